This is an optimization exercise on Yosys and OpenROAD, whose aim is small area and a short achievable clock period, not a production implementation.
At most, simulation tests tie the RTL to the original design; equivalence was not proved.
The runs stand in the order in which they began. Some may have run side by side, so a run need not build on the results above it, and the first need not be the original design.
Some runs may be left out. An edit can pass the tests and still lose a function that they never use.
Function not checked in runs 13 and 20: the RTL went through the layout flow alone.
Power figures rest on the tool's default switching activity, not on a simulated workload.

$ cat design/flow/config.mk
export PLATFORM = sky130hd
export DESIGN_NAME = bcd_top
export DESIGN_NICKNAME = bcd_top
export VERILOG_FILES = /design/flow/design.v
export SDC_FILE = /design/flow/constraint.sdc
export NUM_CORES = 4
export LEC_CHECK = 0
export CAP_MARGIN = 20
export CORE_MARGIN = 2
export CORE_UTILIZATION = 40
export PLACE_DENSITY = 0.6
export SLEW_MARGIN = 20
$ cat design/flow/constraint.sdc
create_clock -name core_clock -period 12.0 [get_ports {clk}]
set_input_delay 2.4000 -clock core_clock [delete_from_list [all_inputs] [get_ports {clk}]]
set_output_delay 2.4000 -clock core_clock [all_outputs]
set_load 0.01 [all_outputs]
$ cat design/flow/design.v
module bcd_top (
  input  wire        clk,
  input  wire [15:0] bin_in,
  output reg  [18:0] bcd_out
);
  reg  [15:0] b_q;
  wire [18:0] p;
  binbcd16 u_conv (.B(b_q), .P(p));
  always @(posedge clk) begin
    b_q     <= bin_in;
    bcd_out <= p;
  end
endmodule

  module binbcd16(B,P);
	input [15:0] B;
	output [18:0] P;
	reg [18:0] P;
	reg [35:0] z;
	integer i;
  always @(B)
  begin
    for(i = 0; i <= 35; i = i+1)
	z[i] = 0;
    z[18:3] = B;
    for(i = 0; i <= 12; i = i+1)
    begin
	if(z[19:16] > 4)	
		z[19:16] = z[19:16] + 3;
	if(z[23:20] > 4) 	
		z[23:20] = z[23:20] + 3;
	if(z[27:24] > 4) 	
		z[27:24] = z[27:24] + 3;
	if(z[31:28] > 4) 	
		z[31:28] = z[31:28] + 3;
		if(z[35:32] > 4) 	
		z[35:32] = z[35:32] + 3;
	z[35:1] = z[34:0];
    end      
    P = z[35:16];	
  end 
endmodule
$ cat design/flow/run.sh
#!/bin/bash
# synth_recipe.tcl (not shown) runs the flow's synth.tcl, then flattens the netlist and writes it again
# the make line also repeats each setting of config.mk as NAME=value (left out here)
make -C /OpenROAD-flow-scripts/flow DESIGN_CONFIG=/design/flow/config.mk WORK_HOME=/design/flow/orfs CLKGATE_MAP_FILE= SYNTH_SCRIPT=/design/flow/synth_recipe.tcl finish
==> results of run 1 <==
## final cells by class
class	instances	area, um2	share of cell area, %
tap	211	264.0	3.859
clock inverter	3	20.02	0.2926
timing repair buffer	43	410.4	5.999
multi-input combinational	726	5145	75.20
sequential	35	700.7	10.24
inverter	47	176.4	2.579
clock buffer	5	125.1	1.829
## routing by layer
metal  part of all wire (%)  wire length, um
met5                      0                0
met3                    5.9              969
met1                     49             8026
met4                    2.1              347
met2                     43             7020
## kinds of logic after synthesis
logic type	after synthesis
adders and majority gates	41
and+or+nand+nor	294
xor gates and xnor gates	32
AOI/OAI and AO/OA	313
buffers and inverters	97
DFF	35
muxes	46
## through the flow
step,hold WS [ps],setup slack (ps),std cells,utilization [%],cell area [um2]
after floorplan,309.6,3018,858,-,6252
after global placement,310.6,1992,1062,43.89,6696
after detailed placement,316.1,1779,1062,43.89,6696
after CTS,330.5,1698,1070,44.84,6842
after global routing,330.5,443.1,1070,44.84,6842
final,327.6,1597,1070,44.84,6842
## layout by cell type, fill, tap and decap left out, drive strengths merged, types with 6 or more instances in the layout
| master | instances |
|---|---|
| nand2 | 80 |
| nor2 | 67 |
| a21oi | 59 |
| o21ai | 51 |
| inv | 45 |
| ha | 40 |
| dfxtp | 35 |
| clkdlybuf4s50 | 35 |
| mux2i | 32 |
| nor3 | 32 |
| nand3 | 27 |
| xnor2 | 24 |
| o211ai | 23 |
| a211oi | 21 |
| a31oi | 17 |
| mux2 | 14 |
| and3 | 11 |
| a22oi | 11 |
| nor4 | 10 |
| nand2b | 9 |
| and2 | 9 |
| or3 | 9 |
| a21boi | 9 |
| a32oi | 8 |
| nand4 | 8 |
| o2111ai | 8 |
| o22ai | 8 |
| a21o | 8 |
| buf | 8 |
| a2111oi | 8 |
| a221oi | 7 |
| a311oi | 7 |
| xor2 | 6 |
| a32o | 6 |
| o21a | 6 |
| o31ai | 6 |
| or2 | 6 |
## sequential cells by signal, summed over array words and instances (netlist names)
signal	cells
bcd_out	19
b_q	16
## worst max-delay path by stage
stage	cells after the start	slack [ps]	to
after floorplan	47	3020	bcd_out[13]
after global placement	47	1990	bcd_out[13]
after detailed placement	47	1780	bcd_out[13]
after CTS	47	1700	bcd_out[13]
after global routing	47	440	bcd_out[13]
final	47	1600	bcd_out[13]
==> flow_metrics.tcl, run 1 <==
set metrics [dict create \
    synth_most_common_cell "nand2_1" \
    numCtsBuffers 5 \
    synthAdderAreaFrac_pct 8.165 \
    area.growth.synth_to_final_pct 9.426 \
    synth_fp_nets 915 \
    yosys_most_used_dff "dfxtp_1" \
    synthesized_area_fraction_occupied_by_and_or_nand_nor_cells_pct 24.03 \
    maximum_number_of_pins_on_one_net_before_global_route_repair 26 \
    detailedRoute.firstIterationViolations 801 \
    yosys.area.top_type "dfxtp_1" \
    crit-reg2reg-launch "b_q[13]" \
    synthArstFlopShare_pct 0 \
    slowest_stage_cell_crit_path "and2_1" \
    worst-path-buf-inv 6 \
    flop_to_flop_setup_slack_ps 1600 \
    avgRoutedWirePerCell_um 15.29 \
    tritoncts "yes" \
    timing.max_slew.rel_slack_pct 38.01 \
    antenna_found_initial 0 \
    count_of_buffers_inserted_at_the_top_level_ports 35 \
    count_of_final_setup_violators 0 \
    synthXorXnorAreaFrac_pct 4.923 \
    hold_path_depth 0 \
    worst_path_most_repeated_cell "ha_1" \
    groute.layer.met1.usage_pct 28.41 \
    fillerInstances 1543 \
    hold_viol 0 \
    totalNegativeSetupSlack_ps 0 \
    die_x_um 129.0 \
    gpl.final_weighted_congestion 0.8800 \
    critical_path.max_stage_delay_ps 690 \
    n_antenna_cell 0 \
    ioPinCount 36 \
    skew_ps 8.226 \
    post-dp-hpwl_um 11720 \
    met2_resource_use_gr_pct 30.47 \
    groute.usage.overall_pct 19.93 \
    post_cts_resized 0 \
    synth_top_cells_by_count "nand2_1 (76), nor2_1 (66), a21oi_1 (57)" \
    fp.dieArea_um2 16650 \
    final_wirelength_um 16360 \
    timing.final.crit_period_ps 10400 \
    critPathTopFamily "compound AO/OA/AOI/OAI gates" \
    r2r_end "bcd_out[13]" \
    share_of_cells_above_drive_strength_1_pct 8.731 \
    path_clk_slew_ps 60 \
    post_cts_hold_buffer_count 0 \
    grt_remaining_overflow 0 \
    route.antenna.remaining_nets 0 \
    htree_levels 2 \
    number_of_detailed_routing_iterations_run_before_antenna_repair 7 \
    max_slew_vio_count 0 \
    rsz0062_at_grt "false" \
    num_vias 6576 \
    post_synth_instance_area_um2 6252 \
    rr_worst_depth 47 \
    synth_cells 858 \
    groute.layer.met3.usage_pct 3.633 \
    synth.mux.area_fraction_pct 7.705 \
    synth_top_family_by_area "compound AO/OA/AOI/OAI gates" \
    cts.sinks 35 \
    timing.fmax_mhz 96.12 \
    ys_ff_latch 35 \
    total_drc_errors_in_the_routed_layout 0 \
    critical_path_peak_fanout 22 \
    chipHeight_um 129.0 \
    fin_crit_sh_pct 86.69 \
    worstSkewPairLatency_ps 310 \
    worst_slew_pin_slew_ps 923.7 \
    first_pass_grt_wire_length_um 28060 \
    hold_path.startpoint "b_q[0]" \
    synth_seq_area_share_pct 11.21 \
    ys_warn_count 2 \
    clock_tree.root_cell "clkbuf_16" \
    crit_path_start "b_q[13]" \
    startpoint_class "flip-flop" \
    starting_density_of_the_core_pct 40.98 \
    top_usage_layer "met2" \
    holdCritPathClass "reg2reg" \
    grt_pass1_vias 5878 \
    rows 45 \
    core_area_um2 15260 \
    syn_area_per_cell_um2 7.287 \
    timing_worst_setup_path_type "reg2reg" \
    synth_edf_count 0 \
    status "timing/DRC/antenna clean" \
    post_synthesis_compound_gate_area_fraction_pct 37.38 \
    worstPathArrival_ps 10590 \
    number_of_max_cap_violations 0 \
    cts-root-to-sink-buffers 2 \
    critical_path.endpoint_type "flip-flop" \
    synthTopCellsByArea "dfxtp_1 (11%), ha_1 (8.0%), mux2i_1 (5.0%)" \
    number_of_buffers_inserted_to_repair_setup_after_cts 0 \
    synth_top_area_share_pct 11.21 \
    hold_end "bcd_out[0]" \
    viasPerCell 6.146 \
    finish.net_count 915 \
    synth.lib_cells_used.distinct 104 \
    timing.critical_path.required_ps 12190 \
]
Power of run 1 is not shown: the default activity estimate is doubtful for this run.
==> inputs of run 2 (changes only) <==
==> design/flow/design.v (replaced) <==
module bcd_top (
  input  wire        clk,
  input  wire [15:0] bin_in,
  output reg  [18:0] bcd_out
);
  reg  [15:0] b_q;
  wire [18:0] p;
  binbcd16 u_conv (.B(b_q), .P(p));
  always @(posedge clk) begin
    b_q     <= bin_in;
    bcd_out <= p;
  end
endmodule

module binbcd16(B,P);
  input [15:0] B;
  output [18:0] P;
  wire t1;
  wire t2;
  wire t3;
  wire t4;
  wire t5;
  wire t6;
  wire t7;
  wire t8;
  wire t9;
  wire t10;
  wire t11;
  wire t12;
  wire t13;
  wire t14;
  wire t15;
  wire t16;
  wire t17;
  wire t18;
  wire t19;
  wire t20;
  wire t21;
  wire t22;
  wire t23;
  wire t24;
  wire t25;
  wire t26;
  wire t27;
  wire t28;
  wire t29;
  wire t30;
  wire t31;
  wire t32;
  wire t33;
  wire t34;
  wire t35;
  wire t36;
  wire t37;
  wire t38;
  wire t39;
  wire t40;
  wire t41;
  wire t42;
  wire t43;
  wire t44;
  wire t45;
  wire t46;
  wire t47;
  wire t48;
  wire t49;
  wire t50;
  wire t51;
  wire t52;
  wire t53;
  wire t54;
  wire t55;
  wire t56;
  wire t57;
  wire t58;
  wire t59;
  wire t60;
  wire t61;
  wire t62;
  wire t63;
  wire t64;
  wire t65;
  wire t66;
  wire t67;
  wire t68;
  wire t69;
  wire t70;
  wire t71;
  wire t72;
  wire t73;
  wire t74;
  wire t75;
  wire t76;
  wire t77;
  wire t78;
  wire t79;
  wire t80;
  wire t81;
  wire t82;
  wire t83;
  wire t84;
  wire t85;
  wire t86;
  wire t87;
  wire t88;
  wire t89;
  wire t90;
  wire t91;
  wire t92;
  wire t93;
  wire t94;
  wire t95;
  wire t96;
  wire t97;
  wire t98;
  wire t99;
  wire t100;
  wire t101;
  wire t102;
  wire t103;
  wire t104;
  wire t105;
  wire t106;
  wire t107;
  wire t108;
  wire t109;
  wire t110;
  wire t111;
  wire t112;
  wire t113;
  wire t114;
  wire t115;
  wire t116;
  wire t117;
  wire t118;
  wire t119;
  wire t120;
  wire t121;
  wire t122;
  wire t123;
  wire t124;
  wire t125;
  wire t126;
  wire t127;
  wire t128;
  wire t129;
  wire t130;
  wire t131;
  wire t132;
  assign t4 = 1'b0 | (B[15] & (B[14] | B[13]));
  assign t3 = (B[15] & ~B[14] & ~B[13]) | (1'b0 & B[13]);
  assign t2 = (1'b0 & ~B[13]) | (B[14] & ~B[15]) | (B[14] & B[13]);
  assign t1 = (B[13] & ~(B[15] | 1'b0)) | (~B[13] & (1'b0 | (B[15] & B[14])));
  assign t8 = t3 | (t2 & (t1 | B[12]));
  assign t7 = (t2 & ~t1 & ~B[12]) | (t3 & B[12]);
  assign t6 = (t3 & ~B[12]) | (t1 & ~t2) | (t1 & B[12]);
  assign t5 = (B[12] & ~(t2 | t3)) | (~B[12] & (t3 | (t2 & t1)));
  assign t12 = t7 | (t6 & (t5 | B[11]));
  assign t11 = (t6 & ~t5 & ~B[11]) | (t7 & B[11]);
  assign t10 = (t7 & ~B[11]) | (t5 & ~t6) | (t5 & B[11]);
  assign t9 = (B[11] & ~(t6 | t7)) | (~B[11] & (t7 | (t6 & t5)));
  assign t16 = t11 | (t10 & (t9 | B[10]));
  assign t15 = (t10 & ~t9 & ~B[10]) | (t11 & B[10]);
  assign t14 = (t11 & ~B[10]) | (t9 & ~t10) | (t9 & B[10]);
  assign t13 = (B[10] & ~(t10 | t11)) | (~B[10] & (t11 | (t10 & t9)));
  assign t20 = 1'b0 | (t4 & (t8 | t12));
  assign t19 = (t4 & ~t8 & ~t12) | (1'b0 & t12);
  assign t18 = (1'b0 & ~t12) | (t8 & ~t4) | (t8 & t12);
  assign t17 = (t12 & ~(t4 | 1'b0)) | (~t12 & (1'b0 | (t4 & t8)));
  assign t24 = t15 | (t14 & (t13 | B[9]));
  assign t23 = (t14 & ~t13 & ~B[9]) | (t15 & B[9]);
  assign t22 = (t15 & ~B[9]) | (t13 & ~t14) | (t13 & B[9]);
  assign t21 = (B[9] & ~(t14 | t15)) | (~B[9] & (t15 | (t14 & t13)));
  assign t28 = t19 | (t18 & (t17 | t16));
  assign t27 = (t18 & ~t17 & ~t16) | (t19 & t16);
  assign t26 = (t19 & ~t16) | (t17 & ~t18) | (t17 & t16);
  assign t25 = (t16 & ~(t18 | t19)) | (~t16 & (t19 | (t18 & t17)));
  assign t32 = t23 | (t22 & (t21 | B[8]));
  assign t31 = (t22 & ~t21 & ~B[8]) | (t23 & B[8]);
  assign t30 = (t23 & ~B[8]) | (t21 & ~t22) | (t21 & B[8]);
  assign t29 = (B[8] & ~(t22 | t23)) | (~B[8] & (t23 | (t22 & t21)));
  assign t36 = t27 | (t26 & (t25 | t24));
  assign t35 = (t26 & ~t25 & ~t24) | (t27 & t24);
  assign t34 = (t27 & ~t24) | (t25 & ~t26) | (t25 & t24);
  assign t33 = (t24 & ~(t26 | t27)) | (~t24 & (t27 | (t26 & t25)));
  assign t40 = t31 | (t30 & (t29 | B[7]));
  assign t39 = (t30 & ~t29 & ~B[7]) | (t31 & B[7]);
  assign t38 = (t31 & ~B[7]) | (t29 & ~t30) | (t29 & B[7]);
  assign t37 = (B[7] & ~(t30 | t31)) | (~B[7] & (t31 | (t30 & t29)));
  assign t44 = t35 | (t34 & (t33 | t32));
  assign t43 = (t34 & ~t33 & ~t32) | (t35 & t32);
  assign t42 = (t35 & ~t32) | (t33 & ~t34) | (t33 & t32);
  assign t41 = (t32 & ~(t34 | t35)) | (~t32 & (t35 | (t34 & t33)));
  assign t48 = 1'b0 | (t20 & (t28 | t36));
  assign t47 = (t20 & ~t28 & ~t36) | (1'b0 & t36);
  assign t46 = (1'b0 & ~t36) | (t28 & ~t20) | (t28 & t36);
  assign t45 = (t36 & ~(t20 | 1'b0)) | (~t36 & (1'b0 | (t20 & t28)));
  assign t52 = t39 | (t38 & (t37 | B[6]));
  assign t51 = (t38 & ~t37 & ~B[6]) | (t39 & B[6]);
  assign t50 = (t39 & ~B[6]) | (t37 & ~t38) | (t37 & B[6]);
  assign t49 = (B[6] & ~(t38 | t39)) | (~B[6] & (t39 | (t38 & t37)));
  assign t56 = t43 | (t42 & (t41 | t40));
  assign t55 = (t42 & ~t41 & ~t40) | (t43 & t40);
  assign t54 = (t43 & ~t40) | (t41 & ~t42) | (t41 & t40);
  assign t53 = (t40 & ~(t42 | t43)) | (~t40 & (t43 | (t42 & t41)));
  assign t60 = t47 | (t46 & (t45 | t44));
  assign t59 = (t46 & ~t45 & ~t44) | (t47 & t44);
  assign t58 = (t47 & ~t44) | (t45 & ~t46) | (t45 & t44);
  assign t57 = (t44 & ~(t46 | t47)) | (~t44 & (t47 | (t46 & t45)));
  assign t64 = t51 | (t50 & (t49 | B[5]));
  assign t63 = (t50 & ~t49 & ~B[5]) | (t51 & B[5]);
  assign t62 = (t51 & ~B[5]) | (t49 & ~t50) | (t49 & B[5]);
  assign t61 = (B[5] & ~(t50 | t51)) | (~B[5] & (t51 | (t50 & t49)));
  assign t68 = t55 | (t54 & (t53 | t52));
  assign t67 = (t54 & ~t53 & ~t52) | (t55 & t52);
  assign t66 = (t55 & ~t52) | (t53 & ~t54) | (t53 & t52);
  assign t65 = (t52 & ~(t54 | t55)) | (~t52 & (t55 | (t54 & t53)));
  assign t72 = t59 | (t58 & (t57 | t56));
  assign t71 = (t58 & ~t57 & ~t56) | (t59 & t56);
  assign t70 = (t59 & ~t56) | (t57 & ~t58) | (t57 & t56);
  assign t69 = (t56 & ~(t58 | t59)) | (~t56 & (t59 | (t58 & t57)));
  assign t76 = t63 | (t62 & (t61 | B[4]));
  assign t75 = (t62 & ~t61 & ~B[4]) | (t63 & B[4]);
  assign t74 = (t63 & ~B[4]) | (t61 & ~t62) | (t61 & B[4]);
  assign t73 = (B[4] & ~(t62 | t63)) | (~B[4] & (t63 | (t62 & t61)));
  assign t80 = t67 | (t66 & (t65 | t64));
  assign t79 = (t66 & ~t65 & ~t64) | (t67 & t64);
  assign t78 = (t67 & ~t64) | (t65 & ~t66) | (t65 & t64);
  assign t77 = (t64 & ~(t66 | t67)) | (~t64 & (t67 | (t66 & t65)));
  assign t84 = t71 | (t70 & (t69 | t68));
  assign t83 = (t70 & ~t69 & ~t68) | (t71 & t68);
  assign t82 = (t71 & ~t68) | (t69 & ~t70) | (t69 & t68);
  assign t81 = (t68 & ~(t70 | t71)) | (~t68 & (t71 | (t70 & t69)));
  assign t88 = t75 | (t74 & (t73 | B[3]));
  assign t87 = (t74 & ~t73 & ~B[3]) | (t75 & B[3]);
  assign t86 = (t75 & ~B[3]) | (t73 & ~t74) | (t73 & B[3]);
  assign t85 = (B[3] & ~(t74 | t75)) | (~B[3] & (t75 | (t74 & t73)));
  assign t92 = t79 | (t78 & (t77 | t76));
  assign t91 = (t78 & ~t77 & ~t76) | (t79 & t76);
  assign t90 = (t79 & ~t76) | (t77 & ~t78) | (t77 & t76);
  assign t89 = (t76 & ~(t78 | t79)) | (~t76 & (t79 | (t78 & t77)));
  assign t96 = t83 | (t82 & (t81 | t80));
  assign t95 = (t82 & ~t81 & ~t80) | (t83 & t80);
  assign t94 = (t83 & ~t80) | (t81 & ~t82) | (t81 & t80);
  assign t93 = (t80 & ~(t82 | t83)) | (~t80 & (t83 | (t82 & t81)));
  assign t100 = t48 | (t60 & (t72 | t84));
  assign t99 = (t60 & ~t72 & ~t84) | (t48 & t84);
  assign t98 = (t48 & ~t84) | (t72 & ~t60) | (t72 & t84);
  assign t97 = (t84 & ~(t60 | t48)) | (~t84 & (t48 | (t60 & t72)));
  assign t104 = t87 | (t86 & (t85 | B[2]));
  assign t103 = (t86 & ~t85 & ~B[2]) | (t87 & B[2]);
  assign t102 = (t87 & ~B[2]) | (t85 & ~t86) | (t85 & B[2]);
  assign t101 = (B[2] & ~(t86 | t87)) | (~B[2] & (t87 | (t86 & t85)));
  assign t108 = t91 | (t90 & (t89 | t88));
  assign t107 = (t90 & ~t89 & ~t88) | (t91 & t88);
  assign t106 = (t91 & ~t88) | (t89 & ~t90) | (t89 & t88);
  assign t105 = (t88 & ~(t90 | t91)) | (~t88 & (t91 | (t90 & t89)));
  assign t112 = t95 | (t94 & (t93 | t92));
  assign t111 = (t94 & ~t93 & ~t92) | (t95 & t92);
  assign t110 = (t95 & ~t92) | (t93 & ~t94) | (t93 & t92);
  assign t109 = (t92 & ~(t94 | t95)) | (~t92 & (t95 | (t94 & t93)));
  assign t116 = t99 | (t98 & (t97 | t96));
  assign t115 = (t98 & ~t97 & ~t96) | (t99 & t96);
  assign t114 = (t99 & ~t96) | (t97 & ~t98) | (t97 & t96);
  assign t113 = (t96 & ~(t98 | t99)) | (~t96 & (t99 | (t98 & t97)));
  assign t120 = t103 | (t102 & (t101 | B[1]));
  assign t119 = (t102 & ~t101 & ~B[1]) | (t103 & B[1]);
  assign t118 = (t103 & ~B[1]) | (t101 & ~t102) | (t101 & B[1]);
  assign t117 = (B[1] & ~(t102 | t103)) | (~B[1] & (t103 | (t102 & t101)));
  assign t124 = t107 | (t106 & (t105 | t104));
  assign t123 = (t106 & ~t105 & ~t104) | (t107 & t104);
  assign t122 = (t107 & ~t104) | (t105 & ~t106) | (t105 & t104);
  assign t121 = (t104 & ~(t106 | t107)) | (~t104 & (t107 | (t106 & t105)));
  assign t128 = t111 | (t110 & (t109 | t108));
  assign t127 = (t110 & ~t109 & ~t108) | (t111 & t108);
  assign t126 = (t111 & ~t108) | (t109 & ~t110) | (t109 & t108);
  assign t125 = (t108 & ~(t110 | t111)) | (~t108 & (t111 | (t110 & t109)));
  assign t132 = t115 | (t114 & (t113 | t112));
  assign t131 = (t114 & ~t113 & ~t112) | (t115 & t112);
  assign t130 = (t115 & ~t112) | (t113 & ~t114) | (t113 & t112);
  assign t129 = (t112 & ~(t114 | t115)) | (~t112 & (t115 | (t114 & t113)));
  assign P = {t100, t116, t132, t131, t130, t129, t128, t127, t126, t125, t124, t123, t122, t121, t120, t119, t118, t117, B[0]};
endmodule
--- a/design/flow/config.mk
+++ b/design/flow/config.mk
@@ -5,6 +5,7 @@
 export SDC_FILE = /design/flow/constraint.sdc
 export NUM_CORES = 4
 export LEC_CHECK = 0
+export ABC_AREA = 1
 export CAP_MARGIN = 20
 export CORE_MARGIN = 2
 export CORE_UTILIZATION = 40
==> run 2 against run 1 <==
Routed wire length decreased by 56%. Global-route usage decreased by 4.3 points. Still clean on timing, DRC and antenna. Critical path type unchanged. Critical endpoint is now bcd_out[5]. Flip-flop and latch count unchanged. First-iteration DRC count decreased by 87%. Die area decreased by 43%. Largest cell class unchanged.
==> flow_metrics.tcl, run 2 <==
set metrics [dict create \
    post-dp-hpwl_um 5942 \
    ioPinCount 36 \
    cts.sinks 35 \
    gpl.final_weighted_congestion 0.8351 \
    critical_path.endpoint_type "flip-flop" \
    numCtsBuffers 5 \
    tritoncts "yes" \
    status "timing/DRC/antenna clean" \
    synth_top_cells_by_count "nand2_1 (265), nand3_1 (78), inv_1 (61)" \
    largest_reg_flops 19 \
    synth_top_area_share_pct 28.45 \
    route.antenna.remaining_nets 0 \
    clock_tree.root_cell "clkbuf_8" \
    viasPerCell 4.773 \
    critical_path_peak_fanout 8 \
    timing.critical_path.required_ps 12180 \
    finish.net_count 695 \
    syn_area_per_cell_um2 5.497 \
    top_library_cells_by_usage_in_the_layout_fill_and_taps_aside "nand2_1 (265), nand3_1 (78), inv_1 (61), nand2_2 (47), nor2_1 (43)" \
    rsz0062_at_grt "false" \
    fp.dieArea_um2 9503 \
    num_vias 3756 \
    worstSkewPairLatency_ps 290 \
    htree_levels 2 \
    slowest_stage_cell_crit_path "dfxtp_1" \
    timing.final.crit_period_ps 3781 \
    antenna_found_initial 0 \
    worst_slew_pin_slew_ps 332.8 \
    most_common_library_cell_in_the_layout_ignoring_fill_and_taps "nand2_1" \
    rows 34 \
    fin_crit_sh_pct 31.51 \
    critical_path.max_stage_delay_ps 400 \
    multi_input_comb_area_um2 2497 \
    synth_seq_area_share_pct 20.04 \
    number_of_max_cap_violations 0 \
    worstPathArrival_ps 3960 \
    timing.max_slew.rel_slack_pct 77.82 \
    worst_path_most_repeated_cell "nand2_2" \
    fillerInstances 913 \
    maximum_number_of_pins_on_one_net_before_global_route_repair 13 \
    die_x_um 97.49 \
    ys_ff_latch 35 \
    first_pass_grt_wire_length_um 13120 \
    count_of_final_setup_violators 0 \
    count_of_buffers_inserted_at_the_top_level_ports 35 \
    hold_viol 0 \
    chipHeight_um 97.49 \
    timing_worst_setup_path_type "reg2reg" \
    rr_worst_depth 35 \
    n_antenna_cell 0 \
    post_cts_resized 0 \
    largest_register "bcd_out" \
    cts-root-to-sink-buffers 2 \
    startpoint_class "flip-flop" \
    grt_remaining_overflow 0 \
    holdCritPathClass "reg2reg" \
    path_clk_slew_ps 80 \
    area.growth.synth_to_final_pct 16.43 \
    final_wirelength_um 7161 \
    core_area_um2 8593 \
    timing.fmax_mhz 264.5 \
    groute.usage.overall_pct 15.65 \
    largest_registers "bcd_out: 19 flops, b_q: 16 flops" \
    synthArstFlopShare_pct 0 \
    synth_edf_count 0 \
    max_slew_vio_count 0 \
    starting_density_of_the_core_pct 40.68 \
    post_synth_instance_area_um2 3496 \
    synthTopCellsByArea "nand2_1 (28%), dfxtp_1 (20%), nand3_1 (11%)" \
    grt_pass1_vias 3363 \
    skew_ps 4.880 \
    synth.lib_cells_used.distinct 23 \
    number_of_buffers_inserted_to_repair_setup_after_cts 0 \
    detailedRoute.firstIterationViolations 108 \
    avgRoutedWirePerCell_um 9.099 \
    synth_fp_nets 653 \
    totalNegativeSetupSlack_ps 0 \
    yosys_most_used_dff "dfxtp_1" \
    ff_latch_area_um2 700.7 \
    yosys.area.top_type "nand2_1" \
    post_cts_hold_buffer_count 0 \
    share_of_cells_above_drive_strength_1_pct 16.79 \
    synth_most_common_cell "nand2_1" \
    total_drc_errors_in_the_routed_layout 0 \
    number_of_detailed_routing_iterations_run_before_antenna_repair 5 \
    hold_path_depth 0 \
    ys_warn_count 1 \
    synth_cells 636 \
]
-- run 2: cell types whose count changed after synthesis, sizes merged, moves of 17 or more --
cell	previous run	this run
clkbuf	25	0
nor3	32	1
inv	45	78
nand3	27	86
a211oi	21	0
buf	25	0
ha	40	0
mux2i	32	0
o21ai	51	26
a31oi	17	0
xnor2	24	0
o211ai	23	0
a21oi	59	24
nand2	80	322
-- run 2: final timing paths --
check | startpoint | end | slack, ps
min reg2reg | b_q[0] | bcd_out[0] | 330
min | b_q[0] | bcd_out[0] | 330
max | b_q[14] | bcd_out[5] | 8220
max reg2reg | b_q[14] | bcd_out[5] | 8220
-- run 2: cells by family after synthesis --
logic type / share of synthesized area, %
simple gates: 62.56
buf+inv: 8.518
compound gates: 8.876
flops: 20.04
-- run 2: per-layer routing --
metal  vias to the layer above  wire, um  track usage (%)
met5                         -         0                0
met4                         0        70            3.632
met3                         7       223            2.806
met2                        53      3132            26.68
met1                      1607      3735            20.54
li1                       2089         -                -
-- run 2: area by class of cell --
type | count | area share (%)
tap | 108 | 3.320
clock inverter | 3 | 0.4919
inverter | 79 | 7.316
sequential | 35 | 17.21
clock buffer | 5 | 1.691
timing repair buffer | 35 | 8.607
multi-input combinational | 522 | 61.36
-- run 2: stage by stage --
step	hold slack [ps]	instances	setup WS (ps)	utilization, %	area [um2]
2_1_floorplan	309.6	636	8746	-	3496
3_3_place_gp	314.6	779	8267	46.33	3981
3_5_place_dp	317.8	779	8237	46.33	3981
4_1_cts	337.0	787	8209	47.36	4070
5_1_grt	351.2	787	7659	47.36	4070
6_report	334.1	787	8219	47.36	4070
-- run 2: critical path: cells and delay by family, from the launching register on --
family | cells | cell delay [ps]
AND/OR/NAND/NOR | 25 | 2310
flip-flops | 1 | 400
buffers and inverters | 7 | 520
AO/OA/AOI/OAI | 3 | 440
Power of run 2 is not shown: the default activity estimate is doubtful for this run.
==> inputs of run 3 (changes only) <==
==> design/flow/flow/run.sh (new file) <==
#!/bin/bash
# Own layout flow: the standard ORFS flow, with two changes:
#  - synthesis maps the logic with flow/abc_area.script (area-oriented ABC
#    mapping) instead of ORFS's; everything else in synthesis is synth_recipe.tcl
#  - placement/CTS/route timing repair aims at a setup margin of $MARGIN ns
set -uo pipefail
HERE=$(pwd)
source flow/params.sh
# scripts folder = ORFS scripts with our ABC script in place of abc_area.script
mkdir -p scripts_ovr
for f in "$FLOW_HOME"/scripts/*; do ln -sf "$f" scripts_ovr/; done
rm -f scripts_ovr/abc_area.script
cp flow/abc_area.script scripts_ovr/abc_area.script
{ echo "set ::env(SCRIPTS_DIR) $HERE/scripts_ovr"; cat synth_recipe.tcl; } > my_synth.tcl
bash standard.sh SYNTH_SCRIPT=$HERE/my_synth.tcl ABC_AREA=1 ABC_CLOCK_PERIOD_IN_PS=$ABC_D synth > synth.log 2>&1 || { tail -50 synth.log; exit 1; }
bash standard.sh SETUP_SLACK_MARGIN=$MARGIN $EXTRA finish > finish.log 2>&1 || { tail -50 finish.log; exit 1; }
cp -r orfs/logs orfs_logs 2>/dev/null
cp -r orfs/reports orfs_reports 2>/dev/null
==> design/flow/flow/abc_area.script (new file) <==
strash
dch
map -a
topo
stime -c
buffer -c
upsize -c
dnsize -c
==> design/flow/flow/params.sh (new file) <==
ABC_D=4000
MARGIN=0
EXTRA=""
==> design/flow/standard.sh (new file) <==
#!/bin/bash
# synth_recipe.tcl (not shown) runs the flow's synth.tcl, then flattens the netlist and writes it again
# the make line also repeats each setting of config.mk as NAME=value (left out here)
make -C /OpenROAD-flow-scripts/flow DESIGN_CONFIG=/design/flow/config.mk WORK_HOME=/design/flow/orfs CLKGATE_MAP_FILE= SYNTH_SCRIPT=/design/flow/synth_recipe.tcl "${@:-finish}"
--- a/design/flow/config.mk
+++ b/design/flow/config.mk
@@ -5,7 +5,6 @@
 export SDC_FILE = /design/flow/constraint.sdc
 export NUM_CORES = 4
 export LEC_CHECK = 0
-export ABC_AREA = 1
 export CAP_MARGIN = 20
 export CORE_MARGIN = 2
 export CORE_UTILIZATION = 40
removed: design/flow/run.sh
==> run 3 against run 2 <==
Count of clock-buffer cells in the layout did not move. Fmax fell by 21%. Utilization is 2.0 points higher. Clock skew is 2.6 ps higher. Global-route usage decreased by 1.3 points.
==> flow_metrics.tcl, run 3 <==
set metrics [dict create \
    hold_path.startpoint "b_q[0]" \
    grt_remaining_overflow 0 \
    cts.sinks 35 \
    post_synth_instance_area_um2 2754 \
    core_area_um2 6719 \
    critical_path_depth 35 \
    worst_path_most_repeated_cell "nand2_1" \
    met3WireLength_um 136 \
    route.antenna.remaining_nets 0 \
    post_cts_hold_buffer_count 0 \
    grt_pass1_vias 2284 \
    worst_slew_pin_slew_ps 415.3 \
    cts-root-to-sink-buffers 2 \
    path_clk_slew_ps 80 \
    critical_path_peak_fanout 4 \
    worst-path-buf-inv 7 \
    placed_cell_area_um2 3204 \
    synth_most_common_cell "nor2_1" \
    timing.critical_path.required_ps 12180 \
    synth_cells 426 \
    timing.fmax_mhz 208.1 \
    worstSkewPairLatency_ps 290 \
    gpl.final_weighted_congestion 0.7937 \
    n_antenna_cell 0 \
    fp.dieArea_um2 7565 \
    number_of_detailed_routing_iterations_run_before_antenna_repair 4 \
    synth_edf_count 0 \
    hold_path_depth 0 \
    hold_viol 0 \
    critPathTopFamily "compound AO/OA/AOI/OAI gates" \
    top_metal_layer_carrying_routed_signals "met4" \
    die_x_um 86.98 \
    detailedRoute.firstIterationViolations 77 \
    yosys.area.top_type "dfxtp_1" \
    viasPerCell 4.852 \
    synth_seq_area_share_pct 25.44 \
    finish.net_count 485 \
    syn_area_per_cell_um2 6.465 \
    number_of_buffers_inserted_to_repair_setup_after_cts 0 \
    synthTopCellsByArea "dfxtp_1 (25%), nor2_1 (9.3%), inv_1 (8.7%)" \
    ys_warn_count 1 \
    synthArstFlopShare_pct 0 \
    ys_ff_latch 35 \
    crit-reg2reg-launch "b_q[15]" \
    slowest_stage_cell_crit_path "dfxtp_1" \
    startpoint_class "flip-flop" \
    hold_end "bcd_out[0]" \
    timing_worst_setup_path_type "reg2reg" \
    first_pass_grt_wire_length_um 8949 \
    flop_to_flop_setup_slack_ps 7200 \
    count_of_buffers_inserted_at_the_top_level_ports 35 \
    maximum_number_of_pins_on_one_net_before_global_route_repair 13 \
    antenna_found_initial 0 \
    skew_ps 7.434 \
    fillerInstances 684 \
    avgRoutedWirePerCell_um 9.186 \
    most_common_library_cell_in_the_layout_ignoring_fill_and_taps "nor2_1" \
    totalNegativeSetupSlack_ps 0 \
    r2r_end "bcd_out[3]" \
    routedLengthMet1_um 2391 \
    chipHeight_um 86.98 \
    synth_top_area_share_pct 25.44 \
    final_wirelength_um 5043 \
    total_drc_errors_in_the_routed_layout 0 \
    met2_wirelength_um 2445 \
    starting_density_of_the_core_pct 40.99 \
    num_vias 2664 \
    ioPinCount 36 \
    critical_path.endpoint_type "flip-flop" \
    number_of_max_cap_violations 0 \
    numCtsBuffers 5 \
    synth.lib_cells_used.distinct 39 \
    timing.final.crit_period_ps 4805 \
    largest_register "bcd_out" \
    post-route-cell-area_um2 3317 \
    post_cts_resized 0 \
    largest_reg_flops 19 \
    synth_fp_nets 443 \
    area.growth.synth_to_final_pct 20.45 \
    rsz0062_at_grt "false" \
    htree_levels 2 \
    count_of_final_setup_violators 0 \
    rr_worst_depth 35 \
    synth_top_cells_by_count "nor2_1 (68), inv_1 (64), nand2_1 (64)" \
    timing.max_slew.rel_slack_pct 72.13 \
    post-dp-hpwl_um 4145 \
    max_slew_vio_count 0 \
    clock_tree.root_cell "clkbuf_8" \
    tritoncts "yes" \
    yosys_most_used_dff "dfxtp_1" \
    fin_crit_sh_pct 40.04 \
    top_library_cells_by_usage_in_the_layout_fill_and_taps_aside "nor2_1 (68), inv_1 (64), nand2_1 (64), inv_2 (38)" \
    holdCritPathClass "reg2reg" \
    rows 30 \
    status "timing/DRC/antenna clean" \
    worstPathArrival_ps 4980 \
    share_of_cells_above_drive_strength_1_pct 21.11 \
    largest_registers "bcd_out: 19 flops, b_q: 16 flops" \
    groute.usage.overall_pct 14.34 \
    hold_ws_ps 337.1 \
    critical_path.max_stage_delay_ps 350 \
]
[run 3: metal layers]
metal	global-route usage [%]	vias up
met2	25.68	27
met4	4.261	0
li1	-	1461
met3	3.128	5
met5	0	-
met1	17.02	1171
[run 3: worst max path at each step]
| stage | start | to |
|---|---|---|
| final | b_q[15] | bcd_out[3] |
| after global routing | b_q[13] | bcd_out[3] |
| after CTS | b_q[15] | bcd_out[3] |
| after detailed placement | b_q[15] | bcd_out[3] |
| after global placement | b_q[15] | bcd_out[3] |
| after floorplan | b_q[15] | bcd_out[14] |
[run 3: cell type report]
cell class | count | area (um2) | area share [%]
tap | 80 | 100.1 | 3.018
timing repair buffer | 35 | 350.3 | 10.56
clock buffer | 5 | 68.82 | 2.075
multi-input combinational | 285 | 1655 | 49.91
clock inverter | 3 | 43.79 | 1.320
sequential | 35 | 700.7 | 21.12
inverter | 106 | 397.9 | 12.00
[run 3: stage by stage]
step	setup slack, ps	utilization, %	std cells
global placement	7300	47.69	541
CTS	7210	49.37	549
global route	6488	49.37	549
finish	7195	49.37	549
floorplan	7875	-	426
detailed placement	7278	47.69	541
[run 3: cells by family (layout without fill, tap and decap cells)]
group                     after synthesis  after routing  synth area share, %
DFF                                    35             35                25.44
and+or+nand+nor                       163            163                25.03
xor gates and xnor gates                1              1               0.3181
AOI/OAI and AO/OA                     121            121                34.76
buffers and inverters                 106            149                14.45
Power of run 3 is not shown: the default activity estimate is doubtful for this run.
==> inputs of run 4 (changes only) <==
==> design/flow/design.v (replaced) <==
module bcd_top (
  input  wire        clk,
  input  wire [15:0] bin_in,
  output reg  [18:0] bcd_out
);
  reg  [15:0] b_q;
  wire [18:0] p;
  binbcd16 u_conv (.B(b_q), .P(p));
  always @(posedge clk) begin
    b_q     <= bin_in;
    bcd_out <= p;
  end
endmodule

module binbcd16(B, P);
  input [15:0] B;
  output [18:0] P;
  wire w1;
  wire w2;
  wire w3;
  wire w4;
  wire w5;
  wire w6;
  wire w7;
  wire w8;
  wire w9;
  wire w10;
  wire w11;
  wire w12;
  wire w13;
  wire w14;
  wire w15;
  wire w16;
  wire w17;
  wire w18;
  wire w19;
  wire w20;
  wire w21;
  wire w22;
  wire w23;
  wire w24;
  wire w25;
  wire w26;
  wire w27;
  wire w28;
  wire w29;
  wire w30;
  wire w31;
  wire w32;
  wire w33;
  wire w34;
  wire w35;
  wire w36;
  wire w37;
  wire w38;
  wire w39;
  wire w40;
  wire w41;
  wire w42;
  wire w43;
  wire w44;
  wire w45;
  wire w46;
  wire w47;
  wire w48;
  wire w49;
  wire w50;
  wire w51;
  wire w52;
  wire w53;
  wire w54;
  wire w55;
  wire w56;
  wire w57;
  wire w58;
  wire w59;
  wire w60;
  wire w61;
  wire w62;
  wire w63;
  wire w64;
  wire w65;
  wire w66;
  wire w67;
  wire w68;
  wire w69;
  wire w70;
  wire w71;
  wire w72;
  wire w73;
  wire w74;
  wire w75;
  wire w76;
  wire w77;
  wire w78;
  wire w79;
  wire w80;
  wire w81;
  wire w82;
  wire w83;
  wire w84;
  wire w85;
  wire w86;
  wire w87;
  wire w88;
  wire w89;
  wire w90;
  wire w91;
  wire w92;
  wire w93;
  wire w94;
  wire w95;
  wire w96;
  wire w97;
  wire w98;
  wire w99;
  wire w100;
  wire w101;
  wire w102;
  wire w103;
  wire w104;
  wire w105;
  wire w106;
  wire w107;
  wire w108;
  wire w109;
  wire w110;
  wire w111;
  wire w112;
  wire w113;
  wire w114;
  wire w115;
  wire w116;
  wire w117;
  wire w118;
  wire w119;
  wire w120;
  wire w121;
  wire w122;
  wire w123;
  wire w124;
  wire w125;
  wire w126;
  wire w127;
  wire w128;
  wire w129;
  wire w130;
  wire w131;
  wire w132;
  wire w133;
  wire w134;
  wire w135;
  wire w136;
  wire w137;
  wire w138;
  wire w139;
  wire w140;
  wire w141;
  wire w142;
  wire w143;
  wire w144;
  wire w145;
  wire w146;
  wire w147;
  wire w148;
  wire w149;
  wire w150;
  wire w151;
  wire w152;
  wire w153;
  wire w154;
  wire w155;
  wire w156;
  wire w157;
  wire w158;
  wire w159;
  wire w160;
  wire w161;
  wire w162;
  wire w163;
  wire w164;
  wire w165;
  wire w166;
  wire w167;
  wire w168;
  wire w169;
  wire w170;
  wire w171;
  wire w172;
  wire w173;
  wire w174;
  wire w175;
  wire w176;
  wire w177;
  wire w178;
  wire w179;
  wire w180;
  wire w181;
  wire w182;
  wire w183;
  wire w184;
  wire w185;
  wire w186;
  wire w187;
  wire w188;
  wire w189;
  wire w190;
  wire w191;
  wire w192;
  wire w193;
  wire w194;
  wire w195;
  wire w196;
  wire w197;
  wire w198;
  wire w199;
  wire w200;
  wire w201;
  wire w202;
  wire w203;
  wire w204;
  wire w205;
  wire w206;
  wire w207;
  wire w208;
  wire w209;
  wire w210;
  wire w211;
  wire w212;
  wire w213;
  wire w214;
  wire w215;
  wire w216;
  wire w217;
  wire w218;
  wire w219;
  wire w220;
  wire w221;
  wire w222;
  wire w223;
  wire w224;
  wire w225;
  wire w226;
  wire w227;
  wire w228;
  wire w229;
  wire w230;
  wire w231;
  wire w232;
  wire w233;
  wire w234;
  wire w235;
  wire w236;
  wire w237;
  wire w238;
  wire w239;
  wire w240;
  wire w241;
  wire w242;
  wire w243;
  wire w244;
  wire w245;
  wire w246;
  wire w247;
  wire w248;
  wire w249;
  wire w250;
  wire w251;
  wire w252;
  wire w253;
  wire w254;
  wire w255;
  wire w256;
  wire w257;
  wire w258;
  wire w259;
  wire w260;
  wire w261;
  wire w262;
  wire w263;
  wire w264;
  wire w265;
  wire w266;
  wire w267;
  wire w268;
  wire w269;
  wire w270;
  wire w271;
  wire w272;
  wire w273;
  wire w274;
  wire w275;
  wire w276;
  wire w277;
  wire w278;
  wire w279;
  wire w280;
  wire w281;
  wire w282;
  wire w283;
  wire w284;
  wire w285;
  assign w1 = B[15] ? 1'b0 : 1'b1;
  assign w2 = B[15] ? 1'b1 : 1'b0;
  assign w3 = B[14] ? 1'b0 : w1;
  assign w4 = B[14] ? w1 : 1'b0;
  assign w5 = B[14] ? 1'b0 : w2;
  assign w6 = B[14] ? w2 : 1'b0;
  assign w7 = B[13] ? w5 : w3;
  assign w8 = B[13] ? w3 : w6;
  assign w9 = B[13] ? w6 : w4;
  assign w10 = B[13] ? w4 : 1'b0;
  assign w11 = B[13] ? 1'b0 : w5;
  assign w12 = w5 & B[13];
  assign w13 = w6 | w12;
  assign w14 = B[12] ? w9 : w7;
  assign w15 = B[12] ? w7 : w10;
  assign w16 = B[12] ? w10 : w8;
  assign w17 = B[12] ? w8 : w11;
  assign w18 = B[12] ? w11 : w9;
  assign w19 = w9 & B[12];
  assign w20 = w10 | w11 | w19;
  assign w21 = w13 ? 1'b0 : 1'b1;
  assign w22 = w13 ? 1'b1 : 1'b0;
  assign w23 = B[11] ? w16 : w14;
  assign w24 = B[11] ? w14 : w17;
  assign w25 = B[11] ? w17 : w15;
  assign w26 = B[11] ? w15 : w18;
  assign w27 = B[11] ? w18 : w16;
  assign w28 = w16 & B[11];
  assign w29 = w17 | w18 | w28;
  assign w30 = w20 ? 1'b0 : w21;
  assign w31 = w20 ? w21 : 1'b0;
  assign w32 = w20 ? 1'b0 : w22;
  assign w33 = w20 ? w22 : 1'b0;
  assign w34 = B[10] ? w25 : w23;
  assign w35 = B[10] ? w23 : w26;
  assign w36 = B[10] ? w26 : w24;
  assign w37 = B[10] ? w24 : w27;
  assign w38 = B[10] ? w27 : w25;
  assign w39 = w25 & B[10];
  assign w40 = w26 | w27 | w39;
  assign w41 = w29 ? w32 : w30;
  assign w42 = w29 ? w30 : w33;
  assign w43 = w29 ? w33 : w31;
  assign w44 = w29 ? w31 : 1'b0;
  assign w45 = w29 ? 1'b0 : w32;
  assign w46 = w32 & w29;
  assign w47 = w33 | w46;
  assign w48 = B[9] ? w36 : w34;
  assign w49 = B[9] ? w34 : w37;
  assign w50 = B[9] ? w37 : w35;
  assign w51 = B[9] ? w35 : w38;
  assign w52 = B[9] ? w38 : w36;
  assign w53 = w36 & B[9];
  assign w54 = w37 | w38 | w53;
  assign w55 = w40 ? w43 : w41;
  assign w56 = w40 ? w41 : w44;
  assign w57 = w40 ? w44 : w42;
  assign w58 = w40 ? w42 : w45;
  assign w59 = w40 ? w45 : w43;
  assign w60 = w43 & w40;
  assign w61 = w44 | w45 | w60;
  assign w62 = w47 ? 1'b0 : 1'b1;
  assign w63 = w47 ? 1'b1 : 1'b0;
  assign w64 = B[8] ? w50 : w48;
  assign w65 = B[8] ? w48 : w51;
  assign w66 = B[8] ? w51 : w49;
  assign w67 = B[8] ? w49 : w52;
  assign w68 = B[8] ? w52 : w50;
  assign w69 = w50 & B[8];
  assign w70 = w51 | w52 | w69;
  assign w71 = w54 ? w57 : w55;
  assign w72 = w54 ? w55 : w58;
  assign w73 = w54 ? w58 : w56;
  assign w74 = w54 ? w56 : w59;
  assign w75 = w54 ? w59 : w57;
  assign w76 = w57 & w54;
  assign w77 = w58 | w59 | w76;
  assign w78 = w61 ? 1'b0 : w62;
  assign w79 = w61 ? w62 : 1'b0;
  assign w80 = w61 ? 1'b0 : w63;
  assign w81 = w61 ? w63 : 1'b0;
  assign w82 = B[7] ? w66 : w64;
  assign w83 = B[7] ? w64 : w67;
  assign w84 = B[7] ? w67 : w65;
  assign w85 = B[7] ? w65 : w68;
  assign w86 = B[7] ? w68 : w66;
  assign w87 = w66 & B[7];
  assign w88 = w67 | w68 | w87;
  assign w89 = w70 ? w73 : w71;
  assign w90 = w70 ? w71 : w74;
  assign w91 = w70 ? w74 : w72;
  assign w92 = w70 ? w72 : w75;
  assign w93 = w70 ? w75 : w73;
  assign w94 = w73 & w70;
  assign w95 = w74 | w75 | w94;
  assign w96 = w77 ? w80 : w78;
  assign w97 = w77 ? w78 : w81;
  assign w98 = w77 ? w81 : w79;
  assign w99 = w77 ? w79 : 1'b0;
  assign w100 = w77 ? 1'b0 : w80;
  assign w101 = w80 & w77;
  assign w102 = w81 | w101;
  assign w103 = B[6] ? w84 : w82;
  assign w104 = B[6] ? w82 : w85;
  assign w105 = B[6] ? w85 : w83;
  assign w106 = B[6] ? w83 : w86;
  assign w107 = B[6] ? w86 : w84;
  assign w108 = w84 & B[6];
  assign w109 = w85 | w86 | w108;
  assign w110 = w88 ? w91 : w89;
  assign w111 = w88 ? w89 : w92;
  assign w112 = w88 ? w92 : w90;
  assign w113 = w88 ? w90 : w93;
  assign w114 = w88 ? w93 : w91;
  assign w115 = w91 & w88;
  assign w116 = w92 | w93 | w115;
  assign w117 = w95 ? w98 : w96;
  assign w118 = w95 ? w96 : w99;
  assign w119 = w95 ? w99 : w97;
  assign w120 = w95 ? w97 : w100;
  assign w121 = w95 ? w100 : w98;
  assign w122 = w98 & w95;
  assign w123 = w99 | w100 | w122;
  assign w124 = w102 ? 1'b0 : 1'b1;
  assign w125 = w102 ? 1'b1 : 1'b0;
  assign w126 = B[5] ? w105 : w103;
  assign w127 = B[5] ? w103 : w106;
  assign w128 = B[5] ? w106 : w104;
  assign w129 = B[5] ? w104 : w107;
  assign w130 = B[5] ? w107 : w105;
  assign w131 = w105 & B[5];
  assign w132 = w106 | w107 | w131;
  assign w133 = w109 ? w112 : w110;
  assign w134 = w109 ? w110 : w113;
  assign w135 = w109 ? w113 : w111;
  assign w136 = w109 ? w111 : w114;
  assign w137 = w109 ? w114 : w112;
  assign w138 = w112 & w109;
  assign w139 = w113 | w114 | w138;
  assign w140 = w116 ? w119 : w117;
  assign w141 = w116 ? w117 : w120;
  assign w142 = w116 ? w120 : w118;
  assign w143 = w116 ? w118 : w121;
  assign w144 = w116 ? w121 : w119;
  assign w145 = w119 & w116;
  assign w146 = w120 | w121 | w145;
  assign w147 = w123 ? 1'b0 : w124;
  assign w148 = w123 ? w124 : 1'b0;
  assign w149 = w123 ? 1'b0 : w125;
  assign w150 = w123 ? w125 : 1'b0;
  assign w151 = B[4] ? w128 : w126;
  assign w152 = B[4] ? w126 : w129;
  assign w153 = B[4] ? w129 : w127;
  assign w154 = B[4] ? w127 : w130;
  assign w155 = B[4] ? w130 : w128;
  assign w156 = w128 & B[4];
  assign w157 = w129 | w130 | w156;
  assign w158 = w132 ? w135 : w133;
  assign w159 = w132 ? w133 : w136;
  assign w160 = w132 ? w136 : w134;
  assign w161 = w132 ? w134 : w137;
  assign w162 = w132 ? w137 : w135;
  assign w163 = w135 & w132;
  assign w164 = w136 | w137 | w163;
  assign w165 = w139 ? w142 : w140;
  assign w166 = w139 ? w140 : w143;
  assign w167 = w139 ? w143 : w141;
  assign w168 = w139 ? w141 : w144;
  assign w169 = w139 ? w144 : w142;
  assign w170 = w142 & w139;
  assign w171 = w143 | w144 | w170;
  assign w172 = w146 ? w149 : w147;
  assign w173 = w146 ? w147 : w150;
  assign w174 = w146 ? w150 : w148;
  assign w175 = w146 ? w148 : 1'b0;
  assign w176 = w146 ? 1'b0 : w149;
  assign w177 = w149 & w146;
  assign w178 = w150 | w177;
  assign w179 = B[3] ? w153 : w151;
  assign w180 = B[3] ? w151 : w154;
  assign w181 = B[3] ? w154 : w152;
  assign w182 = B[3] ? w152 : w155;
  assign w183 = B[3] ? w155 : w153;
  assign w184 = w153 & B[3];
  assign w185 = w154 | w155 | w184;
  assign w186 = w157 ? w160 : w158;
  assign w187 = w157 ? w158 : w161;
  assign w188 = w157 ? w161 : w159;
  assign w189 = w157 ? w159 : w162;
  assign w190 = w157 ? w162 : w160;
  assign w191 = w160 & w157;
  assign w192 = w161 | w162 | w191;
  assign w193 = w164 ? w167 : w165;
  assign w194 = w164 ? w165 : w168;
  assign w195 = w164 ? w168 : w166;
  assign w196 = w164 ? w166 : w169;
  assign w197 = w164 ? w169 : w167;
  assign w198 = w167 & w164;
  assign w199 = w168 | w169 | w198;
  assign w200 = w171 ? w174 : w172;
  assign w201 = w171 ? w172 : w175;
  assign w202 = w171 ? w175 : w173;
  assign w203 = w171 ? w173 : w176;
  assign w204 = w171 ? w176 : w174;
  assign w205 = w174 & w171;
  assign w206 = w175 | w176 | w205;
  assign w207 = w178 ? 1'b0 : 1'b1;
  assign w208 = w178 ? 1'b1 : 1'b0;
  assign w209 = B[2] ? w181 : w179;
  assign w210 = B[2] ? w179 : w182;
  assign w211 = B[2] ? w182 : w180;
  assign w212 = B[2] ? w180 : w183;
  assign w213 = B[2] ? w183 : w181;
  assign w214 = w181 & B[2];
  assign w215 = w182 | w183 | w214;
  assign w216 = w185 ? w188 : w186;
  assign w217 = w185 ? w186 : w189;
  assign w218 = w185 ? w189 : w187;
  assign w219 = w185 ? w187 : w190;
  assign w220 = w185 ? w190 : w188;
  assign w221 = w188 & w185;
  assign w222 = w189 | w190 | w221;
  assign w223 = w192 ? w195 : w193;
  assign w224 = w192 ? w193 : w196;
  assign w225 = w192 ? w196 : w194;
  assign w226 = w192 ? w194 : w197;
  assign w227 = w192 ? w197 : w195;
  assign w228 = w195 & w192;
  assign w229 = w196 | w197 | w228;
  assign w230 = w199 ? w202 : w200;
  assign w231 = w199 ? w200 : w203;
  assign w232 = w199 ? w203 : w201;
  assign w233 = w199 ? w201 : w204;
  assign w234 = w199 ? w204 : w202;
  assign w235 = w202 & w199;
  assign w236 = w203 | w204 | w235;
  assign w237 = w206 ? 1'b0 : w207;
  assign w238 = w206 ? w207 : 1'b0;
  assign w239 = w206 ? 1'b0 : w208;
  assign w240 = w206 ? w208 : 1'b0;
  assign w241 = B[1] ? w211 : w209;
  assign w242 = B[1] ? w209 : w212;
  assign w243 = B[1] ? w212 : w210;
  assign w244 = B[1] ? w210 : w213;
  assign w245 = B[1] ? w213 : w211;
  assign w246 = w211 & B[1];
  assign w247 = w212 | w213 | w246;
  assign w248 = w215 ? w218 : w216;
  assign w249 = w215 ? w216 : w219;
  assign w250 = w215 ? w219 : w217;
  assign w251 = w215 ? w217 : w220;
  assign w252 = w215 ? w220 : w218;
  assign w253 = w218 & w215;
  assign w254 = w219 | w220 | w253;
  assign w255 = w222 ? w225 : w223;
  assign w256 = w222 ? w223 : w226;
  assign w257 = w222 ? w226 : w224;
  assign w258 = w222 ? w224 : w227;
  assign w259 = w222 ? w227 : w225;
  assign w260 = w225 & w222;
  assign w261 = w226 | w227 | w260;
  assign w262 = w229 ? w232 : w230;
  assign w263 = w229 ? w230 : w233;
  assign w264 = w229 ? w233 : w231;
  assign w265 = w229 ? w231 : w234;
  assign w266 = w229 ? w234 : w232;
  assign w267 = w232 & w229;
  assign w268 = w233 | w234 | w267;
  assign w269 = w236 ? w239 : w237;
  assign w270 = w236 ? w237 : w240;
  assign w271 = w236 ? w240 : w238;
  assign w272 = w236 ? w238 : 1'b0;
  assign w273 = w236 ? 1'b0 : w239;
  assign w274 = w239 & w236;
  assign w275 = w240 | w274;
  assign w276 = w242 | w244;
  assign w277 = w243 | w244;
  assign w278 = w249 | w251;
  assign w279 = w250 | w251;
  assign w280 = w256 | w258;
  assign w281 = w257 | w258;
  assign w282 = w263 | w265;
  assign w283 = w264 | w265;
  assign w284 = w270 | w272;
  assign w285 = w271 | w272;
  assign P = {w285, w284, w268, w266, w283, w282, w261, w259, w281, w280, w254, w252, w279, w278, w247, w245, w277, w276, B[0]};
endmodule
==> design/flow/flow/run.sh (replaced) <==
#!/bin/bash
# Own layout flow: the standard ORFS flow, with these changes:
#  - synthesis maps the logic with flow/abc_area.script (area-oriented ABC
#    mapping) instead of ORFS's; everything else in synthesis is synth_recipe.tcl
#  - no half/full-adder extraction before ABC (ADDER_MAP_FILE empty)
#  - every port gets a $PORTBUF buffer
#  - placement/CTS/route timing repair aims at a setup margin of $MARGIN ns
set -uo pipefail
HERE=$(pwd)
source flow/params.sh
# scripts folder = ORFS scripts with our ABC script in place of abc_area.script
mkdir -p scripts_ovr
for f in "$FLOW_HOME"/scripts/*; do ln -sf "$f" scripts_ovr/; done
rm -f scripts_ovr/abc_area.script
cp flow/abc_area.script scripts_ovr/abc_area.script
{ echo "set ::env(SCRIPTS_DIR) $HERE/scripts_ovr"; cat synth_recipe.tcl; } > my_synth.tcl
bash standard.sh SYNTH_SCRIPT=$HERE/my_synth.tcl ADDER_MAP_FILE= ABC_AREA=1 ABC_CLOCK_PERIOD_IN_PS=$ABC_D synth > synth.log 2>&1 || { tail -50 synth.log; exit 1; }
bash standard.sh SETUP_SLACK_MARGIN=$MARGIN "BUFFER_PORTS_ARGS=-buffer_cell $PORTBUF" $EXTRA finish > finish.log 2>&1 || { tail -50 finish.log; exit 1; }
==> design/flow/flow/params.sh (replaced) <==
ABC_D=4000
MARGIN=0
EXTRA=""
PORTBUF=sky130_fd_sc_hd__buf_1
--- a/design/flow/config.mk
+++ b/design/flow/config.mk
@@ -7,6 +7,6 @@
 export LEC_CHECK = 0
 export CAP_MARGIN = 20
 export CORE_MARGIN = 2
-export CORE_UTILIZATION = 40
-export PLACE_DENSITY = 0.6
+export CORE_UTILIZATION = 65
+export PLACE_DENSITY = 0.75
 export SLEW_MARGIN = 20
==> run 4 against run 3 <==
Sequential share of layout area about the same. Global-route usage up 11 points. Via count rose by 15%. Synthesized area increased by 10%. Still clean. Final area shrank 0.15%.
==> flow_metrics.tcl, run 4 <==
set metrics [dict create \
    ir_worst_vdd_mv 0.1969 \
    detailedRoute.firstIterationViolations 139 \
    maximum_number_of_pins_on_one_net_before_global_route_repair 12 \
    cts.sinks 35 \
    gpl.final_weighted_congestion 0.8894 \
    top_library_cells_by_usage_in_the_layout_fill_and_taps_aside "nand2_1 (132), nor2_1 (66), inv_1 (42), o21ai_1 (38)" \
    count_of_final_setup_violators 0 \
    r2r_end "bcd_out[13]" \
    power.share.clock_pct 12.4 \
    route.antenna.remaining_nets 0 \
    timing.critical_path.required_ps 12160 \
    synth_fp_nets 510 \
    post-dp-hpwl_um 4942 \
    chipHeight_um 72.38 \
    area.growth.synth_to_final_pct 8.975 \
    synth.lib_cells_used.distinct 39 \
    rows 24 \
    fin_crit_sh_pct 34.28 \
    critical_path_peak_fanout 11 \
    clock_tree.root_cell "clkbuf_8" \
    die_x_um 72.38 \
    htree_levels 2 \
    critPathTopFamily "simple AND/OR/NAND/NOR gates" \
    antenna_found_initial 0 \
    status "timing/DRC/antenna clean" \
    rr_worst_depth 27 \
    worst_path_most_repeated_cell "nand2_1" \
    sw_frac_of_total_pct 49.60 \
    timing.final.crit_period_ps 4114 \
    ioPinCount 36 \
    hold_end "bcd_out[0]" \
    count_of_buffers_inserted_at_the_top_level_ports 35 \
    number_of_buffers_inserted_to_repair_setup_after_cts 0 \
    avgRoutedWirePerCell_um 10.46 \
    crit-reg2reg-launch "b_q[13]" \
    share_comb_of_total_power_pct 65.3 \
    final_wirelength_um 6128 \
    synth_top_cells_by_count "nand2_1 (132), nor2_1 (66), inv_1 (42)" \
    p_per_area_nw_per_um2 213.5 \
    worstPathArrival_ps 4270 \
    core_area_um2 4444 \
    share_of_cells_above_drive_strength_1_pct 19.10 \
    cts-root-to-sink-buffers 2 \
    grt_remaining_overflow 0 \
    n_antenna_cell 0 \
    power.leakage_nw 1.605 \
    rsz0062_at_grt "false" \
    syn_area_per_cell_um2 6.165 \
    most_common_library_cell_in_the_layout_ignoring_fill_and_taps "nand2_1" \
    timing.max_slew.rel_slack_pct 66.47 \
    totalNegativeSetupSlack_ps 0 \
    synth_top_area_share_pct 23.05 \
    post_cts_hold_buffer_count 0 \
    viasPerCell 5.242 \
    totalPowerFinal_mw 0.7071 \
    hold_ws_ps 345.7 \
    hold_path.startpoint "b_q[0]" \
    timing.fmax_mhz 243.1 \
    total_drc_errors_in_the_routed_layout 0 \
    place_ws_ps 7946 \
    starting_density_of_the_core_pct 68.38 \
    path_clk_slew_ps 80 \
    synthArstFlopShare_pct 0 \
    fillerInstances 403 \
    post_synth_instance_area_um2 3039 \
    timing_worst_setup_path_type "reg2reg" \
    numCtsBuffers 5 \
    ys_warn_count 1 \
    number_of_max_cap_violations 0 \
    largest_register "bcd_out" \
    skew_ps 11.89 \
    holdCritPathClass "reg2reg" \
    finish.net_count 551 \
    largest_reg_flops 19 \
    hold_viol 0 \
    post_cts_resized 0 \
    synth_most_common_cell "nand2_1" \
    first_pass_grt_wire_length_um 11070 \
    finish.utilization_pct 74.52 \
    synth_seq_area_share_pct 23.05 \
    flop_to_flop_setup_slack_ps 7890 \
    post-route-worst-setup-slack_ps 7886 \
    tritoncts "yes" \
    yosys_most_used_dff "dfxtp_1" \
    worst-path-buf-inv 3 \
    largest_registers "bcd_out: 19 flops, b_q: 16 flops" \
    ys_ff_latch 35 \
    pwr-share-seq_pct 22.3 \
    max_slew_vio_count 0 \
    critical_path.max_stage_delay_ps 410 \
    worstSkewPairLatency_ps 300 \
    netSwitchingPower_mw 0.3507 \
    groute.usage.overall_pct 25.72 \
    yosys.area.top_type "dfxtp_1" \
    worst_slew_pin_slew_ps 499.0 \
    startpoint_class "flip-flop" \
    synth_cells 493 \
    number_of_detailed_routing_iterations_run_before_antenna_repair 4 \
    grt_pass1_vias 2805 \
    num_vias 3072 \
    critical_path.endpoint_type "flip-flop" \
    synth_edf_count 0 \
    slowest_stage_cell_crit_path "dfxtp_1" \
    cell_internal_pwr_mw 0.3564 \
    hold_path_depth 0 \
    fp.dieArea_um2 5239 \
    synthTopCellsByArea "dfxtp_1 (23%), nand2_1 (16%), nor2_1 (8.2%)" \
]
-- run 4: changes by cell type in the layout (fill, tap and decap cells not counted), sizes merged, moves of 9 or more --
cell	before	now
o22ai	19	0
nand2	66	140
a22oi	12	1
o21ai	39	78
buf	0	35
clkdlybuf4s50	35	0
mux2i	0	10
a21oi	31	22
inv	102	71
nor2	75	88
-- run 4: area by class of cell --
| cell class | instances | area [um2] | area share [%] |
|---|---|---|---|
| Timing Repair Buffer | 35 | 131.4 | 3.967 |
| Tap cell | 52 | 65.06 | 1.964 |
| Clock inverter | 1 | 5.005 | 0.1511 |
| Multi-Input combinational cell | 385 | 2053 | 61.99 |
| Clock buffer | 6 | 82.58 | 2.493 |
| Sequential cell | 35 | 700.7 | 21.16 |
| Inverter | 72 | 274.0 | 8.274 |
-- run 4: metal layers --
layer	routed length, um	vias to the layer above	GRT usage (%)
met5	0	-	0
met4	89	0	8.230
met3	215	10	5.833
met2	2927	49	45.57
met1	2895	1336	30.77
li1	-	1677	-
-- run 4: cells by family (layout without fill, tap and decap cells) --
kind of cell / Yosys count / in the layout / share of synthesized area, %
AOI/OAI and AO/OA: 122 / 122 / 25.73
DFF: 35 / 35 / 23.05
muxes: 11 / 11 / 3.664
and+or+nand+nor: 252 / 252 / 38.16
buffers and inverters: 73 / 114 / 9.386
-- run 4: worst max path at each step --
stage                     cells past startpoint  slack, ps  startpoint           to
after floorplan                              24       8600     b_q[14]  bcd_out[16]
after global placement                       26       8080     b_q[13]  bcd_out[13]
after detailed placement                     26       7950     b_q[13]  bcd_out[13]
after CTS                                    26       7910     b_q[13]  bcd_out[13]
after global routing                         27       7370     b_q[13]  bcd_out[13]
final                                        27       7890     b_q[13]  bcd_out[13]
-- run 4: power by group through the flow --
| stage | logic, mW | clock network, mW | registers [mW] |
|---|---|---|---|
| after detailed placement | 0.458 | 0 | 0.160 |
| after global placement | 0.443 | 0 | 0.160 |
| after global routing | 0.524 | 0.0962 | 0.160 |
| final | 0.462 | 0.0879 | 0.158 |
| after floorplan | 0.365 | 0 | 0.174 |
| after CTS | 0.460 | 0.0914 | 0.158 |
-- run 4: through the flow --
| stage | cell area (um2) | std cells |
|---|---|---|
| 4_1_cts | 3312 | 586 |
| 5_1_grt | 3312 | 586 |
| 2_1_floorplan | 3039 | 493 |
| 3_3_place_gp | 3224 | 579 |
| 3_5_place_dp | 3224 | 579 |
| 6_report | 3312 | 586 |
-- run 4: worst reg2reg max path, cell delays in order (launching register included) --
cell and delay [ps]:
dfxtp_1 410, inv_2 90, o21ai_2 160, nand2_1 80, o21ai_2 80, nand2_1 80, o21ai_2 80, nor2_1 60
a31oi_1 280, nand2_1 110, o21ai_2 110, nand2_1 120, a22oi_1 220, nand2_2 130, inv_2 140, nand2_1 100
o21ai_2 80, nand2_1 80, nor2_2 400, nor2_1 110, a31oi_2 200, o21a_2 170, inv_2 40, or2_4 240
nor2_8 130, nor2_1 60, nor2_1 120, o211ai_1 120
==> inputs of run 5 (changes only) <==
==> design/flow/flow/abc_area.script (replaced) <==
strash
dch
map -D 3000
topo
stime -c
buffer -c
upsize -c
dnsize -c
==> design/flow/flow/params.sh (replaced) <==
ABC_D=4000
MARGIN=8.2
EXTRA=""
PORTBUF=sky130_fd_sc_hd__buf_1
--- a/design/flow/config.mk
+++ b/design/flow/config.mk
@@ -7,6 +7,6 @@
 export LEC_CHECK = 0
 export CAP_MARGIN = 20
 export CORE_MARGIN = 2
-export CORE_UTILIZATION = 65
-export PLACE_DENSITY = 0.75
+export CORE_UTILIZATION = 55
+export PLACE_DENSITY = 0.7
 export SLEW_MARGIN = 20
==> run 5 against run 4 <==
Still clean on timing, DRC and antenna. Critical path depth is 1 higher. Die area is 8.3% higher. Register-to-register slack better by 280 ps. Sequential power hardly changed. Synthesized cell count is 5.3% lower. Cell count is 2.4% higher. Clock skew is 8.1 ps higher. Hold slack worse by 12 ps. Largest cell class unchanged. Largest power group unchanged. Highest routed layer unchanged.
==> flow_metrics.tcl, run 5 <==
set metrics [dict create \
    status "timing/DRC/antenna clean" \
    worst_slew_pin_slew_ps 409.3 \
    synth_fp_nets 484 \
    critical_path.max_stage_delay_ps 380 \
    holdCritPathClass "reg2reg" \
    route.antenna.remaining_nets 0 \
    power.leakage_nw 1.654 \
    top_metal_layer_carrying_routed_signals "met4" \
    synth_cells 467 \
    tritoncts "yes" \
    cts.sinks 35 \
    slowest_stage_cell_crit_path "dfxtp_4" \
    fp.dieArea_um2 5673 \
    timing_worst_setup_path_type "reg2reg" \
    finish.net_count 549 \
    largest_register "bcd_out" \
    hold_ws_ps 333.5 \
    num_vias 3257 \
    critical_path.endpoint_type "flip-flop" \
    synth_edf_count 0 \
    core_area_um2 4817 \
    hold_path.startpoint "b_q[0]" \
    synthTopCellsByArea "dfxtp_1 (25%), nand2_1 (19%), o21ai_1 (8.9%)" \
    synth_top_cells_by_count "nand2_1 (145), o21ai_1 (50), nor2_1 (48)" \
    crit-reg2reg-launch "b_q[15]" \
    worstPathArrival_ps 4010 \
    syn_area_per_cell_um2 5.991 \
    ys_warn_count 1 \
    layout_cells_excl_fill 600 \
    startpoint_class "flip-flop" \
    synth.lib_cells_used.distinct 32 \
    rsz0062_at_grt "true" \
    met3WireLength_um 264 \
    post_synth_instance_area_um2 2798 \
    synthArstFlopShare_pct 0 \
    synth_seq_area_share_pct 25.04 \
    post_cts_hold_buffer_count 0 \
    grt_remaining_overflow 0 \
    totalNegativeSetupSlack_ps 0 \
    viasPerCell 5.428 \
    detailedRoute.firstIterationViolations 114 \
    gpl.final_weighted_congestion 0.8600 \
    chipHeight_um 75.32 \
    crit_path_start "b_q[15]" \
    numCtsBuffers 5 \
    timing.critical_path.required_ps 12170 \
    hold_path_depth 0 \
    antenna_found_initial 0 \
    flop_to_flop_setup_slack_ps 8170 \
    rows 25 \
    place_ws_ps 8195 \
    timing.final.crit_period_ps 3833 \
    first_pass_grt_wire_length_um 9998 \
    routedLengthMet1_um 3168 \
    groute.usage.overall_pct 21.97 \
    critPathTopFamily "simple AND/OR/NAND/NOR gates" \
    post-dp-hpwl_um 4562 \
    max_slew_vio_count 0 \
    hold_end "bcd_out[0]" \
    met2_wirelength_um 3907 \
    hold_viol 0 \
    htree_levels 2 \
    largest_registers "bcd_out: 19 flops, b_q: 16 flops" \
    largest_reg_flops 19 \
    share_of_cells_above_drive_strength_1_pct 31.52 \
    worstSkewPairLatency_ps 300 \
    timing.max_slew.rel_slack_pct 72.51 \
    count_of_final_setup_violators 0 \
    worst_path_most_repeated_cell "nand2_1" \
    n_antenna_cell 0 \
    die_x_um 75.32 \
    maximum_number_of_pins_on_one_net_before_global_route_repair 12 \
    synth_most_common_cell "nand2_1" \
    ioPinCount 36 \
    worst-path-buf-inv 3 \
    most_common_library_cell_in_the_layout_ignoring_fill_and_taps "nand2_1" \
    area.growth.synth_to_final_pct 34.39 \
    yosys_most_used_dff "dfxtp_1" \
    ys_ff_latch 35 \
    timing.fmax_mhz 260.9 \
    total_drc_errors_in_the_routed_layout 0 \
    post-route-worst-setup-slack_ps 8167 \
    yosys.area.top_type "dfxtp_1" \
    fin_crit_sh_pct 31.94 \
    r2r_end "bcd_out[13]" \
    placed_cells_incl_taps 567 \
    ir_worst_vdd_mv 0.2029 \
    critical_path_peak_fanout 10 \
    skew_ps 19.96 \
    top_library_cells_by_usage_in_the_layout_fill_and_taps_aside "nand2_1 (130), o21ai_2 (44), inv_1 (40), nor2_1 (36), buf_1 (35)" \
    avgRoutedWirePerCell_um 12.50 \
    grt_pass1_vias 2551 \
    synth_top_area_share_pct 25.04 \
    starting_density_of_the_core_pct 58.08 \
    clock_tree.root_cell "clkbuf_8" \
    count_of_buffers_inserted_at_the_top_level_ports 35 \
    p_per_area_nw_per_um2 219.1 \
    rr_worst_depth 28 \
    totalPowerFinal_mw 0.8237 \
    number_of_detailed_routing_iterations_run_before_antenna_repair 5 \
    path_clk_slew_ps 90 \
    final_wirelength_um 7500 \
    number_of_max_cap_violations 0 \
    cts-root-to-sink-buffers 2 \
]
[run 5: logic make-up after synthesis]
family | count (synthesis) | synth area share (%)
DFF | 35 | 25.04
buffers and inverters | 55 | 7.424
AOI/OAI and AO/OA | 136 | 27.95
and+or+nand+nor | 234 | 36.63
muxes | 7 | 2.952
[run 5: layout make-up]
cell class,count,area (um2)
flip-flops and latches,35,713.2
repair buffers,56,301.5
well taps,67,83.83
clock inverters,2,35.03
fillers,376,1057
multi-input cells,381,2325
inverters,53,219.0
clock buffers,6,82.58
[run 5: what timing repair did]
item / CTS / global route
endpoints found under the setup margin: 1 / 18
resized for setup: 5 / 117
buffers inserted: 0 / 21
pin swaps: 0 / 41
endpoints found under the hold margin: 0 / 0
cloned: 0 / 4
[run 5: worst max-delay path by stage]
stage          cells after the start          end
2_1_floorplan                     27  bcd_out[13]
3_3_place_gp                      23  bcd_out[13]
3_5_place_dp                      26  bcd_out[13]
4_1_cts                           27  bcd_out[13]
5_1_grt                           28  bcd_out[13]
6_report                          28  bcd_out[13]
[run 5: per-stage QoR]
step / cell area (um2) / utilization, %
after detailed placement: 3004 / 62.36
final: 3760 / 78.05
after global placement: 3004 / 62.36
after CTS: 3136 / 65.09
after floorplan: 2798 / -
after global routing: 3760 / 78.05
[run 5: layer usage]
metal | global-route usage, % | up-vias
met1 | 28.15 | 1476
met5 | 0 | -
met2 | 38.07 | 72
li1 | - | 1687
met3 | 5.159 | 22
met4 | 4.094 | 0
[run 5: power breakdown]
part	total (mW)	leakage [nW]	switching [mW]	internal (mW)
Sequential	0.160	0.296	0.0107	0.149
Combinational	0.550	1.30	0.344	0.206
Clock	0.114	0.0612	0.0466	0.0673
==> inputs of run 6 (changes only) <==
==> design/flow/flow/params.sh (replaced) <==
ABC_D=4000
MARGIN=8.6
EXTRA=""
PORTBUF=sky130_fd_sc_hd__buf_1
==> run 6 against run 5 <==
Clock skew is 3.3 ps higher. Synthesized area stayed put. Global-route usage is 4.8 points higher. Hold slack better by 1.7 ps. First-iteration DRC count is 110% higher. Final area is 9.8% higher. Die area stayed put. Total power is 25% higher. Combinational power is 37% higher. Sequential share of layout area is 1.7 points lower. Largest cell class unchanged.
==> flow_metrics.tcl, run 6 <==
set metrics [dict create \
    status "timing/DRC/antenna clean" \
    synthTopCellsByArea "dfxtp_1 (25%), nand2_1 (19%), o21ai_1 (8.9%)" \
    slowest_stage_cell_crit_path "dfxtp_4" \
    hold_viol 0 \
    avgRoutedWirePerCell_um 15.62 \
    placed_cell_area_um2 3004 \
    startpoint_class "flip-flop" \
    area.growth.synth_to_final_pct 47.50 \
    route.antenna.remaining_nets 0 \
    die_x_um 75.32 \
    fin_crit_sh_pct 34.16 \
    placed_cells_incl_taps 567 \
    rows 25 \
    ioPinCount 36 \
    post_synth_instance_area_um2 2798 \
    ff_latch_area_um2 713.2 \
    groute.usage.overall_pct 26.77 \
    ys_warn_count 1 \
    totalNegativeSetupSlack_ps 0 \
    hold_end "bcd_out[0]" \
    post-dp-hpwl_um 4562 \
    core_area_um2 4817 \
    count_of_buffers_inserted_at_the_top_level_ports 35 \
    htree_levels 2 \
    most_common_library_cell_in_the_layout_ignoring_fill_and_taps "nand2_1" \
    crit-reg2reg-launch "b_q[14]" \
    synth_top_area_share_pct 25.04 \
    cts-root-to-sink-buffers 2 \
    post_cts_hold_buffer_count 0 \
    number_of_detailed_routing_iterations_run_before_antenna_repair 5 \
    syn_area_per_cell_um2 5.991 \
    critPathTopFamily "simple AND/OR/NAND/NOR gates" \
    antenna_found_initial 0 \
    final_wirelength_um 9635 \
    largest_register "bcd_out" \
    synth_cells 467 \
    timing.critical_path.required_ps 12210 \
    maximum_number_of_pins_on_one_net_before_global_route_repair 12 \
    grt_remaining_overflow 0 \
    count_of_final_setup_violators 0 \
    ys_ff_latch 35 \
    total_drc_errors_in_the_routed_layout 0 \
    rr_worst_depth 29 \
    clock_tree.root_cell "clkbuf_8" \
    largest_registers "bcd_out: 19 flops, b_q: 16 flops" \
    worstPathArrival_ps 4310 \
    synth_seq_area_share_pct 25.04 \
    detailedRoute.firstIterationViolations 243 \
    path_clk_slew_ps 90 \
    synth_edf_count 0 \
    yosys_most_used_dff "dfxtp_1" \
    flop_to_flop_setup_slack_ps 7900 \
    share_of_cells_above_drive_strength_1_pct 38.36 \
    num_vias 3607 \
    numCtsBuffers 5 \
    rsz0062_at_grt "true" \
    tritoncts "yes" \
    timing.fmax_mhz 243.9 \
    worst-path-buf-inv 6 \
    hold_path_depth 0 \
    timing.max_slew.rel_slack_pct 60.27 \
    skew_ps 23.24 \
    cts.sinks 35 \
    synth.lib_cells_used.distinct 32 \
    first_pass_grt_wire_length_um 11960 \
    starting_density_of_the_core_pct 58.08 \
    grt_pass1_vias 2968 \
    post-route-cell-area_um2 4126 \
    p_per_area_nw_per_um2 250.4 \
    top_library_cells_by_usage_in_the_layout_fill_and_taps_aside "nand2_1 (129), o21ai_2 (46), inv_1 (36), buf_1 (35), nor2_1 (33)" \
    synth_fp_nets 484 \
    critical_path_peak_fanout 7 \
    largest_reg_flops 19 \
    ir_worst_vdd_mv 0.2467 \
    timing.final.crit_period_ps 4100 \
    n_antenna_cell 0 \
    multi_input_comb_area_um2 2510 \
    synth_top_cells_by_count "nand2_1 (145), o21ai_1 (50), nor2_1 (48)" \
    gpl.final_weighted_congestion 0.8600 \
    synth_most_common_cell "nand2_1" \
    number_of_max_cap_violations 0 \
    yosys.area.top_type "dfxtp_1" \
    viasPerCell 5.846 \
    fillerInstances 288 \
    finish.net_count 566 \
    r2r_end "bcd_out[13]" \
    worstSkewPairLatency_ps 310 \
    worst_slew_pin_slew_ps 591.4 \
    timing_worst_setup_path_type "reg2reg" \
    layout_cells_excl_fill 617 \
    power.leakage_nw 1.804 \
    fp.dieArea_um2 5673 \
    max_slew_vio_count 0 \
    holdCritPathClass "reg2reg" \
    critical_path.max_stage_delay_ps 400 \
    critical_path.endpoint_type "flip-flop" \
    chipHeight_um 75.32 \
    hold_path.startpoint "b_q[0]" \
    synthArstFlopShare_pct 0 \
]
## run 6: cell counts after synthesis
No cell type changed its count.
## run 6: area by class of cell
type | instances | share of cell area [%]
multi-input combinational | 379 | 60.82
sequential | 35 | 17.28
timing repair buffer | 75 | 11.64
inverter | 53 | 5.367
tap | 67 | 2.032
clock buffer | 6 | 2.001
clock inverter | 2 | 0.8490
## run 6: cells by family (layout without fill, tap and decap cells)
family	count (synthesis)	after routing	synth area share [%]
buffers and inverters	55	136	7.424
flip-flops	35	35	25.04
multiplexers	7	7	2.952
AO/OA/AOI/OAI	136	136	27.95
AND/OR/NAND/NOR	234	236	36.63
## run 6: timing repair
item / 4_1_cts / 5_1_grt
cloned: 1 / 1
endpoints found under the hold margin: 0 / 0
pin swaps: 38 / 45
resized for setup: 112 / 86
buffers inserted: 22 / 18
setup endpoints to repair: 16 / 18
## run 6: metrics by stage
step / utilization (%) / worst slack, ps / hold WS [ps] / total power [mW]
after floorplan: - / 8653 / 309.6 / 0.4829
after global placement: 62.36 / 8242 / 310.1 / 0.5521
after detailed placement: 62.36 / 8195 / 323.0 / 0.5582
after CTS: 76.10 / 8349 / 339.4 / 0.8075
after global routing: 85.66 / 7640 / 346.5 / 1.077
final: 85.66 / 7900 / 335.2 / 1.033
## run 6: metal layers
| metal | up-vias | share of wire, % | global-route usage (%) |
|---|---|---|---|
| met5 | - | 0 | 0 |
| met1 | 1654 | 39 | 31.40 |
| li1 | 1722 | - | - |
| met3 | 54 | 6.4 | 5.820 |
| met2 | 177 | 51 | 48.89 |
| met4 | 0 | 3.8 | 7.602 |
## run 6: how the worst max path moves through the flow
stage,startpoint,end,slack [ps],cells past startpoint
finish,b_q[14],bcd_out[13],7900,29
global placement,b_q[12],bcd_out[13],8240,23
CTS,b_q[15],bcd_out[13],8350,30
global route,b_q[14],bcd_out[13],7640,30
floorplan,b_q[15],bcd_out[13],8650,27
detailed placement,b_q[14],bcd_out[13],8190,26
## run 6: report_power, final
part	total (mW)	internal, mW	switching [mW]
clock network	0.116	0.0673	0.0482
logic	0.756	0.302	0.454
registers	0.162	0.149	0.0123
total	1.03	0.519	0.514
## run 6: worst register-to-register path: cells and delay by family, from the launching register on
kind | cells | cell delay, ps
AOI/OAI and AO/OA | 8 | 710
buffers and inverters | 6 | 750
DFF | 1 | 400
muxes | 1 | 180
and+or+nand+nor | 14 | 1990
==> inputs of run 7 (changes only) <==
==> design/flow/flow/params.sh (replaced) <==
ABC_D=4000
MARGIN=0
EXTRA=""
PORTBUF=sky130_fd_sc_hd__buf_1
--- a/design/flow/config.mk
+++ b/design/flow/config.mk
@@ -7,6 +7,6 @@
 export LEC_CHECK = 0
 export CAP_MARGIN = 20
 export CORE_MARGIN = 2
-export CORE_UTILIZATION = 55
-export PLACE_DENSITY = 0.7
+export CORE_UTILIZATION = 65
+export PLACE_DENSITY = 0.75
 export SLEW_MARGIN = 20
==> run 7 against run 6 <==
Still clean. Clock power rose by 11%. Synthesized area did not move. Clock skew fell by 16 ps. Cell count fell by 9.6%. First-iteration DRC count fell by 44%. Count of clock-buffer cells in the layout did not move. Sequential share of layout area rose by 5.2 points. Die area fell by 15%. Largest cell class unchanged.
==> flow_metrics.tcl, run 7 <==
set metrics [dict create \
    synth_seq_area_share_pct 25.04 \
    starting_density_of_the_core_pct 68.95 \
    worst_slew_pin_slew_ps 398.0 \
    max_slew_vio_count 0 \
    grt_pass1_vias 2672 \
    synth_most_common_cell "nand2_1" \
    post_cts_resized 0 \
    chipHeight_um 69.61 \
    critical_path_peak_fanout 9 \
    holdCritPathClass "reg2reg" \
    fp.dieArea_um2 4845 \
    fin_crit_sh_pct 32.39 \
    count_of_final_setup_violators 0 \
    hold_path_depth 0 \
    number_of_buffers_inserted_to_repair_setup_after_cts 0 \
    path_clk_slew_ps 80 \
    clock_tree.root_cell "clkbuf_8" \
    timing.max_slew.rel_slack_pct 73.26 \
    placed_cell_area_um2 2983 \
    final_wirelength_um 5705 \
    rr_worst_depth 23 \
    ys_warn_count 1 \
    synth.lib_cells_used.distinct 32 \
    totalNegativeSetupSlack_ps 0 \
    synthArstFlopShare_pct 0 \
    startpoint_class "flip-flop" \
    ir_worst_vdd_mv 0.2048 \
    tritoncts "yes" \
    synth_edf_count 0 \
    post-dp-hpwl_um 4535 \
    route.antenna.remaining_nets 0 \
    die_x_um 69.61 \
    flop_to_flop_setup_slack_ps 8110 \
    numCtsBuffers 5 \
    avgRoutedWirePerCell_um 10.22 \
    timing.fmax_mhz 257.2 \
    synth_fp_nets 484 \
    crit_path_start "b_q[12]" \
    groute.usage.overall_pct 25.44 \
    power.leakage_nw 1.448 \
    finish.net_count 524 \
    crit-reg2reg-launch "b_q[12]" \
    number_of_max_cap_violations 0 \
    status "timing/DRC/antenna clean" \
    yosys_most_used_dff "dfxtp_1" \
    top_library_cells_by_usage_in_the_layout_fill_and_taps_aside "nand2_1 (145), o21ai_1 (50), nor2_1 (48), inv_1 (41), o21ai_0 (36)" \
    post_synth_instance_area_um2 2798 \
    share_of_cells_above_drive_strength_1_pct 11.42 \
    first_pass_grt_wire_length_um 10400 \
    synth_top_area_share_pct 25.04 \
    total_drc_errors_in_the_routed_layout 0 \
    area.growth.synth_to_final_pct 11.36 \
    skew_ps 7.479 \
    p_per_area_nw_per_um2 220.6 \
    critical_path.endpoint_type "flip-flop" \
    timing.final.crit_period_ps 3887 \
    n_antenna_cell 0 \
    synthTopCellsByArea "dfxtp_1 (25%), nand2_1 (19%), o21ai_1 (8.9%)" \
    hold_path.startpoint "b_q[0]" \
    rows 23 \
    antenna_found_initial 0 \
    timing.critical_path.required_ps 12180 \
    cts.sinks 35 \
    ioPinCount 36 \
    ys_ff_latch 35 \
    gpl.final_weighted_congestion 0.8435 \
    core_area_um2 4058 \
    yosys.area.top_type "dfxtp_1" \
    htree_levels 2 \
    hold_end "bcd_out[0]" \
    detailedRoute.firstIterationViolations 137 \
    syn_area_per_cell_um2 5.991 \
    synth_top_cells_by_count "nand2_1 (145), o21ai_1 (50), nor2_1 (48)" \
    viasPerCell 5.256 \
    timing_worst_setup_path_type "reg2reg" \
    number_of_detailed_routing_iterations_run_before_antenna_repair 4 \
    worstPathArrival_ps 4060 \
    count_of_buffers_inserted_at_the_top_level_ports 35 \
    maximum_number_of_pins_on_one_net_before_global_route_repair 12 \
    worstSkewPairLatency_ps 290 \
    largest_reg_flops 19 \
    most_common_library_cell_in_the_layout_ignoring_fill_and_taps "nand2_1" \
    hold_viol 0 \
    synth_cells 467 \
    grt_remaining_overflow 0 \
    post_cts_hold_buffer_count 0 \
    largest_registers "bcd_out: 19 flops, b_q: 16 flops" \
    largest_register "bcd_out" \
    cts-root-to-sink-buffers 2 \
    num_vias 2933 \
    post-route-cell-area_um2 3115 \
    r2r_end "bcd_out[13]" \
    rsz0062_at_grt "false" \
]
run 7: cell types whose count changed in the layout (fill, tap and decap cells not counted), sizes merged:
cell	delta
buf	-40
nand3	-1
bufinv	+1
inv	+1
nand2	-1
clkinv	-2
run 7: area by class of cell:
cell class,instances,area (um2)
inverters,53,198.9
well taps,50,62.56
flip-flops and latches,35,700.7
repair buffers,35,131.4
clock inverters,2,60.06
clock buffers,6,72.57
fillers,333,942.2
multi-input cells,377,1889
run 7: critical path: stages, from the launching register on:
cell and delay [ps]:
dfxtp_1 570, mux2i_4 330, nand2_1 90, o21ai_2 90, inv_2 50, nand2_1 50, o21ai_1 70, o21ai_1 240
nand2_1 100, o21ai_2 100, inv_1 60, o21ai_1 220, mux2i_1 140, and2_1 180, nor2_2 240, inv_2 100
o21ai_1 230, nand2_1 100, nor2_2 240, nor2_1 140, nor2_4 180, nor2_1 60, a21oi_1 110, o211ai_1 90
run 7: per-stage QoR:
step                      total power [mW]  util [%]  hold WS [ps]  cells  worst slack [ps]
final                               0.6872     76.78         353.1    558              8113
after global routing                0.7591     76.78         364.1    558              7518
after CTS                           0.6881     76.78         354.9    558              8142
after detailed placement            0.5572     73.51         334.1    550              8191
after global placement              0.5482     73.51         310.3    550              8264
after floorplan                     0.4829         -         309.6    467              8653
run 7: cells by family (layout without fill, tap and decap cells):
logic type             after synthesis  after routing  share of synthesized area [%]
and+or+nand+nor                    234            234                          36.63
buffers and inverters               55             96                          7.424
AOI/OAI and AO/OA                  136            136                          27.95
muxes                                7              7                          2.952
DFF                                 35             35                          25.04
run 7: how the worst max path moves through the flow:
stage                              to  depth (start not counted)
after floorplan           bcd_out[13]                         27
after global placement    bcd_out[13]                         23
after detailed placement  bcd_out[13]                         23
after CTS                 bcd_out[13]                         23
after global routing       bcd_out[9]                         25
final                     bcd_out[13]                         23
run 7: routing by layer:
metal  global-route usage, %  part of all wire, %  vias up  wire [um]
li1                        -                    -     1619          -
met1                   31.09                   49     1267       2814
met2                   43.80                   46       42       2634
met3                   5.959                  3.5        5        198
met4                   8.497                  1.0        0         57
met5                       0                    0        -          0
run 7: power breakdown:
part	switching (mW)	internal, mW
clock network	0.0455	0.0831
logic	0.261	0.139
registers	0.00992	0.149
total	0.316	0.371
==> inputs of run 8 (changes only) <==
--- a/design/flow/config.mk
+++ b/design/flow/config.mk
@@ -8,5 +8,7 @@
 export CAP_MARGIN = 20
 export CORE_MARGIN = 2
 export CORE_UTILIZATION = 65
+export CTS_BUF_LIST = sky130_fd_sc_hd__clkbuf_4
+export CTS_CLUSTER_SIZE = 40
 export PLACE_DENSITY = 0.75
 export SLEW_MARGIN = 20
==> run 8 against run 7 <==
Setup slack gained 3.3 ps. Die area is the same. Sequential share of layout area grew 0.20 points. Non-clock buffer count is the same. Sequential power is essentially flat. Count of clock-buffer cells in the layout is the same. Via count shrank 0.24%. Total power shrank 2.7%. Critical path depth grew 1. Flip-flop and latch count is the same. Fmax is essentially flat. Largest cell class unchanged. Largest power group unchanged.
==> flow_metrics.tcl, run 8 <==
set metrics [dict create \
    power.leakage_nw 1.438 \
    worstSkewPairLatency_ps 350 \
    post_synth_instance_area_um2 2798 \
    syn_area_per_cell_um2 5.991 \
    total_drc_errors_in_the_routed_layout 0 \
    antenna_found_initial 0 \
    grt_remaining_overflow 0 \
    critical_path.max_stage_delay_ps 450 \
    final_wirelength_um 5665 \
    layout_cells_excl_fill 558 \
    placed_cells_incl_taps 550 \
    largest_register "bcd_out" \
    largest_reg_flops 19 \
    timing.max_slew.rel_slack_pct 73.14 \
    largest_registers "bcd_out: 19 flops, b_q: 16 flops" \
    synth.lib_cells_used.distinct 32 \
    detailedRoute.firstIterationViolations 132 \
    area.growth.synth_to_final_pct 10.38 \
    slowest_stage_cell_crit_path "dfxtp_1" \
    n_antenna_cell 0 \
    holdCritPathClass "reg2reg" \
    timing_worst_setup_path_type "reg2reg" \
    timing.fmax_mhz 257.5 \
    p_per_area_nw_per_um2 216.5 \
    yosys_most_used_dff "dfxtp_1" \
    worstPathArrival_ps 4110 \
    number_of_buffers_inserted_to_repair_setup_after_cts 0 \
    worst_slew_pin_slew_ps 399.8 \
    top_library_cells_by_usage_in_the_layout_fill_and_taps_aside "nand2_1 (145), o21ai_1 (50), nor2_1 (48), inv_1 (41), o21ai_0 (36)" \
    post_cts_resized 0 \
    synth_top_cells_by_count "nand2_1 (145), o21ai_1 (50), nor2_1 (48)" \
    synthArstFlopShare_pct 0 \
    clock_tree.root_cell "clkbuf_4" \
    rows 23 \
    num_vias 2926 \
    share_of_cells_above_drive_strength_1_pct 11.61 \
    critical_path_peak_fanout 6 \
    synth_cells 467 \
    count_of_final_setup_violators 0 \
    max_slew_vio_count 0 \
    fin_crit_sh_pct 32.37 \
    htree_levels 2 \
    synth_top_area_share_pct 25.04 \
    status "timing/DRC/antenna clean" \
    post-dp-hpwl_um 4535 \
    number_of_max_cap_violations 0 \
    hold_viol 0 \
    totalNegativeSetupSlack_ps 0 \
    startpoint_class "flip-flop" \
    ys_warn_count 1 \
    post_cts_hold_buffer_count 0 \
    ir_worst_vdd_mv 0.2049 \
    synth_most_common_cell "nand2_1" \
    tritoncts "yes" \
    rsz0062_at_grt "false" \
    timing.critical_path.required_ps 12230 \
    grt_pass1_vias 2637 \
    finish.net_count 524 \
    numCtsBuffers 5 \
    gpl.final_weighted_congestion 0.8435 \
    number_of_detailed_routing_iterations_run_before_antenna_repair 4 \
    ioPinCount 36 \
    synthTopCellsByArea "dfxtp_1 (25%), nand2_1 (19%), o21ai_1 (8.9%)" \
    fp.dieArea_um2 4845 \
    cts-root-to-sink-buffers 2 \
    avgRoutedWirePerCell_um 10.15 \
    chipHeight_um 69.61 \
    yosys.area.top_type "dfxtp_1" \
    critical_path.endpoint_type "flip-flop" \
    starting_density_of_the_core_pct 68.95 \
    count_of_buffers_inserted_at_the_top_level_ports 35 \
    skew_ps 8.741 \
    synth_edf_count 0 \
    first_pass_grt_wire_length_um 10360 \
    synth_fp_nets 484 \
    ys_ff_latch 35 \
    most_common_library_cell_in_the_layout_ignoring_fill_and_taps "nand2_1" \
    synth_seq_area_share_pct 25.04 \
    path_clk_slew_ps 120 \
    route.antenna.remaining_nets 0 \
    timing.final.crit_period_ps 3884 \
    cp_cell_sequence "inv_2 -> o21ai_0 -> o21ai_2 -> o21ai_1 -> nand2_1 -> nand3_1 -> inv_1 -> nor2_1 -> a21oi_1 -> o21ai_1 -> nand2_1 -> o21ai_1 -> and2_1 -> a21oi_1 -> o21ai_0 -> nand2_1 -> o21ai_0 -> nand2_1 -> o21ai_1 -> o21a_1 -> nor2_2 -> o21ai_0 -> or2_1 -> o2111ai_1" \
    core_area_um2 4058 \
    cts.sinks 35 \
    groute.usage.overall_pct 25.30 \
    maximum_number_of_pins_on_one_net_before_global_route_repair 12 \
    die_x_um 69.61 \
    viasPerCell 5.244 \
]
## run 8: kinds of logic after synthesis
kind of cell | count (synthesis) | share of synthesized area, %
flip-flops | 35 | 25.04
AO/OA/AOI/OAI | 136 | 27.95
AND/OR/NAND/NOR | 234 | 36.63
multiplexers | 7 | 2.952
buffers and inverters | 55 | 7.424
## run 8: final cells by class
type | count | area, um2
inverters | 53 | 198.9
well taps | 50 | 62.56
repair buffers | 35 | 131.4
clock buffers | 6 | 45.04
multi-input cells | 377 | 1889
flip-flops and latches | 35 | 700.7
clock inverters | 2 | 60.06
fillers | 338 | 969.7
## run 8: where the power goes
| part | internal (mW) | switching, mW |
|---|---|---|
| combinational | 0.139 | 0.260 |
| clock | 0.0672 | 0.0428 |
| sequential | 0.149 | 0.0102 |
| total | 0.355 | 0.313 |
## run 8: routing by layer
metal	wire, um	part of all wire, %	vias up	global-route usage, %
met4	57	1.0	0	8.497
met3	223	3.9	5	5.378
met5	0	0	-	0
met2	2601	46	49	43.48
met1	2783	49	1252	31.29
li1	-	-	1620	-
## run 8: per-stage QoR
stage | power, mW | setup slack, ps | hold WS [ps] | util (%) | instance area (um2)
after floorplan | 0.4829 | 8653 | 309.6 | - | 2798
after global placement | 0.5482 | 8264 | 310.3 | 73.51 | 2983
after detailed placement | 0.5572 | 8191 | 334.1 | 73.51 | 2983
after CTS | 0.6691 | 8150 | 362.2 | 76.10 | 3088
after global routing | 0.7407 | 7500 | 376.6 | 76.10 | 3088
final | 0.6686 | 8116 | 365.2 | 76.10 | 3088
## run 8: path summary, 6_finish.rpt
kind,startpoint,endpoint,slack (ps),cells past startpoint
max reg2reg,b_q[14],bcd_out[9],8120,24
max,b_q[14],bcd_out[9],8120,24
min,b_q[0],bcd_out[0],370,0
min reg2reg,b_q[0],bcd_out[0],370,0
## run 8: worst max-delay path, delay by kind of cell, from the launching register on
family                 cells  cell delay [ps]
AO/OA/AOI/OAI             13             2050
buffers and inverters      2              140
flip-flops                 1              450
AND/OR/NAND/NOR            9             1120
==> inputs of run 9 (changes only) <==
==> design/flow/flow/abc_area.script (replaced) <==
strash
dc2
dch
map -D 2300
topo
stime -c
buffer -c
upsize -c
dnsize -c
==> run 9 against run 8 <==
Fmax rose by 9.6%. Clock power fell by about 40%. Via count rose by 5.9%. Clock skew rose by 2.7 ps. Still clean. Routed wire length rose by 12%. Highest routed layer unchanged. Critical endpoint is now bcd_out[14]. Sequential share of layout area fell by 1.4 points. Total power rose by 4.5%. Utilization fell by 2.2 points. Hold slack got worse by 24 ps. Register-to-register slack improved by 340 ps. Global-route usage rose by 0.58 points. Largest cell class unchanged.
==> flow_metrics.tcl, run 9 <==
set metrics [dict create \
    detailedRoute.firstIterationViolations 164 \
    starting_density_of_the_core_pct 68.55 \
    largest_registers "bcd_out: 19 flops, b_q: 16 flops" \
    chipHeight_um 72.47 \
    grt_remaining_overflow 0 \
    cts-root-to-sink-buffers 2 \
    layout_cells_excl_fill 565 \
    post_cts_hold_buffer_count 0 \
    totalPowerFinal_mw 0.6985 \
    count_of_final_setup_violators 0 \
    totalNegativeSetupSlack_ps 0 \
    skew_ps 11.45 \
    fillerInstances 384 \
    synthTopCellsByArea "dfxtp_1 (23%), nand2_1 (22%), o21ai_2 (10%)" \
    antenna_found_initial 0 \
    first_pass_grt_wire_length_um 11140 \
    worstSkewPairLatency_ps 350 \
    post_cts_resized 0 \
    fin_crit_sh_pct 29.52 \
    number_of_buffers_inserted_to_repair_setup_after_cts 0 \
    count_of_buffers_inserted_at_the_top_level_ports 35 \
    startpoint_class "flip-flop" \
    status "timing/DRC/antenna clean" \
    worstPathArrival_ps 3780 \
    groute.usage.overall_pct 25.88 \
    largest_reg_flops 19 \
    synth.lib_cells_used.distinct 40 \
    synth_seq_area_share_pct 23.00 \
    placed_cells_incl_taps 557 \
    post-dp-hpwl_um 5108 \
    ys_warn_count 1 \
    critical_path_peak_fanout 8 \
    n_antenna_cell 0 \
    htree_levels 2 \
    timing.critical_path.required_ps 12240 \
    synthArstFlopShare_pct 0 \
    most_common_library_cell_in_the_layout_ignoring_fill_and_taps "nand2_1" \
    critical_path.endpoint_type "flip-flop" \
    ys_ff_latch 35 \
    final_wirelength_um 6369 \
    die_x_um 72.47 \
    top_library_cells_by_usage_in_the_layout_fill_and_taps_aside "nand2_1 (175), o21ai_1 (36), o21ai_2 (35), dfxtp_1 (35), buf_1 (35)" \
    synth_edf_count 0 \
    post_synth_instance_area_um2 3047 \
    core_area_um2 4444 \
    ir_worst_vdd_mv 0.1068 \
    timing.max_slew.rel_slack_pct 71.60 \
    synth_top_cells_by_count "nand2_1 (175), o21ai_1 (36), dfxtp_1 (35), o21ai_2 (35), inv_1 (25)" \
    num_vias 3099 \
    ff_latch_area_um2 700.7 \
    yosys.area.top_type "dfxtp_1" \
    p_per_area_nw_per_um2 212.7 \
    syn_area_per_cell_um2 6.455 \
    largest_register "bcd_out" \
    timing_worst_setup_path_type "reg2reg" \
    rsz0062_at_grt "false" \
    synth_fp_nets 489 \
    synth_most_common_cell "nand2_1" \
    fp.dieArea_um2 5251 \
    path_clk_slew_ps 110 \
    viasPerCell 5.485 \
    hold_ws_ps 341.5 \
    tritoncts "yes" \
    holdCritPathClass "reg2reg" \
    synth_top_area_share_pct 23.00 \
    place_ws_ps 8548 \
    share_of_cells_above_drive_strength_1_pct 18.91 \
    maximum_number_of_pins_on_one_net_before_global_route_repair 12 \
    total_drc_errors_in_the_routed_layout 0 \
    timing.final.crit_period_ps 3543 \
    route.antenna.remaining_nets 0 \
    worst_slew_pin_slew_ps 421.5 \
    power.leakage_nw 1.475 \
    avgRoutedWirePerCell_um 11.27 \
    number_of_max_cap_violations 0 \
    max_slew_vio_count 0 \
    gpl.final_weighted_congestion 0.8773 \
    numCtsBuffers 5 \
    post-route-worst-setup-slack_ps 8457 \
    synth_cells 472 \
    finish.net_count 529 \
    yosys_most_used_dff "dfxtp_1" \
    grt_pass1_vias 2731 \
    cts.sinks 35 \
    area.growth.synth_to_final_pct 7.803 \
    timing.fmax_mhz 282.3 \
    multi_input_comb_area_um2 2176 \
    ioPinCount 36 \
    clock_tree.root_cell "clkbuf_4" \
    hold_viol 0 \
    rows 24 \
    number_of_detailed_routing_iterations_run_before_antenna_repair 5 \
]
==> run 9: cell count changes after synthesis, moves of 6 or more <==
cell / previous run / this run
inv_1: 41 / 25
nand2_1: 145 / 175
a21oi_1: 18 / 9
o21ai_1: 50 / 36
nand3_2: 3 / 11
o21ai_0: 36 / 21
o21ai_2: 12 / 35
o21a_1: 2 / 12
nor2_1: 48 / 22
nand3_1: 11 / 17
==> run 9: metal layers <==
metal	track usage (%)	vias up	wire, um
li1	-	1684	-
met4	6.379	0	63
met2	46.08	56	3088
met1	32.79	1350	2986
met5	0	-	0
met3	3.889	9	230
==> run 9: path summary, 6_finish.rpt <==
kind / start / end / slack (ps) / cells after the start
hold / removal: b_q[0] / bcd_out[0] / 340 / 0
hold reg to reg: b_q[0] / bcd_out[0] / 340 / 0
setup / recovery: b_q[13] / bcd_out[14] / 8460 / 21
setup reg to reg: b_q[13] / bcd_out[14] / 8460 / 21
==> run 9: worst max-delay path: stages (launching register included) <==
cell	delay, ps
dfxtp_1	500
nand3_1	210
o21ai_1	250
nand2_1	110
o21ai_2	100
nand2_2	110
nand2_1	90
nand2_1	60
o21ai_2	80
nand2_1	80
o21ai_2	80
nand2_1	130
nand3_4	130
inv_2	80
o21ai_2	260
o21ai_2	130
a211oi_4	350
nand2_1	170
a22oi_2	250
nor2_1	110
nand2_1	70
o211ai_1	80
==> run 9: area by class of cell <==
class	instances	share of cell area, %
clock buffers	6	1.371
repair buffers	35	4.000
multi-input cells	394	66.25
clock inverters	2	0.3810
flip-flops and latches	35	21.33
inverters	41	4.686
well taps	52	1.981
==> run 9: through the flow <==
stage | utilization [%] | area, um2
floorplan | - | 3047
global placement | 72.61 | 3227
detailed placement | 72.61 | 3227
CTS | 73.90 | 3284
global route | 73.90 | 3284
finish | 73.90 | 3284
==> run 9: kinds of logic (layout without fill, tap and decap cells) <==
group	count (synthesis)	in the layout	synth area share, %
AO/OA/AOI/OAI	143	143	32.61
buffers and inverters	43	84	5.585
flip-flops	35	35	23.00
multiplexers	2	2	0.7802
AND/OR/NAND/NOR	249	249	38.03
==> run 9: power breakdown <==
group          switching [mW]  total (mW)  internal [mW]
Clock                  0.0412      0.0660         0.0248
Sequential             0.0107       0.161          0.150
Combinational           0.303       0.472          0.169
Total                   0.355       0.698          0.344
==> inputs of run 10 (changes only) <==
==> design/flow/flow/abc_area.script (replaced) <==
strash
dc2
dch
map -D 2600
topo
stime -c
buffer -c
upsize -c
dnsize -c
==> run 10 against run 9 <==
Still clean. Non-clock buffer count unchanged. Fmax decreased by 4.4%. Cell count is 1.9% lower. Flip-flop and latch count is the same. Utilization is 0.94 points higher. Critical path depth grew 5. Count of clock-buffer cells in the layout shrank 1. Clock power fell by 11%. Via count down 7.9%. Critical path type unchanged. Highest routed layer unchanged.
==> flow_metrics.tcl, run 10 <==
set metrics [dict create \
    status "timing/DRC/antenna clean" \
    p_per_area_nw_per_um2 207.0 \
    count_of_final_setup_violators 0 \
    post-route-worst-setup-slack_ps 8295 \
    finish.utilization_pct 74.84 \
    largest_register "bcd_out" \
    ir_worst_vdd_mv 0.1056 \
    antenna_found_initial 0 \
    avgRoutedWirePerCell_um 9.765 \
    num_vias 2855 \
    post-route-cell-area_um2 3037 \
    route.antenna.remaining_nets 0 \
    timing.max_slew.rel_slack_pct 74.28 \
    gpl.final_weighted_congestion 0.9352 \
    starting_density_of_the_core_pct 68.92 \
    fin_crit_sh_pct 30.88 \
    synth_seq_area_share_pct 25.06 \
    cts.sinks 35 \
    ys_warn_count 1 \
    cts-root-to-sink-buffers 2 \
    synth.lib_cells_used.distinct 34 \
    synthTopCellsByArea "dfxtp_1 (25%), nand2_1 (20%), o21ai_0 (7.2%)" \
    startpoint_class "flip-flop" \
    largest_reg_flops 19 \
    tritoncts "yes" \
    synth_cells 462 \
    post-dp-hpwl_um 4435 \
    groute.usage.overall_pct 23.53 \
    maximum_number_of_pins_on_one_net_before_global_route_repair 11 \
    most_common_library_cell_in_the_layout_ignoring_fill_and_taps "nand2_1" \
    top_library_cells_by_usage_in_the_layout_fill_and_taps_aside "nand2_1 (151), inv_1 (47), o21ai_0 (40)" \
    worst_slew_pin_slew_ps 381.7 \
    grt_remaining_overflow 0 \
    first_pass_grt_wire_length_um 9611 \
    viasPerCell 5.153 \
    total_drc_errors_in_the_routed_layout 0 \
    n_antenna_cell 0 \
    critical_path_peak_fanout 10 \
    number_of_buffers_inserted_to_repair_setup_after_cts 0 \
    timing_worst_setup_path_type "reg2reg" \
    holdCritPathClass "reg2reg" \
    count_of_buffers_inserted_at_the_top_level_ports 35 \
    timing.final.crit_period_ps 3705 \
    grt_pass1_vias 2497 \
    synthArstFlopShare_pct 0 \
    placed_cell_area_um2 2990 \
    die_x_um 69.59 \
    htree_levels 2 \
    synth_most_common_cell "nand2_1" \
    core_area_um2 4058 \
    syn_area_per_cell_um2 6.053 \
    largest_registers "bcd_out: 19 flops, b_q: 16 flops" \
    layout_cells_excl_fill 554 \
    synth_edf_count 0 \
    timing.critical_path.required_ps 12270 \
    worstPathArrival_ps 3970 \
    area.growth.synth_to_final_pct 8.591 \
    ys_ff_latch 35 \
    detailedRoute.firstIterationViolations 132 \
    timing.fmax_mhz 269.9 \
    post_cts_hold_buffer_count 0 \
    finish.net_count 521 \
    post_synth_instance_area_um2 2796 \
    placed_cells_incl_taps 547 \
    skew_ps 19.44 \
    fp.dieArea_um2 4843 \
    final_wirelength_um 5410 \
    post_cts_resized 0 \
    place_ws_ps 8346 \
    critical_path.endpoint_type "flip-flop" \
    share_of_cells_above_drive_strength_1_pct 12.10 \
    number_of_detailed_routing_iterations_run_before_antenna_repair 5 \
    rows 23 \
    clock_tree.root_cell "clkbuf_4" \
    hold_viol 0 \
    path_clk_slew_ps 110 \
    yosys.area.top_type "dfxtp_1" \
    synth_top_cells_by_count "nand2_1 (151), inv_1 (47), o21ai_0 (40)" \
    number_of_max_cap_violations 0 \
    chipHeight_um 69.59 \
    numCtsBuffers 5 \
    yosys_most_used_dff "dfxtp_1" \
    synth_top_area_share_pct 25.06 \
    rsz0062_at_grt "false" \
    synth_fp_nets 479 \
    totalNegativeSetupSlack_ps 0 \
    power.leakage_nw 1.434 \
    max_slew_vio_count 0 \
    ioPinCount 36 \
    worstSkewPairLatency_ps 350 \
]
[run 10: cell count changes after synthesis, sizes merged, moves of 4 or more]
cell | previous run | this run
a21oi | 12 | 28
nand2 | 185 | 154
o21ai | 93 | 97
o21a | 13 | 9
nand3 | 33 | 23
o211ai | 12 | 2
nor2 | 22 | 38
inv | 41 | 55
[run 10: logic make-up after synthesis]
| group | count (synthesis) | synth area share (%) |
|---|---|---|
| buffers and inverters | 55 | 7.383 |
| AO/OA/AOI/OAI | 143 | 31.32 |
| flip-flops | 35 | 25.06 |
| multiplexers | 2 | 0.7159 |
| AND/OR/NAND/NOR | 227 | 35.53 |
[run 10: worst max-delay path: stages (launching register included)]
cell and delay (ps):
dfxtp_1 390, inv_1 90, nor3_1 200, inv_1 90, o21a_1 210, nand2_1 60, o21a_2 150, nand2_2 80
nand3_4 130, nand2_1 60, o21ai_1 90, inv_2 80, o21ai_1 200, nand2_1 100, o21ai_2 80, nand2_1 110
nand3_2 170, inv_2 90, o21ai_1 240, nor2_1 90, a21oi_2 220, nand2_1 90, o21a_1 140, nand2_1 90
nand2_1 100, o21a_1 200, o21ai_1 70
[run 10: through the flow]
step	hold WS, ps	power (mW)
2_1_floorplan	309.6	0.4950
3_3_place_gp	310.2	0.5607
3_5_place_dp	313.9	0.5713
4_1_cts	347.7	0.6307
5_1_grt	358.9	0.6994
6_report	340.3	0.6286
[run 10: routing by layer]
layer	global-route usage (%)	vias up	routed length [um]
met3	4.797	11	214
met4	8.715	0	97
met1	30.71	1159	2761
met5	0	-	0
li1	-	1630	-
met2	38.35	55	2337
[run 10: cell type report]
cell class                 count  area [um2]
clock buffer                   5       37.54
clock inverter                 2       8.758
fill                         364        1021
inverter                      55       206.4
multi-input combinational    372        1889
sequential                    35       700.7
tap                           50       62.56
timing repair buffer          35       131.4
[run 10: final timing paths]
check | from | end | slack (ps) | cells past startpoint
setup / recovery | b_q[15] | bcd_out[10] | 8290 | 26
hold / removal | b_q[0] | bcd_out[0] | 340 | 0
setup reg to reg | b_q[15] | bcd_out[10] | 8290 | 26
hold reg to reg | b_q[0] | bcd_out[0] | 340 | 0
[run 10: report_power, final]
part	total, mW	leakage [nW]	internal, mW	switching (mW)
clock	0.0585	0.0285	0.0207	0.0378
combinational	0.412	1.11	0.142	0.270
sequential	0.158	0.295	0.149	0.00952
==> inputs of run 11 (changes only) <==
--- a/design/flow/config.mk
+++ b/design/flow/config.mk
@@ -7,8 +7,8 @@
 export LEC_CHECK = 0
 export CAP_MARGIN = 20
 export CORE_MARGIN = 2
-export CORE_UTILIZATION = 65
+export CORE_UTILIZATION = 80
 export CTS_BUF_LIST = sky130_fd_sc_hd__clkbuf_4
 export CTS_CLUSTER_SIZE = 40
-export PLACE_DENSITY = 0.75
+export PLACE_DENSITY = 0.9
 export SLEW_MARGIN = 20
==> run 11 against run 10 <==
The flow now stops in global placement (3_3_place_gp). Synthesized cell count is the same. Synthesized area did not move.
==> flow_metrics.tcl, run 11 <==
set metrics [dict create \
    rows 21 \
    chipHeight_um 63.13 \
    synth_top_cells_by_count "nand2_1 (151), inv_1 (47), o21ai_0 (40)" \
    synth_most_common_cell "nand2_1" \
    synthArstFlopShare_pct 0 \
    stop_error "[ERROR GPL-0301] Utilization 103.356 % exceeds 100%." \
    ys_warn_count 1 \
    synth_seq_area_share_pct 25.06 \
    post_synth_instance_area_um2 2796 \
    status "stopped before the end" \
    synth_top_area_share_pct 25.06 \
    ioPinCount 36 \
    die_x_um 63.13 \
    count_of_buffers_inserted_at_the_top_level_ports 35 \
    synth_fp_nets 479 \
    yosys_most_used_dff "dfxtp_1" \
    synth_edf_count 0 \
    failing_step "global placement (3_3_place_gp)" \
    synthTopCellsByArea "dfxtp_1 (25%), nand2_1 (20%), o21ai_0 (7.2%)" \
    starting_density_of_the_core_pct 83.80 \
    ys_ff_latch 35 \
    synth.lib_cells_used.distinct 34 \
    syn_area_per_cell_um2 6.053 \
    yosys.area.top_type "dfxtp_1" \
    synth_cells 462 \
]
-- run 11: cell counts after synthesis --
No cell type changed its count.
-- run 11: kinds of logic after synthesis --
| logic type | synth area share (%) |
|---|---|
| buffers and inverters | 7.383 |
| multiplexers | 0.7159 |
| AO/OA/AOI/OAI | 31.32 |
| AND/OR/NAND/NOR | 35.53 |
| flip-flops | 25.06 |
==> inputs of run 12 (changes only) <==
==> design/flow/flow/params.sh (replaced) <==
ABC_D=4000
MARGIN=8.4
EXTRA="SETUP_MOVE_SEQUENCE=sizeup,swap SKIP_GATE_CLONING=1 SKIP_LAST_GASP=1"
PORTBUF=sky130_fd_sc_hd__buf_1
--- a/design/flow/config.mk
+++ b/design/flow/config.mk
@@ -7,8 +7,8 @@
 export LEC_CHECK = 0
 export CAP_MARGIN = 20
 export CORE_MARGIN = 2
-export CORE_UTILIZATION = 80
+export CORE_UTILIZATION = 65
 export CTS_BUF_LIST = sky130_fd_sc_hd__clkbuf_4
 export CTS_CLUSTER_SIZE = 40
-export PLACE_DENSITY = 0.9
+export PLACE_DENSITY = 0.75
 export SLEW_MARGIN = 20
==> run 12 against run 11 <==
Now clean on timing, DRC and antenna. Synthesized cell count unchanged. Synthesized area is the same.
==> flow_metrics.tcl, run 12 <==
set metrics [dict create \
    status "timing/DRC/antenna clean" \
    largest_reg_flops 19 \
    hold_viol 0 \
    grt_pass1_vias 2525 \
    holdCritPathClass "reg2reg" \
    number_of_detailed_routing_iterations_run_before_antenna_repair 5 \
    cts.sinks 35 \
    slowest_stage_cell_crit_path "dfxtp_4" \
    ys_warn_count 1 \
    chipHeight_um 69.59 \
    post_synth_instance_area_um2 2796 \
    max_slew_vio_count 0 \
    die_x_um 69.59 \
    n_antenna_cell 0 \
    numCtsBuffers 5 \
    top_library_cells_by_usage_in_the_layout_fill_and_taps_aside "nand2_1 (139), o21ai_2 (46), inv_1 (42), buf_1 (35), dfxtp_1 (32)" \
    synth_fp_nets 479 \
    cts-root-to-sink-buffers 2 \
    synth_seq_area_share_pct 25.06 \
    synth_top_cells_by_count "nand2_1 (151), inv_1 (47), o21ai_0 (40)" \
    final_wirelength_um 7068 \
    post-dp-hpwl_um 4435 \
    most_common_library_cell_in_the_layout_ignoring_fill_and_taps "nand2_1" \
    largest_register "bcd_out" \
    finish.net_count 521 \
    num_vias 3193 \
    timing.final.crit_period_ps 3815 \
    layout_cells_excl_fill 554 \
    number_of_buffers_inserted_to_repair_setup_after_cts 0 \
    groute.usage.overall_pct 23.95 \
    startpoint_class "flip-flop" \
    synth_most_common_cell "nand2_1" \
    gpl.final_weighted_congestion 0.9352 \
    detailedRoute.firstIterationViolations 192 \
    route.antenna.remaining_nets 0 \
    synthArstFlopShare_pct 0 \
    core_area_um2 4058 \
    timing.max_slew.rel_slack_pct 72.12 \
    placed_cells_incl_taps 547 \
    area.growth.synth_to_final_pct 23.67 \
    skew_ps 12.80 \
    fin_crit_sh_pct 31.79 \
    post_cts_hold_buffer_count 0 \
    critical_path.endpoint_type "flip-flop" \
    count_of_buffers_inserted_at_the_top_level_ports 35 \
    synth_edf_count 0 \
    clock_tree.root_cell "clkbuf_4" \
    worst_slew_pin_slew_ps 413.8 \
    hold_ws_ps 342.6 \
    timing.critical_path.required_ps 12240 \
    critical_path.max_stage_delay_ps 390 \
    ys_ff_latch 35 \
    timing_worst_setup_path_type "reg2reg" \
    rsz0062_at_grt "true" \
    worst_path_most_repeated_cell "nand2_1" \
    p_per_area_nw_per_um2 205.6 \
    share_of_cells_above_drive_strength_1_pct 26.98 \
    antenna_found_initial 0 \
    synth_cells 462 \
    yosys.area.top_type "dfxtp_1" \
    starting_density_of_the_core_pct 68.92 \
    viasPerCell 5.764 \
    first_pass_grt_wire_length_um 9791 \
    rows 23 \
    largest_registers "bcd_out: 19 flops, b_q: 16 flops" \
    worstPathArrival_ps 4050 \
    totalNegativeSetupSlack_ps 0 \
    fp.dieArea_um2 4843 \
    tritoncts "yes" \
    count_of_final_setup_violators 0 \
    power.leakage_nw 1.521 \
    worstSkewPairLatency_ps 360 \
    number_of_max_cap_violations 0 \
    synthTopCellsByArea "dfxtp_1 (25%), nand2_1 (20%), o21ai_0 (7.2%)" \
    ir_worst_vdd_mv 0.1150 \
    ioPinCount 36 \
    syn_area_per_cell_um2 6.053 \
    maximum_number_of_pins_on_one_net_before_global_route_repair 11 \
    total_drc_errors_in_the_routed_layout 0 \
    timing.fmax_mhz 262.1 \
    synth_top_area_share_pct 25.06 \
    synth.lib_cells_used.distinct 34 \
    yosys_most_used_dff "dfxtp_1" \
    avgRoutedWirePerCell_um 12.76 \
    path_clk_slew_ps 110 \
    critical_path_peak_fanout 6 \
    htree_levels 2 \
    grt_remaining_overflow 0 \
]
-- run 12: critical path: cells and delay by family (launching register included) --
family	cells	cell delay, ps
compound gates	10	1360
buf+inv	4	370
flops	1	390
simple gates	14	1540
-- run 12: report_power, final --
part / switching [mW] / leakage, nW / internal (mW) / total [mW]
Clock: 0.0409 / 0.0285 / 0.0207 / 0.0617
Sequential: 0.0105 / 0.296 / 0.148 / 0.159
Combinational: 0.322 / 1.20 / 0.168 / 0.490
Total: 0.374 / 1.52 / 0.337 / 0.711
-- run 12: logic make-up after synthesis --
family          count (synthesis)  synth area share (%)
simple gates                  227                 35.53
compound gates                143                 31.32
buf+inv                        55                 7.383
flops                          35                 25.06
mux                             2                0.7159
-- run 12: final timing paths --
path,depth (start not counted),endpoint,slack (ps),start
max,28,bcd_out[12],8190,b_q[14]
min,0,bcd_out[0],340,b_q[0]
max reg2reg,28,bcd_out[12],8190,b_q[14]
min reg2reg,0,bcd_out[0],340,b_q[0]
-- run 12: final cells by class --
type                            count  area (um2)
Fill cell                         254       599.3
Clock buffer                        5       37.54
Multi-Input combinational cell    372        2295
Inverter                           55       211.5
Tap cell                           50       62.56
Sequential cell                    35       711.9
Timing Repair Buffer               35       131.4
Clock inverter                      2       8.758
-- run 12: repair_timing --
item                       4_1_cts  5_1_grt
setup endpoints to repair        8       17
gates cloned                     0        0
pin swaps                        0       20
gates resized for setup         16      109
-- run 12: stage by stage --
| stage | area [um2] | setup WS, ps | power [mW] | utilization [%] |
|---|---|---|---|---|
| final | 3458 | 8185 | 0.7110 | 85.23 |
| after global routing | 3458 | 7834 | 0.7759 | 85.23 |
| after CTS | 3099 | 8405 | 0.6391 | 76.38 |
| after detailed placement | 2990 | 8346 | 0.5713 | 73.70 |
| after global placement | 2990 | 8394 | 0.5607 | 73.70 |
| after floorplan | 2796 | 8806 | 0.4950 | - |
-- run 12: metal layers --
metal	part of all wire (%)	GRT usage, %	vias to the layer above	routed length, um
li1	-	-	1638	-
met1	42	30.80	1414	2975
met2	49	39.74	111	3480
met3	5.6	4.797	30	397
met4	3.0	8.715	0	214
met5	0	0	-	0
==> inputs of run 13 (changes only) <==
==> design/flow/design.v (replaced) <==
module bcd_top (
  input  wire        clk,
  input  wire [15:0] bin_in,
  output reg  [18:0] bcd_out
);
  reg  [15:0] b_q;
  wire [18:0] p;
  binbcd16 u_conv (.B(b_q), .P(p));
  always @(posedge clk) begin
    b_q     <= bin_in;
    bcd_out <= p;
  end
endmodule

module binbcd16(B, P);
  input [15:0] B;
  output [18:0] P;
  wire w1;
  wire w2;
  wire w3;
  wire w4;
  wire w5;
  wire w6;
  wire w7;
  wire w8;
  wire w9;
  wire w10;
  wire w11;
  wire w12;
  wire w13;
  wire w14;
  wire w15;
  wire w16;
  wire w17;
  wire w18;
  wire w19;
  wire w20;
  wire w21;
  wire w22;
  wire w23;
  wire w24;
  wire w25;
  wire w26;
  wire w27;
  wire w28;
  wire w29;
  wire w30;
  wire w31;
  wire w32;
  wire w33;
  wire w34;
  wire w35;
  wire w36;
  wire w37;
  wire w38;
  wire w39;
  wire w40;
  wire w41;
  wire w42;
  wire w43;
  wire w44;
  wire w45;
  wire w46;
  wire w47;
  wire w48;
  wire w49;
  wire w50;
  wire w51;
  wire w52;
  wire w53;
  wire w54;
  wire w55;
  wire w56;
  wire w57;
  wire w58;
  wire w59;
  wire w60;
  wire w61;
  wire w62;
  wire w63;
  wire w64;
  wire w65;
  wire w66;
  wire w67;
  wire w68;
  wire w69;
  wire w70;
  wire w71;
  wire w72;
  wire w73;
  wire w74;
  wire w75;
  wire w76;
  wire w77;
  wire w78;
  wire w79;
  wire w80;
  wire w81;
  wire w82;
  wire w83;
  wire w84;
  wire w85;
  wire w86;
  wire w87;
  wire w88;
  wire w89;
  wire w90;
  wire w91;
  wire w92;
  wire w93;
  wire w94;
  wire w95;
  wire w96;
  wire w97;
  wire w98;
  wire w99;
  wire w100;
  wire w101;
  wire w102;
  wire w103;
  wire w104;
  wire w105;
  wire w106;
  wire w107;
  wire w108;
  wire w109;
  wire w110;
  wire w111;
  wire w112;
  wire w113;
  wire w114;
  wire w115;
  wire w116;
  wire w117;
  wire w118;
  wire w119;
  wire w120;
  wire w121;
  wire w122;
  wire w123;
  wire w124;
  wire w125;
  wire w126;
  wire w127;
  wire w128;
  wire w129;
  wire w130;
  wire w131;
  wire w132;
  wire w133;
  wire w134;
  wire w135;
  wire w136;
  wire w137;
  wire w138;
  wire w139;
  wire w140;
  wire w141;
  wire w142;
  wire w143;
  wire w144;
  wire w145;
  wire w146;
  wire w147;
  wire w148;
  wire w149;
  wire w150;
  wire w151;
  wire w152;
  wire w153;
  wire w154;
  wire w155;
  wire w156;
  wire w157;
  wire w158;
  wire w159;
  wire w160;
  wire w161;
  wire w162;
  wire w163;
  wire w164;
  wire w165;
  wire w166;
  wire w167;
  wire w168;
  wire w169;
  wire w170;
  wire w171;
  wire w172;
  wire w173;
  wire w174;
  wire w175;
  wire w176;
  wire w177;
  wire w178;
  wire w179;
  wire w180;
  wire w181;
  wire w182;
  wire w183;
  wire w184;
  wire w185;
  wire w186;
  wire w187;
  wire w188;
  wire w189;
  wire w190;
  wire w191;
  wire w192;
  wire w193;
  wire w194;
  wire w195;
  wire w196;
  wire w197;
  wire w198;
  wire w199;
  wire w200;
  wire w201;
  wire w202;
  wire w203;
  wire w204;
  wire w205;
  wire w206;
  wire w207;
  wire w208;
  wire w209;
  wire w210;
  wire w211;
  wire w212;
  wire w213;
  wire w214;
  wire w215;
  wire w216;
  wire w217;
  wire w218;
  wire w219;
  wire w220;
  wire w221;
  wire w222;
  wire w223;
  wire w224;
  wire w225;
  wire w226;
  wire w227;
  wire w228;
  wire w229;
  wire w230;
  wire w231;
  wire w232;
  wire w233;
  wire w234;
  wire w235;
  wire w236;
  wire w237;
  wire w238;
  wire w239;
  wire w240;
  wire w241;
  wire w242;
  wire w243;
  wire w244;
  wire w245;
  wire w246;
  wire w247;
  wire w248;
  wire w249;
  wire w250;
  wire w251;
  wire w252;
  wire w253;
  wire w254;
  wire w255;
  wire w256;
  wire w257;
  wire w258;
  wire w259;
  wire w260;
  wire w261;
  wire w262;
  wire w263;
  wire w264;
  wire w265;
  wire w266;
  wire w267;
  wire w268;
  wire w269;
  wire w270;
  wire w271;
  wire w272;
  wire w273;
  wire w274;
  wire w275;
  assign w1 = B[15] ? 1'b0 : 1'b1;
  assign w2 = B[15] ? 1'b1 : 1'b0;
  assign w3 = B[14] ? 1'b0 : w1;
  assign w4 = B[14] ? w1 : 1'b0;
  assign w5 = B[14] ? 1'b0 : w2;
  assign w6 = B[14] ? w2 : 1'b0;
  assign w7 = B[13] ? w5 : w3;
  assign w8 = B[13] ? w3 : w6;
  assign w9 = B[13] ? w6 : w4;
  assign w10 = B[13] ? w4 : 1'b0;
  assign w11 = B[13] ? 1'b0 : w5;
  assign w12 = w5 & B[13];
  assign w13 = w6 | w12;
  assign w14 = B[12] ? w9 : w7;
  assign w15 = B[12] ? w7 : w10;
  assign w16 = B[12] ? w10 : w8;
  assign w17 = B[12] ? w8 : w11;
  assign w18 = B[12] ? w11 : w9;
  assign w19 = w9 & B[12];
  assign w20 = w10 | w11 | w19;
  assign w21 = w13 ? 1'b0 : 1'b1;
  assign w22 = w13 ? 1'b1 : 1'b0;
  assign w23 = B[11] ? w16 : w14;
  assign w24 = B[11] ? w14 : w17;
  assign w25 = B[11] ? w17 : w15;
  assign w26 = B[11] ? w15 : w18;
  assign w27 = B[11] ? w18 : w16;
  assign w28 = w16 & B[11];
  assign w29 = w17 | w18 | w28;
  assign w30 = w20 ? 1'b0 : w21;
  assign w31 = w20 ? w21 : 1'b0;
  assign w32 = w20 ? 1'b0 : w22;
  assign w33 = w20 ? w22 : 1'b0;
  assign w34 = B[10] ? w25 : w23;
  assign w35 = B[10] ? w23 : w26;
  assign w36 = B[10] ? w26 : w24;
  assign w37 = B[10] ? w24 : w27;
  assign w38 = B[10] ? w27 : w25;
  assign w39 = w25 & B[10];
  assign w40 = w26 | w27 | w39;
  assign w41 = w29 ? w32 : w30;
  assign w42 = w29 ? w30 : w33;
  assign w43 = w29 ? w33 : w31;
  assign w44 = w29 ? w31 : 1'b0;
  assign w45 = w29 ? 1'b0 : w32;
  assign w46 = w32 & w29;
  assign w47 = w33 | w46;
  assign w48 = B[9] ? w36 : w34;
  assign w49 = B[9] ? w34 : w37;
  assign w50 = B[9] ? w37 : w35;
  assign w51 = B[9] ? w35 : w38;
  assign w52 = B[9] ? w38 : w36;
  assign w53 = w36 & B[9];
  assign w54 = w37 | w38 | w53;
  assign w55 = w40 ? w43 : w41;
  assign w56 = w40 ? w41 : w44;
  assign w57 = w40 ? w44 : w42;
  assign w58 = w40 ? w42 : w45;
  assign w59 = w40 ? w45 : w43;
  assign w60 = w43 & w40;
  assign w61 = w44 | w45 | w60;
  assign w62 = w47 ? 1'b0 : 1'b1;
  assign w63 = w47 ? 1'b1 : 1'b0;
  assign w64 = B[8] ? w50 : w48;
  assign w65 = B[8] ? w48 : w51;
  assign w66 = B[8] ? w51 : w49;
  assign w67 = B[8] ? w49 : w52;
  assign w68 = B[8] ? w52 : w50;
  assign w69 = w50 & B[8];
  assign w70 = w51 | w52 | w69;
  assign w71 = w54 ? w57 : w55;
  assign w72 = w54 ? w55 : w58;
  assign w73 = w54 ? w58 : w56;
  assign w74 = w54 ? w56 : w59;
  assign w75 = w54 ? w59 : w57;
  assign w76 = w57 & w54;
  assign w77 = w58 | w59 | w76;
  assign w78 = w61 ? 1'b0 : w62;
  assign w79 = w61 ? w62 : 1'b0;
  assign w80 = w61 ? 1'b0 : w63;
  assign w81 = B[7] ? w66 : w64;
  assign w82 = B[7] ? w64 : w67;
  assign w83 = B[7] ? w67 : w65;
  assign w84 = B[7] ? w65 : w68;
  assign w85 = B[7] ? w68 : w66;
  assign w86 = w66 & B[7];
  assign w87 = w67 | w68 | w86;
  assign w88 = w70 ? w73 : w71;
  assign w89 = w70 ? w71 : w74;
  assign w90 = w70 ? w74 : w72;
  assign w91 = w70 ? w72 : w75;
  assign w92 = w70 ? w75 : w73;
  assign w93 = w73 & w70;
  assign w94 = w74 | w75 | w93;
  assign w95 = w77 ? w80 : w78;
  assign w96 = w77 ? w78 : 1'b0;
  assign w97 = w77 ? 1'b0 : w79;
  assign w98 = w77 ? w79 : 1'b0;
  assign w99 = w77 ? 1'b0 : w80;
  assign w100 = w80 & w77;
  assign w101 = B[6] ? w83 : w81;
  assign w102 = B[6] ? w81 : w84;
  assign w103 = B[6] ? w84 : w82;
  assign w104 = B[6] ? w82 : w85;
  assign w105 = B[6] ? w85 : w83;
  assign w106 = w83 & B[6];
  assign w107 = w84 | w85 | w106;
  assign w108 = w87 ? w90 : w88;
  assign w109 = w87 ? w88 : w91;
  assign w110 = w87 ? w91 : w89;
  assign w111 = w87 ? w89 : w92;
  assign w112 = w87 ? w92 : w90;
  assign w113 = w90 & w87;
  assign w114 = w91 | w92 | w113;
  assign w115 = w94 ? w97 : w95;
  assign w116 = w94 ? w95 : w98;
  assign w117 = w94 ? w98 : w96;
  assign w118 = w94 ? w96 : w99;
  assign w119 = w94 ? w99 : w97;
  assign w120 = w97 & w94;
  assign w121 = w98 | w99 | w120;
  assign w122 = w100 ? 1'b0 : 1'b1;
  assign w123 = w100 ? 1'b1 : 1'b0;
  assign w124 = B[5] ? w103 : w101;
  assign w125 = B[5] ? w101 : w104;
  assign w126 = B[5] ? w104 : w102;
  assign w127 = B[5] ? w102 : w105;
  assign w128 = B[5] ? w105 : w103;
  assign w129 = w103 & B[5];
  assign w130 = w104 | w105 | w129;
  assign w131 = w107 ? w110 : w108;
  assign w132 = w107 ? w108 : w111;
  assign w133 = w107 ? w111 : w109;
  assign w134 = w107 ? w109 : w112;
  assign w135 = w107 ? w112 : w110;
  assign w136 = w110 & w107;
  assign w137 = w111 | w112 | w136;
  assign w138 = w114 ? w117 : w115;
  assign w139 = w114 ? w115 : w118;
  assign w140 = w114 ? w118 : w116;
  assign w141 = w114 ? w116 : w119;
  assign w142 = w114 ? w119 : w117;
  assign w143 = w117 & w114;
  assign w144 = w118 | w119 | w143;
  assign w145 = w121 ? 1'b0 : w122;
  assign w146 = w121 ? w122 : 1'b0;
  assign w147 = w121 ? 1'b0 : w123;
  assign w148 = B[4] ? w126 : w124;
  assign w149 = B[4] ? w124 : w127;
  assign w150 = B[4] ? w127 : w125;
  assign w151 = B[4] ? w125 : w128;
  assign w152 = B[4] ? w128 : w126;
  assign w153 = w126 & B[4];
  assign w154 = w127 | w128 | w153;
  assign w155 = w130 ? w133 : w131;
  assign w156 = w130 ? w131 : w134;
  assign w157 = w130 ? w134 : w132;
  assign w158 = w130 ? w132 : w135;
  assign w159 = w130 ? w135 : w133;
  assign w160 = w133 & w130;
  assign w161 = w134 | w135 | w160;
  assign w162 = w137 ? w140 : w138;
  assign w163 = w137 ? w138 : w141;
  assign w164 = w137 ? w141 : w139;
  assign w165 = w137 ? w139 : w142;
  assign w166 = w137 ? w142 : w140;
  assign w167 = w140 & w137;
  assign w168 = w141 | w142 | w167;
  assign w169 = w144 ? w147 : w145;
  assign w170 = w144 ? w145 : 1'b0;
  assign w171 = w144 ? 1'b0 : w146;
  assign w172 = w144 ? w146 : 1'b0;
  assign w173 = w144 ? 1'b0 : w147;
  assign w174 = w147 & w144;
  assign w175 = B[3] ? w150 : w148;
  assign w176 = B[3] ? w148 : w151;
  assign w177 = B[3] ? w151 : w149;
  assign w178 = B[3] ? w149 : w152;
  assign w179 = B[3] ? w152 : w150;
  assign w180 = w150 & B[3];
  assign w181 = w151 | w152 | w180;
  assign w182 = w154 ? w157 : w155;
  assign w183 = w154 ? w155 : w158;
  assign w184 = w154 ? w158 : w156;
  assign w185 = w154 ? w156 : w159;
  assign w186 = w154 ? w159 : w157;
  assign w187 = w157 & w154;
  assign w188 = w158 | w159 | w187;
  assign w189 = w161 ? w164 : w162;
  assign w190 = w161 ? w162 : w165;
  assign w191 = w161 ? w165 : w163;
  assign w192 = w161 ? w163 : w166;
  assign w193 = w161 ? w166 : w164;
  assign w194 = w164 & w161;
  assign w195 = w165 | w166 | w194;
  assign w196 = w168 ? w171 : w169;
  assign w197 = w168 ? w169 : w172;
  assign w198 = w168 ? w172 : w170;
  assign w199 = w168 ? w170 : w173;
  assign w200 = w168 ? w173 : w171;
  assign w201 = w171 & w168;
  assign w202 = w172 | w173 | w201;
  assign w203 = w174 ? 1'b0 : 1'b1;
  assign w204 = B[2] ? w177 : w175;
  assign w205 = B[2] ? w175 : w178;
  assign w206 = B[2] ? w178 : w176;
  assign w207 = B[2] ? w176 : w179;
  assign w208 = B[2] ? w179 : w177;
  assign w209 = w177 & B[2];
  assign w210 = w178 | w179 | w209;
  assign w211 = w181 ? w184 : w182;
  assign w212 = w181 ? w182 : w185;
  assign w213 = w181 ? w185 : w183;
  assign w214 = w181 ? w183 : w186;
  assign w215 = w181 ? w186 : w184;
  assign w216 = w184 & w181;
  assign w217 = w185 | w186 | w216;
  assign w218 = w188 ? w191 : w189;
  assign w219 = w188 ? w189 : w192;
  assign w220 = w188 ? w192 : w190;
  assign w221 = w188 ? w190 : w193;
  assign w222 = w188 ? w193 : w191;
  assign w223 = w191 & w188;
  assign w224 = w192 | w193 | w223;
  assign w225 = w195 ? w198 : w196;
  assign w226 = w195 ? w196 : w199;
  assign w227 = w195 ? w199 : w197;
  assign w228 = w195 ? w197 : w200;
  assign w229 = w195 ? w200 : w198;
  assign w230 = w198 & w195;
  assign w231 = w199 | w200 | w230;
  assign w232 = w202 ? 1'b0 : w203;
  assign w233 = w202 ? w203 : 1'b0;
  assign w234 = B[1] ? w206 : w204;
  assign w235 = B[1] ? w204 : w207;
  assign w236 = B[1] ? w207 : w205;
  assign w237 = B[1] ? w205 : w208;
  assign w238 = B[1] ? w208 : w206;
  assign w239 = w206 & B[1];
  assign w240 = w207 | w208 | w239;
  assign w241 = w210 ? w213 : w211;
  assign w242 = w210 ? w211 : w214;
  assign w243 = w210 ? w214 : w212;
  assign w244 = w210 ? w212 : w215;
  assign w245 = w210 ? w215 : w213;
  assign w246 = w213 & w210;
  assign w247 = w214 | w215 | w246;
  assign w248 = w217 ? w220 : w218;
  assign w249 = w217 ? w218 : w221;
  assign w250 = w217 ? w221 : w219;
  assign w251 = w217 ? w219 : w222;
  assign w252 = w217 ? w222 : w220;
  assign w253 = w220 & w217;
  assign w254 = w221 | w222 | w253;
  assign w255 = w224 ? w227 : w225;
  assign w256 = w224 ? w225 : w228;
  assign w257 = w224 ? w228 : w226;
  assign w258 = w224 ? w226 : w229;
  assign w259 = w224 ? w229 : w227;
  assign w260 = w227 & w224;
  assign w261 = w228 | w229 | w260;
  assign w262 = w231 ? 1'b0 : w232;
  assign w263 = w231 ? w232 : 1'b0;
  assign w264 = w231 ? 1'b0 : w233;
  assign w265 = w231 ? w233 : 1'b0;
  assign w266 = w235 | w237;
  assign w267 = w236 | w237;
  assign w268 = w242 | w244;
  assign w269 = w243 | w244;
  assign w270 = w249 | w251;
  assign w271 = w250 | w251;
  assign w272 = w256 | w258;
  assign w273 = w257 | w258;
  assign w274 = w263 | w265;
  assign w275 = w264 | w265;
  assign P = {w275, w274, w261, w259, w273, w272, w254, w252, w271, w270, w247, w245, w269, w268, w240, w238, w267, w266, B[0]};
endmodule
==> design/flow/flow/abc_area.script (replaced) <==
strash
dc2
dch
map -D 2400
topo
stime -c
buffer -c
upsize -c
dnsize -c
==> design/flow/flow/params.sh (replaced) <==
ABC_D=4000
MARGIN=0
EXTRA=""
PORTBUF=sky130_fd_sc_hd__buf_1
==> run 13 against run 12 <==
Flip-flop and latch count stayed put. Critical path depth is 5 lower. Sequential share of layout area is 2.0 points higher. Fmax is 5.9% higher. Largest cell class unchanged. Register-to-register slack better by 210 ps. Setup slack better by 210 ps. Clock power is 4.5% higher. Synthesized cell count is 0.65% lower. Cell count is 0.36% lower. Clock skew is 6.8 ps lower. Critical path type unchanged. Non-clock buffer count stayed put. Final area is 10% lower.
==> flow_metrics.tcl, run 13 <==
set metrics [dict create \
    status "timing/DRC/antenna clean" \
    power.leakage_nw 1.457 \
    most_common_library_cell_in_the_layout_ignoring_fill_and_taps "nand2_1" \
    groute.usage.overall_pct 23.34 \
    yosys_most_used_dff "dfxtp_1" \
    finish.net_count 516 \
    count_of_final_setup_violators 0 \
    ys_ff_latch 35 \
    post-dp-hpwl_um 4529 \
    synth_top_area_share_pct 24.38 \
    synthTopCellsByArea "dfxtp_1 (24%), nand2_1 (22%), o21ai_2 (8.2%)" \
    hold_viol 0 \
    ioPinCount 36 \
    post_cts_resized 0 \
    largest_register "bcd_out" \
    timing.final.crit_period_ps 3602 \
    synth_seq_area_share_pct 24.38 \
    p_per_area_nw_per_um2 207.0 \
    ys_warn_count 1 \
    synthArstFlopShare_pct 0 \
    rows 24 \
    avgRoutedWirePerCell_um 9.953 \
    yosys.area.top_type "dfxtp_1" \
    holdCritPathClass "reg2reg" \
    maximum_number_of_pins_on_one_net_before_global_route_repair 12 \
    number_of_buffers_inserted_to_repair_setup_after_cts 0 \
    ir_worst_vdd_mv 0.08417 \
    chipHeight_um 70.50 \
    worstSkewPairLatency_ps 340 \
    htree_levels 2 \
    synth_most_common_cell "nand2_1" \
    number_of_max_cap_violations 0 \
    n_antenna_cell 0 \
    cts-root-to-sink-buffers 2 \
    final_wirelength_um 5494 \
    grt_remaining_overflow 0 \
    timing_worst_setup_path_type "reg2reg" \
    top_library_cells_by_usage_in_the_layout_fill_and_taps_aside "nand2_1 (168), o21ai_1 (42), dfxtp_1 (35), buf_1 (35), inv_1 (33)" \
    grt_pass1_vias 2558 \
    crit_path_start "b_q[14]" \
    starting_density_of_the_core_pct 66.93 \
    count_of_buffers_inserted_at_the_top_level_ports 35 \
    totalPowerFinal_mw 0.6427 \
    largest_reg_flops 19 \
    cts.sinks 35 \
    totalNegativeSetupSlack_ps 0 \
    critical_path.endpoint_type "flip-flop" \
    post_cts_hold_buffer_count 0 \
    timing.fmax_mhz 277.6 \
    fp.dieArea_um2 4970 \
    crit-reg2reg-launch "b_q[14]" \
    synth.lib_cells_used.distinct 36 \
    startpoint_class "flip-flop" \
    share_of_cells_above_drive_strength_1_pct 15.00 \
    rsz0062_at_grt "false" \
    flop_to_flop_setup_slack_ps 8400 \
    largest_registers "bcd_out: 19 flops, b_q: 16 flops" \
    route.antenna.remaining_nets 0 \
    synth_edf_count 0 \
    detailedRoute.firstIterationViolations 133 \
    clock_tree.root_cell "clkbuf_4" \
    number_of_detailed_routing_iterations_run_before_antenna_repair 4 \
    syn_area_per_cell_um2 6.261 \
    viasPerCell 5.429 \
    synth_top_cells_by_count "nand2_1 (168), o21ai_1 (42), dfxtp_1 (35)" \
    worst_slew_pin_slew_ps 427.0 \
    first_pass_grt_wire_length_um 9742 \
    hold_ws_ps 343.7 \
    synth_fp_nets 476 \
    numCtsBuffers 5 \
    max_slew_vio_count 0 \
    gpl.final_weighted_congestion 0.8824 \
    post_synth_instance_area_um2 2874 \
    fin_crit_sh_pct 30.02 \
    die_x_um 70.50 \
    total_drc_errors_in_the_routed_layout 0 \
    timing.critical_path.required_ps 12240 \
    timing.max_slew.rel_slack_pct 71.24 \
    area.growth.synth_to_final_pct 8.054 \
    critical_path_peak_fanout 8 \
    hold_path.startpoint "b_q[0]" \
    path_clk_slew_ps 100 \
    tritoncts "yes" \
    num_vias 2997 \
    synth_cells 459 \
    core_area_um2 4294 \
    antenna_found_initial 0 \
    finish.utilization_pct 72.32 \
    skew_ps 5.996 \
    worstPathArrival_ps 3840 \
]
==> run 13: worst max-delay path, cell delays in order, from the launching register on <==
cell      delay (ps)
dfxtp_1          440
nor2_1            90
nand2_1           90
o21ai_2           70
nand2_1           70
o21ai_1          100
o21ai_2          220
nand2_1           90
o21ai_2          120
nand3_2          220
o21ai_2          250
nand2_1           70
o21ai_1          170
and3_1           380
nand2_1          120
o21ai_1          100
nand2_1           60
o21ai_1          120
nand2_1          140
nand2_1          130
nor2_4            60
nand2_1           80
o211ai_1         110
o21a_1           190
==> run 13: kinds of logic after synthesis <==
logic type	synth area share [%]
AND/OR/NAND/NOR	37.14
buffers and inverters	6.792
flip-flops	24.38
AO/OA/AOI/OAI	31.00
multiplexers	0.6966
==> run 13: final cells by class <==
type	instances	area, um2
inverters	46	172.7
clock inverters	2	12.51
fillers	386	1189
flip-flops and latches	35	700.7
well taps	52	65.06
repair buffers	35	131.4
clock buffers	6	45.04
multi-input cells	376	1978
==> run 13: per-stage QoR <==
stage               area [um2]  cells  setup slack, ps
floorplan                 2874    459             8886
finish                    3105    552             8398
global route              3105    552             7934
detailed placement        3048    544             8485
global placement          3048    544             8542
CTS                       3105    552             8459
==> run 13: power breakdown <==
part           switching (mW)  internal (mW)
Combinational           0.270          0.151
Sequential            0.00904          0.149
Clock                  0.0396         0.0248
Total                   0.318          0.324
==> run 13: path summary, 6_finish.rpt <==
path	endpoint	cells past startpoint
setup / recovery	bcd_out[13]	23
hold reg to reg	bcd_out[0]	0
hold / removal	bcd_out[0]	0
setup reg to reg	bcd_out[13]	23
==> run 13: metal layers <==
layer	global-route usage (%)	part of all wire, %
met5	0	0
met4	8.120	1.5
met3	4.329	3.8
met2	41.09	47
met1	28.21	48
==> inputs of run 14 (changes only) <==
==> design/flow/design.v: back to that of run 4 <==
--- a/design/flow/config.mk
+++ b/design/flow/config.mk
@@ -7,8 +7,8 @@
 export LEC_CHECK = 0
 export CAP_MARGIN = 20
 export CORE_MARGIN = 2
-export CORE_UTILIZATION = 65
+export CORE_UTILIZATION = 72
 export CTS_BUF_LIST = sky130_fd_sc_hd__clkbuf_4
 export CTS_CLUSTER_SIZE = 40
-export PLACE_DENSITY = 0.75
+export PLACE_DENSITY = 0.85
 export SLEW_MARGIN = 20
==> run 14 against run 13 <==
Count of clock-buffer cells in the layout shrank 1. Largest power group unchanged. Still clean. Die area fell by 9.8%. First-iteration DRC count grew 7.5%. Highest routed layer unchanged. Critical path type unchanged.
==> flow_metrics.tcl, run 14 <==
set metrics [dict create \
    ff_latch_area_um2 700.7 \
    final_wirelength_um 6415 \
    largest_register "bcd_out" \
    post_cts_resized 0 \
    timing.final.crit_period_ps 3664 \
    area.growth.synth_to_final_pct 8.856 \
    fillerInstances 272 \
    top_library_cells_by_usage_in_the_layout_fill_and_taps_aside "nand2_1 (171), o21ai_1 (37), o21ai_2 (37)" \
    number_of_max_cap_violations 0 \
    status "timing/DRC/antenna clean" \
    worstSkewPairLatency_ps 350 \
    synthArstFlopShare_pct 0 \
    num_vias 3105 \
    post_synth_instance_area_um2 2854 \
    synth_cells 460 \
    rows 22 \
    skew_ps 20.09 \
    timing.max_slew.rel_slack_pct 73.25 \
    grt_pass1_vias 2772 \
    tritoncts "yes" \
    antenna_found_initial 0 \
    post-dp-hpwl_um 5110 \
    worst_slew_pin_slew_ps 397.1 \
    count_of_buffers_inserted_at_the_top_level_ports 35 \
    fin_crit_sh_pct 30.53 \
    viasPerCell 5.656 \
    crit-reg2reg-launch "b_q[15]" \
    largest_registers "bcd_out: 19 flops, b_q: 16 flops" \
    clock_tree.root_cell "clkbuf_4" \
    avgRoutedWirePerCell_um 11.68 \
    startpoint_class "flip-flop" \
    detailedRoute.firstIterationViolations 143 \
    cts.sinks 35 \
    ir_worst_vdd_mv 0.2114 \
    count_of_final_setup_violators 0 \
    die_x_um 66.96 \
    core_area_um2 3744 \
    post_cts_hold_buffer_count 0 \
    first_pass_grt_wire_length_um 10900 \
    chipHeight_um 66.96 \
    maximum_number_of_pins_on_one_net_before_global_route_repair 12 \
    totalNegativeSetupSlack_ps 0 \
    route.antenna.remaining_nets 0 \
    n_antenna_cell 0 \
    synth.lib_cells_used.distinct 31 \
    share_of_cells_above_drive_strength_1_pct 16.77 \
    total_drc_errors_in_the_routed_layout 0 \
    groute.usage.overall_pct 30.75 \
    synth_most_common_cell "nand2_1" \
    path_clk_slew_ps 120 \
    hold_end "bcd_out[0]" \
    power.leakage_nw 1.490 \
    yosys.area.top_type "dfxtp_1" \
    synth_fp_nets 477 \
    post-route-cell-area_um2 3107 \
    gpl.final_weighted_congestion 0.8392 \
    worstPathArrival_ps 3900 \
    rsz0062_at_grt "false" \
    hold_path.startpoint "b_q[0]" \
    p_per_area_nw_per_um2 219.6 \
    ioPinCount 36 \
    htree_levels 2 \
    flop_to_flop_setup_slack_ps 8340 \
    hold_viol 0 \
    rr_worst_depth 26 \
    max_slew_vio_count 0 \
    synth_top_cells_by_count "nand2_1 (171), o21ai_1 (37), o21ai_2 (37)" \
    most_common_library_cell_in_the_layout_ignoring_fill_and_taps "nand2_1" \
    grt_remaining_overflow 0 \
    cts-root-to-sink-buffers 2 \
    hold_path_depth 0 \
    largest_reg_flops 19 \
    synth_edf_count 0 \
    critical_path.endpoint_type "flip-flop" \
    synth_top_area_share_pct 24.55 \
    ys_ff_latch 35 \
    critical_path_peak_fanout 9 \
    timing_worst_setup_path_type "reg2reg" \
    number_of_buffers_inserted_to_repair_setup_after_cts 0 \
    starting_density_of_the_core_pct 76.24 \
    timing.critical_path.required_ps 12240 \
    holdCritPathClass "reg2reg" \
    numCtsBuffers 5 \
    synth_seq_area_share_pct 24.55 \
    syn_area_per_cell_um2 6.204 \
    synthTopCellsByArea "dfxtp_1 (25%), nand2_1 (22%), o21ai_2 (11%)" \
    multi_input_comb_area_um2 1954 \
    ys_warn_count 1 \
    number_of_detailed_routing_iterations_run_before_antenna_repair 5 \
    fp.dieArea_um2 4484 \
    r2r_end "bcd_out[9]" \
    timing.fmax_mhz 273.0 \
    finish.net_count 517 \
    placed_cell_area_um2 3030 \
    yosys_most_used_dff "dfxtp_1" \
]
-- run 14: power by group --
part	leakage (nW)	total, mW	switching, mW	internal (mW)
Sequential	0.295	0.160	0.0106	0.149
Combinational	1.15	0.436	0.284	0.152
Clock	0.0426	0.0860	0.0432	0.0428
Total	1.49	0.682	0.338	0.344
-- run 14: final cells by class --
cell class                      count  area share, %
Multi-Input combinational cell    374          62.91
Tap cell                           48          1.933
Timing Repair Buffer               35          4.229
Inverter                           49          5.920
Sequential cell                    35          22.55
Clock buffer                        5          1.208
Clock inverter                      3          1.248
-- run 14: worst max path at each step --
stage            start          end  slack [ps]  cells past startpoint
6_report       b_q[15]   bcd_out[9]        8340                     26
3_5_place_dp   b_q[15]  bcd_out[13]        8480                     26
5_1_grt        b_q[13]   bcd_out[9]        7900                     26
4_1_cts        b_q[15]  bcd_out[13]        8410                     24
2_1_floorplan  b_q[13]  bcd_out[13]        8930                     22
3_3_place_gp   b_q[13]  bcd_out[13]        8650                     24
-- run 14: routing by layer --
layer	track usage, %	routed length [um]	vias up
met5	0	0	-
met4	11.22	123	0
met3	5.743	283	15
met2	56.50	3132	93
met1	34.94	2876	1368
li1	-	-	1629
-- run 14: kinds of logic (layout without fill, tap and decap cells) --
| kind of cell | Yosys count | in the layout | synth area share (%) |
|---|---|---|---|
| compound gates | 135 | 135 | 31.13 |
| buf+inv | 51 | 92 | 6.971 |
| flops | 35 | 35 | 24.55 |
| mux | 2 | 2 | 0.7015 |
| simple gates | 237 | 237 | 36.65 |
-- run 14: stage by stage --
step / cells / hold slack (ps) / setup WS (ps) / utilization [%] / power (mW)
after floorplan: 460 / 309.6 / 8929 / - / 0.5092
after global placement: 541 / 310.7 / 8648 / 80.95 / 0.5731
after detailed placement: 541 / 317.9 / 8477 / 80.95 / 0.5921
after CTS: 549 / 352.9 / 8415 / 82.99 / 0.6786
after global routing: 549 / 356.1 / 7899 / 82.99 / 0.7446
final: 549 / 349.0 / 8336 / 82.99 / 0.6822
-- run 14: worst max-delay path, cell delays in order (launching register included) --
cell and delay (ps):
dfxtp_1 430, inv_1 90, nor3_2 180, inv_1 90
nand2_1 80, o21ai_2 90, o21ai_2 180, nand2_2 90
nand3_2 180, nand2_1 80, o21ai_1 120, inv_2 90
o21ai_2 170, nand2_2 90, nand2_1 110, nand2_1 60
o21ai_1 130, nand2_1 90, o21ai_1 130, inv_1 100
o21ai_1 200, nand2_1 130, nand3_2 140, o211ai_1 110
o21ai_1 150, nand2_1 90, o21a_1 170
==> inputs of run 15 (changes only) <==
--- a/design/flow/config.mk
+++ b/design/flow/config.mk
@@ -7,8 +7,8 @@
 export LEC_CHECK = 0
 export CAP_MARGIN = 20
 export CORE_MARGIN = 2
-export CORE_UTILIZATION = 72
+export CORE_UTILIZATION = 65
 export CTS_BUF_LIST = sky130_fd_sc_hd__clkbuf_4
 export CTS_CLUSTER_SIZE = 40
-export PLACE_DENSITY = 0.85
+export PLACE_DENSITY = 0.75
 export SLEW_MARGIN = 20
==> run 15 against run 14 <==
Register-to-register slack gained 110 ps. Hold slack improved by 0.67 ps. Global-route usage is 5.9 points lower. Final area grew 0.16%. Cell count is 0.73% higher. First-iteration DRC count decreased by 34%. Sequential share of layout area about the same. Sequential power hardly changed. Critical path depth fell by 4. Routed wire length fell by 11%. Non-clock buffer count is the same. Synthesized cell count did not move. Largest power group unchanged.
==> flow_metrics.tcl, run 15 <==
set metrics [dict create \
    yosys_most_used_dff "dfxtp_1" \
    pwr-share-seq_pct 23.8 \
    synthXorXnorAreaFrac_pct 0 \
    timing.final.crit_period_ps 3555 \
    count_of_buffers_inserted_at_the_top_level_ports 35 \
    share_comb_of_total_power_pct 63.5 \
    clock_tree.root_cell "clkbuf_4" \
    route.antenna.remaining_nets 0 \
    post_synthesis_compound_gate_area_fraction_pct 31.13 \
    first_pass_grt_wire_length_um 10300 \
    rr_worst_depth 22 \
    sw_frac_of_total_pct 48.43 \
    post-route-cell-area_um2 3112 \
    num_vias 2904 \
    synthArstFlopShare_pct 0 \
    worstPathArrival_ps 3790 \
    layout_cells_excl_fill 553 \
    most_common_library_cell_in_the_layout_ignoring_fill_and_taps "nand2_1" \
    post_cts_resized 0 \
    finish.net_count 517 \
    critical_path_peak_fanout 10 \
    placed_cell_area_um2 3035 \
    cts.sinks 35 \
    worstSkewPairLatency_ps 350 \
    syn_area_per_cell_um2 6.204 \
    synthAdderAreaFrac_pct 0 \
    synth_cells 460 \
    starting_density_of_the_core_pct 66.46 \
    post-dp-hpwl_um 4566 \
    count_of_final_setup_violators 0 \
    avgRoutedWirePerCell_um 10.29 \
    synth_fp_nets 477 \
    viasPerCell 5.251 \
    numCtsBuffers 5 \
    synth_edf_count 0 \
    tritoncts "yes" \
    path_clk_slew_ps 120 \
    n_antenna_cell 0 \
    timing.critical_path.required_ps 12230 \
    placed_cells_incl_taps 545 \
    groute.usage.overall_pct 24.80 \
    detailedRoute.firstIterationViolations 94 \
    die_x_um 70.26 \
    post_synth_instance_area_um2 2854 \
    netSwitchingPower_mw 0.3232 \
    antenna_found_initial 0 \
    synth.mux.area_fraction_pct 0.7014 \
    largest_registers "bcd_out: 19 flops, b_q: 16 flops" \
    synthesized_area_fraction_occupied_by_and_or_nand_nor_cells_pct 36.65 \
    hold_viol 0 \
    r2r_end "bcd_out[16]" \
    worst_slew_pin_slew_ps 425.6 \
    final_wirelength_um 5692 \
    critPathCapture "bcd_out[16]" \
    cts-root-to-sink-buffers 2 \
    synthTopCellsByArea "dfxtp_1 (25%), nand2_1 (22%), o21ai_2 (11%)" \
    power.leakage_nw 1.490 \
    hold_ws_ps 349.7 \
    top_library_cells_by_usage_in_the_layout_fill_and_taps_aside "nand2_1 (171), o21ai_1 (37), o21ai_2 (37)" \
    rsz0062_at_grt "false" \
    grt_remaining_overflow 0 \
    status "timing/DRC/antenna clean" \
    maximum_number_of_pins_on_one_net_before_global_route_repair 12 \
    fp.dieArea_um2 4936 \
    htree_levels 2 \
    synth_most_common_cell "nand2_1" \
    synth_top_area_share_pct 24.55 \
    startpoint_class "flip-flop" \
    totalPowerFinal_mw 0.6674 \
    skew_ps 14.76 \
    ys_warn_count 1 \
    ir_worst_vdd_mv 0.1781 \
    fin_crit_sh_pct 29.62 \
    hold_path.startpoint "b_q[0]" \
    place_ws_ps 8483 \
    largest_reg_flops 19 \
    timing.fmax_mhz 281.3 \
    number_of_buffers_inserted_to_repair_setup_after_cts 0 \
    share_of_cells_above_drive_strength_1_pct 16.77 \
    totalNegativeSetupSlack_ps 0 \
    gpl.final_weighted_congestion 0.8593 \
    area.growth.synth_to_final_pct 9.031 \
    synth_top_family_by_area "simple AND/OR/NAND/NOR gates" \
    largest_register "bcd_out" \
    chipHeight_um 70.26 \
    crit_path_start "b_q[13]" \
    yosys.area.top_type "dfxtp_1" \
    rows 24 \
    core_area_um2 4294 \
    power.share.clock_pct 12.7 \
    p_per_area_nw_per_um2 214.5 \
    total_drc_errors_in_the_routed_layout 0 \
    holdCritPathClass "reg2reg" \
    finish.utilization_pct 72.47 \
    synth_top_cells_by_count "nand2_1 (171), o21ai_1 (37), o21ai_2 (37)" \
    flop_to_flop_setup_slack_ps 8450 \
    cell_internal_pwr_mw 0.3442 \
    synth.lib_cells_used.distinct 31 \
    timing_worst_setup_path_type "reg2reg" \
    number_of_max_cap_violations 0 \
    ys_ff_latch 35 \
    synth_seq_area_share_pct 24.55 \
    number_of_detailed_routing_iterations_run_before_antenna_repair 5 \
    critical_path.endpoint_type "flip-flop" \
    timing.max_slew.rel_slack_pct 71.33 \
    crit-reg2reg-launch "b_q[13]" \
    ioPinCount 36 \
    max_slew_vio_count 0 \
    grt_pass1_vias 2592 \
    post_cts_hold_buffer_count 0 \
    post-route-worst-setup-slack_ps 8445 \
]
-- run 15: cell counts after synthesis --
Identical to the previous run, type by type.
-- run 15: power groups by stage --
stage                     clock, mW  sequential [mW]  combinational, mW
after CTS                    0.0869            0.159              0.424
final                        0.0847            0.159              0.424
after global placement            0            0.161              0.415
after detailed placement          0            0.162              0.423
after global routing         0.0900            0.162              0.489
after floorplan                   0            0.175              0.334
-- run 15: cell type report --
cell class              instances  area (um2)
flip-flops and latches         35       700.7
fillers                       382        1182
multi-input cells             374        1954
well taps                      52       65.06
clock inverters                 3       38.79
clock buffers                   5       37.54
repair buffers                 35       131.4
inverters                      49       183.9
-- run 15: logic make-up after synthesis --
kind of cell	Yosys count
compound gates	135
buf+inv	51
flops	35
mux	2
simple gates	237
-- run 15: critical path: stages (launching register included) --
cell and delay [ps]:
dfxtp_1 490, inv_1 90, nand2_1 70, nand2_1 60, nand2_1 50, o21ai_1 90, o21ai_2 230, nand3_2 220
o21ai_2 250, nor2_1 70, a21oi_2 230, o21ai_1 120, o21ai_1 240, nand3_1 190, inv_2 180, nand2_1 60
o21ai_1 110, nand2_1 110, nand3_2 160, inv_2 60, nand2_1 70, o211ai_1 110, o21bai_1 180
-- run 15: worst min path at each step --
stage / depth (start not counted) / slack (ps) / to
floorplan: 0 / 310 / bcd_out[0]
global placement: 0 / 310 / bcd_out[0]
detailed placement: 0 / 330 / bcd_out[0]
CTS: 0 / 350 / bcd_out[0]
global route: 0 / 360 / bcd_out[0]
finish: 0 / 350 / bcd_out[0]
-- run 15: layer usage --
metal	up-vias	part of all wire [%]	GRT usage, %
met2	32	46	42.24
met3	6	2.3	4.185
met4	0	1.1	6.624
li1	1627	-	-
met1	1239	50	32.37
met5	-	0	0
==> inputs of run 16 (changes only) <==
==> design/flow/flow/params.sh (replaced) <==
ABC_D=4000
MARGIN=8.4
EXTRA="SKIP_INCREMENTAL_REPAIR=1"
PORTBUF=sky130_fd_sc_hd__buf_1
==> run 16 against run 15 <==
Still clean. Routed wire length unchanged. Utilization unchanged. Synthesized area unchanged. Via count did not move. Final area did not move. Flip-flop and latch count stayed put. Sequential share of layout area unchanged. Largest cell class unchanged. First-iteration DRC count stayed put.
==> flow_metrics.tcl, run 16 <==
set metrics [dict create \
    status "timing/DRC/antenna clean" \
    fin_crit_sh_pct 29.62 \
    hold_viol 0 \
    finish.net_count 517 \
    critPathTopFamily "compound AO/OA/AOI/OAI gates" \
    yosys.area.top_type "dfxtp_1" \
    total_drc_errors_in_the_routed_layout 0 \
    post_cts_hold_buffer_count 0 \
    n_antenna_cell 0 \
    cell_internal_pwr_mw 0.3442 \
    num_vias 2904 \
    critical_path_peak_fanout 10 \
    antenna_found_initial 0 \
    timing.fmax_mhz 281.3 \
    first_pass_grt_wire_length_um 10300 \
    ir_worst_vdd_mv 0.1781 \
    cp_cell_sequence "inv_1 -> nand2_1 -> nand2_1 -> nand2_1 -> o21ai_1 -> o21ai_2 -> nand3_2 -> o21ai_2 -> nor2_1 -> a21oi_2 -> o21ai_1 -> o21ai_1 -> nand3_1 -> inv_2 -> nand2_1 -> o21ai_1 -> nand2_1 -> nand3_2 -> inv_2 -> nand2_1 -> o211ai_1 -> o21bai_1" \
    viasPerCell 5.251 \
    number_of_detailed_routing_iterations_run_before_antenna_repair 5 \
    numCtsBuffers 5 \
    top_library_cells_by_usage_in_the_layout_fill_and_taps_aside "nand2_1 (171), o21ai_1 (37), o21ai_2 (37)" \
    detailedRoute.firstIterationViolations 94 \
    fp.dieArea_um2 4936 \
    max_slew_vio_count 0 \
    core_area_um2 4294 \
    number_of_max_cap_violations 0 \
    synth_top_area_share_pct 24.55 \
    grt_pass1_vias 2592 \
    timing.max_slew.rel_slack_pct 71.33 \
    die_x_um 70.26 \
    ys_ff_latch 35 \
    layout_cells_excl_fill 553 \
    startpoint_class "flip-flop" \
    slowest_stage_cell_crit_path "dfxtp_1" \
    htree_levels 2 \
    clock_tree.root_cell "clkbuf_4" \
    worst_slew_pin_slew_ps 425.6 \
    number_of_buffers_inserted_to_repair_setup_after_cts 0 \
    holdCritPathClass "reg2reg" \
    synth_edf_count 0 \
    skew_ps 14.76 \
    synth_cells 460 \
    avgRoutedWirePerCell_um 10.29 \
    count_of_buffers_inserted_at_the_top_level_ports 35 \
    largest_register "bcd_out" \
    rows 24 \
    grt_remaining_overflow 0 \
    share_comb_of_total_power_pct 63.5 \
    timing_worst_setup_path_type "reg2reg" \
    starting_density_of_the_core_pct 66.46 \
    largest_reg_flops 19 \
    synth_seq_area_share_pct 24.55 \
    yosys_most_used_dff "dfxtp_1" \
    maximum_number_of_pins_on_one_net_before_global_route_repair 12 \
    timing.critical_path.required_ps 12230 \
    post_cts_resized 0 \
    worst-path-buf-inv 3 \
    p_per_area_nw_per_um2 214.5 \
    synth_top_cells_by_count "nand2_1 (171), o21ai_1 (37), o21ai_2 (37)" \
    critical_path.endpoint_type "flip-flop" \
    route.antenna.remaining_nets 0 \
    post-dp-hpwl_um 4566 \
    placed_cells_incl_taps 545 \
    synthArstFlopShare_pct 0 \
    path_clk_slew_ps 120 \
    power.leakage_nw 1.490 \
    final_wirelength_um 5692 \
    largest_registers "bcd_out: 19 flops, b_q: 16 flops" \
    cts.sinks 35 \
    syn_area_per_cell_um2 6.204 \
    most_common_library_cell_in_the_layout_ignoring_fill_and_taps "nand2_1" \
    fillerInstances 382 \
    power.share.clock_pct 12.7 \
    gpl.final_weighted_congestion 0.8593 \
    worstSkewPairLatency_ps 350 \
    worstPathArrival_ps 3790 \
    share_of_cells_above_drive_strength_1_pct 16.77 \
    critical_path.max_stage_delay_ps 490 \
    ys_warn_count 1 \
    chipHeight_um 70.26 \
    netSwitchingPower_mw 0.3232 \
    area.growth.synth_to_final_pct 9.031 \
    synth_fp_nets 477 \
    synth_most_common_cell "nand2_1" \
    cts-root-to-sink-buffers 2 \
    tritoncts "yes" \
    worst_path_most_repeated_cell "nand2_1" \
    synth.lib_cells_used.distinct 31 \
    totalNegativeSetupSlack_ps 0 \
    sw_frac_of_total_pct 48.43 \
    count_of_final_setup_violators 0 \
    timing.final.crit_period_ps 3555 \
    ioPinCount 36 \
    synthTopCellsByArea "dfxtp_1 (25%), nand2_1 (22%), o21ai_2 (11%)" \
    pwr-share-seq_pct 23.8 \
    groute.usage.overall_pct 24.80 \
    post_synth_instance_area_um2 2854 \
]
-- run 16: final timing paths --
kind / from / endpoint / slack, ps / cells after the start
worst min register to register: b_q[0] / bcd_out[0] / 350 / 0
worst min-delay path: b_q[0] / bcd_out[0] / 350 / 0
worst max-delay path: b_q[13] / bcd_out[16] / 8450 / 22
worst max register to register: b_q[13] / bcd_out[16] / 8450 / 22
-- run 16: power by group through the flow --
stage	combinational, mW	sequential [mW]	clock, mW
2_1_floorplan	0.334	0.175	0
3_3_place_gp	0.415	0.161	0
3_5_place_dp	0.423	0.162	0
4_1_cts	0.424	0.159	0.0869
5_1_grt	0.489	0.162	0.0900
6_report	0.424	0.159	0.0847
-- run 16: metrics by stage --
stage | util, % | setup WS (ps) | hold WS, ps | total power [mW] | area, um2
finish | 72.47 | 8445 | 349.7 | 0.6674 | 3112
global route | 72.47 | 7997 | 358.3 | 0.7403 | 3112
CTS | 72.47 | 8447 | 352.2 | 0.6705 | 3112
detailed placement | 70.69 | 8483 | 326.9 | 0.5845 | 3035
global placement | 70.69 | 8598 | 309.8 | 0.5754 | 3035
floorplan | - | 8929 | 309.6 | 0.5092 | 2854
-- run 16: final cells by class --
| cell class | count | area (um2) | area share (%) |
|---|---|---|---|
| multi-input combinational | 374 | 1954 | 62.81 |
| inverter | 49 | 183.9 | 5.911 |
| timing repair buffer | 35 | 131.4 | 4.222 |
| clock buffer | 5 | 37.54 | 1.206 |
| clock inverter | 3 | 38.79 | 1.246 |
| sequential | 35 | 700.7 | 22.52 |
| tap | 52 | 65.06 | 2.091 |
-- run 16: cells by family after synthesis --
kind of cell / count (synthesis) / synth area share, %
multiplexers: 2 / 0.7015
AND/OR/NAND/NOR: 237 / 36.65
flip-flops: 35 / 24.55
AO/OA/AOI/OAI: 135 / 31.13
buffers and inverters: 51 / 6.971
-- run 16: worst register-to-register path, delay by kind of cell (launching register included) --
family | cells | cell delay (ps)
compound gates | 9 | 1560
buf+inv | 3 | 330
flops | 1 | 490
simple gates | 10 | 1060
-- run 16: metal layers --
metal  track usage, %  vias up  share of wire, %
met1            32.37     1239                50
met2            42.24       32                46
met3            4.185        6               2.3
met5                0        -                 0
met4            6.624        0               1.1
li1                 -     1627                 -
==> inputs of run 17 (changes only) <==
==> design/flow/flow/params.sh (replaced) <==
ABC_D=4000
MARGIN=9.0
EXTRA="SKIP_INCREMENTAL_REPAIR=1"
PORTBUF=sky130_fd_sc_hd__buf_1
==> run 17 against run 16 <==
First-iteration DRC count grew 140%. Sequential share of layout area is 2.8 points lower. Synthesized cell count stayed put. Critical endpoint is now bcd_out[9]. Critical path depth up 4. Largest cell class unchanged. Combinational power rose by 25%. Sequential power hardly changed.
==> flow_metrics.tcl, run 17 <==
set metrics [dict create \
    status "timing/DRC/antenna clean" \
    antenna_found_initial 0 \
    largest_registers "bcd_out: 19 flops, b_q: 16 flops" \
    place_ws_ps 8478 \
    detailedRoute.firstIterationViolations 223 \
    number_of_buffers_inserted_to_repair_setup_after_cts 10 \
    worst_slew_pin_slew_ps 335.4 \
    maximum_number_of_pins_on_one_net_before_global_route_repair 12 \
    final_wirelength_um 6753 \
    n_antenna_cell 0 \
    top_library_cells_by_usage_in_the_layout_fill_and_taps_aside "nand2_1 (153), o21ai_2 (58), inv_1 (31), dfxtp_1 (31)" \
    synth_seq_area_share_pct 24.55 \
    ys_warn_count 1 \
    post-route-cell-area_um2 3625 \
    yosys.area.top_type "dfxtp_1" \
    power.leakage_nw 1.669 \
    fin_crit_sh_pct 28.56 \
    clock_tree.root_cell "clkbuf_4" \
    core_area_um2 4294 \
    die_x_um 70.26 \
    max_slew_vio_count 0 \
    synthArstFlopShare_pct 0 \
    timing_worst_setup_path_type "reg2reg" \
    holdCritPathClass "reg2reg" \
    synth_fp_nets 477 \
    post_cts_resized 125 \
    synth_edf_count 0 \
    worstSkewPairLatency_ps 350 \
    syn_area_per_cell_um2 6.204 \
    rows 24 \
    synth.lib_cells_used.distinct 31 \
    synth_top_cells_by_count "nand2_1 (171), o21ai_1 (37), o21ai_2 (37)" \
    timing.final.crit_period_ps 3427 \
    count_of_buffers_inserted_at_the_top_level_ports 35 \
    ys_ff_latch 35 \
    yosys_most_used_dff "dfxtp_1" \
    avgRoutedWirePerCell_um 11.97 \
    tritoncts "yes" \
    synthTopCellsByArea "dfxtp_1 (25%), nand2_1 (22%), o21ai_2 (11%)" \
    viasPerCell 5.537 \
    finish.net_count 528 \
    post_synth_instance_area_um2 2854 \
    number_of_max_cap_violations 0 \
    number_of_detailed_routing_iterations_run_before_antenna_repair 4 \
    grt_remaining_overflow 0 \
    route.antenna.remaining_nets 0 \
    num_vias 3123 \
    path_clk_slew_ps 120 \
    cts.sinks 35 \
    startpoint_class "flip-flop" \
    chipHeight_um 70.26 \
    most_common_library_cell_in_the_layout_ignoring_fill_and_taps "nand2_1" \
    critical_path.max_stage_delay_ps 380 \
    worstPathArrival_ps 3690 \
    count_of_final_setup_violators 0 \
    post-route-worst-setup-slack_ps 8573 \
    fp.dieArea_um2 4936 \
    hold_viol 0 \
    hold_ws_ps 340.9 \
    share_of_cells_above_drive_strength_1_pct 35.35 \
    slowest_stage_cell_crit_path "dfxtp_4" \
    post_cts_hold_buffer_count 0 \
    ioPinCount 36 \
    totalNegativeSetupSlack_ps 0 \
    htree_levels 2 \
    synth_top_area_share_pct 24.55 \
    timing.critical_path.required_ps 12260 \
    critical_path.endpoint_type "flip-flop" \
    totalPowerFinal_mw 0.7787 \
    timing.max_slew.rel_slack_pct 77.40 \
    synth_most_common_cell "nand2_1" \
    critical_path_peak_fanout 6 \
    gpl.final_weighted_congestion 0.8666 \
    grt_pass1_vias 2946 \
    p_per_area_nw_per_um2 214.8 \
    largest_reg_flops 19 \
    post-dp-hpwl_um 4697 \
    area.growth.synth_to_final_pct 27.01 \
    synth_cells 460 \
    cts-root-to-sink-buffers 2 \
    timing.fmax_mhz 291.8 \
    ir_worst_vdd_mv 0.1959 \
    largest_register "bcd_out" \
    first_pass_grt_wire_length_um 12130 \
    skew_ps 11.11 \
    numCtsBuffers 5 \
    total_drc_errors_in_the_routed_layout 0 \
    worst_path_most_repeated_cell "nand2_1" \
    starting_density_of_the_core_pct 66.46 \
    placed_cell_area_um2 3078 \
    groute.usage.overall_pct 29.26 \
]
-- run 17: cell counts after synthesis --
Identical to the previous run, type by type.
-- run 17: routing by layer --
layer / GRT usage (%) / up-vias / share of wire [%]
met2: 54.61 / 54 / 51
met5: 0 / - / 0
li1: - / 1651 / -
met4: 8.333 / 0 / 1.3
met1: 34.05 / 1407 / 44
met3: 4.618 / 11 / 3.1
-- run 17: cell type report --
class                   instances  area (um2)
well taps                      52       65.06
inverters                      49       198.9
clock buffers                   5       37.54
multi-input cells             374        2323
repair inverters                1       7.507
fillers                       270       669.4
flip-flops and latches         35       713.2
clock inverters                 3       38.79
repair buffers                 45       240.2
-- run 17: worst paths after layout --
path,from,endpoint,slack (ps),depth (start not counted)
worst min register to register,b_q[0],bcd_out[0],340,0
worst max register to register,b_q[15],bcd_out[9],8570,26
worst min-delay path,b_q[0],bcd_out[0],340,0
worst max-delay path,b_q[15],bcd_out[9],8570,26
-- run 17: cells by family after synthesis --
kind of cell | Yosys count | synth area share (%)
buffers and inverters | 51 | 6.971
flip-flops | 35 | 24.55
multiplexers | 2 | 0.7015
AO/OA/AOI/OAI | 135 | 31.13
AND/OR/NAND/NOR | 237 | 36.65
-- run 17: worst max-delay path, delay by kind of cell (launching register included) --
family	cells	cell delay [ps]
flip-flops	1	380
buffers and inverters	2	240
AO/OA/AOI/OAI	12	1680
AND/OR/NAND/NOR	12	1050
-- run 17: per-stage QoR --
| step | cells | utilization, % |
|---|---|---|
| floorplan | 460 | - |
| global placement | 545 | 71.68 |
| detailed placement | 545 | 71.68 |
| CTS | 564 | 84.41 |
| global route | 564 | 84.41 |
| finish | 564 | 84.41 |
-- run 17: power by group --
part | switching (mW) | internal [mW] | leakage [nW]
clock | 0.0433 | 0.0429 | 0.0426
combinational | 0.328 | 0.204 | 1.33
sequential | 0.0113 | 0.149 | 0.296
total | 0.382 | 0.396 | 1.67
==> inputs of run 18 (changes only) <==
==> design/flow/flow/params.sh (replaced) <==
ABC_D=4000
MARGIN=8.7
EXTRA="SKIP_INCREMENTAL_REPAIR=1"
PORTBUF=sky130_fd_sc_hd__buf_1
==> run 18 against run 17 <==
Still clean. Total power decreased by 7.0%. Synthesized area unchanged. Largest power group unchanged. Sequential share of layout area increased by 1.3 points. Setup slack got worse by 67 ps. Critical path depth decreased by 2. Via count decreased by 0.51%. Clock skew increased by 2.7 ps. First-iteration DRC count decreased by 48%.
==> flow_metrics.tcl, run 18 <==
set metrics [dict create \
    largest_registers "bcd_out: 19 flops, b_q: 16 flops" \
    hold_end "bcd_out[0]" \
    status "timing/DRC/antenna clean" \
    fp.dieArea_um2 4936 \
    synth_cells 460 \
    syn_area_per_cell_um2 6.204 \
    cts.sinks 35 \
    timing_worst_setup_path_type "reg2reg" \
    post_cts_resized 54 \
    synth_seq_area_share_pct 24.55 \
    number_of_max_cap_violations 0 \
    ioPinCount 36 \
    placed_cell_area_um2 3035 \
    synth_top_cells_by_count "nand2_1 (171), o21ai_1 (37), o21ai_2 (37)" \
    ys_ff_latch 35 \
    largest_register "bcd_out" \
    placed_cells_incl_taps 545 \
    max_slew_vio_count 0 \
    synth_top_area_share_pct 24.55 \
    area.growth.synth_to_final_pct 18.85 \
    worstPathArrival_ps 3720 \
    synth_edf_count 0 \
    grt_pass1_vias 2807 \
    worst_path_most_repeated_cell "nand2_1" \
    maximum_number_of_pins_on_one_net_before_global_route_repair 12 \
    slowest_stage_cell_crit_path "dfxtp_4" \
    route.antenna.remaining_nets 0 \
    synth.lib_cells_used.distinct 31 \
    first_pass_grt_wire_length_um 11490 \
    post-route-cell-area_um2 3392 \
    fin_crit_sh_pct 29.12 \
    post-dp-hpwl_um 4566 \
    clock_tree.root_cell "clkbuf_4" \
    most_common_library_cell_in_the_layout_ignoring_fill_and_taps "nand2_1" \
    hold_viol 0 \
    rows 24 \
    cts-root-to-sink-buffers 2 \
    cp_cell_sequence "inv_1 -> o21ai_2 -> nand2_1 -> nand2_1 -> o21ai_2 -> nand2_1 -> o21ai_2 -> nand2_1 -> o21ai_2 -> buf_4 -> nand3_4 -> nor2_1 -> a21oi_2 -> nand3_2 -> nor2_1 -> a31oi_1 -> o21ai_1 -> inv_1 -> o21a_1 -> nand3_4 -> inv_2 -> nand2_1 -> o211ai_1 -> o21bai_1" \
    core_area_um2 4294 \
    ir_worst_vdd_mv 0.1906 \
    number_of_buffers_inserted_to_repair_setup_after_cts 9 \
    chipHeight_um 70.26 \
    synthTopCellsByArea "dfxtp_1 (25%), nand2_1 (22%), o21ai_2 (11%)" \
    r2r_end "bcd_out[16]" \
    path_clk_slew_ps 120 \
    p_per_area_nw_per_um2 213.5 \
    largest_reg_flops 19 \
    critical_path.endpoint_type "flip-flop" \
    hold_path.startpoint "b_q[0]" \
    totalPowerFinal_mw 0.7243 \
    yosys.area.top_type "dfxtp_1" \
    ys_warn_count 1 \
    crit-reg2reg-launch "b_q[14]" \
    n_antenna_cell 0 \
    power.leakage_nw 1.576 \
    avgRoutedWirePerCell_um 11.70 \
    totalNegativeSetupSlack_ps 0 \
    antenna_found_initial 0 \
    flop_to_flop_setup_slack_ps 8510 \
    count_of_final_setup_violators 0 \
    worst_slew_pin_slew_ps 439.6 \
    groute.usage.overall_pct 27.76 \
    post_cts_hold_buffer_count 0 \
    timing.critical_path.required_ps 12230 \
    critical_path.max_stage_delay_ps 420 \
    die_x_um 70.26 \
    synthArstFlopShare_pct 0 \
    share_of_cells_above_drive_strength_1_pct 25.24 \
    rr_worst_depth 24 \
    viasPerCell 5.519 \
    number_of_detailed_routing_iterations_run_before_antenna_repair 5 \
    layout_cells_excl_fill 563 \
    top_library_cells_by_usage_in_the_layout_fill_and_taps_aside "nand2_1 (164), o21ai_2 (49), buf_1 (35), inv_1 (33), dfxtp_1 (32)" \
    tritoncts "yes" \
    yosys_most_used_dff "dfxtp_1" \
    final_wirelength_um 6585 \
    place_ws_ps 8483 \
    starting_density_of_the_core_pct 66.46 \
    holdCritPathClass "reg2reg" \
    gpl.final_weighted_congestion 0.8593 \
    skew_ps 13.82 \
    numCtsBuffers 5 \
    synth_most_common_cell "nand2_1" \
    hold_ws_ps 351.7 \
    timing.max_slew.rel_slack_pct 70.38 \
    grt_remaining_overflow 0 \
    htree_levels 2 \
    hold_path_depth 0 \
    count_of_buffers_inserted_at_the_top_level_ports 35 \
    startpoint_class "flip-flop" \
    worstSkewPairLatency_ps 350 \
    detailedRoute.firstIterationViolations 116 \
    post_synth_instance_area_um2 2854 \
    critical_path_peak_fanout 8 \
    post-route-worst-setup-slack_ps 8506 \
    total_drc_errors_in_the_routed_layout 0 \
    timing.fmax_mhz 286.2 \
    finish.utilization_pct 78.99 \
    num_vias 3107 \
    timing.final.crit_period_ps 3494 \
    synth_fp_nets 477 \
    finish.net_count 527 \
]
## run 18: cell counts after synthesis
Identical to the previous run, type by type.
## run 18: layout make-up
| class | instances | area [um2] |
|---|---|---|
| clock buffer | 5 | 37.54 |
| clock inverter | 3 | 38.79 |
| fill | 328 | 902.1 |
| inverter | 49 | 186.4 |
| multi-input combinational | 374 | 2142 |
| sequential | 35 | 711.9 |
| tap | 52 | 65.06 |
| timing repair buffer | 44 | 202.7 |
| timing repair inverter | 1 | 7.507 |
## run 18: how the worst max path moves through the flow
stage | startpoint | cells past startpoint | slack (ps) | to
after floorplan | b_q[13] | 22 | 8930 | bcd_out[13]
final | b_q[14] | 24 | 8510 | bcd_out[16]
after CTS | b_q[14] | 23 | 8660 | bcd_out[13]
after global placement | b_q[13] | 22 | 8600 | bcd_out[13]
after global routing | b_q[14] | 26 | 8190 | bcd_out[5]
after detailed placement | b_q[13] | 22 | 8480 | bcd_out[16]
## run 18: cells by family after synthesis
family | Yosys count | share of synthesized area [%]
AOI/OAI and AO/OA | 135 | 31.13
DFF | 35 | 24.55
muxes | 2 | 0.7015
buffers and inverters | 51 | 6.971
and+or+nand+nor | 237 | 36.65
## run 18: where the power goes
part | switching [mW] | internal, mW | total, mW | leakage (nW)
Clock | 0.0421 | 0.0428 | 0.0850 | 0.0426
Sequential | 0.0106 | 0.149 | 0.159 | 0.296
Combinational | 0.305 | 0.175 | 0.480 | 1.24
Total | 0.357 | 0.367 | 0.724 | 1.58
## run 18: per-layer routing
metal / vias to the layer above / routed length (um) / global-route usage (%)
met5: - / 0 / 0
met4: 0 / 65 / 8.547
met3: 7 / 239 / 4.329
met2: 64 / 3266 / 49.27
met1: 1386 / 3013 / 34.27
li1: 1650 / - / -
## run 18: critical path, delay by kind of cell (launching register included)
| kind | cells | cell delay (ps) |
|---|---|---|
| compound gates | 10 | 1480 |
| buf+inv | 4 | 400 |
| simple gates | 10 | 1060 |
| flops | 1 | 420 |
==> inputs of run 19 (changes only) <==
==> design/flow/flow/abc_area.script (replaced) <==
strash
dc2
dch
map -D 2400
topo
stime -c
buffer -c
dnsize -c
==> design/flow/flow/params.sh (replaced) <==
ABC_D=4000
MARGIN=0
EXTRA=""
PORTBUF=sky130_fd_sc_hd__buf_1
==> run 19 against run 18 <==
First-iteration DRC count rose by 43%. Final area shrank 17%. Utilization down 3.6 points. Fmax fell by 19%. Combinational power shrank 23%. Critical path type unchanged. Critical endpoint is now bcd_out[9]. Highest routed layer unchanged.
==> flow_metrics.tcl, run 19 <==
set metrics [dict create \
    status "timing/DRC/antenna clean" \
    synth_top_area_share_pct 27.03 \
    total_drc_errors_in_the_routed_layout 0 \
    number_of_max_cap_violations 0 \
    ys_ff_latch 35 \
    fp.dieArea_um2 4510 \
    ys_warn_count 1 \
    placed_cells_incl_taps 541 \
    fin_crit_sh_pct 35.92 \
    num_vias 2977 \
    placed_cell_area_um2 2776 \
    maximum_number_of_pins_on_one_net_before_global_route_repair 11 \
    layout_cells_excl_fill 548 \
    post-route-worst-setup-slack_ps 7690 \
    max_slew_vio_count 0 \
    post_cts_hold_buffer_count 0 \
    synthArstFlopShare_pct 0 \
    flop_to_flop_setup_slack_ps 7690 \
    largest_reg_flops 19 \
    grt_pass1_vias 2374 \
    worst_slew_pin_slew_ps 531.2 \
    totalNegativeSetupSlack_ps 0 \
    hold_ws_ps 367.3 \
    multi_input_comb_area_um2 1700 \
    antenna_found_initial 0 \
    clock_tree.root_cell "clkbuf_4" \
    ir_worst_vdd_mv 0.1932 \
    crit_path_start "b_q[14]" \
    synth_edf_count 0 \
    skew_ps 11.90 \
    hold_viol 0 \
    count_of_final_setup_violators 0 \
    number_of_buffers_inserted_to_repair_setup_after_cts 0 \
    yosys.area.top_type "dfxtp_1" \
    ff_latch_area_um2 700.7 \
    number_of_detailed_routing_iterations_run_before_antenna_repair 4 \
    timing.critical_path.required_ps 12250 \
    die_x_um 67.16 \
    post-route-cell-area_um2 2823 \
    rr_worst_depth 20 \
    r2r_end "bcd_out[9]" \
    core_area_um2 3744 \
    rows 22 \
    viasPerCell 5.432 \
    worstSkewPairLatency_ps 350 \
    timing_worst_setup_path_type "reg2reg" \
    synth_seq_area_share_pct 27.03 \
    timing.final.crit_period_ps 4310 \
    finish.utilization_pct 75.40 \
    gpl.final_weighted_congestion 0.8753 \
    synth_fp_nets 477 \
    synth_top_cells_by_count "nand2_1 (175), o21ai_0 (97), inv_1 (48)" \
    avgRoutedWirePerCell_um 10.35 \
    synth_cells 460 \
    critical_path.endpoint_type "flip-flop" \
    yosys_most_used_dff "dfxtp_1" \
    most_common_library_cell_in_the_layout_ignoring_fill_and_taps "nand2_1" \
    route.antenna.remaining_nets 0 \
    totalPowerFinal_mw 0.5884 \
    startpoint_class "flip-flop" \
    detailedRoute.firstIterationViolations 166 \
    post-dp-hpwl_um 4590 \
    top_library_cells_by_usage_in_the_layout_fill_and_taps_aside "nand2_1 (175), o21ai_0 (97), inv_1 (48), dfxtp_1 (35), buf_1 (35)" \
    synthTopCellsByArea "dfxtp_1 (27%), nand2_1 (25%), o21ai_0 (19%)" \
    critPathCapture "bcd_out[9]" \
    worstPathArrival_ps 4560 \
    final_wirelength_um 5673 \
    largest_registers "bcd_out: 19 flops, b_q: 16 flops" \
    first_pass_grt_wire_length_um 9363 \
    groute.usage.overall_pct 26.21 \
    holdCritPathClass "reg2reg" \
    fillerInstances 318 \
    timing.fmax_mhz 232.0 \
    count_of_buffers_inserted_at_the_top_level_ports 35 \
    chipHeight_um 67.16 \
    syn_area_per_cell_um2 5.636 \
    finish.net_count 517 \
    largest_register "bcd_out" \
    crit-reg2reg-launch "b_q[14]" \
    power.leakage_nw 1.388 \
    timing.max_slew.rel_slack_pct 64.21 \
    area.growth.synth_to_final_pct 8.880 \
    rsz0062_at_grt "false" \
    starting_density_of_the_core_pct 69.25 \
    cts-root-to-sink-buffers 2 \
    n_antenna_cell 0 \
    p_per_area_nw_per_um2 208.5 \
    numCtsBuffers 5 \
    grt_remaining_overflow 0 \
    synth_most_common_cell "nand2_1" \
    cts.sinks 35 \
    path_clk_slew_ps 100 \
    ioPinCount 36 \
    critical_path_peak_fanout 9 \
    htree_levels 2 \
    share_of_cells_above_drive_strength_1_pct 1.600 \
    synth.lib_cells_used.distinct 23 \
    place_ws_ps 7787 \
    post_synth_instance_area_um2 2592 \
    post_cts_resized 0 \
    tritoncts "yes" \
]
==> run 19: cell count changes after synthesis, sizes merged <==
cell,previous run,this run
clkinv,0,1
clkbuf,1,2
buf,1,0
inv,49,48
==> run 19: worst min-delay path by stage <==
stage	from	end	slack (ps)	depth (start not counted)
after global routing	b_q[0]	bcd_out[0]	370	0
after floorplan	b_q[0]	bcd_out[0]	310	0
after CTS	b_q[0]	bcd_out[0]	360	0
after detailed placement	b_q[0]	bcd_out[0]	340	0
final	b_q[0]	bcd_out[0]	370	0
after global placement	b_q[0]	bcd_out[0]	310	0
==> run 19: critical path, stage by stage (launching register included) <==
cell and delay [ps]:
dfxtp_1 430, nor2_1 100, nand2_1 80, o21ai_0 110
nand2_1 80, o21ai_0 90, o21ai_0 320, nand3_1 300
o21ai_0 440, nor2_1 70, a21oi_1 250, o21ai_0 150
o21ai_0 310, nand2_1 80, o21ai_0 130, nand3_1 240
inv_1 200, o21ai_0 190, o21ai_0 400, nand2_1 100
o21a_1 170
==> run 19: final cells by class <==
type / instances / area share [%]
Tap cell: 48 / 2.128
Inverter: 49 / 6.516
Timing Repair Buffer: 35 / 4.654
Clock inverter: 2 / 0.3103
Clock buffer: 5 / 1.330
Multi-Input combinational cell: 374 / 60.24
Sequential cell: 35 / 24.82
==> run 19: metal layers <==
metal | wire length (um) | GRT usage (%)
met3 | 221 | 5.167
met1 | 2698 | 31.65
met5 | 0 | 0
met2 | 2675 | 46.78
met4 | 76 | 7.908
==> run 19: kinds of logic after synthesis <==
logic type	share of synthesized area [%]
AND/OR/NAND/NOR	36.39
AO/OA/AOI/OAI	28.43
multiplexers	0.7722
flip-flops	27.03
buffers and inverters	7.384
==> run 19: report_power, final <==
part,internal (mW),switching [mW]
clock,0.0207,0.0388
combinational,0.126,0.244
sequential,0.149,0.00986
total,0.296,0.292
==> inputs of run 20 (changes only) <==
==> design/flow/design.v: back to that of run 13 <==
==> design/flow/flow/abc_area.script (replaced) <==
strash
dc2
dch
map -D 2400
topo
stime -c
upsize -c
dnsize -c
==> run 20 against run 19 <==
Fmax increased by 15%. Setup slack improved by 580 ps. Highest routed layer unchanged. Synthesized area increased by 7.0%.
==> flow_metrics.tcl, run 20 <==
set metrics [dict create \
    status "timing/DRC/antenna clean" \
    hold_viol 0 \
    synth_cells 457 \
    synth_fp_nets 474 \
    first_pass_grt_wire_length_um 10560 \
    place_ws_ps 8302 \
    synth.lib_cells_used.distinct 35 \
    cts-root-to-sink-buffers 2 \
    post-dp-hpwl_um 4655 \
    core_area_um2 4058 \
    chipHeight_um 69.34 \
    top_library_cells_by_usage_in_the_layout_fill_and_taps_aside "nand2_1 (171), o21ai_1 (58), dfxtp_1 (35), buf_1 (35)" \
    timing_worst_setup_path_type "reg2reg" \
    synth_edf_count 0 \
    path_clk_slew_ps 110 \
    die_x_um 69.34 \
    synth_most_common_cell "nand2_1" \
    slowest_stage_cell_crit_path "dfxtp_1" \
    clock_tree.root_cell "clkbuf_4" \
    worstSkewPairLatency_ps 340 \
    fin_crit_sh_pct 31.12 \
    max_slew_vio_count 0 \
    fp.dieArea_um2 4808 \
    largest_register "bcd_out" \
    yosys.area.top_type "dfxtp_1" \
    rows 23 \
    number_of_buffers_inserted_to_repair_setup_after_cts 0 \
    finish.net_count 516 \
    yosys_most_used_dff "dfxtp_1" \
    grt_pass1_vias 2692 \
    groute.usage.overall_pct 25.70 \
    ys_ff_latch 35 \
    holdCritPathClass "reg2reg" \
    timing.final.crit_period_ps 3734 \
    worstPathArrival_ps 3970 \
    avgRoutedWirePerCell_um 10.48 \
    ys_warn_count 1 \
    timing.max_slew.rel_slack_pct 73.31 \
    viasPerCell 5.504 \
    post_synth_instance_area_um2 2775 \
    numCtsBuffers 5 \
    ff_latch_area_um2 700.7 \
    critical_path.endpoint_type "flip-flop" \
    totalPowerFinal_mw 0.6587 \
    number_of_detailed_routing_iterations_run_before_antenna_repair 4 \
    p_per_area_nw_per_um2 216.3 \
    post_cts_resized 0 \
    skew_ps 7.770 \
    antenna_found_initial 0 \
    fillerInstances 340 \
    multi_input_comb_area_um2 1902 \
    num_vias 3027 \
    share_of_cells_above_drive_strength_1_pct 13.80 \
    rsz0062_at_grt "false" \
    route.antenna.remaining_nets 0 \
    power.leakage_nw 1.359 \
    number_of_max_cap_violations 0 \
    tritoncts "yes" \
    synthTopCellsByArea "dfxtp_1 (25%), nand2_1 (23%), o21ai_1 (10%)" \
    final_wirelength_um 5763 \
    syn_area_per_cell_um2 6.073 \
    area.growth.synth_to_final_pct 9.738 \
    post_cts_hold_buffer_count 0 \
    timing.fmax_mhz 267.8 \
    htree_levels 2 \
    n_antenna_cell 0 \
    cp_cell_sequence "nand2_1 -> o21ai_1 -> nand2_1 -> o21ai_1 -> nand2_1 -> nand2_1 -> nand2_1 -> o21ai_1 -> o21ai_1 -> o21ai_0 -> o21ai_1 -> o21ai_1 -> nand2_1 -> nand3_1 -> inv_2 -> o21ai_1 -> inv_2 -> nand3_1 -> o211ai_2 -> nand3_1 -> nand4_1 -> o21a_1" \
    critical_path_peak_fanout 7 \
    cts.sinks 35 \
    critPathTopFamily "compound AO/OA/AOI/OAI gates" \
    total_drc_errors_in_the_routed_layout 0 \
    most_common_library_cell_in_the_layout_ignoring_fill_and_taps "nand2_1" \
    critical_path.max_stage_delay_ps 450 \
    ir_worst_vdd_mv 0.1122 \
    worst_path_most_repeated_cell "o21ai_1" \
    worst-path-buf-inv 2 \
    synth_top_cells_by_count "nand2_1 (171), o21ai_1 (58), dfxtp_1 (35)" \
    largest_registers "bcd_out: 19 flops, b_q: 16 flops" \
    grt_remaining_overflow 0 \
    starting_density_of_the_core_pct 68.39 \
    synthArstFlopShare_pct 0 \
    maximum_number_of_pins_on_one_net_before_global_route_repair 12 \
    gpl.final_weighted_congestion 0.8389 \
    totalNegativeSetupSlack_ps 0 \
    detailedRoute.firstIterationViolations 141 \
    post-route-worst-setup-slack_ps 8266 \
    worst_slew_pin_slew_ps 397.9 \
    timing.critical_path.required_ps 12240 \
    synth_seq_area_share_pct 25.25 \
    startpoint_class "flip-flop" \
    count_of_final_setup_violators 0 \
    synth_top_area_share_pct 25.25 \
    ioPinCount 36 \
    largest_reg_flops 19 \
    count_of_buffers_inserted_at_the_top_level_ports 35 \
]
[run 20: cell type report]
cell class | count | area share, %
Clock inverter | 3 | 1.274
Tap cell | 50 | 2.054
Sequential cell | 35 | 23.01
Multi-Input combinational cell | 376 | 62.45
Timing Repair Buffer | 35 | 4.314
Clock buffer | 5 | 1.233
Inverter | 46 | 5.670
[run 20: logic make-up after synthesis]
logic type / Yosys count / synth area share, %
muxes: 2 / 0.7214
DFF: 35 / 25.25
and+or+nand+nor: 239 / 37.38
buffers and inverters: 46 / 6.222
AOI/OAI and AO/OA: 135 / 30.43
[run 20: power breakdown]
group | internal, mW | switching [mW] | leakage (nW) | total, mW
Combinational | 0.147 | 0.270 | 1.02 | 0.417
Sequential | 0.149 | 0.00976 | 0.295 | 0.159
Clock | 0.0428 | 0.0404 | 0.0426 | 0.0832
[run 20: worst paths after layout]
check / startpoint / to / slack [ps] / cells past startpoint
setup / recovery: b_q[14] / bcd_out[13] / 8270 / 22
hold / removal: b_q[0] / bcd_out[0] / 340 / 0
setup reg to reg: b_q[14] / bcd_out[13] / 8270 / 22
hold reg to reg: b_q[0] / bcd_out[0] / 340 / 0
[run 20: through the flow]
stage	util [%]	std cells	hold slack (ps)	instance area [um2]
after CTS	75.05	550	349.8	3045
final	75.05	550	342.1	3045
after floorplan	-	457	309.6	2775
after global routing	75.05	550	359.7	3045
after global placement	73.17	542	316.0	2969
after detailed placement	73.17	542	324.3	2969
[run 20: routing by layer]
layer | routed length, um | share of wire [%] | track usage, % | up-vias
met2 | 2639 | 46 | 45.30 | 70
met3 | 236 | 4.1 | 4.506 | 17
met5 | 0 | 0 | 0 | -
li1 | - | - | - | 1633
met1 | 2768 | 48 | 31.85 | 1307
met4 | 119 | 2.1 | 7.843 | 0
==> inputs of run 21 (changes only) <==
==> design/flow/design.v: back to that of run 4 <==
==> run 21 against run 20 <==
Non-clock buffer count unchanged. Critical endpoint is now bcd_out[9]. Routed wire length decreased by 0.69%. Final area increased by 3.8%. Count of clock-buffer cells in the layout unchanged. Clock skew decreased by 3.5 ps. Synthesized cell count increased by 0.22%. Critical path type unchanged.
==> flow_metrics.tcl, run 21 <==
set metrics [dict create \
    p_per_area_nw_per_um2 213.0 \
    fillerInstances 351 \
    top_library_cells_by_usage_in_the_layout_fill_and_taps_aside "nand2_1 (174), o21ai_2 (41), o21ai_1 (35), dfxtp_1 (35), buf_1 (35)" \
    grt_remaining_overflow 0 \
    starting_density_of_the_core_pct 67.25 \
    timing.critical_path.required_ps 12260 \
    synthTopCellsByArea "dfxtp_1 (24%), nand2_1 (22%), o21ai_2 (12%)" \
    final_wirelength_um 5723 \
    tritoncts "yes" \
    post-dp-hpwl_um 4649 \
    synth_seq_area_share_pct 24.10 \
    slowest_stage_cell_crit_path "dfxtp_1" \
    rr_worst_depth 26 \
    area.growth.synth_to_final_pct 8.735 \
    max_slew_vio_count 0 \
    post_cts_hold_buffer_count 0 \
    clock_tree.root_cell "clkbuf_4" \
    netSwitchingPower_mw 0.3422 \
    grt_pass1_vias 2677 \
    totalPowerFinal_mw 0.6734 \
    multi_input_comb_area_um2 2023 \
    syn_area_per_cell_um2 6.349 \
    number_of_max_cap_violations 0 \
    number_of_detailed_routing_iterations_run_before_antenna_repair 4 \
    power.share.clock_pct 10.0 \
    cell_internal_pwr_mw 0.3312 \
    share_of_cells_above_drive_strength_1_pct 20.16 \
    detailedRoute.firstIterationViolations 120 \
    synth_most_common_cell "nand2_1" \
    total_drc_errors_in_the_routed_layout 0 \
    numCtsBuffers 5 \
    startpoint_class "flip-flop" \
    finish.utilization_pct 73.12 \
    n_antenna_cell 0 \
    timing_worst_setup_path_type "reg2reg" \
    synth_cells 458 \
    timing.fmax_mhz 288.3 \
    hold_end "bcd_out[0]" \
    die_x_um 70.89 \
    worst_path_most_repeated_cell "nand2_1" \
    path_clk_slew_ps 120 \
    cts-root-to-sink-buffers 2 \
    placed_cell_area_um2 3104 \
    yosys_most_used_dff "dfxtp_1" \
    sw_frac_of_total_pct 50.82 \
    count_of_final_setup_violators 0 \
    synth_fp_nets 475 \
    power.leakage_nw 1.396 \
    fp.dieArea_um2 5025 \
    largest_registers "bcd_out: 19 flops, b_q: 16 flops" \
    post_synth_instance_area_um2 2908 \
    worst-path-buf-inv 4 \
    rows 24 \
    synthArstFlopShare_pct 0 \
    rsz0062_at_grt "false" \
    share_comb_of_total_power_pct 66.3 \
    number_of_buffers_inserted_to_repair_setup_after_cts 0 \
    core_area_um2 4324 \
    crit-reg2reg-launch "b_q[15]" \
    worstSkewPairLatency_ps 350 \
    finish.net_count 517 \
    totalNegativeSetupSlack_ps 0 \
    status "timing/DRC/antenna clean" \
    first_pass_grt_wire_length_um 10630 \
    avgRoutedWirePerCell_um 10.35 \
    htree_levels 2 \
    synth_top_area_share_pct 24.10 \
    flop_to_flop_setup_slack_ps 8530 \
    ys_warn_count 1 \
    hold_path.startpoint "b_q[0]" \
    largest_register "bcd_out" \
    synth.lib_cells_used.distinct 34 \
    pwr-share-seq_pct 23.7 \
    num_vias 2953 \
    hold_path_depth 0 \
    ioPinCount 36 \
    yosys.area.top_type "dfxtp_1" \
    groute.usage.overall_pct 25.14 \
    synth_edf_count 0 \
    critical_path.endpoint_type "flip-flop" \
    critical_path_peak_fanout 8 \
    most_common_library_cell_in_the_layout_ignoring_fill_and_taps "nand2_1" \
    hold_viol 0 \
    chipHeight_um 70.89 \
    critPathTopFamily "simple AND/OR/NAND/NOR gates" \
    r2r_end "bcd_out[9]" \
    skew_ps 4.263 \
    viasPerCell 5.340 \
    post-route-cell-area_um2 3162 \
    critical_path.max_stage_delay_ps 420 \
    antenna_found_initial 0 \
    ys_ff_latch 35 \
    maximum_number_of_pins_on_one_net_before_global_route_repair 13 \
    worstPathArrival_ps 3730 \
    synth_top_cells_by_count "nand2_1 (174), o21ai_2 (41), dfxtp_1 (35), o21ai_1 (35), nor2_1 (24)" \
    post_cts_resized 0 \
    timing.final.crit_period_ps 3469 \
    ir_worst_vdd_mv 0.1796 \
    count_of_buffers_inserted_at_the_top_level_ports 35 \
    cts.sinks 35 \
    gpl.final_weighted_congestion 0.8781 \
    ff_latch_area_um2 700.7 \
    worst_slew_pin_slew_ps 350.3 \
    fin_crit_sh_pct 28.91 \
    holdCritPathClass "reg2reg" \
    largest_reg_flops 19 \
    route.antenna.remaining_nets 0 \
    timing.max_slew.rel_slack_pct 76.51 \
]
## run 21: layout make-up
class / instances / area share (%)
inverters: 49 / 5.817
well taps: 52 / 2.058
repair buffers: 35 / 4.155
flip-flops and latches: 35 / 22.16
multi-input cells: 374 / 63.99
clock inverters: 3 / 0.6332
clock buffers: 5 / 1.187
## run 21: stage by stage
step | setup WS (ps) | instances | hold WS [ps]
final | 8531 | 553 | 344.8
after global routing | 7975 | 553 | 353.6
after global placement | 8659 | 545 | 311.3
after CTS | 8536 | 553 | 349.8
after detailed placement | 8571 | 545 | 322.2
after floorplan | 8971 | 458 | 309.6
## run 21: worst max-delay path by stage
stage          depth (start not counted)           to  startpoint
4_1_cts                               26   bcd_out[9]     b_q[14]
2_1_floorplan                         23  bcd_out[13]     b_q[15]
5_1_grt                               25  bcd_out[16]     b_q[15]
6_report                              26   bcd_out[9]     b_q[15]
3_3_place_gp                          28   bcd_out[9]     b_q[15]
3_5_place_dp                          26   bcd_out[9]     b_q[15]
## run 21: per-layer routing
layer / GRT usage (%) / wire, um / part of all wire [%] / up-vias
met5: 0 / 0 / 0 / -
met4: 7.757 / 76 / 1.3 / 0
met3: 4.558 / 198 / 3.5 / 9
met2: 43.82 / 2700 / 47 / 40
met1: 31.56 / 2747 / 48 / 1274
li1: - / - / - / 1630
## run 21: cells by family (layout without fill, tap and decap cells)
kind of cell,Yosys count,in the layout,share of synthesized area [%]
and+or+nand+nor,237,237,36.32
muxes,2,2,0.6885
DFF,35,35,24.10
AOI/OAI and AO/OA,135,135,32.57
buffers and inverters,49,92,6.325
## run 21: power by group through the flow
stage	clock network (mW)	registers (mW)	logic, mW
floorplan	0	0.176	0.351
global placement	0	0.161	0.434
detailed placement	0	0.162	0.446
CTS	0.0687	0.159	0.447
global route	0.0722	0.162	0.513
finish	0.0676	0.159	0.446
==> inputs of run 22 (changes only) <==
--- a/design/flow/config.mk
+++ b/design/flow/config.mk
@@ -9,6 +9,6 @@
 export CORE_MARGIN = 2
 export CORE_UTILIZATION = 65
 export CTS_BUF_LIST = sky130_fd_sc_hd__clkbuf_4
-export CTS_CLUSTER_SIZE = 40
+export CTS_CLUSTER_SIZE = 25
 export PLACE_DENSITY = 0.75
 export SLEW_MARGIN = 20
==> run 22 against run 21 <==
Setup slack did not move. First-iteration DRC count is the same. Non-clock buffer count stayed put. Via count is the same. Combinational power about the same. Flip-flop and latch count stayed put. Synthesized cell count stayed put. Utilization stayed put. Routed wire length did not move. Largest power group unchanged. Highest routed layer unchanged. Synthesized area is the same.
==> flow_metrics.tcl, run 22 <==
set metrics [dict create \
    status "timing/DRC/antenna clean" \
    hold_viol 0 \
    ys_warn_count 1 \
    timing_worst_setup_path_type "reg2reg" \
    gpl.final_weighted_congestion 0.8781 \
    grt_remaining_overflow 0 \
    synth_top_family_by_area "simple AND/OR/NAND/NOR gates" \
    post_synth_instance_area_um2 2908 \
    avgRoutedWirePerCell_um 10.35 \
    syn_area_per_cell_um2 6.349 \
    antenna_found_initial 0 \
    yosys_most_used_dff "dfxtp_1" \
    largest_register "bcd_out" \
    number_of_buffers_inserted_to_repair_setup_after_cts 0 \
    most_common_library_cell_in_the_layout_ignoring_fill_and_taps "nand2_1" \
    power.leakage_nw 1.396 \
    largest_reg_flops 19 \
    die_x_um 70.89 \
    cts.sinks 35 \
    path_clk_slew_ps 120 \
    synth_edf_count 0 \
    holdCritPathClass "reg2reg" \
    critical_path.endpoint_type "flip-flop" \
    post_cts_hold_buffer_count 0 \
    synth_most_common_cell "nand2_1" \
    flop_to_flop_setup_slack_ps 8530 \
    total_drc_errors_in_the_routed_layout 0 \
    post_synthesis_compound_gate_area_fraction_pct 32.57 \
    fillerInstances 351 \
    post_cts_resized 0 \
    timing.fmax_mhz 288.3 \
    ioPinCount 36 \
    worst_slew_pin_slew_ps 350.3 \
    detailedRoute.firstIterationViolations 120 \
    htree_levels 2 \
    max_slew_vio_count 0 \
    route.antenna.remaining_nets 0 \
    skew_ps 4.263 \
    synth.mux.area_fraction_pct 0.6885 \
    number_of_detailed_routing_iterations_run_before_antenna_repair 4 \
    chipHeight_um 70.89 \
    rows 24 \
    finish.utilization_pct 73.12 \
    placed_cell_area_um2 3104 \
    maximum_number_of_pins_on_one_net_before_global_route_repair 13 \
    starting_density_of_the_core_pct 67.25 \
    timing.max_slew.rel_slack_pct 76.51 \
    clock_tree.root_cell "clkbuf_4" \
    synth_seq_area_share_pct 24.10 \
    synth_cells 458 \
    area.growth.synth_to_final_pct 8.735 \
    rsz0062_at_grt "false" \
    number_of_max_cap_violations 0 \
    largest_registers "bcd_out: 19 flops, b_q: 16 flops" \
    synthesized_area_fraction_occupied_by_and_or_nand_nor_cells_pct 36.32 \
    synthXorXnorAreaFrac_pct 0 \
    worstSkewPairLatency_ps 350 \
    numCtsBuffers 5 \
    synth_top_cells_by_count "nand2_1 (174), o21ai_2 (41), dfxtp_1 (35), o21ai_1 (35), nor2_1 (24)" \
    synthArstFlopShare_pct 0 \
    viasPerCell 5.340 \
    groute.usage.overall_pct 25.14 \
    yosys.area.top_type "dfxtp_1" \
    p_per_area_nw_per_um2 213.0 \
    top_library_cells_by_usage_in_the_layout_fill_and_taps_aside "nand2_1 (174), o21ai_2 (41), o21ai_1 (35), dfxtp_1 (35), buf_1 (35)" \
    critical_path_peak_fanout 8 \
    fin_crit_sh_pct 28.91 \
    startpoint_class "flip-flop" \
    synthTopCellsByArea "dfxtp_1 (24%), nand2_1 (22%), o21ai_2 (12%)" \
    grt_pass1_vias 2677 \
    tritoncts "yes" \
    count_of_buffers_inserted_at_the_top_level_ports 35 \
    ys_ff_latch 35 \
    ir_worst_vdd_mv 0.1796 \
    final_wirelength_um 5723 \
    cts-root-to-sink-buffers 2 \
    timing.final.crit_period_ps 3469 \
    worstPathArrival_ps 3730 \
    synth_top_area_share_pct 24.10 \
    count_of_final_setup_violators 0 \
    timing.critical_path.required_ps 12260 \
    synth.lib_cells_used.distinct 34 \
    synthAdderAreaFrac_pct 0 \
    num_vias 2953 \
    fp.dieArea_um2 5025 \
    finish.net_count 517 \
    first_pass_grt_wire_length_um 10630 \
    post-route-cell-area_um2 3162 \
    share_of_cells_above_drive_strength_1_pct 20.16 \
    post-dp-hpwl_um 4649 \
    n_antenna_cell 0 \
    core_area_um2 4324 \
    synth_fp_nets 475 \
    totalNegativeSetupSlack_ps 0 \
]
-- run 22: final cells by class --
cell class	count	area [um2]	share of cell area, %
clock inverter	3	20.02	0.6332
inverter	49	183.9	5.817
sequential	35	700.7	22.16
multi-input combinational	374	2023	63.99
timing repair buffer	35	131.4	4.155
tap	52	65.06	2.058
clock buffer	5	37.54	1.187
-- run 22: per-layer routing --
metal,share of wire (%),global-route usage [%],routed length (um),vias up
met2,47,43.82,2700,40
met5,0,0,0,-
met1,48,31.56,2747,1274
li1,-,-,-,1630
met3,3.5,4.558,198,9
met4,1.3,7.757,76,0
-- run 22: stage by stage --
stage          power (mW)  setup WS, ps  hold slack (ps)  cells
2_1_floorplan      0.5266          8971            309.6    458
3_3_place_gp       0.5955          8659            311.3    545
3_5_place_dp       0.6078          8571            322.2    545
4_1_cts            0.6750          8536            349.8    553
5_1_grt            0.7474          7975            353.6    553
6_report           0.6734          8531            344.8    553
-- run 22: worst paths after layout --
kind,cells after the start,from,to
setup / recovery,26,b_q[15],bcd_out[9]
hold reg to reg,0,b_q[0],bcd_out[0]
hold / removal,0,b_q[0],bcd_out[0]
setup reg to reg,26,b_q[15],bcd_out[9]
-- run 22: kinds of logic (layout without fill, tap and decap cells) --
family	count (synthesis)	in the layout
AO/OA/AOI/OAI	135	135
multiplexers	2	2
AND/OR/NAND/NOR	237	237
flip-flops	35	35
buffers and inverters	49	92
-- run 22: where the power goes --
group / internal, mW / total (mW) / leakage (nW) / switching [mW]
Combinational: 0.160 / 0.446 / 1.07 / 0.287
Sequential: 0.149 / 0.159 / 0.295 / 0.0103
Clock: 0.0224 / 0.0676 / 0.0272 / 0.0452
-- run 22: critical path, cell delays in order (launching register included) --
cell and delay (ps):
dfxtp_1 420, inv_1 90, nor3_2 180, inv_1 80, nand2_1 70, o21ai_2 90, o21ai_2 150, nand2_1 120
nand2_1 110, nand2_1 60, nand2_1 90, nand2_1 50, o21ai_1 130, nand2_1 70, o21ai_1 110, nand2_1 110
nand3_2 170, inv_2 60, o21ai_1 180, nand2_1 110, nand3_2 160, inv_2 100, nand2_1 120, o21ai_4 80
o21ai_1 200, nand2_1 70, o21a_1 170
==> inputs of run 23 (changes only) <==
--- a/design/flow/config.mk
+++ b/design/flow/config.mk
@@ -8,7 +8,7 @@
 export CAP_MARGIN = 20
 export CORE_MARGIN = 2
 export CORE_UTILIZATION = 65
-export CTS_BUF_LIST = sky130_fd_sc_hd__clkbuf_4
-export CTS_CLUSTER_SIZE = 25
+export CTS_BUF_LIST = sky130_fd_sc_hd__clkbuf_8
+export CTS_CLUSTER_SIZE = 40
 export PLACE_DENSITY = 0.75
 export SLEW_MARGIN = 20
==> run 23 against run 22 <==
Sequential share of layout area is 0.22 points lower. Total power increased by 2.7%. Sequential power about the same. Register-to-register slack about the same. Hold slack worse by 10 ps. Clock skew rose by 1.1 ps. Critical path type unchanged.
==> flow_metrics.tcl, run 23 <==
set metrics [dict create \
    die_x_um 70.89 \
    post_synth_instance_area_um2 2908 \
    startpoint_class "flip-flop" \
    placed_cell_area_um2 3104 \
    post-dp-hpwl_um 4649 \
    htree_levels 2 \
    post_cts_resized 0 \
    synthTopCellsByArea "dfxtp_1 (24%), nand2_1 (22%), o21ai_2 (12%)" \
    rsz0062_at_grt "false" \
    synthXorXnorAreaFrac_pct 0 \
    synth_top_family_by_area "simple AND/OR/NAND/NOR gates" \
    timing.final.crit_period_ps 3461 \
    synthesized_area_fraction_occupied_by_and_or_nand_nor_cells_pct 36.32 \
    ys_warn_count 1 \
    timing.critical_path.required_ps 12180 \
    crit-reg2reg-launch "b_q[15]" \
    hold_viol 0 \
    numCtsBuffers 5 \
    core_area_um2 4324 \
    fp.dieArea_um2 5025 \
    critical_path.endpoint_type "flip-flop" \
    power.leakage_nw 1.409 \
    synth_edf_count 0 \
    cts-root-to-sink-buffers 2 \
    largest_register "bcd_out" \
    antenna_found_initial 0 \
    route.antenna.remaining_nets 0 \
    holdCritPathClass "reg2reg" \
    critPathTopFamily "simple AND/OR/NAND/NOR gates" \
    post-route-cell-area_um2 3193 \
    groute.usage.overall_pct 24.87 \
    synth.lib_cells_used.distinct 34 \
    num_vias 2942 \
    first_pass_grt_wire_length_um 10580 \
    largest_registers "bcd_out: 19 flops, b_q: 16 flops" \
    maximum_number_of_pins_on_one_net_before_global_route_repair 13 \
    max_slew_vio_count 0 \
    n_antenna_cell 0 \
    critical_path_depth 26 \
    fillerInstances 348 \
    syn_area_per_cell_um2 6.349 \
    viasPerCell 5.320 \
    top_library_cells_by_usage_in_the_layout_fill_and_taps_aside "nand2_1 (174), o21ai_2 (41), o21ai_1 (35), dfxtp_1 (35), buf_1 (35)" \
    totalNegativeSetupSlack_ps 0 \
    netSwitchingPower_mw 0.3420 \
    worstPathArrival_ps 3640 \
    cts.sinks 35 \
    fin_crit_sh_pct 28.84 \
    grt_pass1_vias 2642 \
    synthArstFlopShare_pct 0 \
    timing.max_slew.rel_slack_pct 76.56 \
    synth_top_cells_by_count "nand2_1 (174), o21ai_2 (41), dfxtp_1 (35), o21ai_1 (35), nor2_1 (24)" \
    ys_ff_latch 35 \
    ir_worst_vdd_mv 0.1799 \
    count_of_final_setup_violators 0 \
    synth_fp_nets 475 \
    skew_ps 5.367 \
    sw_frac_of_total_pct 49.47 \
    total_drc_errors_in_the_routed_layout 0 \
    clock_tree.root_cell "clkbuf_8" \
    critical_path.max_stage_delay_ps 400 \
    timing_worst_setup_path_type "reg2reg" \
    synth_most_common_cell "nand2_1" \
    post_cts_hold_buffer_count 0 \
    chipHeight_um 70.89 \
    r2r_end "bcd_out[9]" \
    avgRoutedWirePerCell_um 10.29 \
    detailedRoute.firstIterationViolations 114 \
    post_synthesis_compound_gate_area_fraction_pct 32.57 \
    largest_reg_flops 19 \
    share_comb_of_total_power_pct 64.5 \
    gpl.final_weighted_congestion 0.8781 \
    synthAdderAreaFrac_pct 0 \
    finish.net_count 517 \
    hold_path.startpoint "b_q[0]" \
    most_common_library_cell_in_the_layout_ignoring_fill_and_taps "nand2_1" \
    worst_slew_pin_slew_ps 349.5 \
    synth_top_area_share_pct 24.10 \
    critical_path_peak_fanout 8 \
    number_of_buffers_inserted_to_repair_setup_after_cts 0 \
    number_of_detailed_routing_iterations_run_before_antenna_repair 4 \
    yosys.area.top_type "dfxtp_1" \
    starting_density_of_the_core_pct 67.25 \
    hold_path_depth 0 \
    hold_ws_ps 334.7 \
    status "timing/DRC/antenna clean" \
    p_per_area_nw_per_um2 216.5 \
    slowest_stage_cell_crit_path "dfxtp_1" \
    worst_path_most_repeated_cell "nand2_1" \
    rows 24 \
    hold_end "bcd_out[0]" \
    area.growth.synth_to_final_pct 9.811 \
    final_wirelength_um 5692 \
    grt_remaining_overflow 0 \
    share_of_cells_above_drive_strength_1_pct 20.16 \
    worstSkewPairLatency_ps 290 \
    rr_worst_depth 26 \
    path_clk_slew_ps 80 \
    synth.mux.area_fraction_pct 0.6885 \
    yosys_most_used_dff "dfxtp_1" \
    pwr-share-seq_pct 23.1 \
    tritoncts "yes" \
    power.share.clock_pct 12.4 \
    ioPinCount 36 \
    flop_to_flop_setup_slack_ps 8540 \
    number_of_max_cap_violations 0 \
    cell_internal_pwr_mw 0.3493 \
    timing.fmax_mhz 289.0 \
    worst-path-buf-inv 4 \
    synth_cells 458 \
    synth_seq_area_share_pct 24.10 \
    count_of_buffers_inserted_at_the_top_level_ports 35 \
]
-- run 23: area by class of cell --
| class | count | area [um2] | area share (%) |
|---|---|---|---|
| Multi-Input combinational cell | 374 | 2023 | 63.36 |
| Sequential cell | 35 | 700.7 | 21.94 |
| Inverter | 49 | 183.9 | 5.760 |
| Timing Repair Buffer | 35 | 131.4 | 4.114 |
| Clock buffer | 5 | 68.82 | 2.155 |
| Tap cell | 52 | 65.06 | 2.038 |
| Clock inverter | 3 | 20.02 | 0.6270 |
-- run 23: how the worst max path moves through the flow --
stage / start / endpoint / slack [ps]
6_report: b_q[15] / bcd_out[9] / 8540
4_1_cts: b_q[14] / bcd_out[9] / 8550
3_3_place_gp: b_q[15] / bcd_out[9] / 8660
3_5_place_dp: b_q[15] / bcd_out[9] / 8570
5_1_grt: b_q[15] / bcd_out[16] / 7980
2_1_floorplan: b_q[15] / bcd_out[13] / 8970
-- run 23: per-stage QoR --
step,power (mW),util [%],setup WS [ps],std cells
after floorplan,0.5266,-,8971,458
after global placement,0.5955,71.79,8659,545
after detailed placement,0.6078,71.79,8571,545
after CTS,0.6947,73.84,8546,553
after global routing,0.7668,73.84,7978,553
final,0.6914,73.84,8539,553
-- run 23: power by group through the flow --
| stage | clock (mW) | sequential (mW) | combinational, mW |
|---|---|---|---|
| floorplan | 0 | 0.176 | 0.351 |
| global placement | 0 | 0.161 | 0.434 |
| detailed placement | 0 | 0.162 | 0.446 |
| CTS | 0.0884 | 0.159 | 0.447 |
| global route | 0.0916 | 0.162 | 0.513 |
| finish | 0.0857 | 0.159 | 0.446 |
-- run 23: cell families (layout without fill, tap and decap cells) --
| group | count (synthesis) | count (layout) |
|---|---|---|
| buf+inv | 49 | 92 |
| compound gates | 135 | 135 |
| flops | 35 | 35 |
| simple gates | 237 | 237 |
| mux | 2 | 2 |
-- run 23: layer usage --
layer,part of all wire (%),track usage (%),up-vias
met3,2.9,4.274,4
met1,48,31.91,1272
met2,48,43.82,37
met4,0.70,5.451,0
met5,0,0,-
li1,-,-,1629
==> inputs of run 24 (changes only) <==
--- a/design/flow/config.mk
+++ b/design/flow/config.mk
@@ -8,7 +8,5 @@
 export CAP_MARGIN = 20
 export CORE_MARGIN = 2
 export CORE_UTILIZATION = 65
-export CTS_BUF_LIST = sky130_fd_sc_hd__clkbuf_8
-export CTS_CLUSTER_SIZE = 40
 export PLACE_DENSITY = 0.75
 export SLEW_MARGIN = 20
==> run 24 against run 23 <==
Critical path type unchanged. Via count stayed put. Still clean. Combinational power hardly changed. Cell count did not move. Highest routed layer unchanged. Global-route usage stayed put. Largest power group unchanged. Routed wire length unchanged.
==> flow_metrics.tcl, run 24 <==
set metrics [dict create \
    synth_most_common_cell "nand2_1" \
    rows 24 \
    first_pass_grt_wire_length_um 10580 \
    finish.net_count 517 \
    synth.lib_cells_used.distinct 34 \
    number_of_max_cap_violations 0 \
    grt_remaining_overflow 0 \
    sw_frac_of_total_pct 49.47 \
    chipHeight_um 70.89 \
    avgRoutedWirePerCell_um 10.29 \
    synth_fp_nets 475 \
    count_of_final_setup_violators 0 \
    rsz0062_at_grt "false" \
    groute.layer.met3.usage_pct 4.274 \
    post_cts_hold_buffer_count 0 \
    route.antenna.remaining_nets 0 \
    path_clk_slew_ps 80 \
    critical_path.endpoint_type "flip-flop" \
    top_library_cells_by_usage_in_the_layout_fill_and_taps_aside "nand2_1 (174), o21ai_2 (41), o21ai_1 (35), dfxtp_1 (35), buf_1 (35)" \
    groute.layer.met1.usage_pct 31.91 \
    startpoint_class "flip-flop" \
    numCtsBuffers 5 \
    pwr-share-seq_pct 23.1 \
    timing.critical_path.required_ps 12180 \
    worstSkewPairLatency_ps 290 \
    finish.utilization_pct 73.84 \
    final_wirelength_um 5692 \
    totalNegativeSetupSlack_ps 0 \
    detailedRoute.firstIterationViolations 114 \
    netSwitchingPower_mw 0.3420 \
    antenna_found_initial 0 \
    num_vias 2942 \
    timing.fmax_mhz 289.0 \
    number_of_detailed_routing_iterations_run_before_antenna_repair 4 \
    count_of_buffers_inserted_at_the_top_level_ports 35 \
    power.share.clock_pct 12.4 \
    share_of_cells_above_drive_strength_1_pct 20.16 \
    syn_area_per_cell_um2 6.349 \
    gpl.final_weighted_congestion 0.8781 \
    fin_crit_sh_pct 28.84 \
    critical_path_peak_fanout 8 \
    largest_registers "bcd_out: 19 flops, b_q: 16 flops" \
    synth_top_area_share_pct 24.10 \
    top_usage_layer "met2" \
    n_antenna_cell 0 \
    area.growth.synth_to_final_pct 9.811 \
    synthArstFlopShare_pct 0 \
    worstPathArrival_ps 3640 \
    ys_ff_latch 35 \
    status "timing/DRC/antenna clean" \
    synthTopCellsByArea "dfxtp_1 (24%), nand2_1 (22%), o21ai_2 (12%)" \
    synth_seq_area_share_pct 24.10 \
    cts-root-to-sink-buffers 2 \
    holdCritPathClass "reg2reg" \
    post-dp-hpwl_um 4649 \
    cts.sinks 35 \
    fp.dieArea_um2 5025 \
    ys_warn_count 1 \
    tritoncts "yes" \
    synth_cells 458 \
    power.leakage_nw 1.409 \
    maximum_number_of_pins_on_one_net_before_global_route_repair 13 \
    total_drc_errors_in_the_routed_layout 0 \
    post_synth_instance_area_um2 2908 \
    clock_tree.root_cell "clkbuf_8" \
    hold_viol 0 \
    htree_levels 2 \
    most_common_library_cell_in_the_layout_ignoring_fill_and_taps "nand2_1" \
    synth_top_cells_by_count "nand2_1 (174), o21ai_2 (41), dfxtp_1 (35), o21ai_1 (35), nor2_1 (24)" \
    cell_internal_pwr_mw 0.3493 \
    number_of_buffers_inserted_to_repair_setup_after_cts 0 \
    yosys_most_used_dff "dfxtp_1" \
    largest_reg_flops 19 \
    grt_pass1_vias 2642 \
    p_per_area_nw_per_um2 216.5 \
    totalPowerFinal_mw 0.6914 \
    viasPerCell 5.320 \
    timing.max_slew.rel_slack_pct 76.56 \
    max_slew_vio_count 0 \
    synth_edf_count 0 \
    ir_worst_vdd_mv 0.1799 \
    timing.final.crit_period_ps 3461 \
    worst_slew_pin_slew_ps 349.5 \
    met2_resource_use_gr_pct 43.82 \
    core_area_um2 4324 \
    starting_density_of_the_core_pct 67.25 \
    share_comb_of_total_power_pct 64.5 \
    ioPinCount 36 \
    timing_worst_setup_path_type "reg2reg" \
    die_x_um 70.89 \
    skew_ps 5.367 \
    groute.usage.overall_pct 24.87 \
    largest_register "bcd_out" \
    yosys.area.top_type "dfxtp_1" \
    post_cts_resized 0 \
]
[run 24: cell counts in the layout (fill, tap and decap cells not counted)]
No cell type changed its count.
[run 24: power by group through the flow]
stage / registers, mW / clock network (mW) / logic (mW)
after floorplan: 0.176 / 0 / 0.351
after global placement: 0.161 / 0 / 0.434
after detailed placement: 0.162 / 0 / 0.446
after CTS: 0.159 / 0.0884 / 0.447
after global routing: 0.162 / 0.0916 / 0.513
final: 0.159 / 0.0857 / 0.446
[run 24: area by class of cell]
class                      instances  area [um2]
clock inverter                     3       20.02
fill                             348        1131
sequential                        35       700.7
multi-input combinational        374        2023
inverter                          49       183.9
tap                               52       65.06
clock buffer                       5       68.82
timing repair buffer              35       131.4
[run 24: metrics by stage]
| step | setup slack (ps) | instances | hold slack (ps) | cell area (um2) |
|---|---|---|---|---|
| finish | 8539 | 553 | 334.7 | 3193 |
| global route | 7978 | 553 | 345.4 | 3193 |
| CTS | 8546 | 553 | 340.4 | 3193 |
| detailed placement | 8571 | 545 | 322.2 | 3104 |
| global placement | 8659 | 545 | 311.3 | 3104 |
| floorplan | 8971 | 458 | 309.6 | 2908 |
[run 24: per-layer routing]
| metal | share of wire (%) | vias up |
|---|---|---|
| li1 | - | 1629 |
| met5 | 0 | - |
| met4 | 0.70 | 0 |
| met1 | 48 | 1272 |
| met2 | 48 | 37 |
| met3 | 2.9 | 4 |
[run 24: worst paths after layout]
check        cells past startpoint     from  slack, ps         end
min reg2reg                      0   b_q[0]        330  bcd_out[0]
min                              0   b_q[0]        330  bcd_out[0]
max reg2reg                     26  b_q[15]       8540  bcd_out[9]
max                             26  b_q[15]       8540  bcd_out[9]
[run 24: worst max-delay path, stage by stage, from the launching register on]
cell,delay (ps)
dfxtp_1,400
inv_1,90
nor3_2,180
inv_1,80
nand2_1,70
o21ai_2,90
o21ai_2,150
nand2_1,120
nand2_1,110
nand2_1,60
nand2_1,90
nand2_1,50
o21ai_1,130
nand2_1,70
o21ai_1,110
nand2_1,110
nand3_2,170
inv_2,60
o21ai_1,180
nand2_1,110
nand3_2,170
inv_2,100
nand2_1,110
o21ai_4,80
o21ai_1,200
nand2_1,70
o21a_1,170
[run 24: cell families after synthesis]
kind of cell	count (synthesis)	share of synthesized area, %
multiplexers	2	0.6885
buffers and inverters	49	6.325
flip-flops	35	24.10
AND/OR/NAND/NOR	237	36.32
AO/OA/AOI/OAI	135	32.57
==> inputs of run 25 (changes only) <==
--- a/design/flow/config.mk
+++ b/design/flow/config.mk
@@ -7,6 +7,6 @@
 export LEC_CHECK = 0
 export CAP_MARGIN = 20
 export CORE_MARGIN = 2
-export CORE_UTILIZATION = 65
-export PLACE_DENSITY = 0.75
+export CORE_UTILIZATION = 55
+export PLACE_DENSITY = 0.65
 export SLEW_MARGIN = 20
==> run 25 against run 24 <==
Still clean. Non-clock buffer count unchanged. Critical path depth unchanged. Die area increased by 17%. First-iteration DRC count decreased by 7.9%. Combinational power about the same. Final area increased by 1.5%. Via count increased by 1.6%. Largest cell class unchanged.
==> flow_metrics.tcl, run 25 <==
set metrics [dict create \
    synthAdderAreaFrac_pct 0 \
    synthArstFlopShare_pct 0 \
    core_area_um2 5107 \
    rows 26 \
    timing.critical_path.required_ps 12190 \
    synth_most_common_cell "nand2_1" \
    synthXorXnorAreaFrac_pct 0 \
    worst-path-buf-inv 3 \
    timing.final.crit_period_ps 3481 \
    startpoint_class "flip-flop" \
    area.growth.synth_to_final_pct 11.40 \
    worstPathArrival_ps 3670 \
    clock_tree.root_cell "clkbuf_8" \
    cts.sinks 35 \
    status "timing/DRC/antenna clean" \
    ys_warn_count 1 \
    largest_reg_flops 19 \
    synth_edf_count 0 \
    slowest_stage_cell_crit_path "dfxtp_1" \
    timing_worst_setup_path_type "reg2reg" \
    hold_viol 0 \
    worstSkewPairLatency_ps 290 \
    timing.max_slew.rel_slack_pct 75.33 \
    count_of_buffers_inserted_at_the_top_level_ports 35 \
    timing.fmax_mhz 287.3 \
    detailedRoute.firstIterationViolations 105 \
    critical_path.endpoint_type "flip-flop" \
    largest_register "bcd_out" \
    route.antenna.remaining_nets 0 \
    count_of_final_setup_violators 0 \
    ioPinCount 36 \
    synth_top_family_by_area "simple AND/OR/NAND/NOR gates" \
    antenna_found_initial 0 \
    placed_cells_incl_taps 563 \
    starting_density_of_the_core_pct 56.93 \
    met2_wirelength_um 2751 \
    grt_pass1_vias 2639 \
    synth.lib_cells_used.distinct 34 \
    critical_path_peak_fanout 9 \
    worst_path_most_repeated_cell "nand2_1" \
    synthTopCellsByArea "dfxtp_1 (24%), nand2_1 (22%), o21ai_2 (12%)" \
    rsz0062_at_grt "false" \
    synth_top_cells_by_count "nand2_1 (174), o21ai_2 (41), dfxtp_1 (35), o21ai_1 (35), nor2_1 (24)" \
    synth_cells 458 \
    number_of_detailed_routing_iterations_run_before_antenna_repair 5 \
    power.leakage_nw 1.427 \
    ir_worst_vdd_mv 0.1755 \
    largest_registers "bcd_out: 19 flops, b_q: 16 flops" \
    die_x_um 76.71 \
    syn_area_per_cell_um2 6.349 \
    tritoncts "yes" \
    synth_seq_area_share_pct 24.10 \
    post_cts_hold_buffer_count 0 \
    path_clk_slew_ps 80 \
    grt_remaining_overflow 0 \
    n_antenna_cell 0 \
    cts-root-to-sink-buffers 2 \
    synth_top_area_share_pct 24.10 \
    post_synthesis_compound_gate_area_fraction_pct 32.57 \
    ys_ff_latch 35 \
    viasPerCell 5.236 \
    critical_path.max_stage_delay_ps 410 \
    skew_ps 10.13 \
    post_synth_instance_area_um2 2908 \
    holdCritPathClass "reg2reg" \
    numCtsBuffers 5 \
    synth.mux.area_fraction_pct 0.6885 \
    yosys_most_used_dff "dfxtp_1" \
    chipHeight_um 76.71 \
    fp.dieArea_um2 5884 \
    post-dp-hpwl_um 4794 \
    fin_crit_sh_pct 29.00 \
    p_per_area_nw_per_um2 220.2 \
    synthesized_area_fraction_occupied_by_and_or_nand_nor_cells_pct 36.32 \
    gpl.final_weighted_congestion 0.8506 \
    routedLengthMet1_um 2879 \
    top_library_cells_by_usage_in_the_layout_fill_and_taps_aside "nand2_1 (174), o21ai_2 (41), o21ai_1 (35), dfxtp_1 (35), buf_1 (35)" \
    post_cts_resized 0 \
    met3WireLength_um 220 \
    final_wirelength_um 5946 \
    number_of_max_cap_violations 0 \
    avgRoutedWirePerCell_um 10.41 \
    totalNegativeSetupSlack_ps 0 \
    groute.usage.overall_pct 21.25 \
    htree_levels 2 \
    top_metal_layer_carrying_routed_signals "met4" \
    num_vias 2990 \
    number_of_buffers_inserted_to_repair_setup_after_cts 0 \
    finish.net_count 517 \
    worst_slew_pin_slew_ps 366.1 \
    max_slew_vio_count 0 \
    most_common_library_cell_in_the_layout_ignoring_fill_and_taps "nand2_1" \
    critPathTopFamily "simple AND/OR/NAND/NOR gates" \
    synth_fp_nets 475 \
    layout_cells_excl_fill 571 \
    share_of_cells_above_drive_strength_1_pct 20.16 \
    first_pass_grt_wire_length_um 10610 \
    total_drc_errors_in_the_routed_layout 0 \
    maximum_number_of_pins_on_one_net_before_global_route_repair 13 \
    yosys.area.top_type "dfxtp_1" \
]
-- run 25: changes by cell type in the layout (fill, tap and decap cells not counted) --
cell,delta
clkinv_4,+1
clkinvlp_4,-2
bufinv_16,+1
-- run 25: cell type report --
class	count	area, um2
inverters	49	183.9
multi-input cells	374	2023
fillers	505	1868
clock inverters	3	43.79
flip-flops and latches	35	700.7
well taps	70	87.58
repair buffers	35	131.4
clock buffers	5	68.82
-- run 25: worst paths after layout --
kind,startpoint,to,slack (ps),cells after the start
setup / recovery,b_q[15],bcd_out[9],8520,26
hold reg to reg,b_q[0],bcd_out[0],340,0
hold / removal,b_q[0],bcd_out[0],340,0
setup reg to reg,b_q[15],bcd_out[9],8520,26
-- run 25: cell families (layout without fill, tap and decap cells) --
kind of cell / Yosys count / count (layout)
AOI/OAI and AO/OA: 135 / 135
buffers and inverters: 49 / 92
DFF: 35 / 35
muxes: 2 / 2
and+or+nand+nor: 237 / 237
-- run 25: stage by stage --
stage | setup WS (ps) | hold slack [ps] | util [%] | power, mW | cell area, um2
after floorplan | 8971 | 309.6 | - | 0.5266 | 2908
final | 8519 | 338.6 | 63.42 | 0.7134 | 3239
after CTS | 8530 | 344.3 | 63.42 | 0.7199 | 3239
after global routing | 8006 | 351.7 | 63.42 | 0.7867 | 3239
after global placement | 8624 | 313.3 | 61.22 | 0.5989 | 3127
after detailed placement | 8540 | 326.3 | 61.22 | 0.6080 | 3127
-- run 25: worst register-to-register path, stage by stage, from the launching register on --
cell and delay, ps:
dfxtp_1 410, inv_1 90, nor3_2 170, inv_1 80
nand2_1 80, o21ai_2 90, o21ai_2 160, nand2_1 120
nand3_4 140, nand2_1 70, o21ai_0 90, inv_2 90
o21ai_1 210, nand2_1 100, o21ai_2 90, nand2_2 90
nand2_1 100, nand2_1 60, o21ai_1 130, nand2_1 100
o21ai_1 200, nor2_1 90, a21oi_1 220, nand2_1 100
nand3_2 120, nand3_1 90, o21a_1 110
-- run 25: where the power goes --
part | switching (mW) | internal, mW
Combinational | 0.286 | 0.160
Sequential | 0.0102 | 0.149
Clock | 0.0467 | 0.0619
-- run 25: routing by layer --
| layer | vias to the layer above | global-route usage (%) |
|---|---|---|
| li1 | 1634 | - |
| met1 | 1295 | 26.39 |
| met2 | 49 | 36.93 |
| met3 | 12 | 3.412 |
| met4 | 0 | 7.818 |
| met5 | - | 0 |
==> inputs of run 26 (changes only) <==
--- a/design/flow/flow/run.sh
+++ b/design/flow/flow/run.sh
@@ -14,5 +14,5 @@
 rm -f scripts_ovr/abc_area.script
 cp flow/abc_area.script scripts_ovr/abc_area.script
 { echo "set ::env(SCRIPTS_DIR) $HERE/scripts_ovr"; cat synth_recipe.tcl; } > my_synth.tcl
-bash standard.sh SYNTH_SCRIPT=$HERE/my_synth.tcl ADDER_MAP_FILE= ABC_AREA=1 ABC_CLOCK_PERIOD_IN_PS=$ABC_D synth > synth.log 2>&1 || { tail -50 synth.log; exit 1; }
+bash standard.sh SYNTH_SCRIPT=$HERE/my_synth.tcl ADDER_MAP_FILE= ABC_AREA=1 ABC_CLOCK_PERIOD_IN_PS=$ABC_D $SYNTH_EXTRA synth > synth.log 2>&1 || { tail -50 synth.log; exit 1; }
 bash standard.sh SETUP_SLACK_MARGIN=$MARGIN "BUFFER_PORTS_ARGS=-buffer_cell $PORTBUF" $EXTRA finish > finish.log 2>&1 || { tail -50 finish.log; exit 1; }
==> design/flow/flow/params.sh (replaced) <==
ABC_D=4000
MARGIN=0
EXTRA=""
PORTBUF=sky130_fd_sc_hd__buf_1
SYNTH_EXTRA="ABC_DRIVER_CELL=sky130_fd_sc_hd__inv_1"
--- a/design/flow/config.mk
+++ b/design/flow/config.mk
@@ -7,6 +7,6 @@
 export LEC_CHECK = 0
 export CAP_MARGIN = 20
 export CORE_MARGIN = 2
-export CORE_UTILIZATION = 55
-export PLACE_DENSITY = 0.65
+export CORE_UTILIZATION = 65
+export PLACE_DENSITY = 0.75
 export SLEW_MARGIN = 20
==> run 26 against run 25 <==
Hold slack worse by 7.5 ps. Count of clock-buffer cells in the layout is the same. Setup slack better by 21 ps. Flip-flop and latch count unchanged. Largest cell class unchanged. Highest routed layer unchanged.
==> flow_metrics.tcl, run 26 <==
set metrics [dict create \
    largest_register "bcd_out" \
    numCtsBuffers 5 \
    core_area_um2 4444 \
    cts.sinks 35 \
    post_synth_instance_area_um2 3059 \
    synth_cells 458 \
    avgRoutedWirePerCell_um 10.80 \
    post-dp-hpwl_um 4811 \
    largest_reg_flops 19 \
    die_x_um 72.61 \
    rows 24 \
    num_vias 2961 \
    total_drc_errors_in_the_routed_layout 0 \
    synth.lib_cells_used.distinct 37 \
    ioPinCount 36 \
    synth_most_common_cell "nand2_1" \
    htree_levels 2 \
    largest_registers "bcd_out: 19 flops, b_q: 16 flops" \
    synth_top_area_share_pct 22.90 \
    most_common_library_cell_in_the_layout_ignoring_fill_and_taps "nand2_1" \
    top_library_cells_by_usage_in_the_layout_fill_and_taps_aside "nand2_1 (165), o21ai_2 (48), dfxtp_1 (35), buf_1 (35), o21ai_1 (30)" \
    layout_cells_excl_fill 553 \
    synth_seq_area_share_pct 22.90 \
    ys_warn_count 1 \
    finish.net_count 517 \
    placed_cell_area_um2 3256 \
    antenna_found_initial 0 \
    post_cts_hold_buffer_count 0 \
    fp.dieArea_um2 5271 \
    totalPowerFinal_mw 0.7460 \
    timing.max_slew.rel_slack_pct 70.28 \
    status "timing/DRC/antenna clean" \
    timing.fmax_mhz 289.0 \
    number_of_detailed_routing_iterations_run_before_antenna_repair 4 \
    ir_worst_vdd_mv 0.2013 \
    count_of_final_setup_violators 0 \
    number_of_buffers_inserted_to_repair_setup_after_cts 0 \
    timing.critical_path.required_ps 12180 \
    count_of_buffers_inserted_at_the_top_level_ports 35 \
    power.leakage_nw 1.450 \
    totalNegativeSetupSlack_ps 0 \
    synth_top_cells_by_count "nand2_1 (165), o21ai_2 (48), dfxtp_1 (35)" \
    route.antenna.remaining_nets 0 \
    ff_latch_area_um2 700.7 \
    clock_tree.root_cell "clkbuf_8" \
    first_pass_grt_wire_length_um 10980 \
    ys_ff_latch 35 \
    chipHeight_um 72.61 \
    share_of_cells_above_drive_strength_1_pct 25.35 \
    detailedRoute.firstIterationViolations 121 \
    synthTopCellsByArea "dfxtp_1 (23%), nand2_1 (20%), o21ai_2 (14%)" \
    hold_viol 0 \
    skew_ps 10.09 \
    grt_pass1_vias 2671 \
    max_slew_vio_count 0 \
    startpoint_class "flip-flop" \
    synth_fp_nets 475 \
    synthArstFlopShare_pct 0 \
    worstSkewPairLatency_ps 300 \
    critical_path_peak_fanout 9 \
    number_of_max_cap_violations 0 \
    starting_density_of_the_core_pct 68.83 \
    path_clk_slew_ps 80 \
    holdCritPathClass "reg2reg" \
    finish.utilization_pct 75.79 \
    maximum_number_of_pins_on_one_net_before_global_route_repair 13 \
    worstPathArrival_ps 3640 \
    timing_worst_setup_path_type "reg2reg" \
    rsz0062_at_grt "false" \
    yosys_most_used_dff "dfxtp_1" \
    gpl.final_weighted_congestion 0.8559 \
    post_cts_resized 0 \
    post-route-cell-area_um2 3368 \
    grt_remaining_overflow 0 \
    multi_input_comb_area_um2 2167 \
    worst_slew_pin_slew_ps 441.2 \
    n_antenna_cell 0 \
    placed_cells_incl_taps 545 \
    area.growth.synth_to_final_pct 10.10 \
    syn_area_per_cell_um2 6.679 \
    tritoncts "yes" \
    p_per_area_nw_per_um2 221.5 \
    cts-root-to-sink-buffers 2 \
    fin_crit_sh_pct 28.83 \
    fillerInstances 367 \
    viasPerCell 5.354 \
    timing.final.crit_period_ps 3460 \
    final_wirelength_um 5975 \
    groute.usage.overall_pct 25.39 \
    yosys.area.top_type "dfxtp_1" \
    synth_edf_count 0 \
    critical_path.endpoint_type "flip-flop" \
]
[run 26: cell types whose count changed after synthesis, moves of 2 or more]
cell	previous run	this run
nand2_1	174	165
nand2_2	1	10
nand3_2	16	9
nand3_4	1	8
o21ai_2	41	48
o21ai_1	35	30
inv_4	0	3
a21oi_1	13	11
inv_1	5	3
nor2_1	24	22
nor2_2	0	2
o21ai_0	19	17
[run 26: cell families (layout without fill, tap and decap cells)]
kind of cell	Yosys count	count (layout)	synth area share [%]
AND/OR/NAND/NOR	237	237	37.30
AO/OA/AOI/OAI	135	135	32.88
buffers and inverters	49	92	6.258
flip-flops	35	35	22.90
multiplexers	2	2	0.6544
[run 26: path summary, 6_finish.rpt]
check,startpoint,endpoint,slack [ps],cells after the start
worst max-delay path,b_q[13],bcd_out[10],8540,24
worst min-delay path,b_q[0],bcd_out[0],330,0
worst max register to register,b_q[13],bcd_out[10],8540,24
worst min register to register,b_q[0],bcd_out[0],330,0
[run 26: area by class of cell]
class / instances / area share [%]
multi-input cells: 374 / 64.34
clock inverters: 3 / 1.300
inverters: 49 / 5.684
well taps: 52 / 1.932
clock buffers: 5 / 2.043
repair buffers: 35 / 3.900
flip-flops and latches: 35 / 20.80
[run 26: per-stage QoR]
step | hold slack [ps] | setup WS (ps)
floorplan | 309.6 | 8966
global placement | 313.3 | 8692
detailed placement | 318.5 | 8604
CTS | 336.8 | 8566
global route | 339.8 | 8071
finish | 331.1 | 8540
[run 26: worst max-delay path, stage by stage (launching register included)]
cell	delay, ps
dfxtp_1	500
nand3_1	190
o21ai_1	230
nand2_1	100
o21ai_2	90
nand2_2	100
nand3_4	130
nand2_1	60
o21ai_1	90
inv_2	80
o21ai_1	220
nand2_1	100
o21ai_2	90
nand2_2	100
nand3_4	120
inv_4	60
o21ai_2	250
nand2_1	90
o21ai_1	110
nand2_1	80
o21ai_2	120
nor2_1	110
a21oi_1	130
o21a_1	120
o21ai_1	50
[run 26: where the power goes]
| group | switching (mW) | internal, mW |
|---|---|---|
| clock network | 0.0475 | 0.0619 |
| logic | 0.305 | 0.173 |
| registers | 0.00974 | 0.149 |
| total | 0.362 | 0.384 |
[run 26: per-layer routing]
metal  GRT usage (%)  share of wire (%)  routed length [um]
met4           8.848                1.6                  93
met1           33.11                 49                2916
met2           42.63                 46                2736
met3           3.867                3.8                 228
met5               0                  0                   0

## afterwards: timing with drivers on the ports
In the flow no input, the clock included, has a driving cell. The finished layouts below were timed again as built, in two steps. Step 1 sets driving cells, clkbuf_16 on the clock port and buf_2 on the other inputs (assumed; they add their load-dependent delay and slew). Step 2 adds t to the input delays and takes it off the output delays; t is the mean of the earliest and latest rising clock arrival at the registers after step 1. Input paths then give back, and output paths get back, about the clock's delay inside the block. a / b / c = ideal ports / drivers / drivers and shift; a / b = the first two.
run	t (ns)	setup slack, ns	worst setup path at the end	worst slew at a driven data input, ns
run 1	0.341	1.597 / 1.597 / 1.597	register to register	0.03
run 2	0.316	8.219 / 8.219 / 8.219	register to register	0.03
run 3	0.318	7.195 / 7.195 / 7.195	register to register	0.04
run 4	0.320	7.886 / 7.886 / 7.886	register to register	0.03
run 5	0.324	8.167 / 8.167 / 8.167	register to register	0.03
run 6	0.324	7.900 / 7.900 / 7.900	register to register	0.03
run 7	0.315	8.113 / 8.113 / 8.113	register to register	0.03
run 8	0.370	8.116 / 8.116 / 8.116	register to register	0.03
run 9	0.367	8.457 / 8.457 / 8.457	register to register	0.03
run 10	0.363	8.295 / 8.295 / 8.295	register to register	0.03
run 12	0.379	8.185 / 8.185 / 8.185	register to register	0.03
run 13	0.364	8.398 / 8.398 / 8.398	register to register	0.03
run 14	0.371	8.336 / 8.336 / 8.336	register to register	0.03
run 15	0.367	8.445 / 8.445 / 8.445	register to register	0.03
run 16	0.367	8.445 / 8.445 / 8.445	register to register	0.03
run 17	0.372	8.573 / 8.573 / 8.573	register to register	0.03
run 18	0.367	8.506 / 8.506 / 8.506	register to register	0.03
run 19	0.362	7.690 / 7.690 / 7.690	register to register	0.03
run 20	0.360	8.266 / 8.266 / 8.266	register to register	0.03
run 21	0.376	8.531 / 8.531 / 8.531	register to register	0.03
run 22	0.376	8.531 / 8.531 / 8.531	register to register	0.03
run 23	0.310	8.539 / 8.539 / 8.539	register to register	0.03
run 24	0.310	8.539 / 8.539 / 8.539	register to register	0.03
run 25	0.318	8.519 / 8.519 / 8.519	register to register	0.03
run 26	0.325	8.540 / 8.540 / 8.540	register to register	0.03
After both steps setup and hold are still met in every run listed.
